Source: an optimization exercise on an open RTL-to-GDS flow (aim: small area). Production flows keep margins and buffers that such runs may drop.
RTL that was checked went through simulation tests only; none was proved equivalent to the original.
Runs are listed by start time; runs that overlapped did not see each other's results, and the first one shown may already differ from the original design.
The series may have gaps, and a smaller design here may also do less where the tests do not look.
No functional check of the RTL was part of runs 1 and 3 to 5.
The flow treats the clock pin as an ideal source, which a real chip does not have.

## design/flow/config.mk

```make
export PLATFORM = sky130hd
export DESIGN_NAME = I2CDevice
export DESIGN_NICKNAME = I2CDevice
export VERILOG_FILES = /design/flow/design.v
export SDC_FILE = /design/flow/constraint.sdc
export NUM_CORES = 4
export LEC_CHECK = 0
export CAP_MARGIN = 20
export CORE_MARGIN = 2
export CORE_UTILIZATION = 40
export SLEW_MARGIN = 20
```

## design/flow/constraint.sdc

```tcl
create_clock -name core_clock -period 5.0 [get_ports {i_clk}]
set_input_delay 1.0000 -clock core_clock [delete_from_list [all_inputs] [get_ports {i_clk}]]
set_output_delay 1.0000 -clock core_clock [all_outputs]
set_load 0.01 [all_outputs]
```

## design/flow/design.v

```verilog
module DebounceFilter #(parameter DEBOUNCE_LIMIT = 5000000)(
	input i_clk,
	input i_rst,
	input i_bouncy,
	output o_debounced);
	reg [$clog2(DEBOUNCE_LIMIT):0] r_count;
	reg r_state;
	always @(posedge i_clk)
	begin
		if (i_rst)
		begin
			r_state <= 1'b0;
			r_count <= 0;
		end
		else if (i_bouncy != r_state && r_count < DEBOUNCE_LIMIT - 1)
			r_count <= r_count + 1;
		else if (r_count == DEBOUNCE_LIMIT - 1)
		begin
			r_state <= i_bouncy;
			r_count <= 0;
		end
		else
			r_count <= 0;
	end
	assign o_debounced = r_state;
endmodule
module StateMachineI2C(
	input i_clk,
	input i_rst,
	input [7:0] i_data,
	input i_scl,
	input [6:0] i_addr,
	input i_sda,
	output o_sda_oe,
	output o_sda_out,
	output  [7:0] o_rddata);
	localparam IDLE = 3'd0;
	localparam SHIFT_ADDR = 3'd1;
	localparam ADDR_ACK = 3'd2;
	localparam DATA_RX = 3'd3;
	localparam RX_ACK = 3'd4;
	localparam DATA_TX = 3'd5;
	localparam TX_ACK = 3'd6;
	reg [2:0] r_state;
	reg [1:0] r_sda_sync, r_scl_sync;
	reg r_drive_en;
	reg r_sda_out;
	reg [3:0] r_count;
	reg [7:0] r_addr_read;
	reg r_acked;
	wire w_sda_fall = r_sda_sync[1] && !r_sda_sync[0] && r_scl_sync[1];
	wire w_sda_rise = !r_sda_sync[1] && r_sda_sync[0] && r_scl_sync[1];
	wire w_scl_rise = !r_scl_sync[1] && r_scl_sync[0];
	wire w_scl_fall = r_scl_sync[1] && !r_scl_sync[0];
	always @(posedge i_clk)
	begin
		if (i_rst)
		begin
			r_state <= IDLE;
			r_drive_en <= 0;
			r_count <= 0;
			r_acked <= 0;
		end
		else if (w_sda_fall)
		begin
			r_state <= SHIFT_ADDR;
			r_drive_en <= 0;
			r_count <= 0;
			r_acked <= 0;
		end
		else if (w_sda_rise)
			r_state <= IDLE;
		else
		begin
			case (r_state)
			IDLE:
			begin
				r_drive_en <= 0;
				r_count <= 0;
				r_acked <= 0;
			end
			SHIFT_ADDR:
			begin
				if (r_count <= 3'd7)
				begin
					if (w_scl_rise)
					begin
						r_addr_read <= {r_addr_read[6:0], r_sda_sync[1]};
						r_count <= r_count + 1;
					end
				end
				else
				begin
					r_state <= ADDR_ACK;
					r_count <= 0;
				end
			end
			ADDR_ACK:
			begin
				if (w_scl_fall & !r_acked)
				begin
					r_acked <= 1'b1;
					if (i_addr == r_addr_read[7:1])
					begin
						r_drive_en <= 1'b1;
						r_sda_out <= 1'b0;
					end
					else
						r_state <= IDLE;
				end
				else if (w_scl_fall & r_acked)
				begin
					r_acked <= 1'b0;
					if (r_addr_read[0])
					begin
						r_drive_en <= 1'b1;
						r_state <= DATA_TX;
						r_sda_out <= i_data[7];
						r_count <= r_count + 1;
					end
					else
					begin
						r_state <= DATA_RX;
						r_drive_en <= 1'b0;
					end
				end
			end
			DATA_RX:
			begin
				if (r_count <= 7)
				begin
					if (w_scl_rise)
					begin
						r_count <= r_count + 1;
					end
				end
				else
				begin
					r_state <= RX_ACK;
					r_count <= 0;
				end
			end
			RX_ACK:
			begin
				if (w_scl_fall & !r_acked)
				begin
					r_acked <= 1'b1;
					r_drive_en <= 1'b1;
					r_sda_out <= 1'b0;
				end
				else if (w_scl_fall & r_acked)
				begin
					r_acked <= 1'b0;
					r_drive_en <= 1'b0;
					r_state <= DATA_RX;
				end
			end
			DATA_TX:
			begin
				if (w_scl_fall)
				begin
					if (r_count <= 3'd7)
					begin
						r_sda_out <= i_data[7 - r_count];
						r_count <= r_count + 1;
					end
					else
					begin
						r_count <= 0;
						r_drive_en <= 1'b0;
						r_state <= TX_ACK;
					end
				end
			end
			TX_ACK:
			begin
				if (w_scl_rise)
				begin
					if (!r_sda_sync[0])
					begin
						r_state <= DATA_TX;
						r_sda_out <= i_data[0];
						r_count <= r_count + 1;
					end
					else
						r_state <= IDLE;
				end
			end	
			default:
			begin
				r_state <= IDLE;
			end
			endcase	
		end
	end
	always @(posedge i_clk)
	begin
		r_sda_sync[0] <= i_sda;
		r_scl_sync[0] <= i_scl;
		r_sda_sync[1] <= r_sda_sync[0];
		r_scl_sync[1] <= r_scl_sync[0];
	end
	assign o_sda_oe = r_drive_en;
	assign o_sda_out = r_sda_out;
	assign o_rddata = r_state;
endmodule	
module I2CDevice(
	input i_clk,
	input i_rst,
	input [3:0] i_sw,
	input i_scl,
	input i_sda,
	output o_sda_oe,
	output o_sda_out,
	output [7:0] o_led);
	localparam DEBOUNCE_LIMIT = 5000000;
	localparam SLAVE_ADDR = 7'h50;
	wire [3:0] w_sw;
	wire [7:0] w_rddata;
	StateMachineI2C state_inst(
	.i_clk(i_clk),
	.i_rst(i_rst),
	.i_data(w_sw),
	.i_scl(i_scl),
	.i_addr(SLAVE_ADDR),
	.i_sda(i_sda),
	.o_sda_oe(o_sda_oe),
	.o_sda_out(o_sda_out),
	.o_rddata(w_rddata));
	DebounceFilter #(.DEBOUNCE_LIMIT(DEBOUNCE_LIMIT)) debounce_sw0(
		.i_clk(i_clk),
		.i_rst(i_rst),
		.i_bouncy(i_sw[0]),
		.o_debounced(w_sw[0]));
	DebounceFilter #(.DEBOUNCE_LIMIT(DEBOUNCE_LIMIT)) debounce_sw1(
		.i_clk(i_clk),
		.i_rst(i_rst),
		.i_bouncy(i_sw[1]),
		.o_debounced(w_sw[1]));
	DebounceFilter #(.DEBOUNCE_LIMIT(DEBOUNCE_LIMIT)) debounce_sw2(
		.i_clk(i_clk),
		.i_rst(i_rst),
		.i_bouncy(i_sw[2]),
		.o_debounced(w_sw[2]));
	DebounceFilter #(.DEBOUNCE_LIMIT(DEBOUNCE_LIMIT)) debounce_sw3(
		.i_clk(i_clk),
		.i_rst(i_rst),
		.i_bouncy(i_sw[3]),
		.o_debounced(w_sw[3]));
	assign o_led[0] = w_rddata[0];
	assign o_led[1] = w_rddata[1];
	assign o_led[2] = w_rddata[2];
	assign o_led[3] = w_rddata[3];
	assign o_led[4] = w_rddata[4];
	assign o_led[5] = w_rddata[5];
	assign o_led[6] = w_rddata[6];
	assign o_led[7] = w_rddata[7];
endmodule
```

## design/flow/run.sh

```bash
#!/bin/bash
# synth_recipe.tcl (not shown) runs the flow's synth.tcl, then flattens the netlist and writes it again
# the make line also repeats each setting of config.mk as NAME=value (left out here)
make -C /OpenROAD-flow-scripts/flow DESIGN_CONFIG=/design/flow/config.mk WORK_HOME=/design/flow/orfs CLKGATE_MAP_FILE= SYNTH_SCRIPT=/design/flow/synth_recipe.tcl finish
```

==> flow_summary.ini, run 1 <==
[layout]
fillers = 1334
syn_to_final_growth_pct = 13.9
nets = 690
final_cell_mix = 121 x nor2_1, 113 x dfxtp_1, 54 x xor2_1
final_common_cell = nor2_1
diodes = 0
drive_gt1_share_pct = 5.66

[grt]
grt_pass1_wl_um = 20100
grt_use_total_pct = 15.3
grt_pass1_vias = 4467
grt_overflow_total = 0
grt_antenna_before_repair = 0
grt_max_degree = 22

[critical_path]
required_ns = 4.00
slowest_stage = dfxtp_1
rr_startpoint = debounce_sw1.r_count[13]
crit_type = register to output pin
r2r_cells = 5
critPathTopFamily = flip-flops
crit_fanout = 20
reg2reg_to = debounce_sw1.r_count[11]
ff2ff_setup_slack_ns = 2.75
crit_chain = clkdlybuf4s50_1
slowest_delay_ns = 0.73
crit_path_end_kind = output pin
cp_num_buf_inv = 1
cp-start-kind = register
crit_start = state_inst.r_state[2]
crit_arrival_ns = 1.80

[clock_network]
clk_path_buf_depth = 2
cts-root-buf = clkbuf_16
cts_sinks = 122
cts_tree = yes
clk_latency_ns = 0.41
clkTransAtPathRegs_ns = 0.05
cts_buffers = 17
ctsResizeCount = 0
cts_hold_buf = 0
post_cts_buffers = 0
ctsHtreeMaxLevel = 4

[placed_design]
io_buffers = 12
hpwl_um = 8010
gp_congestion = 0.862

[sta]
grt_setup_unrepaired = false
fin_crit_sh_pct = 56.0
worstMarginPinSlew_ns = 0.908
clock.fmax_mhz = 357
layout_min_cycle_time_ns = 2.80
final_max_slew_viol_count = 0
relSlewSlack_pct = 39.3
tns_ns = 0
finClkSkew_ns = 0.00581
setup_viol = 0
hold_viol = 0

[routing]
drt_wl_total_um = 11500
drt_iter0_drc = 300
via_per_inst = 5.38
drtPass1Iterations = 4
wl_per_cell_um = 13.2
detail-route-antenna-nets = 0
vias = 4694
drcViolationCount = 0

[logic_synthesis]
ys_seq_area_share_pct = 43.5
syn_area_sq_mm = 0.00582
synth_area_per_cell_sq_um = 8.75
netlist_instances = 665
synthDistinctLibCells = 65
ys.flop_type = dfxtp_1
synth_seq_cells = 122
yosysWarnings = 3
postSynth.asyncResetShare_pct = 0
synth_edf_count = 9

[die]
die_area_sq_mm = 0.0155
die_h_um = 125
initial_utilization_pct = 40.5
fp.dieW_um = 125
pin_count = 18
core_area_sq_mm = 0.0144
num_rows = 44

[hold_path]
min_path_type = register to register
whs_path_depth = 0
hold_path.startpoint = state_inst.r_scl_sync[0]
worstHoldEndpoint = state_inst.r_scl_sync[1]

[outcome]
status = timing/DRC/antenna clean

[job]
drv_cap = 0
## layout make-up
cell class,instances,area [sq um],area share [%]
multi-input cells,510,3120,47.0
flip-flops and latches,122,2530,38.2
repair buffers,13,128,1.93
clock buffers,23,478,7.21
well taps,184,230,3.47
clock inverters,8,93.8,1.42
inverters,13,48.8,0.736
## worst max-delay path by stage
stage | to | slack, ns | cells after the start
after floorplan | state_inst.r_addr_read[0] | 2.31 | 3
after global placement | debounce_sw1.r_count[14] | 1.92 | 6
after detailed placement | debounce_sw1.r_count[11] | 1.84 | 6
after CTS | o_led[2] | 2.23 | 1
after global routing | debounce_sw1.r_count[1] | 2.07 | 6
final | o_led[2] | 2.20 | 1
## logic make-up (layout without fill, tap and decap cells)
kind of cell,Yosys count,count (layout),synth area share (%)
xor gates and xnor gates,83,83,12.5
muxes,4,4,0.903
buffers and inverters,41,57,3.44
and+or+nand+nor,332,332,29.5
DFF,122,122,43.5
AOI/OAI and AO/OA,77,77,8.99
other,1,9,0.0644
adders and majority gates,5,5,1.08
## routing by layer
layer  wire (um)  GRT usage, %  up-vias
li1            -             -     2361
met2        5430          24.8       80
met3         448          5.11       15
met1        5500          19.1     2238
met4         167          5.22        0
met5           0             0        -
## cell usage after synthesis (all sizes together), types with 4 or more instances
cell type	n	area, sq um
a211o	7	61.3
a21oi	19	95.1
a31oi	8	50.1
and2	8	50.1
and3	10	62.6
and4	9	78.8
buf	17	110
clkbuf	11	41.3
dfxtp	113	2260
edfxtp	9	270
ha	5	62.6
inv	13	48.8
nand2	38	143
nand2b	5	31.3
nand3	44	220
nand3b	5	37.5
nand4	21	138
nand4b	4	35.0
nor2	121	454
nor2b	4	25.0
nor3	26	130
nor4	11	96.3
o211ai	6	50.1
o21ai	14	70.1
or2	5	31.3
or4	4	33.8
xnor2	29	254
xor2	54	473
## sequential cells by signal, summed over array words and instances (netlist names)
signal,count
state_inst.r_state,3
debounce_sw3.r_state,1
state_inst.r_drive_en,1
debounce_sw2.r_state,1
state_inst.r_count,4
state_inst.r_sda_out,1
debounce_sw0.r_state,1
state_inst.r_scl_sync,2
debounce_sw1.r_state,1
debounce_sw2.r_count,24
state_inst.r_acked,1
state_inst.r_sda_sync,2
state_inst.r_addr_read,8
debounce_sw1.r_count,24
debounce_sw3.r_count,24
debounce_sw0.r_count,24
## per-stage QoR
step           cells  hold slack (ns)  cell area (sq um)  setup slack, ns  utilization (%)
2_1_floorplan    673            0.389               5850             2.31                -
3_3_place_gp     842            0.433               6060             1.92             42.1
3_5_place_dp     842            0.430               6060             1.84             42.1
4_1_cts          873            0.440               6630             2.23             46.1
5_1_grt          873            0.452               6630             2.07             46.1
6_report         873            0.435               6630             2.20             46.1
Power of run 1 is not shown: the default activity estimate is doubtful for this run.
==> run 2, diff against run 1 <==
==> design/flow/design.v (replaced) <==
module DebounceFilter(
	input i_clk,
	input i_rst,
	input i_bouncy,
	output o_debounced);
	localparam [22:0] START = 23'h28211b;
	localparam [22:0] TERM  = 23'h43ebf1;
	localparam [22:0] MASK  = 23'h7ffff0;
	reg [22:0] r_count;
	reg r_state;
	wire w_term = ((r_count ^ TERM) & MASK) == 23'd0;
	wire w_clr = i_rst | (i_bouncy == r_state) | w_term;
	wire [22:0] w_next = {~r_count[21:0], r_count[22] ~^ r_count[17]};
	always @(posedge i_clk)
	begin
		r_count <= w_clr ? START : w_next;
		if (i_rst)
			r_state <= 1'b0;
		else if (w_term)
			r_state <= i_bouncy;
	end
	assign o_debounced = r_state;
endmodule
module StateMachineI2C(
	input i_clk,
	input i_rst,
	input [3:0] i_data,
	input i_scl,
	input i_sda,
	output o_sda_oe,
	output o_sda_out,
	output [2:0] o_state);
	localparam IDLE = 3'd0;
	localparam SHIFT_ADDR = 3'd1;
	localparam ADDR_ACK = 3'd2;
	localparam DATA_RX = 3'd3;
	localparam RX_ACK = 3'd4;
	localparam DATA_TX = 3'd5;
	localparam TX_ACK = 3'd6;
	reg [2:0] r_state;
	reg [1:0] r_sda_sync, r_scl_sync;
	reg r_drive_en;
	reg r_sda_out;
	reg [3:0] r_count;
	wire w_sda_fall = r_sda_sync[1] && !r_sda_sync[0] && r_scl_sync[1];
	wire w_sda_rise = !r_sda_sync[1] && r_sda_sync[0] && r_scl_sync[1];
	wire w_scl_rise = !r_scl_sync[1] && r_scl_sync[0];
	wire w_scl_fall = r_scl_sync[1] && !r_scl_sync[0];
	wire w_addr_bit = !r_count[0] && !r_count[2];
	always @(posedge i_clk)
	begin
		if (i_rst)
		begin
			r_state <= IDLE;
			r_drive_en <= 1'b0;
		end
		else if (w_sda_fall)
		begin
			r_state <= SHIFT_ADDR;
			r_drive_en <= 1'b0;
			r_count <= 4'd0;
			r_sda_out <= 1'b1;
		end
		else if (w_sda_rise)
			r_state <= IDLE;
		else
		begin
			case (r_state)
			IDLE:
				r_drive_en <= 1'b0;
			SHIFT_ADDR:
			begin
				if (!r_count[3])
				begin
					if (w_scl_rise)
					begin
						r_count <= (r_count + 4'd1) | {3'b000, r_count[0] & r_count[1] & r_count[2] & r_sda_sync[1]};
						if (!(r_count[0] & r_count[1] & r_count[2]))
							r_sda_out <= r_sda_out & (r_sda_sync[1] == w_addr_bit);
					end
				end
				else
				begin
					r_state <= ADDR_ACK;
					r_count <= {3'b000, r_count[0]};
				end
			end
			ADDR_ACK:
			begin
				if (w_scl_fall)
				begin
					if (!r_drive_en)
					begin
						if (r_sda_out)
						begin
							r_drive_en <= 1'b1;
							r_sda_out <= 1'b0;
						end
						else
							r_state <= IDLE;
					end
					else if (r_count[0])
						r_state <= DATA_TX;
					else
					begin
						r_state <= DATA_RX;
						r_drive_en <= 1'b0;
					end
				end
			end
			DATA_RX:
			begin
				if (!r_count[3])
				begin
					if (w_scl_rise)
						r_count <= r_count + 4'd1;
				end
				else
				begin
					r_state <= RX_ACK;
					r_count <= 4'd0;
				end
			end
			RX_ACK:
			begin
				if (w_scl_fall)
				begin
					if (!r_drive_en)
					begin
						r_drive_en <= 1'b1;
						r_sda_out <= 1'b0;
					end
					else
					begin
						r_drive_en <= 1'b0;
						r_state <= DATA_RX;
					end
				end
			end
			DATA_TX:
			begin
				if (w_scl_fall)
				begin
					if (!r_count[3])
					begin
						r_sda_out <= r_count[2] & i_data[~r_count[1:0]];
						r_count <= r_count + 4'd1;
					end
					else
					begin
						r_count <= 4'd0;
						r_drive_en <= 1'b0;
						r_state <= TX_ACK;
					end
				end
			end
			TX_ACK:
			begin
				if (w_scl_rise)
				begin
					if (!r_sda_sync[0])
					begin
						r_state <= DATA_TX;
						r_count <= 4'd1;
					end
					else
						r_state <= IDLE;
				end
			end
			default:
				r_state <= IDLE;
			endcase
		end
	end
	always @(posedge i_clk)
	begin
		r_sda_sync[0] <= i_sda;
		r_scl_sync[0] <= i_scl;
		r_sda_sync[1] <= r_sda_sync[0];
		r_scl_sync[1] <= r_scl_sync[0];
	end
	assign o_sda_oe = r_drive_en;
	assign o_sda_out = r_sda_out;
	assign o_state = r_state;
endmodule
module I2CDevice(
	input i_clk,
	input i_rst,
	input [3:0] i_sw,
	input i_scl,
	input i_sda,
	output o_sda_oe,
	output o_sda_out,
	output [7:0] o_led);
	wire [3:0] w_sw;
	wire [2:0] w_state;
	StateMachineI2C state_inst(
		.i_clk(i_clk),
		.i_rst(i_rst),
		.i_data(w_sw),
		.i_scl(i_scl),
		.i_sda(i_sda),
		.o_sda_oe(o_sda_oe),
		.o_sda_out(o_sda_out),
		.o_state(w_state));
	DebounceFilter debounce_sw0(.i_clk(i_clk), .i_rst(i_rst), .i_bouncy(i_sw[0]), .o_debounced(w_sw[0]));
	DebounceFilter debounce_sw1(.i_clk(i_clk), .i_rst(i_rst), .i_bouncy(i_sw[1]), .o_debounced(w_sw[1]));
	DebounceFilter debounce_sw2(.i_clk(i_clk), .i_rst(i_rst), .i_bouncy(i_sw[2]), .o_debounced(w_sw[2]));
	DebounceFilter debounce_sw3(.i_clk(i_clk), .i_rst(i_rst), .i_bouncy(i_sw[3]), .o_debounced(w_sw[3]));
	assign o_led = {5'b00000, w_state};
endmodule
==> run 2 against run 1 <==
Effect of this change: worst hold slack got worse by 0.065 ns; utilization decreased by 1.1 points; area after synthesis decreased by 36%; maximum frequency increased by 0.44%; cell area decreased by 38%; die area decreased by 35%; worst setup slack improved by 0.012 ns; register-to-register slack improved by 0.11 ns; critical endpoint is now o_led[0]; final cell count decreased by 41%; global-route usage decreased by 1.1 points; clock skew increased by 0.0030 ns.
==> flow_summary.ini, run 2 <==
[die]
die_h_um = 101
die_area_sq_mm = 0.0102
core_area_sq_mm = 0.00915
fp.dieW_um = 101
pin_count = 18
num_rows = 35
initial_utilization_pct = 41.0

[critical_path]
crit_fanout = 21
cp-start-kind = register
slowest_stage = dfxtp_1
slowest_delay_ns = 0.76
cp_num_buf_inv = 1
crit_type = register to output pin
crit_chain = clkdlybuf4s50_1
crit_arrival_ns = 1.79
required_ns = 4.00
critPathTopFamily = flip-flops
crit_path_end_kind = output pin

[clock_network]
cts_hold_buf = 0
cts-root-buf = clkbuf_8
ctsResizeCount = 0
cts_buffers = 9
ctsHtreeMaxLevel = 3
clk_path_buf_depth = 2
clk_latency_ns = 0.36
cts_sinks = 109
post_cts_buffers = 0
cts_tree = yes
clkTransAtPathRegs_ns = 0.10

[sta]
fin_crit_sh_pct = 55.8
tns_ns = 0
setup_viol = 0
hold_viol = 0
finClkSkew_ns = 0.00878
whs_ns = 0.371
clock.fmax_mhz = 359
layout_min_cycle_time_ns = 2.79
relSlewSlack_pct = 55.8
worstMarginPinSlew_ns = 0.663
grt_setup_unrepaired = false
final_max_slew_viol_count = 0

[placed_design]
hpwl_um = 4620
gp_congestion = 0.829
io_buffers = 12

[logic_synthesis]
yosys.area.top_type = dfxtp_1
synthDistinctLibCells = 54
ys_seq_area_share_pct = 59.5
synth_edf_count = 5
postSynth.asyncResetShare_pct = 0
ys.flop_type = dfxtp_1
synth_area_per_cell_sq_um = 9.72
syn_area_sq_mm = 0.00375
ys_top_cells_by_count = 104 x dfxtp_1, 75 x nor2_1, 47 x nand2_1
yosys.area.top_type_share_pct = 55.5
yosysMostFrequentCell = dfxtp_1
synth_seq_cells = 109
yosysWarnings = 2
synthTopCellsByArea = dfxtp_1 56%, nor2_1 7.5%, nand2_1 4.7%
netlist_instances = 386

[layout]
syn_to_final_growth_pct = 9.77
nets = 406
diodes = 0
drive_gt1_share_pct = 6.00
final_cell_mix = 104 x dfxtp_1, 75 x nor2_1, 47 x nand2_1
final_common_cell = dfxtp_1

[routing]
drt_iter0_drc = 91
via_per_inst = 4.98
wl_per_cell_um = 12.6
drt_wl_total_um = 6460
drtPass1Iterations = 4
detail-route-antenna-nets = 0
drcViolationCount = 0
vias = 2544

[grt]
grt_use_total_pct = 14.2
grt_pass1_vias = 2502
grt_antenna_before_repair = 0
grt_max_degree = 22
grt_pass1_wl_um = 11500
grt_overflow_total = 0

[job]
drv_cap = 0

[outcome]
status = timing/DRC/antenna clean

[hold_path]
min_path_type = register to register
run 2: changes by cell type after synthesis, sizes merged, moves of 9 or more:
| cell | before | now |
|---|---|---|
| and3 | 10 | 1 |
| nor3 | 26 | 9 |
| nor4 | 11 | 1 |
| xnor2 | 29 | 0 |
| nor2 | 121 | 75 |
| and4 | 9 | 0 |
| nand2 | 38 | 48 |
| nand3 | 44 | 6 |
| dfxtp | 113 | 104 |
| nand4 | 21 | 10 |
| xor2 | 54 | 9 |
run 2: area by class of cell:
type | instances | area (sq um)
tap | 111 | 139
inverter | 6 | 22.5
clock buffer | 10 | 138
timing repair buffer | 12 | 120
multi-input combinational | 257 | 1410
sequential | 109 | 2230
clock inverter | 6 | 52.6
fill | 898 | 5030
run 2: worst reg2reg max path: cells and delay by family, from the launching register on:
family / cells / cell delay (ns)
DFF: 1 / 0.73
AOI/OAI and AO/OA: 2 / 0.45
and+or+nand+nor: 2 / 0.66
run 2: final timing paths:
| path | from | depth (start not counted) | slack [ns] | end |
|---|---|---|---|---|
| max | state_inst.r_state[0] | 1 | 2.21 | o_led[0] |
| max reg2reg | state_inst.r_state[1] | 4 | 2.86 | state_inst.r_count[2] |
| min reg2reg | debounce_sw3.r_count[3] | 1 | 0.37 | debounce_sw3.r_count[4] |
| min | debounce_sw3.r_count[3] | 1 | 0.37 | debounce_sw3.r_count[4] |
run 2: per-stage QoR:
step                      area (sq um)  utilization, %  worst slack [ns]  cells
after floorplan                   3770               -              3.00    390
after global placement            3930            42.9              2.11    495
after detailed placement          3930            42.9              2.05    495
after CTS                         4120            45.0              2.23    511
after global routing              4120            45.0              2.14    511
final                             4120            45.0              2.21    511
run 2: cells by family (layout without fill, tap and decap cells):
family / Yosys count / count (layout) / synth area share [%]
simple gates: 186 / 186 / 23.5
flops: 109 / 109 / 59.5
compound gates: 47 / 47 / 8.41
buf+inv: 24 / 34 / 3.20
xor+xnor: 9 / 9 / 2.10
mux: 6 / 6 / 1.93
fa+ha+maj: 4 / 4 / 1.27
other cells: 1 / 5 / 0.100
run 2: metal layers:
layer	track usage [%]	wire (um)	part of all wire, %	up-vias
met1	18.9	3210	50	1189
met5	0	0	0	-
met2	22.2	2920	45	33
met3	3.81	226	3.5	8
li1	-	-	-	1314
met4	5.69	109	1.7	0
Power of run 2 is not shown: the default activity estimate is doubtful for this run.
==> run 3, diff against run 2 <==
--- a/design/flow/design.v
+++ b/design/flow/design.v
@@ -46,7 +46,39 @@
 	wire w_sda_rise = !r_sda_sync[1] && r_sda_sync[0] && r_scl_sync[1];
 	wire w_scl_rise = !r_scl_sync[1] && r_scl_sync[0];
 	wire w_scl_fall = r_scl_sync[1] && !r_scl_sync[0];
+	wire w_shift = r_state == SHIFT_ADDR;
+	wire w_rx = r_state == DATA_RX;
+	wire w_tx = r_state == DATA_TX;
+	wire w_txack = r_state == TX_ACK;
+	wire w_last = r_count[2:0] == 3'd7;
 	wire w_addr_bit = !r_count[0] && !r_count[2];
+	wire w_inc = !r_count[3] && (((w_shift || w_rx) && w_scl_rise) || (w_tx && w_scl_fall)
+		|| (w_txack && w_scl_rise && !r_sda_sync[0]));
+	wire w_wrap = r_count[3] && (w_shift || w_rx || (w_tx && w_scl_fall));
+	always @(posedge i_clk)
+	begin
+		if (w_sda_fall)
+			r_count <= 4'd0;
+		else if (w_inc)
+			r_count <= (r_count + 4'd1) | {3'b000, w_shift && w_last && r_sda_sync[1]};
+		else if (w_wrap)
+			r_count <= {3'b000, r_count[0]};
+	end
+	always @(posedge i_clk)
+	begin
+		if (w_sda_fall)
+			r_sda_out <= 1'b1;
+		else if (!w_sda_rise)
+		begin
+			if (w_shift)
+			begin
+				if (w_scl_rise && !r_count[3] && !w_last)
+					r_sda_out <= r_sda_out & (r_sda_sync[1] == w_addr_bit);
+			end
+			else if (w_scl_fall)
+				r_sda_out <= w_tx & r_count[2] & i_data[~r_count[1:0]];
+		end
+	end
 	always @(posedge i_clk)
 	begin
 		if (i_rst)
@@ -58,8 +90,6 @@
 		begin
 			r_state <= SHIFT_ADDR;
 			r_drive_en <= 1'b0;
-			r_count <= 4'd0;
-			r_sda_out <= 1'b1;
 		end
 		else if (w_sda_rise)
 			r_state <= IDLE;
@@ -69,104 +99,42 @@
 			IDLE:
 				r_drive_en <= 1'b0;
 			SHIFT_ADDR:
-			begin
-				if (!r_count[3])
-				begin
-					if (w_scl_rise)
-					begin
-						r_count <= (r_count + 4'd1) | {3'b000, r_count[0] & r_count[1] & r_count[2] & r_sda_sync[1]};
-						if (!(r_count[0] & r_count[1] & r_count[2]))
-							r_sda_out <= r_sda_out & (r_sda_sync[1] == w_addr_bit);
-					end
-				end
-				else
-				begin
+				if (r_count[3])
 					r_state <= ADDR_ACK;
-					r_count <= {3'b000, r_count[0]};
-				end
-			end
 			ADDR_ACK:
-			begin
 				if (w_scl_fall)
 				begin
 					if (!r_drive_en)
 					begin
-						if (r_sda_out)
-						begin
-							r_drive_en <= 1'b1;
-							r_sda_out <= 1'b0;
-						end
-						else
+						r_drive_en <= r_sda_out;
+						if (!r_sda_out)
 							r_state <= IDLE;
-					end
-					else if (r_count[0])
-						r_state <= DATA_TX;
-					else
-					begin
-						r_state <= DATA_RX;
-						r_drive_en <= 1'b0;
-					end
-				end
-			end
-			DATA_RX:
-			begin
-				if (!r_count[3])
-				begin
-					if (w_scl_rise)
-						r_count <= r_count + 4'd1;
-				end
-				else
-				begin
-					r_state <= RX_ACK;
-					r_count <= 4'd0;
-				end
-			end
-			RX_ACK:
-			begin
-				if (w_scl_fall)
-				begin
-					if (!r_drive_en)
-					begin
-						r_drive_en <= 1'b1;
-						r_sda_out <= 1'b0;
 					end
 					else
 					begin
-						r_drive_en <= 1'b0;
-						r_state <= DATA_RX;
+						r_drive_en <= r_count[0];
+						r_state <= r_count[0] ? DATA_TX : DATA_RX;
 					end
 				end
-			end
-			DATA_TX:
-			begin
+			DATA_RX:
+				if (r_count[3])
+					r_state <= RX_ACK;
+			RX_ACK:
 				if (w_scl_fall)
 				begin
-					if (!r_count[3])
-					begin
-						r_sda_out <= r_count[2] & i_data[~r_count[1:0]];
-						r_count <= r_count + 4'd1;
-					end
-					else
-					begin
-						r_count <= 4'd0;
-						r_drive_en <= 1'b0;
-						r_state <= TX_ACK;
-					end
+					r_drive_en <= !r_drive_en;
+					if (r_drive_en)
+						r_state <= DATA_RX;
 				end
-			end
+			DATA_TX:
+				if (w_scl_fall && r_count[3])
+				begin
+					r_drive_en <= 1'b0;
+					r_state <= TX_ACK;
+				end
 			TX_ACK:
-			begin
 				if (w_scl_rise)
-				begin
-					if (!r_sda_sync[0])
-					begin
-						r_state <= DATA_TX;
-						r_count <= 4'd1;
-					end
-					else
-						r_state <= IDLE;
-				end
-			end
+					r_state <= r_sda_sync[0] ? IDLE : DATA_TX;
 			default:
 				r_state <= IDLE;
 			endcase
==> design/flow/flow/run.sh (new file) <==
#!/bin/bash
# Standard ORFS layout (standard.sh, standard synthesis unchanged) with
# area-oriented knobs: minimum-size port buffers, no CTS dummy loads, and
# power (area) recovery after global routing.
set -euo pipefail
export BUFFER_PORTS_ARGS="-buffer_cell sky130_fd_sc_hd__buf_1"
export CTS_ARGS="-sink_clustering_enable -repair_clock_nets -dont_use_dummy_load -buf_list {sky130_fd_sc_hd__clkbuf_4 sky130_fd_sc_hd__clkbuf_8}"
export RECOVER_POWER=100
bash standard.sh > standard_flow.log 2>&1
==> design/flow/standard.sh (new file) <==
#!/bin/bash
# synth_recipe.tcl (not shown) runs the flow's synth.tcl, then flattens the netlist and writes it again
# the make line also repeats each setting of config.mk as NAME=value (left out here)
make -C /OpenROAD-flow-scripts/flow DESIGN_CONFIG=/design/flow/config.mk WORK_HOME=/design/flow/orfs CLKGATE_MAP_FILE= SYNTH_SCRIPT=/design/flow/synth_recipe.tcl "${@:-finish}"
--- a/design/flow/config.mk
+++ b/design/flow/config.mk
@@ -5,7 +5,9 @@
 export SDC_FILE = /design/flow/constraint.sdc
 export NUM_CORES = 4
 export LEC_CHECK = 0
+export ABC_AREA = 1
 export CAP_MARGIN = 20
 export CORE_MARGIN = 2
-export CORE_UTILIZATION = 40
+export CORE_UTILIZATION = 60
+export CTS_BUF_LIST = sky130_fd_sc_hd__clkbuf_4 sky130_fd_sc_hd__clkbuf_8
 export SLEW_MARGIN = 20
removed: design/flow/run.sh
==> run 3 against run 2 <==
Effect of this change: still clean on timing, DRC and antenna; cell area decreased by 7.1%; sequential share of layout area up 2.8 points; maximum frequency is 13% higher; final cell count grew 1.2%; global-route usage up 5.4 points; routed wire length shrank 6.9%; via count grew 2.7%; critical endpoint is now debounce_sw3.r_count[9].
==> flow_summary.ini, run 3 <==
[outcome]
status = timing/DRC/antenna clean

[routing]
drt_iter0_drc = 91
drtPass1Iterations = 4
vias = 2612
wl_per_cell_um = 11.6
via_per_inst = 5.05
drt_wl_total_um = 6010
detail-route-antenna-nets = 0
drcViolationCount = 0

[sta]
fin_crit_sh_pct = 49.5
final_max_slew_viol_count = 0
relSlewSlack_pct = 53.2
hold_viol = 0
clock.fmax_mhz = 404
worstMarginPinSlew_ns = 0.702
tns_ns = 0
finClkSkew_ns = 0.0367
grt_setup_unrepaired = false
layout_min_cycle_time_ns = 2.47
setup_viol = 0

[placed_design]
io_buffers = 12
placedInstanceArea_sq_mm = 0.00373
hpwl_um = 4210
gp_congestion = 0.767

[die]
die_area_sq_mm = 0.00676
num_rows = 28
fp.dieW_um = 82.2
die_h_um = 82.2
core_area_sq_mm = 0.00592
initial_utilization_pct = 62.0
pin_count = 18

[clock_network]
cts-root-buf = clkbuf_8
clk_latency_ns = 0.36
post_cts_buffers = 0
cts_sinks = 109
clkTransAtPathRegs_ns = 0.11
cts_tree = yes
cts_buffers = 9
clk_path_buf_depth = 2
cts_hold_buf = 0
ctsResizeCount = 0
ctsHtreeMaxLevel = 3

[critical_path]
slowest_stage = a21oi_1
crit_arrival_ns = 2.74
ff2ff_setup_slack_ns = 3.20
required_ns = 5.26
r2r_cells = 4
crit_fanout = 15
crit_end = debounce_sw3.r_count[9]
crit_start = i_rst
reg2reg_to = debounce_sw3.r_count[9]
slowest_delay_ns = 0.57
crit_type = input pin to register
crit_chain = buf_1 > inv_1 > o21ai_0 > a21oi_1 > nand2_1 > nor2_1
rr_startpoint = debounce_sw3.r_state
crit_path_end_kind = register
cp-start-kind = input pin

[logic_synthesis]
netlist_instances = 429
yosysMostFrequentCell = dfxtp_1
ys.flop_type = dfxtp_1
synth_edf_count = 0
synth_area_per_cell_sq_um = 8.56
ys_top_cells_by_count = 109 x dfxtp_1, 97 x nor2_1, 82 x nand2_1
synthDistinctLibCells = 27
yosysWarnings = 2
yosys.area.top_type_share_pct = 59.4
synthTopCellsByArea = dfxtp_1 59%, nor2_1 9.9%, nand2_1 8.4%
yosys.area.top_type = dfxtp_1
ys_seq_area_share_pct = 59.4
postSynth.asyncResetShare_pct = 0
synth_seq_cells = 109
syn_area_sq_mm = 0.00367

[grt]
grt_use_total_pct = 19.6
grt_antenna_before_repair = 0
grt_pass1_vias = 2337
grt_overflow_total = 0
grt_pass1_wl_um = 10200
grt_max_degree = 22
grtUsageMet1_pct = 25.6
met3_usage_pct = 5.43
top_usage_layer = met2
grt_use_met2_pct = 31.0

[job]
drv_cap = 0

[hold_path]
whs_path_depth = 1
min_path_type = register to register

[layout]
nets = 454
drive_gt1_share_pct = 3.17
syn_to_final_growth_pct = 4.16
fin_area_sq_mm = 0.00382
final_common_cell = dfxtp_1
diodes = 0
final_cell_mix = 109 x dfxtp_1, 97 x nor2_1, 87 x nand2_1
[run 3: worst min path at each step]
stage                                    to                    start  slack (ns)
floorplan           debounce_sw1.r_count[1]  debounce_sw1.r_count[0]        0.35
global placement    debounce_sw2.r_count[1]  debounce_sw2.r_count[0]        0.35
detailed placement  debounce_sw1.r_count[3]  debounce_sw1.r_count[2]        0.36
CTS                 debounce_sw0.r_count[2]  debounce_sw0.r_count[1]        0.36
global route        debounce_sw0.r_count[2]  debounce_sw0.r_count[1]        0.37
finish              debounce_sw0.r_count[2]  debounce_sw0.r_count[1]        0.36
[run 3: metal layers]
layer	vias up	share of wire, %	wire length (um)
met5	-	0	0
met4	0	1.6	99
met3	10	4.0	240
met2	48	44	2670
met1	1169	50	3000
li1	1385	-	-
[run 3: logic make-up after synthesis]
logic type / count (synthesis) / share of synthesized area, %
AND/OR/NAND/NOR: 247 / 29.4
flip-flops: 109 / 59.4
buffers and inverters: 40 / 5.55
AO/OA/AOI/OAI: 25 / 3.61
XOR/XNOR: 5 / 1.19
adder cells (fa/ha/maj): 2 / 0.681
other: 1 / 0.102
[run 3: cell type report]
| cell class | instances | area [sq um] |
|---|---|---|
| multi-input combinational | 284 | 1270 |
| fill | 508 | 2100 |
| tap | 75 | 93.8 |
| sequential | 109 | 2180 |
| clock buffer | 9 | 124 |
| inverter | 28 | 105 |
| timing repair buffer | 12 | 45.0 |
[run 3: critical path, delay by kind of cell]
family / cells / cell delay, ns
AND/OR/NAND/NOR: 2 / 0.68
AO/OA/AOI/OAI: 2 / 0.72
buffers and inverters: 2 / 0.34
[run 3: metrics by stage]
stage,std cells,setup slack [ns],utilization [%],hold slack [ns]
6_report,517,2.53,64.6,0.364
5_1_grt,517,2.26,64.6,0.373
4_1_cts,517,2.87,65.0,0.362
3_5_place_dp,508,2.62,63.0,0.358
3_3_place_gp,508,2.71,63.0,0.354
2_1_floorplan,433,3.16,-,0.351
Power of run 3 is not shown: the default activity estimate is doubtful for this run.
==> run 4, diff against run 3 <==
==> design/flow/run.sh (new file) <==
#!/bin/bash
# synth_recipe.tcl (not shown) runs the flow's synth.tcl, then flattens the netlist and writes it again
# the make line also repeats each setting of config.mk as NAME=value (left out here)
make -C /OpenROAD-flow-scripts/flow DESIGN_CONFIG=/design/flow/config.mk WORK_HOME=/design/flow/orfs CLKGATE_MAP_FILE= SYNTH_SCRIPT=/design/flow/synth_recipe.tcl finish
--- a/design/flow/config.mk
+++ b/design/flow/config.mk
@@ -8,6 +8,5 @@
 export ABC_AREA = 1
 export CAP_MARGIN = 20
 export CORE_MARGIN = 2
-export CORE_UTILIZATION = 60
-export CTS_BUF_LIST = sky130_fd_sc_hd__clkbuf_4 sky130_fd_sc_hd__clkbuf_8
+export CORE_UTILIZATION = 40
 export SLEW_MARGIN = 20
removed: design/flow/flow/run.sh
removed: design/flow/standard.sh
==> run 4 against run 3 <==
Effect of this change: first-iteration DRC count shrank 40%; count of clock-buffer cells in the layout is 2 higher; global-route usage down 6.0 points; sequential share of layout area fell by 3.2 points; final cell count increased by 7.7%; via count rose by 0.88%; critical endpoint is now o_led[1].
==> flow_summary.ini, run 4 <==
[sta]
relSlewSlack_pct = 64.7
worstMarginPinSlew_ns = 0.528
grt_setup_unrepaired = false
hold_viol = 0
setup_viol = 0
tns_ns = 0
finClkSkew_ns = 0.0126
fin_crit_sh_pct = 51.4
final_max_slew_viol_count = 0
clock.fmax_mhz = 389
layout_min_cycle_time_ns = 2.57

[layout]
final_cells = 557
register_area_sq_mm = 0.00218
multiInputGateArea_sq_mm = 0.00130
diodes = 0
syn_to_final_growth_pct = 10.4
nets = 454
fillers = 854
drive_gt1_share_pct = 6.68
final_common_cell = dfxtp_1
final_cell_mix = 109 x dfxtp_1, 97 x nor2_1, 82 x nand2_1
fin_area_sq_mm = 0.00405

[die]
fp.dieW_um = 99.8
pin_count = 18
die_h_um = 99.8
initial_utilization_pct = 41.7
core_area_sq_mm = 0.00881
die_area_sq_mm = 0.00996
num_rows = 34

[logic_synthesis]
yosys.area.top_type_share_pct = 59.4
ys_seq_area_share_pct = 59.4
postSynth.asyncResetShare_pct = 0
netlist_instances = 429
yosys.area.top_type = dfxtp_1
ys_top_cells_by_count = 109 x dfxtp_1, 97 x nor2_1, 82 x nand2_1
synth_area_per_cell_sq_um = 8.56
ys.flop_type = dfxtp_1
synthTopCellsByArea = dfxtp_1 59%, nor2_1 9.9%, nand2_1 8.4%
synthDistinctLibCells = 27
synth_seq_cells = 109
yosysMostFrequentCell = dfxtp_1
syn_area_sq_mm = 0.00367
synth_edf_count = 0
yosysWarnings = 2

[clock_network]
cts_sinks = 109
clk_latency_ns = 0.37
cts-root-buf = clkbuf_8
cts_hold_buf = 0
cts_buffers = 9
clk_path_buf_depth = 2
clkTransAtPathRegs_ns = 0.10
post_cts_buffers = 0
ctsResizeCount = 0
cts_tree = yes
ctsHtreeMaxLevel = 3

[placed_design]
dp.cells = 541
hpwl_um = 4400
io_buffers = 12
gp_congestion = 0.877
placedInstanceArea_sq_mm = 0.00384

[hold_path]
whs_path_depth = 1
min_path_type = register to register

[critical_path]
worst-path-stages = 1
slowest_delay_ns = 0.62
crit_arrival_ns = 1.57
cp-start-kind = register
required_ns = 4.00
crit_fanout = 10
crit_chain = clkdlybuf4s50_1
slowest_stage = clkdlybuf4s50_1
critPathTopFamily = buffers and inverters
ff2ff_setup_slack_ns = 3.50
crit_path_end_kind = output pin
crit_type = register to output pin
r2r_cells = 7
cp_num_buf_inv = 1

[grt]
grt_pass1_wl_um = 10800
grt_max_degree = 19
grt_pass1_vias = 2517
grt_overflow_total = 0
grt_use_total_pct = 13.6
grt_antenna_before_repair = 0

[routing]
drt_wl_total_um = 6190
wl_per_cell_um = 11.1
drt_iter0_drc = 55
drcViolationCount = 0
vias = 2635
detail-route-antenna-nets = 0
drtPass1Iterations = 4
via_per_inst = 4.73

[outcome]
status = timing/DRC/antenna clean

[job]
drv_cap = 0
==> run 4: cell counts after synthesis <==
Identical to the previous run, type by type.
==> run 4: routing by layer <==
layer	vias up	GRT usage, %	routed length, um
li1	1401	-	-
met1	1189	16.9	3100
met2	36	22.1	2760
met3	9	3.76	209
met4	0	6.22	123
met5	-	0	0
==> run 4: path summary, 6_finish.rpt <==
kind | startpoint | endpoint
max reg2reg | debounce_sw2.r_count[21] | debounce_sw2.r_count[8]
max | state_inst.r_state[1] | o_led[1]
min | debounce_sw1.r_count[0] | debounce_sw1.r_count[1]
min reg2reg | debounce_sw1.r_count[0] | debounce_sw1.r_count[1]
==> run 4: layout make-up <==
type | instances | area share [%]
clock buffers | 11 | 3.49
inverters | 28 | 2.59
multi-input cells | 284 | 32.1
repair buffers | 12 | 2.96
flip-flops and latches | 109 | 53.8
clock inverters | 5 | 1.67
well taps | 108 | 3.33
==> run 4: cell families after synthesis <==
logic type / count (synthesis) / share of synthesized area [%]
DFF: 109 / 59.4
adders and majority gates: 2 / 0.681
buffers and inverters: 40 / 5.55
other: 1 / 0.102
xor gates and xnor gates: 5 / 1.19
and+or+nand+nor: 247 / 29.4
AOI/OAI and AO/OA: 25 / 3.61
==> run 4: metrics by stage <==
step	worst slack [ns]	util (%)	hold WS, ns
floorplan	3.16	-	0.351
global placement	2.33	43.6	0.355
detailed placement	2.27	43.6	0.356
CTS	2.42	46.0	0.380
global route	2.37	46.0	0.395
finish	2.43	46.0	0.378
==> run 4: worst register-to-register path, delay by kind of cell, from the launching register on <==
family,cells,cell delay (ns)
flip-flops,1,0.33
AND/OR/NAND/NOR,6,0.96
buffers and inverters,1,0.15
Power of run 4 is not shown: the default activity estimate is doubtful for this run.
==> run 5, diff against run 4 <==
--- a/design/flow/design.v
+++ b/design/flow/design.v
@@ -1,23 +1,59 @@
 module DebounceFilter(
 	input i_clk,
 	input i_rst,
+	input i_rst_n,
 	input i_bouncy,
 	output o_debounced);
-	localparam [22:0] START = 23'h28211b;
-	localparam [22:0] TERM  = 23'h43ebf1;
-	localparam [22:0] MASK  = 23'h7ffff0;
 	reg [22:0] r_count;
 	reg r_state;
-	wire w_term = ((r_count ^ TERM) & MASK) == 23'd0;
-	wire w_clr = i_rst | (i_bouncy == r_state) | w_term;
-	wire [22:0] w_next = {~r_count[21:0], r_count[22] ~^ r_count[17]};
-	always @(posedge i_clk)
-	begin
-		r_count <= w_clr ? START : w_next;
-		if (i_rst)
-			r_state <= 1'b0;
-		else if (w_term)
-			r_state <= i_bouncy;
+	wire [22:0] w_next;
+	wire w_ne, w_term_n, w_clrn, w_clr, w_fb, w_sn, w_s;
+	g_xor2 u_ne(.a(i_bouncy), .b(r_state), .y(w_ne));
+	wire w_o0;
+	g_nand4 u_o0(.a(r_count[4]), .b(r_count[5]), .c(r_count[8]), .d(r_count[9]), .y(w_o0));
+	wire w_o1;
+	g_nand4 u_o1(.a(r_count[10]), .b(r_count[11]), .c(r_count[14]), .d(r_count[16]), .y(w_o1));
+	wire w_o2;
+	g_nand3 u_o2(.a(r_count[17]), .b(r_count[18]), .c(r_count[21]), .y(w_o2));
+	wire w_ones;
+	g_nor3 u_ones(.a(w_o0), .b(w_o1), .c(w_o2), .y(w_ones));
+	wire w_z0;
+	g_nor4 u_z0(.a(r_count[6]), .b(r_count[7]), .c(r_count[12]), .d(r_count[13]), .y(w_z0));
+	wire w_z1;
+	g_nor4 u_z1(.a(r_count[15]), .b(r_count[19]), .c(r_count[20]), .d(r_count[22]), .y(w_z1));
+	g_nand3 u_term(.a(w_ones), .b(w_z0), .c(w_z1), .y(w_term_n));
+	g_nand3 u_clr(.a(i_rst_n), .b(w_ne), .c(w_term_n), .y(w_clr));
+	g_inv u_clrn(.a(w_clr), .y(w_clrn));
+	g_xor2 u_fb(.a(r_count[22]), .b(r_count[17]), .y(w_fb));
+	g_nand2 u_n0(.a(w_fb), .b(w_clrn), .y(w_next[0]));
+	g_nand2 u_n1(.a(r_count[0]), .b(w_clrn), .y(w_next[1]));
+	g_nor2 u_n2(.a(r_count[1]), .b(w_clr), .y(w_next[2]));
+	g_nand2 u_n3(.a(r_count[2]), .b(w_clrn), .y(w_next[3]));
+	g_nand2 u_n4(.a(r_count[3]), .b(w_clrn), .y(w_next[4]));
+	g_nor2 u_n5(.a(r_count[4]), .b(w_clr), .y(w_next[5]));
+	g_nor2 u_n6(.a(r_count[5]), .b(w_clr), .y(w_next[6]));
+	g_nand2 u_n7(.a(r_count[6]), .b(w_clrn), .y(w_next[7]));
+	g_nor2 u_n8(.a(r_count[7]), .b(w_clr), .y(w_next[8]));
+	g_nand2 u_n9(.a(r_count[8]), .b(w_clrn), .y(w_next[9]));
+	g_nand2 u_n10(.a(r_count[9]), .b(w_clrn), .y(w_next[10]));
+	g_nor2 u_n11(.a(r_count[10]), .b(w_clr), .y(w_next[11]));
+	g_nand2 u_n12(.a(r_count[11]), .b(w_clrn), .y(w_next[12]));
+	g_nor2 u_n13(.a(r_count[12]), .b(w_clr), .y(w_next[13]));
+	g_nand2 u_n14(.a(r_count[13]), .b(w_clrn), .y(w_next[14]));
+	g_nor2 u_n15(.a(r_count[14]), .b(w_clr), .y(w_next[15]));
+	g_nor2 u_n16(.a(r_count[15]), .b(w_clr), .y(w_next[16]));
+	g_nand2 u_n17(.a(r_count[16]), .b(w_clrn), .y(w_next[17]));
+	g_nor2 u_n18(.a(r_count[17]), .b(w_clr), .y(w_next[18]));
+	g_nor2 u_n19(.a(r_count[18]), .b(w_clr), .y(w_next[19]));
+	g_nand2 u_n20(.a(r_count[19]), .b(w_clrn), .y(w_next[20]));
+	g_nand2 u_n21(.a(r_count[20]), .b(w_clrn), .y(w_next[21]));
+	g_nand2 u_n22(.a(r_count[21]), .b(w_clrn), .y(w_next[22]));
+	g_mux2i u_sm(.a0(i_bouncy), .a1(r_state), .s(w_term_n), .y(w_sn));
+	g_nor2 u_s(.a(w_sn), .b(i_rst), .y(w_s));
+	always @(posedge i_clk)
+	begin
+		r_count <= w_next;
+		r_state <= w_s;
 	end
 	assign o_debounced = r_state;
 endmodule
@@ -162,6 +198,8 @@
 	output [7:0] o_led);
 	wire [3:0] w_sw;
 	wire [2:0] w_state;
+	wire w_rst_n;
+	g_inv u_rst_n(.a(i_rst), .y(w_rst_n));
 	StateMachineI2C state_inst(
 		.i_clk(i_clk),
 		.i_rst(i_rst),
@@ -171,9 +209,20 @@
 		.o_sda_oe(o_sda_oe),
 		.o_sda_out(o_sda_out),
 		.o_state(w_state));
-	DebounceFilter debounce_sw0(.i_clk(i_clk), .i_rst(i_rst), .i_bouncy(i_sw[0]), .o_debounced(w_sw[0]));
-	DebounceFilter debounce_sw1(.i_clk(i_clk), .i_rst(i_rst), .i_bouncy(i_sw[1]), .o_debounced(w_sw[1]));
-	DebounceFilter debounce_sw2(.i_clk(i_clk), .i_rst(i_rst), .i_bouncy(i_sw[2]), .o_debounced(w_sw[2]));
-	DebounceFilter debounce_sw3(.i_clk(i_clk), .i_rst(i_rst), .i_bouncy(i_sw[3]), .o_debounced(w_sw[3]));
+	DebounceFilter debounce_sw0(.i_clk(i_clk), .i_rst(i_rst), .i_rst_n(w_rst_n), .i_bouncy(i_sw[0]), .o_debounced(w_sw[0]));
+	DebounceFilter debounce_sw1(.i_clk(i_clk), .i_rst(i_rst), .i_rst_n(w_rst_n), .i_bouncy(i_sw[1]), .o_debounced(w_sw[1]));
+	DebounceFilter debounce_sw2(.i_clk(i_clk), .i_rst(i_rst), .i_rst_n(w_rst_n), .i_bouncy(i_sw[2]), .o_debounced(w_sw[2]));
+	DebounceFilter debounce_sw3(.i_clk(i_clk), .i_rst(i_rst), .i_rst_n(w_rst_n), .i_bouncy(i_sw[3]), .o_debounced(w_sw[3]));
 	assign o_led = {5'b00000, w_state};
 endmodule
+module g_inv(input a, output y); assign y = ~a; endmodule
+module g_nand2(input a, input b, output y); assign y = ~(a & b); endmodule
+module g_nor2(input a, input b, output y); assign y = ~(a | b); endmodule
+module g_nand3(input a, input b, input c, output y); assign y = ~(a & b & c); endmodule
+module g_nor3(input a, input b, input c, output y); assign y = ~(a | b | c); endmodule
+module g_nand4(input a, input b, input c, input d, output y); assign y = ~(a & b & c & d); endmodule
+module g_nor4(input a, input b, input c, input d, output y); assign y = ~(a | b | c | d); endmodule
+module g_and4(input a, input b, input c, input d, output y); assign y = a & b & c & d; endmodule
+module g_xor2(input a, input b, output y); assign y = a ^ b; endmodule
+module g_xnor2(input a, input b, output y); assign y = ~(a ^ b); endmodule
+module g_mux2i(input a0, input a1, input s, output y); assign y = ~(s ? a1 : a0); endmodule
==> design/flow/flow/run.sh (new file) <==
#!/bin/bash
# Standard ORFS layout (standard.sh, standard synthesis unchanged) with
# area-oriented knobs: minimum-size port buffers, no CTS dummy loads, and
# power (area) recovery after global routing.
set -euo pipefail
export BUFFER_PORTS_ARGS="-buffer_cell sky130_fd_sc_hd__buf_1"
export CTS_ARGS="-sink_clustering_enable -repair_clock_nets -dont_use_dummy_load -buf_list {sky130_fd_sc_hd__clkbuf_4 sky130_fd_sc_hd__clkbuf_8}"
export RECOVER_POWER=100
bash standard.sh > standard_flow.log 2>&1
==> design/flow/standard.sh (new file) <==
#!/bin/bash
# synth_recipe.tcl (not shown) runs the flow's synth.tcl, then flattens the netlist and writes it again
# the make line also repeats each setting of config.mk as NAME=value (left out here)
make -C /OpenROAD-flow-scripts/flow DESIGN_CONFIG=/design/flow/config.mk WORK_HOME=/design/flow/orfs CLKGATE_MAP_FILE= SYNTH_SCRIPT=/design/flow/synth_recipe.tcl "${@:-finish}"
--- a/design/flow/config.mk
+++ b/design/flow/config.mk
@@ -5,8 +5,9 @@
 export SDC_FILE = /design/flow/constraint.sdc
 export NUM_CORES = 4
 export LEC_CHECK = 0
-export ABC_AREA = 1
 export CAP_MARGIN = 20
 export CORE_MARGIN = 2
-export CORE_UTILIZATION = 40
+export CORE_UTILIZATION = 60
+export CTS_BUF_LIST = sky130_fd_sc_hd__clkbuf_4 sky130_fd_sc_hd__clkbuf_8
 export SLEW_MARGIN = 20
+export SYNTH_HIERARCHICAL = 1
removed: design/flow/run.sh
==> run 5 against run 4 <==
Effect of this change: still clean; sequential cell count stayed put; non-clock buffer count did not move; area after synthesis shrank 3.2%; critical endpoint is now o_led[2]; highest routed layer unchanged.
==> flow_summary.ini, run 5 <==
[routing]
drcViolationCount = 0
detail-route-antenna-nets = 0
wl_per_cell_um = 13.1
drt_iter0_drc = 76
drtPass1Iterations = 4
drt_wl_total_um = 5770
vias = 2311
via_per_inst = 5.23

[clock_network]
clk_path_buf_depth = 2
cts_sinks = 109
cts_buffers = 9
cts_hold_buf = 0
post_cts_buffers = 0
cts_tree = yes
cts-root-buf = clkbuf_8
clkTransAtPathRegs_ns = 0.09
ctsHtreeMaxLevel = 3
ctsResizeCount = 0
clk_latency_ns = 0.36

[hold_path]
min_path_type = register to register
hold_path.startpoint = debounce_sw3.r_count[2]

[critical_path]
crit_fanout = 18
slowest_stage = dfxtp_1
slowest_delay_ns = 0.67
rr_startpoint = state_inst.r_state[1]
cp_num_buf_inv = 1
crit_arrival_ns = 1.21
crit_chain = buf_1
critPathTopFamily = flip-flops
crit_start = state_inst.r_state[2]
crit_type = register to output pin
required_ns = 4.00
crit_path_end_kind = output pin
cp-start-kind = register

[sta]
tns_ns = 0
final_max_slew_viol_count = 0
setup_viol = 0
worstMarginPinSlew_ns = 0.552
grt_setup_unrepaired = false
hold_viol = 0
clock.fmax_mhz = 452
finClkSkew_ns = 0.0261
layout_min_cycle_time_ns = 2.21
relSlewSlack_pct = 63.1
fin_crit_sh_pct = 44.2

[logic_synthesis]
postSynth.asyncResetShare_pct = 0
synth_edf_count = 0
syn_area_sq_mm = 0.00356
ys_seq_area_share_pct = 61.4
synth_area_per_cell_sq_um = 10.1
netlist_instances = 352
synth_seq_cells = 109
yosys.area.top_type = dfxtp_1
ys.flop_type = dfxtp_1
ys_top_cells_by_count = 109 x dfxtp_1, 61 x nand2_1, 54 x nor2_1
synthTopCellsByArea = dfxtp_1 61%, nand2_1 6.4%, nor2_1 5.7%
yosys.area.top_type_share_pct = 61.4
synthDistinctLibCells = 47
yosysMostFrequentCell = dfxtp_1
yosysWarnings = 8

[layout]
fillers = 494
nets = 379
final_common_cell = dfxtp_1
drive_gt1_share_pct = 5.99
diodes = 0
register_area_sq_mm = 0.00218
syn_to_final_growth_pct = 5.49
final_cell_mix = 109 x dfxtp_1, 61 x nand2_1, 54 x nor2_1
multiInputGateArea_sq_mm = 0.00127

[die]
initial_utilization_pct = 61.1
die_h_um = 81.0
core_area_sq_mm = 0.00582
die_area_sq_mm = 0.00656
fp.dieW_um = 81.0
pin_count = 18
num_rows = 28

[grt]
grt_overflow_total = 0
grt_use_total_pct = 19.6
grt_antenna_before_repair = 0
grt_pass1_wl_um = 9680
grt_max_degree = 19
grt_pass1_vias = 2135

[outcome]
status = timing/DRC/antenna clean

[placed_design]
gp_congestion = 0.806
io_buffers = 12
hpwl_um = 4010

[job]
drv_cap = 0
-- run 5: cell types whose count changed after synthesis, sizes merged, moves of 4 or more --
| cell | delta |
|---|---|
| a21o | +4 |
| a21oi | -10 |
| inv | -19 |
| mux2i | +6 |
| nand2 | -26 |
| nand2b | +6 |
| nand3 | -16 |
| nand4 | -4 |
| nor2 | -44 |
| nor3 | -5 |
| nor4 | +8 |
| o21ai | -4 |
| xor2 | +5 |
-- run 5: per-layer routing --
metal | up-vias | wire [um] | global-route usage (%)
li1 | 1205 | - | -
met1 | 1058 | 2960 | 26.4
met4 | 0 | 103 | 8.14
met2 | 38 | 2460 | 28.6
met3 | 10 | 247 | 7.22
met5 | - | 0 | 0
-- run 5: modules after synthesis (local to each module, per instance), excerpt --
module,flip-flops and latches,area [sq um],times used,cells
I2CDevice,0,41.3,1,6
StateMachineI2C,13,853,1,105
g_inv,0,3.75,5,1
g_mux2i,0,10.0,4,1
g_nand2,0,3.75,52,1
g_nor2,0,3.75,44,1
g_xor2,0,8.76,8,1
-- run 5: area by class of cell --
class | instances | area share, %
multi-input cells | 228 | 33.9
clock buffers | 9 | 3.30
well taps | 75 | 2.50
repair buffers | 12 | 1.20
flip-flops and latches | 109 | 58.2
inverters | 9 | 0.901
-- run 5: worst paths after layout --
check / endpoint / slack [ns] / cells past startpoint
setup / recovery: o_led[2] / 2.79 / 1
hold / removal: debounce_sw3.r_count[3] / 0.36 / 1
setup reg to reg: state_inst.r_state[1] / 2.82 / 5
hold reg to reg: debounce_sw3.r_count[3] / 0.36 / 1
-- run 5: metrics by stage --
stage	hold slack, ns	std cells	utilization, %	cell area, sq um	setup slack (ns)
3_3_place_gp	0.354	433	62.8	3650	2.62
2_1_floorplan	0.352	356	-	3570	3.15
5_1_grt	0.372	442	64.5	3750	2.67
4_1_cts	0.358	442	64.9	3770	2.79
3_5_place_dp	0.356	433	62.8	3650	2.61
6_report	0.357	442	64.5	3750	2.79
-- run 5: cell families (layout without fill, tap and decap cells) --
family                     after synthesis  in the layout  synth area share, %
adders and majority gates                2              2                0.704
xor gates and xnor gates                10             10                 2.46
AOI/OAI and AO/OA                       29             29                 5.59
muxes                                    7              7                 2.32
and+or+nand+nor                        175            175                 24.8
DFF                                    109            109                 61.4
other                                    1              5                0.105
buffers and inverters                   19             30                 2.64
Power of run 5 is not shown: the default activity estimate is doubtful for this run.
==> run 6, diff against run 5 <==
--- a/design/flow/design.v
+++ b/design/flow/design.v
@@ -66,122 +66,52 @@
 	output o_sda_oe,
 	output o_sda_out,
 	output [2:0] o_state);
-	localparam IDLE = 3'd0;
-	localparam SHIFT_ADDR = 3'd1;
-	localparam ADDR_ACK = 3'd2;
-	localparam DATA_RX = 3'd3;
-	localparam RX_ACK = 3'd4;
-	localparam DATA_TX = 3'd5;
-	localparam TX_ACK = 3'd6;
 	reg [2:0] r_state;
 	reg [1:0] r_sda_sync, r_scl_sync;
 	reg r_drive_en;
 	reg r_sda_out;
 	reg [3:0] r_count;
-	wire w_sda_fall = r_sda_sync[1] && !r_sda_sync[0] && r_scl_sync[1];
-	wire w_sda_rise = !r_sda_sync[1] && r_sda_sync[0] && r_scl_sync[1];
-	wire w_scl_rise = !r_scl_sync[1] && r_scl_sync[0];
-	wire w_scl_fall = r_scl_sync[1] && !r_scl_sync[0];
-	wire w_shift = r_state == SHIFT_ADDR;
-	wire w_rx = r_state == DATA_RX;
-	wire w_tx = r_state == DATA_TX;
-	wire w_txack = r_state == TX_ACK;
-	wire w_last = r_count[2:0] == 3'd7;
-	wire w_addr_bit = !r_count[0] && !r_count[2];
-	wire w_inc = !r_count[3] && (((w_shift || w_rx) && w_scl_rise) || (w_tx && w_scl_fall)
-		|| (w_txack && w_scl_rise && !r_sda_sync[0]));
-	wire w_wrap = r_count[3] && (w_shift || w_rx || (w_tx && w_scl_fall));
+	wire a0 = r_sda_sync[0], a1 = r_sda_sync[1];
+	wire k0 = r_scl_sync[0], k1 = r_scl_sync[1];
+	wire b0 = r_state[0], b1 = r_state[1], b2 = r_state[2];
+	wire n0 = r_count[0], n1 = r_count[1], n2 = r_count[2], n3 = r_count[3];
+	wire de = r_drive_en, so = r_sda_out;
+	wire w_start = k1 & a1 & !a0;
+	wire w_stop = k1 & !a1 & a0;
+	wire w_keep = !(i_rst | (k1 & (a1 ^ a0)));    
+	wire w_rise = !k1 & k0;
+	wire w_fall = k1 & !k0 & !(a0 & !a1);         
+	wire q = n3 & (!b2 | w_fall);
+	wire fde = w_fall & de;
+	wire s_aack = b1 & !b2, s_rxack = b2 & !b1, s_txack = b1 & b2;    
+	wire n_0 = b0 ? !q : ((s_aack | s_rxack) & fde) | (s_txack & w_rise & !a0);
+	wire n_1 = b0 ? (b1 ^ q) : (s_aack & (!w_fall | (de ? !n0 : so))) | (s_rxack & fde) | (s_txack & !w_rise);
+	wire n_2 = b0 ? (b2 | (b1 & q)) : (s_aack & fde & n0) | (s_rxack & !fde) | (s_txack & !(w_rise & a0));
+	wire ev = !n3 & ((w_rise & ((!b2 & b0) | (s_txack & !b0 & !a0))) | (w_fall & b2 & b0));
+	wire e3 = ev & n0 & n1 & n2;
+	wire [3:0] w_count;
+	assign w_count[0] = (n0 ^ ev) | (e3 & !b2 & !b1 & a1);
+	assign w_count[1] = n1 ^ (ev & n0);
+	assign w_count[2] = n2 ^ (ev & n0 & n1);
+	assign w_count[3] = (n3 & b2 & !w_fall) | e3;
+	wire s_idle = !b2 & !b1 & !b0;
+	wire w_de_fall = b0 ? (b2 & de & !n3) : ((s_aack & (de ? n0 : so)) | (s_rxack & !de));
+	wire w_de = w_fall ? w_de_fall : (de & !s_idle);
+	wire s_shift = b0 & !b1 & !b2;
+	wire w_so_shift = w_rise & !n3 & !(n0 & n1 & n2);
+	wire w_addr_bit = !n0 & !n2;    
+	wire w_so = s_shift ? (w_so_shift ? (so & (a1 == w_addr_bit)) : so)
+		: (w_fall ? (b2 & b0 & n2 & i_data[~r_count[1:0]]) : so);
 	always @(posedge i_clk)
 	begin
-		if (w_sda_fall)
-			r_count <= 4'd0;
-		else if (w_inc)
-			r_count <= (r_count + 4'd1) | {3'b000, w_shift && w_last && r_sda_sync[1]};
-		else if (w_wrap)
-			r_count <= {3'b000, r_count[0]};
-	end
-	always @(posedge i_clk)
-	begin
-		if (w_sda_fall)
-			r_sda_out <= 1'b1;
-		else if (!w_sda_rise)
-		begin
-			if (w_shift)
-			begin
-				if (w_scl_rise && !r_count[3] && !w_last)
-					r_sda_out <= r_sda_out & (r_sda_sync[1] == w_addr_bit);
-			end
-			else if (w_scl_fall)
-				r_sda_out <= w_tx & r_count[2] & i_data[~r_count[1:0]];
-		end
-	end
-	always @(posedge i_clk)
-	begin
-		if (i_rst)
-		begin
-			r_state <= IDLE;
-			r_drive_en <= 1'b0;
-		end
-		else if (w_sda_fall)
-		begin
-			r_state <= SHIFT_ADDR;
-			r_drive_en <= 1'b0;
-		end
-		else if (w_sda_rise)
-			r_state <= IDLE;
-		else
-		begin
-			case (r_state)
-			IDLE:
-				r_drive_en <= 1'b0;
-			SHIFT_ADDR:
-				if (r_count[3])
-					r_state <= ADDR_ACK;
-			ADDR_ACK:
-				if (w_scl_fall)
-				begin
-					if (!r_drive_en)
-					begin
-						r_drive_en <= r_sda_out;
-						if (!r_sda_out)
-							r_state <= IDLE;
-					end
-					else
-					begin
-						r_drive_en <= r_count[0];
-						r_state <= r_count[0] ? DATA_TX : DATA_RX;
-					end
-				end
-			DATA_RX:
-				if (r_count[3])
-					r_state <= RX_ACK;
-			RX_ACK:
-				if (w_scl_fall)
-				begin
-					r_drive_en <= !r_drive_en;
-					if (r_drive_en)
-						r_state <= DATA_RX;
-				end
-			DATA_TX:
-				if (w_scl_fall && r_count[3])
-				begin
-					r_drive_en <= 1'b0;
-					r_state <= TX_ACK;
-				end
-			TX_ACK:
-				if (w_scl_rise)
-					r_state <= r_sda_sync[0] ? IDLE : DATA_TX;
-			default:
-				r_state <= IDLE;
-			endcase
-		end
-	end
-	always @(posedge i_clk)
-	begin
-		r_sda_sync[0] <= i_sda;
-		r_scl_sync[0] <= i_scl;
-		r_sda_sync[1] <= r_sda_sync[0];
-		r_scl_sync[1] <= r_scl_sync[0];
+		r_state[2] <= w_keep & n_2;
+		r_state[1] <= w_keep & n_1;
+		r_state[0] <= !i_rst & !w_stop & (w_start | n_0);
+		r_count <= w_start ? 4'd0 : w_count;
+		r_drive_en <= !i_rst & !w_start & w_de;
+		r_sda_out <= w_start | w_so;
+		r_sda_sync <= {r_sda_sync[0], i_sda};
+		r_scl_sync <= {r_scl_sync[0], i_scl};
 	end
 	assign o_sda_oe = r_drive_en;
 	assign o_sda_out = r_sda_out;
==> design/flow/flow/run.sh (replaced) <==
#!/bin/bash
# Standard ORFS layout (standard.sh, standard synthesis unchanged) with
# area-oriented knobs: minimum-size port buffers, combinational cells downsized
# before repair_design, no CTS dummy loads, and power (area) recovery after
# global routing. The full log of each ORFS step is in orfs/logs/; this
# script's own output is in standard_flow.log.
set -euo pipefail
export BUFFER_PORTS_ARGS="-buffer_cell sky130_fd_sc_hd__buf_1"
export PRE_RESIZE_TCL="$PWD/flow/downsize.tcl"
export CTS_ARGS="-sink_clustering_enable -repair_clock_nets -dont_use_dummy_load -buf_list {sky130_fd_sc_hd__clkbuf_4 sky130_fd_sc_hd__clkbuf_8}"
export RECOVER_POWER=100
bash standard.sh > standard_flow.log 2>&1
==> design/flow/flow/downsize.tcl (new file) <==
# Area recovery before repair_design: give every combinational cell the
# smallest drive strength of its own function (same cell family), skipping
# flip-flops, clock cells, tap/fill cells and don't-use cells. repair_design,
# which runs next, upsizes or buffers again wherever slew or capacitance
# needs it, and timing repair follows later in the flow.
set db [ord::get_db]
set block [[$db getChip] getBlock]
set dont_use [split $::env(DONT_USE_CELLS)]
set masters {}
foreach lib [$db getLibs] {
  foreach m [$lib getMasters] {
    dict set masters [$m getName] $m
  }
}
set n 0
foreach inst [$block getInsts] {
  set m [$inst getMaster]
  set name [$m getName]
  if {![regexp {^(sky130_fd_sc_hd__[a-z0-9]+)_([0-9]+)$} $name -> base drv]} { continue }
  if {[regexp {df|dl|clk|tap|fill|decap|conb|probe|lpflow|sdf|buf} $base]} { continue }
  set best $name
  set bestw [$m getWidth]
  dict for {cn cm} $masters {
    if {![regexp "^${base}_\[0-9\]+\$" $cn]} { continue }
    if {[lsearch -exact $dont_use $cn] >= 0} { continue }
    if {[$cm getWidth] < $bestw} { set best $cn; set bestw [$cm getWidth] }
  }
  if {$best ne $name} {
    replace_cell [$inst getName] $best
    incr n
  }
}
puts "downsize: resized $n instances"
==> run 6 against run 5 <==
Effect of this change: worst setup slack got worse by 0.19 ns; still clean on timing, DRC and antenna; via count is 3.9% lower; maximum frequency down 7.8%; final cell count shrank 4.5%; cell area is 3.6% lower; sequential share of layout area increased by 2.2 points.
==> flow_summary.ini, run 6 <==
[critical_path]
crit_path_end_kind = register
cp-start-kind = register
crit_start = state_inst.r_sda_sync[1]
worst-path-stages = 10
reg2reg_to = state_inst.r_count[2]
crit_chain = inv_1 > ha_1 > or3b_1 > nand2_1 > o21ai_0 > a211oi_1 > ha_1 > ha_1 > ha_1 > nor2b_1
slowest_stage = or3b_1
crit_path_frequent_cell = ha_1
r2r_cells = 10
crit_type = register to register
crit_fanout = 7
crit_end = state_inst.r_count[2]
cp_num_buf_inv = 1
slowest_delay_ns = 0.46
rr_startpoint = state_inst.r_sda_sync[1]
ff2ff_setup_slack_ns = 2.60
crit_arrival_ns = 2.62
required_ns = 5.22
critPathTopFamily = adder cells

[clock_network]
ctsHtreeMaxLevel = 3
ctsResizeCount = 0
cts_tree = yes
clkTransAtPathRegs_ns = 0.07
cts-root-buf = clkbuf_8
post_cts_buffers = 0
cts_sinks = 109
clk_latency_ns = 0.34
clk_path_buf_depth = 2
cts_hold_buf = 0
cts_buffers = 9

[hold_path]
min_path_type = register to register
whs_path_depth = 1

[logic_synthesis]
yosys.area.top_type = dfxtp_1
synthTopCellsByArea = dfxtp_1 62%, nand2_1 6.0%, nor2_1 5.2%
synth_area_per_cell_sq_um = 10.5
yosysWarnings = 8
synth_edf_count = 0
synth_seq_cells = 109
syn_area_sq_mm = 0.00352
ys_seq_area_share_pct = 61.9
netlist_instances = 336
synthDistinctLibCells = 45
ys.flop_type = dfxtp_1
ys_top_cells_by_count = 109 x dfxtp_1, 56 x nand2_1, 49 x nor2_1
postSynth.asyncResetShare_pct = 0
yosysMostFrequentCell = dfxtp_1
yosys.area.top_type_share_pct = 61.9

[routing]
met1_length_um = 2760
drtPass1Iterations = 4
via_per_inst = 5.26
drt_iter0_drc = 65
dr_wl_met2_um = 2560
vias = 2221
wl_per_cell_um = 13.2
drt_wl_total_um = 5590
wl_met3_um = 206
top_layer = met4
detail-route-antenna-nets = 0
drcViolationCount = 0

[sta]
tns_ns = 0
final_max_slew_viol_count = 0
setup_viol = 0
finClkSkew_ns = 0.0212
grt_setup_unrepaired = false
hold_viol = 0
clock.fmax_mhz = 417
layout_min_cycle_time_ns = 2.40
fin_crit_sh_pct = 47.9

[layout]
nets = 369
final_cells = 422
fillers = 486
diodes = 0
final_cell_mix = 109 x dfxtp_1, 57 x nand2_1, 49 x nor2_1
syn_to_final_growth_pct = 2.59
register_area_sq_mm = 0.00218
final_common_cell = dfxtp_1
multiInputGateArea_sq_mm = 0.00113
drive_gt1_share_pct = 3.14

[die]
fp.dieW_um = 80.6
die_area_sq_mm = 0.00650
pin_count = 18
num_rows = 27
core_area_sq_mm = 0.00557
initial_utilization_pct = 63.2
die_h_um = 80.6

[grt]
grt_use_total_pct = 19.5
grt_pass1_wl_um = 9540
grt_antenna_before_repair = 0
grt_overflow_total = 0
grt_max_degree = 20
grt_pass1_vias = 2131

[placed_design]
dp.cells = 413
hpwl_um = 3810
gp_congestion = 0.871
io_buffers = 12

[job]
drv_cap = 0

[outcome]
status = timing/DRC/antenna clean
## run 6: changes by cell type after synthesis, sizes merged, moves of 3 or more
cell	before	now
a21o	4	1
ha	2	9
inv	9	12
nand2	61	57
nand2b	6	3
nor2	54	49
## run 6: per-stage QoR
stage / hold slack (ns) / cell area, sq um / utilization, % / setup WS [ns]
after detailed placement: 0.356 / 3490 / 62.6 / 2.58
after floorplan: 0.352 / 3540 / - / 2.86
after global placement: 0.354 / 3590 / 64.5 / 2.60
after CTS: 0.374 / 3620 / 64.9 / 2.61
after global routing: 0.385 / 3620 / 64.9 / 2.35
final: 0.371 / 3620 / 64.9 / 2.60
## run 6: modules after synthesis (local to each module, per instance), excerpt
| module | cell area [sq um] | flip-flops and latches | cells |
|---|---|---|---|
| g_nor4 | 12.5 | 0 | 1 |
| g_nor3 | 10.0 | 0 | 1 |
| g_mux2i | 10.0 | 0 | 1 |
| g_xor2 | 8.76 | 0 | 1 |
| g_nand3 | 5.00 | 0 | 1 |
| g_inv | 3.75 | 0 | 1 |
| g_nand2 | 3.75 | 0 | 1 |
## run 6: cells by family (layout without fill, tap and decap cells)
logic type	count (synthesis)	count (layout)	share of synthesized area, %
compound gates	27	27	5.68
xor+xnor	8	8	1.99
fa+ha+maj	9	9	3.19
buf+inv	23	33	3.55
flops	109	109	61.9
mux	5	5	1.77
other cells	1	5	0.106
simple gates	154	154	21.8
## run 6: worst min path at each step
stage                            startpoint                       to  slack, ns
floorplan           debounce_sw0.r_count[0]  debounce_sw0.r_count[1]       0.35
global placement    debounce_sw2.r_count[3]  debounce_sw2.r_count[4]       0.35
detailed placement  debounce_sw3.r_count[0]  debounce_sw3.r_count[1]       0.36
CTS                 debounce_sw3.r_count[0]  debounce_sw3.r_count[1]       0.37
global route        debounce_sw2.r_count[2]  debounce_sw2.r_count[3]       0.39
finish              debounce_sw3.r_count[0]  debounce_sw3.r_count[1]       0.37
## run 6: layout make-up
type | count | share of cell area, %
inverter | 12 | 1.25
clock buffer | 9 | 3.43
tap | 72 | 2.49
sequential | 109 | 60.3
multi-input combinational | 208 | 31.2
timing repair buffer | 12 | 1.25
## run 6: metal layers
layer,vias up,GRT usage [%]
met3,8,6.74
met4,0,7.46
met1,1041,25.5
li1,1135,-
met2,37,29.6
met5,-,0
Power of run 6 is not shown: the default activity estimate is doubtful for this run.
==> run 7, diff against run 6 <==
--- a/design/flow/design.v
+++ b/design/flow/design.v
@@ -71,45 +71,21 @@
 	reg r_drive_en;
 	reg r_sda_out;
 	reg [3:0] r_count;
-	wire a0 = r_sda_sync[0], a1 = r_sda_sync[1];
-	wire k0 = r_scl_sync[0], k1 = r_scl_sync[1];
-	wire b0 = r_state[0], b1 = r_state[1], b2 = r_state[2];
-	wire n0 = r_count[0], n1 = r_count[1], n2 = r_count[2], n3 = r_count[3];
-	wire de = r_drive_en, so = r_sda_out;
-	wire w_start = k1 & a1 & !a0;
-	wire w_stop = k1 & !a1 & a0;
-	wire w_keep = !(i_rst | (k1 & (a1 ^ a0)));    
-	wire w_rise = !k1 & k0;
-	wire w_fall = k1 & !k0 & !(a0 & !a1);         
-	wire q = n3 & (!b2 | w_fall);
-	wire fde = w_fall & de;
-	wire s_aack = b1 & !b2, s_rxack = b2 & !b1, s_txack = b1 & b2;    
-	wire n_0 = b0 ? !q : ((s_aack | s_rxack) & fde) | (s_txack & w_rise & !a0);
-	wire n_1 = b0 ? (b1 ^ q) : (s_aack & (!w_fall | (de ? !n0 : so))) | (s_rxack & fde) | (s_txack & !w_rise);
-	wire n_2 = b0 ? (b2 | (b1 & q)) : (s_aack & fde & n0) | (s_rxack & !fde) | (s_txack & !(w_rise & a0));
-	wire ev = !n3 & ((w_rise & ((!b2 & b0) | (s_txack & !b0 & !a0))) | (w_fall & b2 & b0));
-	wire e3 = ev & n0 & n1 & n2;
+	wire [2:0] w_state;
 	wire [3:0] w_count;
-	assign w_count[0] = (n0 ^ ev) | (e3 & !b2 & !b1 & a1);
-	assign w_count[1] = n1 ^ (ev & n0);
-	assign w_count[2] = n2 ^ (ev & n0 & n1);
-	assign w_count[3] = (n3 & b2 & !w_fall) | e3;
-	wire s_idle = !b2 & !b1 & !b0;
-	wire w_de_fall = b0 ? (b2 & de & !n3) : ((s_aack & (de ? n0 : so)) | (s_rxack & !de));
-	wire w_de = w_fall ? w_de_fall : (de & !s_idle);
-	wire s_shift = b0 & !b1 & !b2;
-	wire w_so_shift = w_rise & !n3 & !(n0 & n1 & n2);
-	wire w_addr_bit = !n0 & !n2;    
-	wire w_so = s_shift ? (w_so_shift ? (so & (a1 == w_addr_bit)) : so)
-		: (w_fall ? (b2 & b0 & n2 & i_data[~r_count[1:0]]) : so);
+	wire w_drive_en, w_sda_out;
+	SM_next next_inst(
+		.a0(r_sda_sync[0]), .a1(r_sda_sync[1]), .k0(r_scl_sync[0]), .k1(r_scl_sync[1]),
+		.b0(r_state[0]), .b1(r_state[1]), .b2(r_state[2]),
+		.n0(r_count[0]), .n1(r_count[1]), .n2(r_count[2]), .n3(r_count[3]),
+		.de(r_drive_en), .so(r_sda_out), .rst(i_rst), .sw(i_data),
+		.nb(w_state), .nn(w_count), .nde(w_drive_en), .nso(w_sda_out));
 	always @(posedge i_clk)
 	begin
-		r_state[2] <= w_keep & n_2;
-		r_state[1] <= w_keep & n_1;
-		r_state[0] <= !i_rst & !w_stop & (w_start | n_0);
-		r_count <= w_start ? 4'd0 : w_count;
-		r_drive_en <= !i_rst & !w_start & w_de;
-		r_sda_out <= w_start | w_so;
+		r_state <= w_state;
+		r_count <= w_count;
+		r_drive_en <= w_drive_en;
+		r_sda_out <= w_sda_out;
 		r_sda_sync <= {r_sda_sync[0], i_sda};
 		r_scl_sync <= {r_scl_sync[0], i_scl};
 	end
@@ -117,6 +93,542 @@
 	assign o_sda_out = r_sda_out;
 	assign o_state = r_state;
 endmodule
+module SM_next(a0, a1, k0, k1, b0, b1, b2, n0, n1, n2, n3, de, so, rst, sw, nb, nn, nde, nso);
+  input a0;
+  wire a0;
+  input a1;
+  wire a1;
+  input k0;
+  wire k0;
+  input k1;
+  wire k1;
+  input b0;
+  wire b0;
+  input b1;
+  wire b1;
+  input b2;
+  wire b2;
+  input n0;
+  wire n0;
+  input n1;
+  wire n1;
+  input n2;
+  wire n2;
+  input n3;
+  wire n3;
+  input de;
+  wire de;
+  input so;
+  wire so;
+  input rst;
+  wire rst;
+  input [3:0] sw;
+  wire [3:0] sw;
+  output [2:0] nb;
+  wire [2:0] nb;
+  output [3:0] nn;
+  wire [3:0] nn;
+  output nde;
+  wire nde;
+  output nso;
+  wire nso;
+  wire _000_;
+  wire _001_;
+  wire _002_;
+  wire _003_;
+  wire _004_;
+  wire _005_;
+  wire _006_;
+  wire _007_;
+  wire _008_;
+  wire _009_;
+  wire _010_;
+  wire _011_;
+  wire _012_;
+  wire _013_;
+  wire _014_;
+  wire _015_;
+  wire _016_;
+  wire _017_;
+  wire _018_;
+  wire _019_;
+  wire _020_;
+  wire _021_;
+  wire _022_;
+  wire _023_;
+  wire _024_;
+  wire _025_;
+  wire _026_;
+  wire _027_;
+  wire _028_;
+  wire _029_;
+  wire _030_;
+  wire _031_;
+  wire _032_;
+  wire _033_;
+  wire _034_;
+  wire _035_;
+  wire _036_;
+  wire _037_;
+  wire _038_;
+  wire _039_;
+  wire _040_;
+  wire _041_;
+  wire _042_;
+  wire _043_;
+  wire _044_;
+  wire _045_;
+  wire _046_;
+  wire _047_;
+  wire _048_;
+  wire _049_;
+  wire _050_;
+  wire _051_;
+  wire _052_;
+  wire _053_;
+  wire _054_;
+  wire _055_;
+  wire _056_;
+  wire _057_;
+  wire _058_;
+  wire _059_;
+  wire _060_;
+  wire _061_;
+  wire _062_;
+  wire _063_;
+  wire _064_;
+  c_clkinv _065_ (
+    .A(n0),
+    .Y(_001_)
+  );
+  c_clkinv _066_ (
+    .A(k1),
+    .Y(_002_)
+  );
+  c_clkinv _067_ (
+    .A(b2),
+    .Y(_003_)
+  );
+  c_clkinv _068_ (
+    .A(b0),
+    .Y(_004_)
+  );
+  c_clkinv _069_ (
+    .A(b1),
+    .Y(_005_)
+  );
+  c_clkinv _070_ (
+    .A(a1),
+    .Y(_006_)
+  );
+  c_clkinv _071_ (
+    .A(n1),
+    .Y(_007_)
+  );
+  c_clkinv _072_ (
+    .A(n2),
+    .Y(_008_)
+  );
+  c_clkinv _073_ (
+    .A(de),
+    .Y(_009_)
+  );
+  c_nor2b _074_ (
+    .A(k1),
+    .B_N(k0),
+    .Y(_010_)
+  );
+  c_nand2 _075_ (
+    .A(a0),
+    .B(_010_),
+    .Y(_011_)
+  );
+  c_a31oi _076_ (
+    .A1(b2),
+    .A2(b1),
+    .A3(_011_),
+    .B1(b0),
+    .Y(_012_)
+  );
+  c_clkinv _077_ (
+    .A(_012_),
+    .Y(_013_)
+  );
+  c_nor2 _078_ (
+    .A(_003_),
+    .B(_004_),
+    .Y(_014_)
+  );
+  c_clkinv _079_ (
+    .A(_014_),
+    .Y(_015_)
+  );
+  c_a211oi _080_ (
+    .A1(a0),
+    .A2(_006_),
+    .B1(_002_),
+    .C1(k0),
+    .Y(_016_)
+  );
+  c_clkinv _081_ (
+    .A(_016_),
+    .Y(_017_)
+  );
+  c_nor2 _082_ (
+    .A(_010_),
+    .B(_014_),
+    .Y(_018_)
+  );
+  c_nor2 _083_ (
+    .A(n3),
+    .B(_018_),
+    .Y(_019_)
+  );
+  c_o211ai _084_ (
+    .A1(_015_),
+    .A2(_016_),
+    .B1(_019_),
+    .C1(_013_),
+    .Y(_020_)
+  );
+  c_nor2 _085_ (
+    .A(_001_),
+    .B(_020_),
+    .Y(_021_)
+  );
+  c_nand2 _086_ (
+    .A(n1),
+    .B(_021_),
+    .Y(_022_)
+  );
+  c_nor3 _087_ (
+    .A(_002_),
+    .B(_006_),
+    .C(a0),
+    .Y(_023_)
+  );
+  c_clkinv _088_ (
+    .A(_023_),
+    .Y(_024_)
+  );
+  c_o21ai _089_ (
+    .A1(n1),
+    .A2(_021_),
+    .B1(_022_),
+    .Y(_025_)
+  );
+  c_nor2 _090_ (
+    .A(_023_),
+    .B(_025_),
+    .Y(nn[1])
+  );
+  c_nand2 _091_ (
+    .A(_003_),
+    .B(_005_),
+    .Y(_026_)
+  );
+  c_o41a _092_ (
+    .A1(_006_),
+    .A2(_007_),
+    .A3(_008_),
+    .A4(_026_),
+    .B1(_021_),
+    .X(_027_)
+  );
+  c_a211oi _093_ (
+    .A1(_001_),
+    .A2(_020_),
+    .B1(_023_),
+    .C1(_027_),
+    .Y(nn[0])
+  );
+  c_nor2 _094_ (
+    .A(_008_),
+    .B(_022_),
+    .Y(_028_)
+  );
+  c_a211oi _095_ (
+    .A1(_008_),
+    .A2(_022_),
+    .B1(_023_),
+    .C1(_028_),
+    .Y(nn[2])
+  );
+  c_nor2 _096_ (
+    .A(_009_),
+    .B(_017_),
+    .Y(_029_)
+  );
+  c_nor2 _097_ (
+    .A(b1),
+    .B(_029_),
+    .Y(_030_)
+  );
+  c_nand3 _098_ (
+    .A(b2),
+    .B(_004_),
+    .C(_030_),
+    .Y(_031_)
+  );
+  c_o22ai _099_ (
+    .A1(_017_),
+    .A2(_019_),
+    .B1(b0),
+    .B2(_026_),
+    .Y(_032_)
+  );
+  c_nor3 _100_ (
+    .A(de),
+    .B(so),
+    .C(_017_),
+    .Y(_033_)
+  );
+  c_nor4 _101_ (
+    .A(b2),
+    .B(b0),
+    .C(_005_),
+    .D(_033_),
+    .Y(_034_)
+  );
+  c_o21ai _102_ (
+    .A1(n0),
+    .A2(_009_),
+    .B1(_034_),
+    .Y(_035_)
+  );
+  c_nor2 _103_ (
+    .A(rst),
+    .B(_023_),
+    .Y(_036_)
+  );
+  c_o21ai _104_ (
+    .A1(de),
+    .A2(_032_),
+    .B1(_036_),
+    .Y(_037_)
+  );
+  c_a31oi _105_ (
+    .A1(_032_),
+    .A2(_035_),
+    .A3(_031_),
+    .B1(_037_),
+    .Y(nde)
+  );
+  c_a31oi _106_ (
+    .A1(b2),
+    .A2(_017_),
+    .A3(n3),
+    .B1(_028_),
+    .Y(_038_)
+  );
+  c_nor2 _107_ (
+    .A(_023_),
+    .B(_038_),
+    .Y(nn[3])
+  );
+  c_a31o _108_ (
+    .A1(a0),
+    .A2(_006_),
+    .A3(k1),
+    .B1(rst),
+    .X(_039_)
+  );
+  c_o21ai _109_ (
+    .A1(_003_),
+    .A2(_016_),
+    .B1(n3),
+    .Y(_040_)
+  );
+  c_nor3 _110_ (
+    .A(_003_),
+    .B(b0),
+    .C(_010_),
+    .Y(_041_)
+  );
+  c_nor2 _111_ (
+    .A(_012_),
+    .B(_041_),
+    .Y(_042_)
+  );
+  c_nand2 _112_ (
+    .A(_040_),
+    .B(_042_),
+    .Y(_043_)
+  );
+  c_nand3 _113_ (
+    .A(_026_),
+    .B(_029_),
+    .C(_012_),
+    .Y(_044_)
+  );
+  c_a31oi _114_ (
+    .A1(_024_),
+    .A2(_044_),
+    .A3(_043_),
+    .B1(_039_),
+    .Y(nb[0])
+  );
+  c_a21oi _115_ (
+    .A1(_001_),
+    .A2(_008_),
+    .B1(a1),
+    .Y(_045_)
+  );
+  c_nor2 _116_ (
+    .A(_004_),
+    .B(_026_),
+    .Y(_046_)
+  );
+  c_a31oi _117_ (
+    .A1(_001_),
+    .A2(_008_),
+    .A3(a1),
+    .B1(_045_),
+    .Y(_047_)
+  );
+  c_nand3 _118_ (
+    .A(_019_),
+    .B(_046_),
+    .C(_047_),
+    .Y(_048_)
+  );
+  c_o221ai _119_ (
+    .A1(_017_),
+    .A2(_046_),
+    .B1(_028_),
+    .B2(_048_),
+    .C1(so),
+    .Y(_049_)
+  );
+  c_o22ai _120_ (
+    .A1(_007_),
+    .A2(sw[1]),
+    .B1(n1),
+    .B2(sw[3]),
+    .Y(_050_)
+  );
+  c_nand3 _121_ (
+    .A(n2),
+    .B(_014_),
+    .C(_016_),
+    .Y(_051_)
+  );
+  c_nor2 _122_ (
+    .A(_007_),
+    .B(sw[0]),
+    .Y(_052_)
+  );
+  c_nor2 _123_ (
+    .A(n1),
+    .B(sw[2]),
+    .Y(_053_)
+  );
+  c_o32a _124_ (
+    .A1(_001_),
+    .A2(_053_),
+    .A3(_052_),
+    .B1(n0),
+    .B2(_050_),
+    .X(_054_)
+  );
+  c_o211ai _125_ (
+    .A1(_051_),
+    .A2(_054_),
+    .B1(_024_),
+    .C1(_049_),
+    .Y(nso)
+  );
+  c_nor2 _126_ (
+    .A(_023_),
+    .B(_039_),
+    .Y(_055_)
+  );
+  c_nand2 _127_ (
+    .A(n0),
+    .B(_029_),
+    .Y(_056_)
+  );
+  c_a21oi _128_ (
+    .A1(_034_),
+    .A2(_056_),
+    .B1(_041_),
+    .Y(_057_)
+  );
+  c_nor2 _129_ (
+    .A(_030_),
+    .B(_057_),
+    .Y(_058_)
+  );
+  c_nand2 _130_ (
+    .A(_005_),
+    .B(_040_),
+    .Y(_059_)
+  );
+  c_nand2 _131_ (
+    .A(b1),
+    .B(n3),
+    .Y(_060_)
+  );
+  c_nand2 _132_ (
+    .A(b0),
+    .B(_060_),
+    .Y(_061_)
+  );
+  c_o21ai _133_ (
+    .A1(_015_),
+    .A2(_016_),
+    .B1(_061_),
+    .Y(_062_)
+  );
+  c_a21oi _134_ (
+    .A1(_059_),
+    .A2(_062_),
+    .B1(_058_),
+    .Y(_063_)
+  );
+  c_nor3 _135_ (
+    .A(_023_),
+    .B(_039_),
+    .C(_063_),
+    .Y(nb[1])
+  );
+  c_nand3 _136_ (
+    .A(n0),
+    .B(_029_),
+    .C(b1),
+    .Y(_064_)
+  );
+  c_o21ai _137_ (
+    .A1(b2),
+    .A2(_061_),
+    .B1(_055_),
+    .Y(_000_)
+  );
+  c_a31oi _138_ (
+    .A1(_012_),
+    .A2(_031_),
+    .A3(_064_),
+    .B1(_000_),
+    .Y(nb[2])
+  );
+endmodule
+module c_a211oi(input A1, input A2, input B1, input C1, output Y); assign Y = (~A1&~B1&~C1) | (~A2&~B1&~C1); endmodule
+module c_a21oi(input A1, input A2, input B1, output Y); assign Y = (~A1&~B1) | (~A2&~B1); endmodule
+module c_a31o(input A1, input A2, input A3, input B1, output X); assign X = (A1&A2&A3) | (B1); endmodule
+module c_a31oi(input A1, input A2, input A3, input B1, output Y); assign Y = (~A1&~B1) | (~A2&~B1) | (~A3&~B1); endmodule
+module c_clkinv(input A, output Y); assign Y = (~A); endmodule
+module c_nand2(input A, input B, output Y); assign Y = (~A) | (~B); endmodule
+module c_nand3(input A, input B, input C, output Y); assign Y = (~A) | (~B) | (~C); endmodule
+module c_nor2(input A, input B, output Y); assign Y = (~A&~B); endmodule
+module c_nor2b(input A, input B_N, output Y); assign Y = (~A&B_N); endmodule
+module c_nor3(input A, input B, input C, output Y); assign Y = (~A&~B&~C); endmodule
+module c_nor4(input A, input B, input C, input D, output Y); assign Y = (~A&~B&~C&~D); endmodule
+module c_o211ai(input A1, input A2, input B1, input C1, output Y); assign Y = (~A1&~A2) | (~B1) | (~C1); endmodule
+module c_o21ai(input A1, input A2, input B1, output Y); assign Y = (~A1&~A2) | (~B1); endmodule
+module c_o221ai(input A1, input A2, input B1, input B2, input C1, output Y); assign Y = (~B1&~B2) | (~A1&~A2) | (~C1); endmodule
+module c_o22ai(input A1, input A2, input B1, input B2, output Y); assign Y = (~B1&~B2) | (~A1&~A2); endmodule
+module c_o32a(input A1, input A2, input A3, input B1, input B2, output X); assign X = (A1&B1) | (A1&B2) | (A2&B1) | (A3&B1) | (A2&B2) | (A3&B2); endmodule
+module c_o41a(input A1, input A2, input A3, input A4, input B1, output X); assign X = (A1&B1) | (A2&B1) | (A3&B1) | (A4&B1); endmodule
 module I2CDevice(
 	input i_clk,
 	input i_rst,
==> run 7 against run 6 <==
Effect of this change: still clean; area after synthesis is 3.3% lower; via count is 1.5% lower; routed wire length is 7.2% lower; die area is 3.2% lower; clock skew is 0.0036 ns higher; global-route usage is 0.86 points lower; first-iteration DRC count is 35% higher; sequential cell count stayed put; critical path depth is 1 lower; critical path type unchanged.
==> flow_summary.ini, run 7 <==
[placed_design]
placedInstanceArea_sq_mm = 0.00337
gp_congestion = 0.838
hpwl_um = 3580
io_buffers = 12

[clock_network]
ctsResizeCount = 0
cts_buffers = 9
cts-root-buf = clkbuf_8
clk_latency_ns = 0.35
cts_sinks = 109
cts_hold_buf = 0
clkTransAtPathRegs_ns = 0.09
post_cts_buffers = 0
cts_tree = yes
clk_path_buf_depth = 2
ctsHtreeMaxLevel = 3

[critical_path]
crit_arrival_ns = 2.30
cp_num_buf_inv = 2
cp-start-kind = register
slowest_stage = a211oi_1
required_ns = 5.18
crit_chain = inv_1 > a211oi_1 > inv_1 > nor2_1 > nand2_1 > a21oi_1 > nor2_1 > a21oi_1 > nor3_1
slowest_delay_ns = 0.57
critPathTopFamily = compound AO/OA/AOI/OAI gates
crit_fanout = 5
crit_type = register to register
crit_path_end_kind = register

[layout]
multiInputGateArea_sq_um = 988
fillers = 476
drive_gt1_share_pct = 2.54
diodes = 0
final_common_cell = dfxtp_1
final_cell_mix = 109 x dfxtp_1, 60 x nand2_1, 60 x nor2_1
register_area_sq_mm = 0.00218
syn_to_final_growth_pct = 2.64
nets = 364
fin_area_sq_mm = 0.00350

[logic_synthesis]
ys_seq_area_share_pct = 64.0
yosysMostFrequentCell = dfxtp_1
synth_area_per_cell_sq_um = 10.2
synth_edf_count = 0
netlist_instances = 334
synthDistinctLibCells = 23
synthAdderAreaFrac_pct = 0
synthXorXnorAreaFrac_pct = 2.06
synth_seq_cells = 109
yosys.area.top_type_share_pct = 64.0
synth_compound_gate_area_share_pct = 6.28
ys.flop_type = dfxtp_1
ys_top_cells_by_count = 109 x dfxtp_1, 60 x nand2_1, 60 x nor2_1
postSynth.asyncResetShare_pct = 0
synth_top_family_by_area = simple AND/OR/NAND/NOR gates
synthTopCellsByArea = dfxtp_1 64%, nand2_1 6.6%, nor2_1 6.6%
syn_area_sq_mm = 0.00341
yosysWarnings = 8
synthSimpleGateAreaFrac_pct = 23.2
yosys.area.top_type = dfxtp_1
yosys-mux-area-fraction_pct = 1.18

[die]
die_area_sq_mm = 0.00630
num_rows = 27
pin_count = 18
initial_utilization_pct = 61.9
die_h_um = 79.4
fp.dieW_um = 79.4
core_area_sq_mm = 0.00551

[routing]
vias = 2187
drtPass1Iterations = 4
drcViolationCount = 0
wl_per_cell_um = 12.2
drt_iter0_drc = 88
drt_wl_total_um = 5190
via_per_inst = 5.13
detail-route-antenna-nets = 0

[sta]
worstMarginPinSlew_ns = 0.854
finClkSkew_ns = 0.0247
fin_crit_sh_pct = 42.4
layout_min_cycle_time_ns = 2.12
tns_ns = 0
final_max_slew_viol_count = 0
grt_setup_unrepaired = false
relSlewSlack_pct = 42.6
setup_viol = 0
clock.fmax_mhz = 472
hold_viol = 0

[outcome]
status = timing/DRC/antenna clean

[grt]
grt_pass1_wl_um = 9020
grt_use_total_pct = 18.6
grt_overflow_total = 0
grt_max_degree = 18
grt_pass1_vias = 2018
grt_antenna_before_repair = 0

[job]
drv_cap = 0

[hold_path]
min_path_type = register to register
[run 7: cell types whose count changed in the layout (fill, tap and decap cells not counted), sizes merged, moves of 2 or more]
| cell | delta |
|---|---|
| a21oi | -2 |
| a31oi | +2 |
| ha | -9 |
| inv | +6 |
| nand2 | +3 |
| nand2b | -3 |
| nand3 | +2 |
| nor2 | +11 |
| nor3 | +4 |
| o211ai | +2 |
| o22ai | +2 |
[run 7: worst reg2reg max path: stages (launching register included)]
cell and delay (ns):
dfxtp_1 0.36, inv_1 0.09, a211oi_1 0.57, inv_1 0.22
nor2_1 0.27, nand2_1 0.08, a21oi_1 0.14, nor2_1 0.06
a21oi_1 0.12, nor3_1 0.06
[run 7: logic make-up (layout without fill, tap and decap cells)]
family          Yosys count  after routing
simple gates            163            163
compound gates           26             26
mux                       4              4
buf+inv                  23             39
xor+xnor                  8              8
flops                   109            109
other cells               1              5
[run 7: Yosys stat by module (local to each module, per instance), excerpt]
| module | area (sq um) | flip-flops and latches |
|---|---|---|
| c_nor2b | 13.8 | 0 |
| c_o41a | 11.3 | 0 |
| c_nor3 | 10.0 | 0 |
| g_nor3 | 10.0 | 0 |
| g_nand4 | 6.26 | 0 |
| c_nand3 | 5.00 | 0 |
| g_nand2 | 3.75 | 0 |
[run 7: final cells by class]
type,count,area share (%)
inverters,18,1.93
clock buffers,9,3.54
well taps,72,2.58
flip-flops and latches,109,62.4
repair buffers,12,1.29
multi-input cells,206,28.3
[run 7: worst paths after layout]
path | from | to | slack, ns | cells past startpoint
max reg2reg | state_inst.r_sda_sync[1] | state_inst.r_state[1] | 2.88 | 9
min reg2reg | debounce_sw3.r_count[0] | debounce_sw3.r_count[1] | 0.36 | 1
min | debounce_sw3.r_count[0] | debounce_sw3.r_count[1] | 0.36 | 1
max | state_inst.r_sda_sync[1] | state_inst.r_state[1] | 2.88 | 9
[run 7: metrics by stage]
step	util, %	std cells	worst slack (ns)	hold WS, ns
detailed placement	61.3	417	2.61	0.359
global route	63.5	426	2.66	0.380
global placement	63.9	417	2.64	0.353
CTS	63.5	426	2.92	0.368
finish	63.5	426	2.88	0.360
floorplan	-	338	3.15	0.352
[run 7: metal layers]
layer	share of wire (%)	track usage, %	vias to the layer above
met5	0	0	-
met4	0.96	7.76	0
met3	3.5	5.80	5
met2	45	27.7	35
met1	51	25.1	1012
li1	-	-	1135
Power of run 7 is not shown: the default activity estimate is doubtful for this run.
==> run 8, diff against run 7 <==
--- a/design/flow/design.v
+++ b/design/flow/design.v
@@ -194,427 +194,408 @@
   wire _059_;
   wire _060_;
   wire _061_;
-  wire _062_;
-  wire _063_;
-  wire _064_;
-  c_clkinv _065_ (
+  c_clkinv _062_ (
+    .A(n1),
+    .Y(_000_)
+  );
+  c_clkinv _063_ (
     .A(n0),
     .Y(_001_)
   );
-  c_clkinv _066_ (
-    .A(k1),
+  c_clkinv _064_ (
+    .A(n3),
     .Y(_002_)
   );
-  c_clkinv _067_ (
-    .A(b2),
+  c_clkinv _065_ (
+    .A(b0),
     .Y(_003_)
   );
-  c_clkinv _068_ (
-    .A(b0),
+  c_clkinv _066_ (
+    .A(b2),
     .Y(_004_)
   );
-  c_clkinv _069_ (
-    .A(b1),
+  c_clkinv _067_ (
+    .A(k0),
     .Y(_005_)
   );
-  c_clkinv _070_ (
-    .A(a1),
+  c_clkinv _068_ (
+    .A(n2),
     .Y(_006_)
   );
-  c_clkinv _071_ (
-    .A(n1),
+  c_clkinv _069_ (
+    .A(b1),
     .Y(_007_)
   );
-  c_clkinv _072_ (
-    .A(n2),
+  c_clkinv _070_ (
+    .A(de),
     .Y(_008_)
   );
-  c_clkinv _073_ (
-    .A(de),
+  c_nand2 _071_ (
+    .A(a0),
+    .B(a1),
     .Y(_009_)
   );
-  c_nor2b _074_ (
-    .A(k1),
-    .B_N(k0),
+  c_o21ai _072_ (
+    .A1(a0),
+    .A2(a1),
+    .B1(_009_),
     .Y(_010_)
   );
-  c_nand2 _075_ (
-    .A(a0),
-    .B(_010_),
+  c_nand3 _073_ (
+    .A(k1),
+    .B(_005_),
+    .C(_010_),
     .Y(_011_)
   );
-  c_a31oi _076_ (
-    .A1(b2),
-    .A2(b1),
-    .A3(_011_),
-    .B1(b0),
+  c_clkinv _074_ (
+    .A(_011_),
     .Y(_012_)
   );
-  c_clkinv _077_ (
-    .A(_012_),
+  c_nor2 _075_ (
+    .A(_004_),
+    .B(_012_),
     .Y(_013_)
   );
-  c_nor2 _078_ (
-    .A(_003_),
-    .B(_004_),
+  c_nor2 _076_ (
+    .A(k1),
+    .B(_005_),
     .Y(_014_)
   );
-  c_clkinv _079_ (
-    .A(_014_),
+  c_nor2 _077_ (
+    .A(_003_),
+    .B(_004_),
     .Y(_015_)
   );
-  c_a211oi _080_ (
-    .A1(a0),
-    .A2(_006_),
+  c_o211ai _078_ (
+    .A1(b2),
+    .A2(_014_),
     .B1(_002_),
-    .C1(k0),
+    .C1(b0),
     .Y(_016_)
   );
-  c_clkinv _081_ (
-    .A(_016_),
+  c_nor2 _079_ (
+    .A(_013_),
+    .B(_016_),
     .Y(_017_)
   );
-  c_nor2 _082_ (
-    .A(_010_),
-    .B(_014_),
+  c_nand2 _080_ (
+    .A(n0),
+    .B(_017_),
     .Y(_018_)
   );
-  c_nor2 _083_ (
-    .A(n3),
+  c_nor2 _081_ (
+    .A(_000_),
     .B(_018_),
     .Y(_019_)
   );
-  c_o211ai _084_ (
-    .A1(_015_),
-    .A2(_016_),
-    .B1(_019_),
-    .C1(_013_),
+  c_nor2b _082_ (
+    .A(_010_),
+    .B_N(k1),
     .Y(_020_)
   );
-  c_nor2 _085_ (
-    .A(_001_),
+  c_nand2 _083_ (
+    .A(a1),
     .B(_020_),
     .Y(_021_)
   );
-  c_nand2 _086_ (
-    .A(n1),
-    .B(_021_),
+  c_clkinv _084_ (
+    .A(_021_),
     .Y(_022_)
   );
-  c_nor3 _087_ (
+  c_a211oi _085_ (
+    .A1(_000_),
+    .A2(_018_),
+    .B1(_019_),
+    .C1(_022_),
+    .Y(nn[1])
+  );
+  c_nor2 _086_ (
     .A(_002_),
-    .B(_006_),
-    .C(a0),
+    .B(_013_),
     .Y(_023_)
   );
-  c_clkinv _088_ (
+  c_clkinv _087_ (
     .A(_023_),
     .Y(_024_)
   );
-  c_o21ai _089_ (
-    .A1(n1),
-    .A2(_021_),
-    .B1(_022_),
+  c_a21oi _088_ (
+    .A1(_001_),
+    .A2(_006_),
+    .B1(a1),
     .Y(_025_)
   );
-  c_nor2 _090_ (
-    .A(_023_),
-    .B(_025_),
-    .Y(nn[1])
-  );
-  c_nand2 _091_ (
-    .A(_003_),
-    .B(_005_),
+  c_a311oi _089_ (
+    .A1(_001_),
+    .A2(_006_),
+    .A3(a1),
+    .B1(b1),
+    .C1(_025_),
     .Y(_026_)
   );
-  c_o41a _092_ (
-    .A1(_006_),
+  c_a31oi _090_ (
+    .A1(b0),
     .A2(_007_),
-    .A3(_008_),
-    .A4(_026_),
-    .B1(_021_),
-    .X(_027_)
-  );
-  c_a211oi _093_ (
-    .A1(_001_),
-    .A2(_020_),
-    .B1(_023_),
-    .C1(_027_),
-    .Y(nn[0])
+    .A3(_004_),
+    .B1(_011_),
+    .Y(_027_)
   );
-  c_nor2 _094_ (
-    .A(_008_),
-    .B(_022_),
+  c_nand2 _091_ (
+    .A(n2),
+    .B(_019_),
     .Y(_028_)
   );
-  c_a211oi _095_ (
-    .A1(_008_),
-    .A2(_022_),
-    .B1(_023_),
-    .C1(_028_),
-    .Y(nn[2])
-  );
-  c_nor2 _096_ (
-    .A(_009_),
-    .B(_017_),
+  c_a31oi _092_ (
+    .A1(_017_),
+    .A2(_026_),
+    .A3(_028_),
+    .B1(_027_),
     .Y(_029_)
   );
-  c_nor2 _097_ (
-    .A(b1),
-    .B(_029_),
+  c_a21oi _093_ (
+    .A1(_026_),
+    .A2(_029_),
+    .B1(_018_),
     .Y(_030_)
   );
-  c_nand3 _098_ (
-    .A(b2),
-    .B(_004_),
-    .C(_030_),
+  c_o21ai _094_ (
+    .A1(n0),
+    .A2(_017_),
+    .B1(_021_),
     .Y(_031_)
   );
-  c_o22ai _099_ (
-    .A1(_017_),
+  c_o22ai _095_ (
+    .A1(_004_),
+    .A2(_024_),
+    .B1(_030_),
+    .B2(_031_),
+    .Y(nn[0])
+  );
+  c_o21ai _096_ (
+    .A1(n2),
     .A2(_019_),
-    .B1(b0),
-    .B2(_026_),
+    .B1(_028_),
     .Y(_032_)
   );
-  c_nor3 _100_ (
-    .A(de),
-    .B(so),
-    .C(_017_),
+  c_nor2 _097_ (
+    .A(_022_),
+    .B(_032_),
+    .Y(nn[2])
+  );
+  c_nor2 _098_ (
+    .A(_001_),
+    .B(_007_),
     .Y(_033_)
   );
-  c_nor4 _101_ (
-    .A(b2),
-    .B(b0),
-    .C(_005_),
-    .D(_033_),
+  c_nor2 _099_ (
+    .A(_004_),
+    .B(b1),
     .Y(_034_)
   );
-  c_o21ai _102_ (
-    .A1(n0),
-    .A2(_009_),
-    .B1(_034_),
+  c_clkinv _100_ (
+    .A(_034_),
     .Y(_035_)
   );
-  c_nor2 _103_ (
-    .A(rst),
-    .B(_023_),
+  c_a21oi _101_ (
+    .A1(_004_),
+    .A2(b1),
+    .B1(_034_),
     .Y(_036_)
   );
-  c_o21ai _104_ (
-    .A1(de),
-    .A2(_032_),
-    .B1(_036_),
+  c_nor3 _102_ (
+    .A(_008_),
+    .B(_011_),
+    .C(_036_),
     .Y(_037_)
   );
-  c_a31oi _105_ (
-    .A1(_032_),
-    .A2(_035_),
-    .A3(_031_),
-    .B1(_037_),
-    .Y(nde)
-  );
-  c_a31oi _106_ (
-    .A1(b2),
-    .A2(_017_),
-    .A3(n3),
-    .B1(_028_),
+  c_clkinv _103_ (
+    .A(_037_),
     .Y(_038_)
   );
-  c_nor2 _107_ (
-    .A(_023_),
-    .B(_038_),
-    .Y(nn[3])
-  );
-  c_a31o _108_ (
-    .A1(a0),
-    .A2(_006_),
-    .A3(k1),
-    .B1(rst),
-    .X(_039_)
+  c_o21ai _104_ (
+    .A1(_033_),
+    .A2(_038_),
+    .B1(_003_),
+    .Y(_039_)
   );
-  c_o21ai _109_ (
-    .A1(_003_),
-    .A2(_016_),
-    .B1(n3),
+  c_nor3 _105_ (
+    .A(k1),
+    .B(_005_),
+    .C(a0),
     .Y(_040_)
   );
-  c_nor3 _110_ (
-    .A(_003_),
-    .B(b0),
-    .C(_010_),
+  c_a311oi _106_ (
+    .A1(b2),
+    .A2(b1),
+    .A3(_040_),
+    .B1(b0),
+    .C1(_037_),
     .Y(_041_)
   );
-  c_nor2 _111_ (
-    .A(_012_),
-    .B(_041_),
+  c_a21oi _107_ (
+    .A1(_035_),
+    .A2(_041_),
+    .B1(_039_),
     .Y(_042_)
   );
-  c_nand2 _112_ (
-    .A(_040_),
-    .B(_042_),
+  c_a21oi _108_ (
+    .A1(_008_),
+    .A2(so),
+    .B1(_011_),
     .Y(_043_)
   );
-  c_nand3 _113_ (
-    .A(_026_),
-    .B(_029_),
-    .C(_012_),
+  c_nor3 _109_ (
+    .A(b2),
+    .B(_007_),
+    .C(_043_),
     .Y(_044_)
   );
-  c_a31oi _114_ (
-    .A1(_024_),
-    .A2(_044_),
-    .A3(_043_),
-    .B1(_039_),
-    .Y(nb[0])
-  );
-  c_a21oi _115_ (
-    .A1(_001_),
-    .A2(_008_),
-    .B1(a1),
+  c_o21ai _110_ (
+    .A1(_004_),
+    .A2(_012_),
+    .B1(_016_),
     .Y(_045_)
   );
-  c_nor2 _116_ (
-    .A(_004_),
-    .B(_026_),
+  c_a2111oi _111_ (
+    .A1(b0),
+    .A2(_011_),
+    .B1(_045_),
+    .C1(_044_),
+    .D1(_042_),
     .Y(_046_)
   );
-  c_a31oi _117_ (
-    .A1(_001_),
-    .A2(_008_),
-    .A3(a1),
-    .B1(_045_),
+  c_a21oi _112_ (
+    .A1(_003_),
+    .A2(_012_),
+    .B1(de),
     .Y(_047_)
   );
-  c_nand3 _118_ (
-    .A(_019_),
-    .B(_046_),
+  c_nor4 _113_ (
+    .A(rst),
+    .B(_022_),
     .C(_047_),
+    .D(_046_),
+    .Y(nde)
+  );
+  c_nand2 _114_ (
+    .A(n3),
+    .B(_013_),
     .Y(_048_)
   );
-  c_o221ai _119_ (
-    .A1(_017_),
-    .A2(_046_),
-    .B1(_028_),
-    .B2(_048_),
-    .C1(so),
+  c_a21oi _115_ (
+    .A1(_028_),
+    .A2(_048_),
+    .B1(_022_),
+    .Y(nn[3])
+  );
+  c_nor2 _116_ (
+    .A(_003_),
+    .B(_024_),
     .Y(_049_)
   );
-  c_o22ai _120_ (
-    .A1(_007_),
-    .A2(sw[1]),
-    .B1(n1),
-    .B2(sw[3]),
-    .Y(_050_)
+  c_or2 _117_ (
+    .A(rst),
+    .B(_020_),
+    .X(_050_)
   );
-  c_nand3 _121_ (
-    .A(n2),
-    .B(_014_),
-    .C(_016_),
+  c_o32ai _118_ (
+    .A1(_041_),
+    .A2(_050_),
+    .A3(_049_),
+    .B1(rst),
+    .B2(_021_),
+    .Y(nb[0])
+  );
+  c_nand2 _119_ (
+    .A(so),
+    .B(_029_),
     .Y(_051_)
   );
-  c_nor2 _122_ (
-    .A(_007_),
+  c_nor2 _120_ (
+    .A(_001_),
     .B(sw[0]),
     .Y(_052_)
   );
-  c_nor2 _123_ (
-    .A(n1),
-    .B(sw[2]),
+  c_nor2 _121_ (
+    .A(n0),
+    .B(sw[1]),
     .Y(_053_)
   );
-  c_o32a _124_ (
+  c_o22ai _122_ (
     .A1(_001_),
-    .A2(_053_),
-    .A3(_052_),
+    .A2(sw[2]),
     .B1(n0),
-    .B2(_050_),
-    .X(_054_)
-  );
-  c_o211ai _125_ (
-    .A1(_051_),
-    .A2(_054_),
-    .B1(_024_),
-    .C1(_049_),
-    .Y(nso)
+    .B2(sw[3]),
+    .Y(_054_)
   );
-  c_nor2 _126_ (
-    .A(_023_),
-    .B(_039_),
-    .Y(_055_)
+  c_o32a _123_ (
+    .A1(_000_),
+    .A2(_053_),
+    .A3(_052_),
+    .B1(n1),
+    .B2(_054_),
+    .X(_055_)
   );
-  c_nand2 _127_ (
-    .A(n0),
-    .B(_029_),
+  c_nand2 _124_ (
+    .A(n2),
+    .B(_015_),
     .Y(_056_)
   );
-  c_a21oi _128_ (
-    .A1(_034_),
+  c_o311ai _125_ (
+    .A1(_011_),
     .A2(_056_),
-    .B1(_041_),
+    .A3(_055_),
+    .B1(_021_),
+    .C1(_051_),
+    .Y(nso)
+  );
+  c_nor3 _126_ (
+    .A(_004_),
+    .B(_007_),
+    .C(_014_),
     .Y(_057_)
   );
-  c_nor2 _129_ (
-    .A(_030_),
-    .B(_057_),
+  c_nor3 _127_ (
+    .A(_039_),
+    .B(_044_),
+    .C(_057_),
     .Y(_058_)
   );
-  c_nand2 _130_ (
-    .A(_005_),
-    .B(_040_),
+  c_nor3 _128_ (
+    .A(_003_),
+    .B(_024_),
+    .C(_007_),
     .Y(_059_)
   );
-  c_nand2 _131_ (
-    .A(b1),
-    .B(n3),
+  c_nor3 _129_ (
+    .A(_003_),
+    .B(b1),
+    .C(_023_),
     .Y(_060_)
   );
-  c_nand2 _132_ (
-    .A(b0),
+  c_nor4 _130_ (
+    .A(_050_),
     .B(_060_),
-    .Y(_061_)
-  );
-  c_o21ai _133_ (
-    .A1(_015_),
-    .A2(_016_),
-    .B1(_061_),
-    .Y(_062_)
-  );
-  c_a21oi _134_ (
-    .A1(_059_),
-    .A2(_062_),
-    .B1(_058_),
-    .Y(_063_)
-  );
-  c_nor3 _135_ (
-    .A(_023_),
-    .B(_039_),
-    .C(_063_),
+    .C(_058_),
+    .D(_059_),
     .Y(nb[1])
   );
-  c_nand3 _136_ (
-    .A(n0),
-    .B(_029_),
-    .C(b1),
-    .Y(_064_)
-  );
-  c_o21ai _137_ (
-    .A1(b2),
-    .A2(_061_),
-    .B1(_055_),
-    .Y(_000_)
+  c_nor4 _131_ (
+    .A(_057_),
+    .B(_059_),
+    .C(_042_),
+    .D(_015_),
+    .Y(_061_)
   );
-  c_a31oi _138_ (
-    .A1(_012_),
-    .A2(_031_),
-    .A3(_064_),
-    .B1(_000_),
+  c_nor2 _132_ (
+    .A(_050_),
+    .B(_061_),
     .Y(nb[2])
   );
 endmodule
+module c_a2111oi(input A1, input A2, input B1, input C1, input D1, output Y); assign Y = (~A1&~B1&~C1&~D1) | (~A2&~B1&~C1&~D1); endmodule
 module c_a211oi(input A1, input A2, input B1, input C1, output Y); assign Y = (~A1&~B1&~C1) | (~A2&~B1&~C1); endmodule
 module c_a21oi(input A1, input A2, input B1, output Y); assign Y = (~A1&~B1) | (~A2&~B1); endmodule
-module c_a31o(input A1, input A2, input A3, input B1, output X); assign X = (A1&A2&A3) | (B1); endmodule
+module c_a311oi(input A1, input A2, input A3, input B1, input C1, output Y); assign Y = (~A1&~B1&~C1) | (~A2&~B1&~C1) | (~A3&~B1&~C1); endmodule
 module c_a31oi(input A1, input A2, input A3, input B1, output Y); assign Y = (~A1&~B1) | (~A2&~B1) | (~A3&~B1); endmodule
 module c_clkinv(input A, output Y); assign Y = (~A); endmodule
 module c_nand2(input A, input B, output Y); assign Y = (~A) | (~B); endmodule
@@ -625,10 +606,11 @@
 module c_nor4(input A, input B, input C, input D, output Y); assign Y = (~A&~B&~C&~D); endmodule
 module c_o211ai(input A1, input A2, input B1, input C1, output Y); assign Y = (~A1&~A2) | (~B1) | (~C1); endmodule
 module c_o21ai(input A1, input A2, input B1, output Y); assign Y = (~A1&~A2) | (~B1); endmodule
-module c_o221ai(input A1, input A2, input B1, input B2, input C1, output Y); assign Y = (~B1&~B2) | (~A1&~A2) | (~C1); endmodule
 module c_o22ai(input A1, input A2, input B1, input B2, output Y); assign Y = (~B1&~B2) | (~A1&~A2); endmodule
+module c_o311ai(input A1, input A2, input A3, input B1, input C1, output Y); assign Y = (~A1&~A2&~A3) | (~B1) | (~C1); endmodule
 module c_o32a(input A1, input A2, input A3, input B1, input B2, output X); assign X = (A1&B1) | (A1&B2) | (A2&B1) | (A3&B1) | (A2&B2) | (A3&B2); endmodule
-module c_o41a(input A1, input A2, input A3, input A4, input B1, output X); assign X = (A1&B1) | (A2&B1) | (A3&B1) | (A4&B1); endmodule
+module c_o32ai(input A1, input A2, input A3, input B1, input B2, output Y); assign Y = (~A1&~A2&~A3) | (~B1&~B2); endmodule
+module c_or2(input A, input B, output X); assign X = (A) | (B); endmodule
 module I2CDevice(
 	input i_clk,
 	input i_rst,
==> design/flow/flow/run.sh (replaced) <==
#!/bin/bash
# Standard ORFS layout (standard.sh, standard synthesis unchanged) with
# area-oriented knobs: minimum-size port buffers, combinational cells downsized
# before repair_design, no CTS dummy loads, clock buffers downsized after CTS
# where the clock slew allows, and power (area) recovery after
# global routing. The full log of each ORFS step is in orfs/logs/; this
# script's own output is in standard_flow.log.
set -euo pipefail
export BUFFER_PORTS_ARGS="-buffer_cell sky130_fd_sc_hd__buf_1"
export PRE_RESIZE_TCL="$PWD/flow/downsize.tcl"
export CTS_ARGS="-sink_clustering_enable -repair_clock_nets -dont_use_dummy_load -buf_list {sky130_fd_sc_hd__clkbuf_4 sky130_fd_sc_hd__clkbuf_8}"
export POST_CTS_TCL="$PWD/flow/clock_downsize.tcl"
export CLK_SLEW_TARGET=0.120
export RECOVER_POWER=100
bash standard.sh > standard_flow.log 2>&1
==> design/flow/flow/clock_downsize.tcl (new file) <==
set target 0.100
if {[info exists ::env(CLK_SLEW_TARGET)]} { set target $::env(CLK_SLEW_TARGET) }
set sizes {sky130_fd_sc_hd__clkbuf_1 sky130_fd_sc_hd__clkbuf_2 sky130_fd_sc_hd__clkbuf_4 sky130_fd_sc_hd__clkbuf_8 sky130_fd_sc_hd__clkbuf_16}
estimate_parasitics -placement

proc clk_worst_slew {} {
  set w 0.0
  foreach p [get_pins -hierarchical */CLK] {
    set s [get_property $p slew_max]
    if {$s > $w} { set w $s }
  }
  foreach b $::clk_tree_bufs {
    set s [get_property [get_pins $b/A] slew_max]
    if {$s > $w} { set w $s }
  }
  return $w
}

# clock-tree buffers: clkbufs whose output drives flip-flop CLK pins or other clkbufs
set ::clk_tree_bufs {}
foreach inst [get_cells *] {
  if {![string match "sky130_fd_sc_hd__clkbuf_*" [get_property $inst ref_name]]} { continue }
  set b [get_full_name $inst]
  set isclk 0
  foreach p [get_pins -of_objects [get_nets -of_objects [get_pins $b/X]]] {
    set pn [get_full_name $p]
    if {$pn eq "$b/X"} { continue }
    if {[string match "*/CLK" $pn]} { set isclk 1 }
    if {[string match "sky130_fd_sc_hd__clkbuf_*" [get_property [get_cells -of_objects $p] ref_name]]} { set isclk 1 }
  }
  if {$isclk} { lappend ::clk_tree_bufs $b }
}
set bufs $::clk_tree_bufs
puts "clock_downsize: start worst clock slew [clk_worst_slew]"
set changed 0
foreach b [lreverse $bufs] {
  set orig [get_property [get_cells $b] ref_name]
  foreach c $sizes {
    if {$c eq $orig} { break }
    replace_cell $b $c
    if {[clk_worst_slew] <= $target} { incr changed; break }
    replace_cell $b $orig
  }
}
puts "clock_downsize: resized $changed buffers, worst clock slew [clk_worst_slew]"
==> run 8 against run 7 <==
Effect of this change: area after synthesis increased by 0.59%; cell area fell by 1.1%; maximum frequency fell by 4.5%; non-clock buffer count stayed put; sequential cell count unchanged; worst setup slack got worse by 0.10 ns; final cell count shrank 0.70%; routed wire length is 5.2% higher; utilization fell by 0.73 points; count of clock-buffer cells in the layout unchanged; synthesized cell count is 0.90% lower; highest routed layer unchanged.
==> flow_summary.ini, run 8 <==
[logic_synthesis]
netlist_instances = 331
yosysMostFrequentCell = dfxtp_1
ys_top_cells_by_count = 109 x dfxtp_1, 59 x nand2_1, 57 x nor2_1
synth_seq_cells = 109
yosys.area.top_type = dfxtp_1
yosysWarnings = 8
synth_edf_count = 0
synthDistinctLibCells = 25
postSynth.asyncResetShare_pct = 0
synth_area_per_cell_sq_um = 10.4
ys.flop_type = dfxtp_1
yosys.area.top_type_share_pct = 63.7
synthTopCellsByArea = dfxtp_1 64%, nand2_1 6.5%, nor2_1 6.2%
syn_area_sq_mm = 0.00343
ys_seq_area_share_pct = 63.7

[critical_path]
crit_path_end_kind = register
crit_end = state_inst.r_count[0]
slowest_delay_ns = 0.36
crit_path_frequent_cell = nor2_1
critPathTopFamily = simple AND/OR/NAND/NOR gates
crit_type = register to register
ff2ff_setup_slack_ns = 2.78
cp_num_buf_inv = 1
rr_startpoint = state_inst.r_sda_sync[1]
cp-start-kind = register
crit_fanout = 6
crit_chain = o21ai_0 > nand3_1 > inv_1 > nor2_1 > nor2_1 > nand2_1 > nor2_1 > nand2_1 > a31oi_1 > a21oi_1 > o22ai_1
crit_start = state_inst.r_sda_sync[1]
reg2reg_to = state_inst.r_count[0]
slowest_stage = dfxtp_1
worst-path-stages = 11
crit_arrival_ns = 2.59
r2r_cells = 11
required_ns = 5.37

[hold_path]
min_path_type = register to register

[routing]
drtPass1Iterations = 4
via_per_inst = 5.17
wl_per_cell_um = 12.9
drt_wl_total_um = 5460
detail-route-antenna-nets = 0
vias = 2187
drcViolationCount = 0
drt_iter0_drc = 102

[die]
pin_count = 18
num_rows = 27
die_area_sq_mm = 0.00633
initial_utilization_pct = 62.2
die_h_um = 79.6
core_area_sq_mm = 0.00551
fp.dieW_um = 79.6

[clock_network]
clk_latency_ns = 0.44
clkTransAtPathRegs_ns = 0.11
cts_sinks = 109
cts_tree = yes

[grt]
grt_max_degree = 19
grt_antenna_before_repair = 0
grt_pass1_wl_um = 9280
grt_overflow_total = 0
grt_use_total_pct = 19.2
grt_pass1_vias = 2080

[layout]
diodes = 0
final_common_cell = dfxtp_1
drive_gt1_share_pct = 2.56
final_cell_mix = 109 x dfxtp_1, 59 x nand2_1, 57 x nor2_1
syn_to_final_growth_pct = 0.876
register_area_sq_mm = 0.00218
multiInputGateArea_sq_um = 970
final_cells = 423
fin_util_pct = 62.8
nets = 361
fillers = 491

[outcome]
status = timing/DRC/antenna clean

[sta]
grt_setup_unrepaired = false
fin_crit_sh_pct = 44.4
clock.fmax_mhz = 451
final_max_slew_viol_count = 0
setup_viol = 0
layout_min_cycle_time_ns = 2.22
finClkSkew_ns = 0.0336
hold_viol = 0
tns_ns = 0

[placed_design]
gp_congestion = 0.813
hpwl_um = 3690
dp.cells = 414
io_buffers = 12

[job]
drv_cap = 0
run 8: changes by cell type in the layout (fill, tap and decap cells not counted), moves of 3 or more:
cell	change
nor2_1	-3
a21oi_1	+4
nor3_1	+3
nand3_1	-4
clkbuf_8	-4
clkbuf_4	+4
a31oi_1	-4
o21ai_1	-3
run 8: modules after synthesis, one instance, submodules excluded, a selection:
module	cell area, sq um	cells	flops+latches	copies in the design
DebounceFilter	480	24	24	4
I2CDevice	41.3	6	0	1
c_a21oi	8.76	1	0	7
c_a311oi	8.76	1	0	2
c_clkinv	3.75	1	0	14
c_nand2	3.75	1	0	7
c_nor2	3.75	1	0	13
c_nor4	12.5	1	0	3
c_o211ai	12.5	1	0	1
c_o22ai	6.26	1	0	2
c_o311ai	8.76	1	0	1
g_inv	3.75	1	0	5
g_nand2	3.75	1	0	52
g_nand3	5.00	1	0	12
g_nor2	3.75	1	0	44
g_xor2	8.76	1	0	8
run 8: per-stage QoR:
step,cell area [sq um],setup slack (ns),hold slack (ns)
final,3460,2.78,0.352
after detailed placement,3360,2.57,0.343
after global placement,3540,2.50,0.336
after global routing,3460,2.44,0.350
after floorplan,3440,2.85,0.331
run 8: worst min-delay path by stage:
stage,from,end,slack (ns),depth (start not counted)
final,state_inst.r_scl_sync[0],state_inst.r_scl_sync[1],0.35,0
after global routing,state_inst.r_scl_sync[0],state_inst.r_scl_sync[1],0.35,0
after detailed placement,state_inst.r_scl_sync[0],state_inst.r_scl_sync[1],0.34,0
after global placement,state_inst.r_scl_sync[0],state_inst.r_scl_sync[1],0.34,0
after floorplan,state_inst.r_scl_sync[0],state_inst.r_scl_sync[1],0.33,0
run 8: kinds of logic (layout without fill, tap and decap cells):
| logic type | Yosys count | count (layout) | synth area share, % |
|---|---|---|---|
| XOR/XNOR | 8 | 8 | 2.04 |
| flip-flops | 109 | 109 | 63.7 |
| other | 1 | 5 | 0.109 |
| AND/OR/NAND/NOR | 161 | 161 | 23.9 |
| buffers and inverters | 24 | 40 | 3.18 |
| multiplexers | 4 | 4 | 1.17 |
| AO/OA/AOI/OAI | 24 | 24 | 5.95 |
run 8: area by class of cell:
cell class              count  share of cell area [%]
repair buffers             12                    1.30
clock buffers               9                    2.86
multi-input cells         202                    28.0
flip-flops and latches    109                    63.1
well taps                  72                    2.61
inverters                  19                    2.06
run 8: routing by layer:
metal	up-vias	global-route usage (%)	wire (um)
met5	-	0	0
met4	0	7.59	85
met3	11	7.01	232
met2	42	28.9	2390
met1	1010	25.2	2750
li1	1124	-	-
Power of run 8 is not shown: the default activity estimate is doubtful for this run.
==> run 9, diff against run 8 <==
--- a/design/flow/flow/run.sh
+++ b/design/flow/flow/run.sh
@@ -8,7 +8,7 @@
 set -euo pipefail
 export BUFFER_PORTS_ARGS="-buffer_cell sky130_fd_sc_hd__buf_1"
 export PRE_RESIZE_TCL="$PWD/flow/downsize.tcl"
-export CTS_ARGS="-sink_clustering_enable -repair_clock_nets -dont_use_dummy_load -buf_list {sky130_fd_sc_hd__clkbuf_4 sky130_fd_sc_hd__clkbuf_8}"
+export CTS_ARGS="-sink_clustering_enable -repair_clock_nets -dont_use_dummy_load -buf_list {sky130_fd_sc_hd__clkbuf_2 sky130_fd_sc_hd__clkbuf_4 sky130_fd_sc_hd__clkbuf_8} -sink_clustering_size 8 -sink_clustering_max_diameter 25"
 export POST_CTS_TCL="$PWD/flow/clock_downsize.tcl"
 export CLK_SLEW_TARGET=0.120
 export RECOVER_POWER=100
==> run 9 against run 8 <==
Effect of this change: still clean on timing, DRC and antenna; global-route usage did not move; register-to-register slack barely moved; routed wire length did not move; final cell count did not move; utilization did not move; cell area did not move; sequential cell count did not move; clock skew did not move; sequential share of layout area did not move; synthesized cell count did not move; maximum frequency did not move; first-iteration DRC count did not move; critical path type unchanged; largest cell class unchanged.
==> flow_summary.ini, run 9 <==
[die]
initial_utilization_pct = 62.2
die_h_um = 79.6
core_area_sq_mm = 0.00551
num_rows = 27
die_area_sq_mm = 0.00633
pin_count = 18
fp.dieW_um = 79.6

[hold_path]
hold_path.startpoint = state_inst.r_scl_sync[0]
min_path_type = register to register
whs_path_depth = 0
worstHoldEndpoint = state_inst.r_scl_sync[1]

[critical_path]
rr_startpoint = state_inst.r_sda_sync[1]
crit_fanout = 6
crit_type = register to register
crit_arrival_ns = 2.59
critPathTopFamily = simple AND/OR/NAND/NOR gates
slowest_delay_ns = 0.36
crit_chain = o21ai_0 > nand3_1 > inv_1 > nor2_1 > nor2_1 > nand2_1 > nor2_1 > nand2_1 > a31oi_1 > a21oi_1 > o22ai_1
r2r_cells = 11
crit_path_end_kind = register
cp-start-kind = register
worst-path-stages = 11
ff2ff_setup_slack_ns = 2.78
crit_path_frequent_cell = nor2_1
slowest_stage = dfxtp_1
required_ns = 5.37
cp_num_buf_inv = 1
reg2reg_to = state_inst.r_count[0]

[logic_synthesis]
yosys.area.top_type_share_pct = 63.7
postSynth.asyncResetShare_pct = 0
synthTopCellsByArea = dfxtp_1 64%, nand2_1 6.5%, nor2_1 6.2%
ys_seq_area_share_pct = 63.7
ys_top_cells_by_count = 109 x dfxtp_1, 59 x nand2_1, 57 x nor2_1
synth_edf_count = 0
yosysWarnings = 8
synthDistinctLibCells = 25
synth_area_per_cell_sq_um = 10.4
ys.flop_type = dfxtp_1
yosysMostFrequentCell = dfxtp_1
netlist_instances = 331
syn_area_sq_mm = 0.00343
synth_seq_cells = 109
yosys.area.top_type = dfxtp_1

[layout]
fillers = 491
syn_to_final_growth_pct = 0.876
register_area_sq_mm = 0.00218
final_cell_mix = 109 x dfxtp_1, 59 x nand2_1, 57 x nor2_1
multiInputGateArea_sq_um = 970
final_common_cell = dfxtp_1
diodes = 0
drive_gt1_share_pct = 2.56
nets = 361

[routing]
drtPass1Iterations = 4
drt_iter0_drc = 102
vias = 2187
drt_wl_total_um = 5460
detail-route-antenna-nets = 0
wl_per_cell_um = 12.9
drcViolationCount = 0
via_per_inst = 5.17

[placed_design]
gp_congestion = 0.813
hpwl_um = 3690
io_buffers = 12

[sta]
hold_viol = 0
grt_setup_unrepaired = false
finClkSkew_ns = 0.0336
layout_min_cycle_time_ns = 2.22
clock.fmax_mhz = 451
setup_viol = 0
tns_ns = 0
fin_crit_sh_pct = 44.4
final_max_slew_viol_count = 0

[grt]
grt_use_total_pct = 19.2
grt_antenna_before_repair = 0
grt_max_degree = 19
grt_overflow_total = 0
met3_usage_pct = 7.01
grtUsageMet1_pct = 25.2
top_usage_layer = met2
grt_use_met2_pct = 28.9
grt_pass1_wl_um = 9280
grt_pass1_vias = 2080

[clock_network]
cts_sinks = 109
clkTransAtPathRegs_ns = 0.11
clk_latency_ns = 0.44
cts_tree = yes

[job]
drv_cap = 0

[outcome]
status = timing/DRC/antenna clean
## run 9: kinds of logic after synthesis
family,share of synthesized area (%)
XOR/XNOR,2.04
AO/OA/AOI/OAI,5.95
AND/OR/NAND/NOR,23.9
flip-flops,63.7
other,0.109
multiplexers,1.17
buffers and inverters,3.18
## run 9: worst max path at each step
stage / start / end
6_report: state_inst.r_sda_sync[1] / state_inst.r_count[0]
5_1_grt: state_inst.r_sda_sync[1] / state_inst.r_count[0]
3_5_place_dp: i_rst / debounce_sw2.r_count[12]
3_3_place_gp: state_inst.r_sda_sync[1] / state_inst.r_count[0]
2_1_floorplan: state_inst.r_sda_sync[1] / state_inst.r_count[0]
## run 9: layout make-up
class / count / share of cell area, %
Tap cell: 72 / 2.61
Inverter: 19 / 2.06
Multi-Input combinational cell: 202 / 28.0
Clock buffer: 9 / 2.86
Timing Repair Buffer: 12 / 1.30
Sequential cell: 109 / 63.1
## run 9: modules after synthesis (local to each module, per instance), excerpt
module	flops+latches	copies in the design
DebounceFilter	24	4
I2CDevice	0	1
c_o32ai	0	1
c_a2111oi	0	1
c_o211ai	0	1
g_mux2i	0	4
c_o32a	0	1
c_a21oi	0	7
g_xor2	0	8
c_o311ai	0	1
g_nand4	0	8
c_o21ai	0	5
c_nor2	0	13
c_clkinv	0	14
c_nand2	0	7
g_nor2	0	44
## run 9: worst register-to-register path, delay by kind of cell, from the launching register on
kind / cells / cell delay, ns
compound gates: 4 / 0.72
buf+inv: 1 / 0.16
flops: 1 / 0.36
simple gates: 6 / 0.94
## run 9: per-layer routing
layer	wire [um]	share of wire [%]
met1	2750	50
met2	2390	44
met3	232	4.3
met4	85	1.6
met5	0	0
## run 9: through the flow
step	setup slack [ns]	util [%]	hold WS [ns]	instances	instance area [sq um]
6_report	2.78	62.8	0.352	423	3460
2_1_floorplan	2.85	-	0.331	335	3440
3_3_place_gp	2.50	64.3	0.336	414	3540
3_5_place_dp	2.57	61.0	0.343	414	3360
5_1_grt	2.44	62.8	0.350	423	3460
Power of run 9 is not shown: the default activity estimate is doubtful for this run.
==> run 10, diff against run 9 <==
--- a/design/flow/flow/run.sh
+++ b/design/flow/flow/run.sh
@@ -8,7 +8,7 @@
 set -euo pipefail
 export BUFFER_PORTS_ARGS="-buffer_cell sky130_fd_sc_hd__buf_1"
 export PRE_RESIZE_TCL="$PWD/flow/downsize.tcl"
-export CTS_ARGS="-sink_clustering_enable -repair_clock_nets -dont_use_dummy_load -buf_list {sky130_fd_sc_hd__clkbuf_2 sky130_fd_sc_hd__clkbuf_4 sky130_fd_sc_hd__clkbuf_8} -sink_clustering_size 8 -sink_clustering_max_diameter 25"
+export CTS_ARGS="-sink_clustering_enable -repair_clock_nets -dont_use_dummy_load -buf_list {sky130_fd_sc_hd__clkbuf_4 sky130_fd_sc_hd__clkbuf_8}"
 export POST_CTS_TCL="$PWD/flow/clock_downsize.tcl"
 export CLK_SLEW_TARGET=0.120
 export RECOVER_POWER=100
--- a/design/flow/config.mk
+++ b/design/flow/config.mk
@@ -7,7 +7,8 @@
 export LEC_CHECK = 0
 export CAP_MARGIN = 20
 export CORE_MARGIN = 2
-export CORE_UTILIZATION = 60
+export CORE_UTILIZATION = 80
 export CTS_BUF_LIST = sky130_fd_sc_hd__clkbuf_4 sky130_fd_sc_hd__clkbuf_8
+export PLACE_DENSITY = 0.85
 export SLEW_MARGIN = 20
 export SYNTH_HIERARCHICAL = 1
==> run 10 against run 9 <==
Effect of this change: critical path depth stayed put; still clean; non-clock buffer count stayed put; count of clock-buffer cells in the layout stayed put; first-iteration DRC count is 66% higher; utilization is 22 points higher; global-route usage is 7.7 points higher; highest routed layer unchanged; sequential cell count stayed put; worst hold slack better by 0.014 ns.
==> flow_summary.ini, run 10 <==
[clock_network]
cts_tree = yes
clk_latency_ns = 0.43
clkTransAtPathRegs_ns = 0.10
cts_sinks = 109

[critical_path]
crit_arrival_ns = 2.68
crit_path_end_kind = register
ff2ff_setup_slack_ns = 2.69
r2r_cells = 11
required_ns = 5.37
rr_startpoint = state_inst.r_sda_sync[1]
cp-start-kind = register
crit_type = register to register
reg2reg_to = state_inst.r_count[0]
crit_fanout = 6

[routing]
via_per_inst = 5.72
drt_wl_total_um = 5980
vias = 2292
wl_per_cell_um = 14.9
drcViolationCount = 0
drtPass1Iterations = 4
drt_iter0_drc = 169
detail-route-antenna-nets = 0

[sta]
clock.fmax_mhz = 432
finClkSkew_ns = 0.0275
setup_viol = 0
fin_crit_sh_pct = 46.3
tns_ns = 0
grt_setup_unrepaired = false
layout_min_cycle_time_ns = 2.31
hold_viol = 0
final_max_slew_viol_count = 0

[grt]
grt_overflow_total = 0
grt_use_total_pct = 27.0
grt_pass1_vias = 2305
grt_antenna_before_repair = 0
grt_pass1_wl_um = 10100
grt_max_degree = 19

[placed_design]
dp.cells = 392
io_buffers = 12
hpwl_um = 4230
gp_congestion = 0.840

[die]
core_area_sq_mm = 0.00406
die_area_sq_mm = 0.00482
pin_count = 18
initial_utilization_pct = 84.5
die_h_um = 69.5
fp.dieW_um = 69.5
num_rows = 23

[layout]
final_cells = 401
final_common_cell = dfxtp_1
diodes = 0
nets = 361
final_cell_mix = 109 x dfxtp_1, 59 x nand2_1, 57 x nor2_1
drive_gt1_share_pct = 2.56
syn_to_final_growth_pct = 0.0730

[logic_synthesis]
ys.flop_type = dfxtp_1
netlist_instances = 331
synth_area_per_cell_sq_um = 10.4
synthDistinctLibCells = 25
yosysWarnings = 8
syn_area_sq_mm = 0.00343
synth_seq_cells = 109
synth_edf_count = 0
synthTopCellsByArea = dfxtp_1 64%, nand2_1 6.5%, nor2_1 6.2%
postSynth.asyncResetShare_pct = 0
yosys.area.top_type = dfxtp_1
ys_top_cells_by_count = 109 x dfxtp_1, 59 x nand2_1, 57 x nor2_1
ys_seq_area_share_pct = 63.7
yosys.area.top_type_share_pct = 63.7
yosysMostFrequentCell = dfxtp_1

[hold_path]
whs_path_depth = 0
hold_path.startpoint = state_inst.r_scl_sync[0]
min_path_type = register to register
worstHoldEndpoint = state_inst.r_scl_sync[1]

[job]
drv_cap = 0

[outcome]
status = timing/DRC/antenna clean
==> run 10: layout make-up <==
cell class / count / area (sq um)
flip-flops and latches: 109 / 2180
multi-input cells: 202 / 970
fillers: 243 / 628
clock buffers: 9 / 98.8
inverters: 19 / 71.3
well taps: 50 / 62.6
repair buffers: 12 / 45.0
==> run 10: worst max-delay path, cell delays in order, from the launching register on <==
cell     delay [ns]
dfxtp_1        0.35
o21ai_0        0.23
nand3_1        0.26
inv_1          0.16
nor2_1         0.08
nor2_1         0.19
nand2_1        0.14
nor2_1         0.20
nand2_1        0.14
a31oi_1        0.24
a21oi_1        0.10
o22ai_1        0.15
==> run 10: kinds of logic after synthesis <==
family,after synthesis,synth area share [%]
other,1,0.109
xor gates and xnor gates,8,2.04
buffers and inverters,24,3.18
and+or+nand+nor,161,23.9
muxes,4,1.17
AOI/OAI and AO/OA,24,5.95
DFF,109,63.7
==> run 10: worst max path at each step <==
stage                             start                 endpoint  slack (ns)  cells past startpoint
3_5_place_dp                      i_rst  debounce_sw2.r_count[9]        2.54                      5
3_3_place_gp   state_inst.r_sda_sync[1]    state_inst.r_count[0]        2.59                     12
6_report       state_inst.r_sda_sync[1]    state_inst.r_count[0]        2.69                     11
2_1_floorplan  state_inst.r_sda_sync[1]    state_inst.r_count[0]        2.85                     12
5_1_grt        state_inst.r_sda_sync[1]    state_inst.r_count[0]        2.43                     11
==> run 10: per-layer routing <==
layer | up-vias | wire length (um) | GRT usage, %
met5 | - | 0 | 0
met3 | 21 | 337 | 10.9
met4 | 0 | 199 | 12.9
met2 | 72 | 2850 | 44.0
met1 | 1072 | 2600 | 30.8
li1 | 1127 | - | -
==> run 10: stage by stage <==
| step | hold WS, ns | utilization (%) | setup WS [ns] | area (sq um) |
|---|---|---|---|---|
| 6_report | 0.366 | 84.5 | 2.69 | 3430 |
| 2_1_floorplan | 0.331 | - | 2.85 | 3440 |
| 3_3_place_gp | 0.334 | 86.6 | 2.59 | 3510 |
| 3_5_place_dp | 0.351 | 82.1 | 2.54 | 3330 |
| 5_1_grt | 0.372 | 84.5 | 2.43 | 3430 |
==> run 10: Yosys stat by module, one instance, submodules excluded, a selection <==
module	times used	flip-flops and latches	cells
c_or2	1	0	1
g_nor4	8	0	1
c_a311oi	2	0	1
c_o22ai	2	0	1
g_mux2i	4	0	1
g_nand2	52	0	1
c_a31oi	2	0	1
c_a211oi	1	0	1
c_nor2	13	0	1
c_nor2b	1	0	1
c_o32a	1	0	1
DebounceFilter	4	24	24
c_clkinv	14	0	1
c_a21oi	7	0	1
c_nor4	3	0	1
Power of run 10 is not shown: the default activity estimate is doubtful for this run.
==> run 11, diff against run 10 <==
--- a/design/flow/flow/run.sh
+++ b/design/flow/flow/run.sh
@@ -8,7 +8,7 @@
 set -euo pipefail
 export BUFFER_PORTS_ARGS="-buffer_cell sky130_fd_sc_hd__buf_1"
 export PRE_RESIZE_TCL="$PWD/flow/downsize.tcl"
-export CTS_ARGS="-sink_clustering_enable -repair_clock_nets -dont_use_dummy_load -buf_list {sky130_fd_sc_hd__clkbuf_4 sky130_fd_sc_hd__clkbuf_8}"
+export CTS_ARGS="-sink_clustering_enable -repair_clock_nets -dont_use_dummy_load -buf_list {sky130_fd_sc_hd__clkbuf_4 sky130_fd_sc_hd__clkbuf_8} -sink_clustering_size 12 -sink_clustering_max_diameter 40 -sink_clustering_buffer sky130_fd_sc_hd__clkbuf_4 -sink_clustering_levels 1"
 export POST_CTS_TCL="$PWD/flow/clock_downsize.tcl"
 export CLK_SLEW_TARGET=0.120
 export RECOVER_POWER=100
--- a/design/flow/config.mk
+++ b/design/flow/config.mk
@@ -7,8 +7,7 @@
 export LEC_CHECK = 0
 export CAP_MARGIN = 20
 export CORE_MARGIN = 2
-export CORE_UTILIZATION = 80
+export CORE_UTILIZATION = 60
 export CTS_BUF_LIST = sky130_fd_sc_hd__clkbuf_4 sky130_fd_sc_hd__clkbuf_8
-export PLACE_DENSITY = 0.85
 export SLEW_MARGIN = 20
 export SYNTH_HIERARCHICAL = 1
==> run 11 against run 10 <==
Effect of this change: first-iteration DRC count is 40% lower; critical path depth stayed put; worst setup slack gained 0.095 ns; clock skew increased by 0.0061 ns; sequential share of layout area decreased by 0.51 points; routed wire length decreased by 8.8%; sequential cell count unchanged; area after synthesis did not move; count of clock-buffer cells in the layout unchanged.
==> flow_summary.ini, run 11 <==
[die]
num_rows = 27
fp.dieW_um = 79.6
die_area_sq_mm = 0.00633
core_area_sq_mm = 0.00551
pin_count = 18
initial_utilization_pct = 62.2
die_h_um = 79.6

[logic_synthesis]
yosys.area.top_type_share_pct = 63.7
synth_edf_count = 0
postSynth.asyncResetShare_pct = 0
netlist_instances = 331
yosysWarnings = 8
ys_seq_area_share_pct = 63.7
ys_top_cells_by_count = 109 x dfxtp_1, 59 x nand2_1, 57 x nor2_1
synthTopCellsByArea = dfxtp_1 64%, nand2_1 6.5%, nor2_1 6.2%
yosys.area.top_type = dfxtp_1
synthDistinctLibCells = 25
ys.flop_type = dfxtp_1
yosysMostFrequentCell = dfxtp_1
synth_seq_cells = 109
syn_area_sq_mm = 0.00343
synth_area_per_cell_sq_um = 10.4

[routing]
drtPass1Iterations = 4
drcViolationCount = 0
drt_iter0_drc = 102
detail-route-antenna-nets = 0
via_per_inst = 5.17
drt_wl_total_um = 5460
wl_per_cell_um = 12.9
vias = 2187

[outcome]
status = timing/DRC/antenna clean

[grt]
grt_antenna_before_repair = 0
grt_use_total_pct = 19.2
grt_pass1_wl_um = 9280
grt_overflow_total = 0
grt_max_degree = 19
grt_pass1_vias = 2080

[critical_path]
required_ns = 5.37
rr_startpoint = state_inst.r_sda_sync[1]
critPathTopFamily = simple AND/OR/NAND/NOR gates
r2r_cells = 11
cp_num_buf_inv = 1
crit_chain = o21ai_0 > nand3_1 > inv_1 > nor2_1 > nor2_1 > nand2_1 > nor2_1 > nand2_1 > a31oi_1 > a21oi_1 > o22ai_1
crit_type = register to register
crit_path_frequent_cell = nor2_1
cp-start-kind = register
ff2ff_setup_slack_ns = 2.78
crit_arrival_ns = 2.59
slowest_stage = dfxtp_1
slowest_delay_ns = 0.36
crit_path_end_kind = register
reg2reg_to = state_inst.r_count[0]
crit_fanout = 6

[clock_network]
clk_latency_ns = 0.44
clkTransAtPathRegs_ns = 0.11
cts_tree = yes
cts_sinks = 109

[sta]
hold_viol = 0
setup_viol = 0
grt_setup_unrepaired = false
layout_min_cycle_time_ns = 2.22
final_max_slew_viol_count = 0
finClkSkew_ns = 0.0336
tns_ns = 0
clock.fmax_mhz = 451
fin_crit_sh_pct = 44.4

[placed_design]
hpwl_um = 3690
io_buffers = 12
gp_congestion = 0.813

[hold_path]
whs_path_depth = 0
worstHoldEndpoint = state_inst.r_scl_sync[1]
hold_path.startpoint = state_inst.r_scl_sync[0]
min_path_type = register to register

[layout]
nets = 361
diodes = 0
drive_gt1_share_pct = 2.56
final_common_cell = dfxtp_1
final_cell_mix = 109 x dfxtp_1, 59 x nand2_1, 57 x nor2_1
syn_to_final_growth_pct = 0.876

[job]
drv_cap = 0
run 11: cell counts in the layout (fill, tap and decap cells not counted):
Identical to the previous run, type by type.
run 11: kinds of logic (layout without fill, tap and decap cells):
family / after synthesis / after routing / synth area share [%]
AO/OA/AOI/OAI: 24 / 24 / 5.95
other: 1 / 5 / 0.109
AND/OR/NAND/NOR: 161 / 161 / 23.9
buffers and inverters: 24 / 40 / 3.18
flip-flops: 109 / 109 / 63.7
multiplexers: 4 / 4 / 1.17
XOR/XNOR: 8 / 8 / 2.04
run 11: worst reg2reg max path: stages (launching register included):
cell and delay (ns):
dfxtp_1 0.36, o21ai_0 0.22, nand3_1 0.24, inv_1 0.16, nor2_1 0.09, nor2_1 0.18, nand2_1 0.12, nor2_1 0.19
nand2_1 0.12, a31oi_1 0.24, a21oi_1 0.10, o22ai_1 0.16
run 11: through the flow:
step                      hold WS, ns  cells  cell area (sq um)  worst slack, ns  util [%]
after floorplan                 0.331    335               3440             2.85         -
after global placement          0.336    414               3540             2.50      64.3
after detailed placement        0.343    414               3360             2.57      61.0
after global routing            0.350    423               3460             2.44      62.8
final                           0.352    423               3460             2.78      62.8
run 11: how the worst max path moves through the flow:
| stage | startpoint | end | slack [ns] | cells after the start |
|---|---|---|---|---|
| floorplan | state_inst.r_sda_sync[1] | state_inst.r_count[0] | 2.85 | 12 |
| global placement | state_inst.r_sda_sync[1] | state_inst.r_count[0] | 2.50 | 12 |
| detailed placement | i_rst | debounce_sw2.r_count[12] | 2.57 | 5 |
| global route | state_inst.r_sda_sync[1] | state_inst.r_count[0] | 2.44 | 11 |
| finish | state_inst.r_sda_sync[1] | state_inst.r_count[0] | 2.78 | 11 |
run 11: cell type report:
class | instances | area, sq um
Sequential cell | 109 | 2180
Fill cell | 491 | 2050
Multi-Input combinational cell | 202 | 970
Clock buffer | 9 | 98.8
Tap cell | 72 | 90.1
Inverter | 19 | 71.3
Timing Repair Buffer | 12 | 45.0
run 11: routing by layer:
metal	part of all wire, %	global-route usage (%)	up-vias
met1	50	25.2	1010
li1	-	-	1124
met2	44	28.9	42
met4	1.6	7.59	0
met3	4.3	7.01	11
met5	0	0	-
run 11: modules after synthesis, one instance, submodules excluded, a selection:
module	flip-flops and latches	cells
g_nor3	0	1
c_a311oi	0	1
c_o211ai	0	1
c_clkinv	0	1
g_nand2	0	1
c_nor2	0	1
c_nor3	0	1
c_a211oi	0	1
g_mux2i	0	1
g_nand3	0	1
StateMachineI2C	13	13
g_xor2	0	1
Power of run 11 is not shown: the default activity estimate is doubtful for this run.
==> run 12, diff against run 11 <==
==> design/flow/flow/run.sh (replaced) <==
#!/bin/bash
# Standard ORFS layout (standard.sh, standard synthesis unchanged) with
# area-oriented knobs: minimum-size port buffers, combinational cells downsized
# before repair_design, no CTS dummy loads, the clock tree's leaves
# re-partitioned after CTS into clusters of at most 11 flip-flops with every
# clock buffer downsized as far as the clock slew allows, and power (area) recovery after
# global routing. The full log of each ORFS step is in orfs/logs/; this
# script's own output is in standard_flow.log.
set -euo pipefail
export BUFFER_PORTS_ARGS="-buffer_cell sky130_fd_sc_hd__buf_1"
export PRE_RESIZE_TCL="$PWD/flow/downsize.tcl"
export CTS_ARGS="-sink_clustering_enable -repair_clock_nets -dont_use_dummy_load -buf_list {sky130_fd_sc_hd__clkbuf_4 sky130_fd_sc_hd__clkbuf_8}"
export POST_CTS_TCL="$PWD/flow/clock_rebalance.tcl"
export CLK_LEAF_CAP=11
export CLK_SLEW_TARGET=0.120
export RECOVER_POWER=100
bash standard.sh > standard_flow.log 2>&1
==> design/flow/flow/clock_rebalance.tcl (new file) <==
set cap 11
if {[info exists ::env(CLK_LEAF_CAP)]} { set cap $::env(CLK_LEAF_CAP) }
set target 0.120
if {[info exists ::env(CLK_SLEW_TARGET)]} { set target $::env(CLK_SLEW_TARGET) }
set sizes {sky130_fd_sc_hd__clkbuf_1 sky130_fd_sc_hd__clkbuf_2 sky130_fd_sc_hd__clkbuf_4 sky130_fd_sc_hd__clkbuf_8 sky130_fd_sc_hd__clkbuf_16}
set block [ord::get_db_block]
set dbu [$block getDefUnits]

proc is_clkbuf {inst} { return [string match "sky130_fd_sc_hd__clkbuf_*" [get_property $inst ref_name]] }
proc inst_xy {name} {
  set i [sta::sta_to_db_inst [get_cells $name]]
  set bb [$i getBBox]
  return [list [expr {([$bb xMin] + [$bb xMax]) / 2.0}] [expr {([$bb yMin] + [$bb yMax]) / 2.0}]]
}

# leaves: clkbufs driving flip-flop CLK pins; root net: the net driving their inputs
set leaves {}
set sinks {}
set rootnet ""
foreach inst [get_cells *] {
  if {![is_clkbuf $inst]} { continue }
  set b [get_full_name $inst]
  set out [get_nets -of_objects [get_pins $b/X]]
  set ck {}
  foreach p [get_pins -of_objects $out] {
    if {[string match "*/CLK" [get_full_name $p]]} { lappend ck [get_full_name $p] }
  }
  if {[llength $ck] == 0} { continue }
  lappend leaves $b
  foreach p $ck { lappend sinks $p }
  set rn [get_full_name [get_nets -of_objects [get_pins $b/A]]]
  if {$rootnet eq ""} { set rootnet $rn } elseif {$rootnet ne $rn} { puts "clock_rebalance: leaves on different nets, skipped"; return }
}
set n [llength $sinks]
set k [expr {($n + $cap - 1) / $cap}]
puts "clock_rebalance: $n clock pins, [llength $leaves] leaves, target $k leaves of at most $cap"
if {$k <= [llength $leaves]} { set k [llength $leaves] }

# sink locations
set sx {}; set sy {}
foreach p $sinks {
  set i [sta::sta_to_db_inst [get_cells -of_objects [get_pins $p]]]
  set bb [$i getBBox]
  set xy [list [expr {([$bb xMin] + [$bb xMax]) / 2.0}] [expr {([$bb yMin] + [$bb yMax]) / 2.0}]]
  lappend sx [lindex $xy 0]; lappend sy [lindex $xy 1]
}
# initial centres: existing leaves, then the sinks farthest from all centres
set cx {}; set cy {}
foreach b $leaves { set xy [inst_xy $b]; lappend cx [lindex $xy 0]; lappend cy [lindex $xy 1] }
while {[llength $cx] < $k} {
  set best -1; set bd -1
  for {set i 0} {$i < $n} {incr i} {
    set d 1e30
    foreach x $cx y $cy { set e [expr {abs($x - [lindex $sx $i]) + abs($y - [lindex $sy $i])}]; if {$e < $d} { set d $e } }
    if {$d > $bd} { set bd $d; set best $i }
  }
  lappend cx [lindex $sx $best]; lappend cy [lindex $sy $best]
}
# capacitated k-means (greedy assignment by distance)
for {set it 0} {$it < 20} {incr it} {
  set pairs {}
  for {set i 0} {$i < $n} {incr i} {
    for {set c 0} {$c < $k} {incr c} {
      lappend pairs [list [expr {abs([lindex $cx $c] - [lindex $sx $i]) + abs([lindex $cy $c] - [lindex $sy $i])}] $i $c]
    }
  }
  set pairs [lsort -real -index 0 $pairs]
  set assign [lrepeat $n -1]; set cnt [lrepeat $k 0]
  foreach pr $pairs {
    lassign $pr d i c
    if {[lindex $assign $i] >= 0 || [lindex $cnt $c] >= $cap} { continue }
    lset assign $i $c; lset cnt $c [expr {[lindex $cnt $c] + 1}]
  }
  set nx [lrepeat $k 0.0]; set ny [lrepeat $k 0.0]
  for {set i 0} {$i < $n} {incr i} {
    set c [lindex $assign $i]
    lset nx $c [expr {[lindex $nx $c] + [lindex $sx $i]}]; lset ny $c [expr {[lindex $ny $c] + [lindex $sy $i]}]
  }
  for {set c 0} {$c < $k} {incr c} {
    if {[lindex $cnt $c] > 0} {
      lset cx $c [expr {[lindex $nx $c] / [lindex $cnt $c]}]; lset cy $c [expr {[lindex $ny $c] / [lindex $cnt $c]}]
    }
  }
}
puts "clock_rebalance: cluster sizes $cnt"

# leaf buffers: the existing ones for the first clusters, new ones for the rest
set bufs $leaves
set nets {}
foreach b $leaves { lappend nets [get_full_name [get_nets -of_objects [get_pins $b/X]]] }
set db [ord::get_db]
set rootdbnet [$block findNet $rootnet]
for {set c [llength $leaves]} {$c < $k} {incr c} {
  set b "clkbuf_leaf_rb_$c"; set nn "clknet_leaf_rb_$c"
  set inst [odb::dbInst_create $block [$db findMaster sky130_fd_sc_hd__clkbuf_8] $b]
  set net [odb::dbNet_create $block $nn]
  $net setSigType CLOCK
  [$inst findITerm A] connect $rootdbnet
  [$inst findITerm X] connect $net
  lappend bufs $b; lappend nets $nn
}
# rewire the clock pins
for {set i 0} {$i < $n} {incr i} {
  set p [lindex $sinks $i]
  set old [get_full_name [get_nets -of_objects [get_pins $p]]]
  set new [lindex $nets [lindex $assign $i]]
  if {$old ne $new} {
    set it [[sta::sta_to_db_inst [get_cells -of_objects [get_pins $p]]] findITerm CLK]
    $it disconnect
    $it connect [$block findNet $new]
  }
}
# all leaves at the largest leaf size while placing; sized down below
foreach b $leaves { replace_cell $b sky130_fd_sc_hd__clkbuf_8 }
# place every leaf at its cluster's centre, then legalise
for {set c 0} {$c < $k} {incr c} {
  set b [lindex $bufs $c]
  place_inst -name $b -location [list [expr {[lindex $cx $c] / $dbu}] [expr {[lindex $cy $c] / $dbu}]] -status PLACED
}
detailed_placement
estimate_parasitics -placement

proc leaf_slew {b} {
  set w 0.0
  foreach p [get_pins -of_objects [get_nets -of_objects [get_pins $b/X]]] {
    if {[string match "*/CLK" [get_full_name $p]]} { set s [get_property $p slew_max]; if {$s > $w} { set w $s } }
  }
  return $w
}
# smallest size per leaf (only downsizing, so placement stays legal)
foreach b $bufs {
  set orig [get_property [get_cells $b] ref_name]
  foreach c $sizes {
    if {$c eq $orig} { break }
    replace_cell $b $c
    if {[leaf_slew $b] <= $target} { break }
    replace_cell $b $orig
  }
  puts [format "clock_rebalance: %s %s slew %.4f" $b [get_property [get_cells $b] ref_name] [leaf_slew $b]]
}
# root: smallest size keeping every leaf within target
set root [get_full_name [get_cells -of_objects [lindex [get_pins -of_objects [get_nets $rootnet] -filter "direction==output"] 0]]]
if {[is_clkbuf [get_cells $root]]} {
  set orig [get_property [get_cells $root] ref_name]
  foreach c $sizes {
    if {$c eq $orig} { break }
    replace_cell $root $c
    set ok 1
    foreach b $bufs { if {[leaf_slew $b] > $target} { set ok 0 } }
    if {$ok} { break }
    replace_cell $root $orig
  }
  puts "clock_rebalance: root $root [get_property [get_cells $root] ref_name]"
}
detailed_placement
check_placement
removed: design/flow/flow/clock_downsize.tcl
==> run 12 against run 11 <==
Effect of this change: still clean on timing, DRC and antenna; highest routed layer unchanged; die area unchanged; first-iteration DRC count decreased by 6.9%; critical path depth decreased by 10; worst hold slack got worse by 0.086 ns; via count decreased by 1.3%; largest cell class unchanged; synthesized cell count unchanged.
==> flow_summary.ini, run 12 <==
[placed_design]
io_buffers = 12
place_worst_setup_slack_ns = 2.57
dp.cells = 414
hpwl_um = 3690
gp_congestion = 0.813

[layout]
final_cells = 425
final_cell_mix = 109 x dfxtp_1, 59 x nand2_1, 57 x nor2_1
drive_gt1_share_pct = 2.83
diodes = 0
final_common_cell = dfxtp_1
fin_util_pct = 62.4
syn_to_final_growth_pct = 0.292
nets = 363

[clock_network]
cts_sinks = 109
cts_tree = yes
clk_latency_ns = 0.81
clkTransAtPathRegs_ns = 0.11

[sta]
tns_ns = 0
grt_setup_unrepaired = false
setup_viol = 0
clock.fmax_mhz = 406
setup_ws_ns = 2.54
fin_crit_sh_pct = 49.3
worstMarginPinSlew_ns = 0.633
relSlewSlack_pct = 57.8
layout_min_cycle_time_ns = 2.46
hold_viol = 0
final_max_slew_viol_count = 0
finClkSkew_ns = 0.00871

[critical_path]
crit_fanout = 7
cp_num_buf_inv = 1
cp-start-kind = register
slowest_stage = dfxtp_1
crit_type = register to output pin
crit_path_end_kind = output pin
required_ns = 4.00
slowest_delay_ns = 0.47
critPathTopFamily = flip-flops
crit_chain = buf_1
crit_arrival_ns = 1.46

[grt]
grt_antenna_before_repair = 0
grt_max_degree = 14
grt_use_total_pct = 19.5
grt_pass1_wl_um = 9240
grt_pass1_vias = 2078
grt_overflow_total = 0

[logic_synthesis]
syn_area_sq_mm = 0.00343
ys_top_cells_by_count = 109 x dfxtp_1, 59 x nand2_1, 57 x nor2_1
postSynth.asyncResetShare_pct = 0
yosysWarnings = 8
synth_edf_count = 0
netlist_instances = 331
ys_seq_area_share_pct = 63.7
synthDistinctLibCells = 25
synth_seq_cells = 109
synth_area_per_cell_sq_um = 10.4
yosys.area.top_type = dfxtp_1
yosys.area.top_type_share_pct = 63.7
yosysMostFrequentCell = dfxtp_1
synthTopCellsByArea = dfxtp_1 64%, nand2_1 6.5%, nor2_1 6.2%
ys.flop_type = dfxtp_1

[routing]
via_per_inst = 5.08
drcViolationCount = 0
drt_iter0_drc = 95
drt_wl_total_um = 5370
detail-route-antenna-nets = 0
drtPass1Iterations = 4
vias = 2159
wl_per_cell_um = 12.6

[job]
drv_cap = 0

[outcome]
status = timing/DRC/antenna clean

[die]
num_rows = 27
die_h_um = 79.6
core_area_sq_mm = 0.00551
initial_utilization_pct = 62.2
die_area_sq_mm = 0.00633
fp.dieW_um = 79.6
pin_count = 18

[hold_path]
min_path_type = input pin to register
==> run 12: metrics by stage <==
stage | cell area (sq um) | hold WS (ns)
after global routing | 3440 | 0.141
final | 3440 | 0.266
after floorplan | 3440 | 0.331
after global placement | 3540 | 0.336
after detailed placement | 3360 | 0.343
==> run 12: layout make-up, clock buffers not listed <==
type                       instances  area, sq um
multi-input combinational        202          970
tap                               72         90.1
inverter                          19         71.3
sequential                       109         2180
buffer                             2         15.0
fill                             487         2070
timing repair buffer              12         45.0
==> run 12: worst reg2reg max path, cell delays in order (launching register included) <==
cell,delay (ns)
dfxtp_1,0.36
o21ai_0,0.23
nand3_1,0.24
inv_1,0.16
nor2_1,0.09
nor2_1,0.17
nand2_1,0.12
nor2_1,0.19
nand2_1,0.12
a31oi_1,0.23
a21oi_1,0.10
o22ai_1,0.16
==> run 12: per-module statistics from Yosys (local to each module, per instance), excerpt <==
module | cells inside | copies in the design
I2CDevice | 6 | 1
c_a21oi | 1 | 7
c_a311oi | 1 | 2
c_a31oi | 1 | 2
c_clkinv | 1 | 14
c_nand2 | 1 | 7
c_nor2 | 1 | 13
c_nor2b | 1 | 1
c_o311ai | 1 | 1
c_o32a | 1 | 1
c_or2 | 1 | 1
g_inv | 1 | 5
g_mux2i | 1 | 4
g_nor2 | 1 | 44
g_nor4 | 1 | 8
g_xor2 | 1 | 8
==> run 12: worst paths after layout <==
path / startpoint / endpoint / slack, ns / depth (start not counted)
setup reg to reg: state_inst.r_sda_sync[1] / state_inst.r_count[0] / 2.76 / 11
hold / removal: i_sda / state_inst.r_sda_sync[0] / 0.27 / 1
hold reg to reg: state_inst.r_scl_sync[0] / state_inst.r_scl_sync[1] / 0.36 / 0
setup / recovery: state_inst.r_state[1] / o_led[1] / 2.54 / 1
==> run 12: kinds of logic after synthesis <==
family | Yosys count | synth area share (%)
other cells | 1 | 0.109
compound gates | 24 | 5.95
mux | 4 | 1.17
xor+xnor | 8 | 2.04
flops | 109 | 63.7
buf+inv | 24 | 3.18
simple gates | 161 | 23.9
==> run 12: layer usage <==
layer | global-route usage [%] | share of wire (%)
met1 | 25.0 | 51
met2 | 28.7 | 44
met3 | 8.94 | 3.5
met4 | 7.07 | 0.86
met5 | 0 | 0
Power of run 12 is not shown: the default activity estimate is doubtful for this run.
==> run 13, diff against run 12 <==
--- a/design/flow/flow/run.sh
+++ b/design/flow/flow/run.sh
@@ -14,4 +14,5 @@
 export CLK_LEAF_CAP=11
 export CLK_SLEW_TARGET=0.120
 export RECOVER_POWER=100
+export SKIP_REPAIR_TIE_FANOUT=1
 bash standard.sh > standard_flow.log 2>&1
==> run 13 against run 12 <==
Effect of this change: synthesized cell count is the same; utilization shrank 0.27 points; critical path depth is the same; register-to-register slack lost 0.02 ns; global-route usage shrank 0.087 points; die area is the same; worst hold slack gained 0.038 ns; worst setup slack gained 0.020 ns; sequential cell count is the same; first-iteration DRC count shrank 16%; clock skew grew 0.0039 ns; critical path type unchanged; critical endpoint unchanged; largest cell class unchanged.
==> flow_summary.ini, run 13 <==
[hold_path]
whs_path_depth = 1
min_path_type = input pin to register

[layout]
diodes = 0
drive_gt1_share_pct = 2.87
final_cell_mix = 109 x dfxtp_1, 59 x nand2_1, 57 x nor2_1
nets = 359
syn_to_final_growth_pct = -0.146
final_common_cell = dfxtp_1

[logic_synthesis]
ys_top_cells_by_count = 109 x dfxtp_1, 59 x nand2_1, 57 x nor2_1
synthDistinctLibCells = 25
synth_area_per_cell_sq_um = 10.4
syn_area_sq_mm = 0.00343
synthTopCellsByArea = dfxtp_1 64%, nand2_1 6.5%, nor2_1 6.2%
yosys.area.top_type_share_pct = 63.7
yosysMostFrequentCell = dfxtp_1
ys.flop_type = dfxtp_1
yosysWarnings = 8
yosys.area.top_type = dfxtp_1
synth_seq_cells = 109
netlist_instances = 331
postSynth.asyncResetShare_pct = 0
ys_seq_area_share_pct = 63.7
synth_edf_count = 0

[routing]
drt_wl_total_um = 5340
drtPass1Iterations = 4
wl_per_cell_um = 12.7
vias = 2165
via_per_inst = 5.14
drcViolationCount = 0
drt_iter0_drc = 80
detail-route-antenna-nets = 0

[grt]
grt_max_degree = 14
grt_pass1_vias = 2050
grt_pass1_wl_um = 9230
grt_overflow_total = 0
grt_antenna_before_repair = 0
grt_use_total_pct = 19.4

[sta]
layout_min_cycle_time_ns = 2.44
worstMarginPinSlew_ns = 0.596
grt_setup_unrepaired = false
finClkSkew_ns = 0.0126
tns_ns = 0
clock.fmax_mhz = 409
fin_crit_sh_pct = 48.8
setup_viol = 0
final_max_slew_viol_count = 0
hold_viol = 0
relSlewSlack_pct = 60.3
setup_ws_ns = 2.56

[critical_path]
slowest_delay_ns = 0.48
critPathTopFamily = flip-flops
worst-path-stages = 1
crit_chain = buf_1
ff2ff_setup_slack_ns = 2.74
crit_type = register to output pin
cp_num_buf_inv = 1
cp-start-kind = register
crit_arrival_ns = 1.44
r2r_cells = 11
slowest_stage = dfxtp_1
crit_fanout = 7
crit_path_end_kind = output pin
required_ns = 4.00

[die]
num_rows = 27
core_area_sq_mm = 0.00551
die_area_sq_mm = 0.00633
pin_count = 18
initial_utilization_pct = 62.2
die_h_um = 79.6
fp.dieW_um = 79.6

[placed_design]
gp_congestion = 0.780
hpwl_um = 3650
io_buffers = 12
place_worst_setup_slack_ns = 2.55

[clock_network]
cts_tree = yes
clk_latency_ns = 0.78
clkTransAtPathRegs_ns = 0.12
cts_sinks = 109

[outcome]
status = timing/DRC/antenna clean

[job]
drv_cap = 0
run 13: cell counts after synthesis:
Identical to the previous run, type by type.
run 13: path summary, 6_finish.rpt:
path,start,end
worst max-delay path,state_inst.r_state[1],o_led[1]
worst min-delay path,i_scl,state_inst.r_scl_sync[0]
worst max register to register,state_inst.r_sda_sync[1],state_inst.r_count[0]
worst min register to register,state_inst.r_scl_sync[0],state_inst.r_scl_sync[1]
run 13: area by class of cell, clock buffers not listed:
class / instances / area, sq um
inverter: 19 / 71.3
fill: 502 / 2080
sequential: 109 / 2180
tap: 72 / 90.1
timing repair buffer: 12 / 45.0
multi-input combinational: 198 / 955
buffer: 2 / 15.0
run 13: modules after synthesis (local to each module, per instance), a selection:
| module | flip-flops and latches | times used | area (sq um) |
|---|---|---|---|
| g_nand3 | 0 | 12 | 5.00 |
| c_nor3 | 0 | 7 | 10.0 |
| c_a2111oi | 0 | 1 | 15.0 |
| g_nor2 | 0 | 44 | 3.75 |
| c_o32ai | 0 | 1 | 16.3 |
| c_nor4 | 0 | 3 | 12.5 |
| g_xor2 | 0 | 8 | 8.76 |
| StateMachineI2C | 13 | 1 | 260 |
run 13: cells by family after synthesis:
kind of cell / share of synthesized area [%]
buffers and inverters: 3.18
other: 0.109
muxes: 1.17
and+or+nand+nor: 23.9
DFF: 63.7
xor gates and xnor gates: 2.04
AOI/OAI and AO/OA: 5.95
run 13: metal layers:
layer	global-route usage (%)	wire, um	share of wire [%]	up-vias
met4	7.93	105	2.0	0
met5	0	0	0	-
met1	25.2	2710	51	1001
met2	27.5	2310	43	37
met3	9.39	218	4.1	6
li1	-	-	-	1121
run 13: per-stage QoR:
| step | utilization [%] | area (sq um) | hold WS [ns] | instances |
|---|---|---|---|---|
| final | 62.1 | 3420 | 0.304 | 421 |
| after global routing | 62.1 | 3420 | 0.140 | 421 |
| after detailed placement | 60.7 | 3340 | 0.343 | 410 |
| after floorplan | - | 3430 | 0.331 | 331 |
| after global placement | 64.0 | 3520 | 0.335 | 410 |
Power of run 13 is not shown: the default activity estimate is doubtful for this run.
==> run 14, diff against run 13 <==
--- a/design/flow/flow/run.sh
+++ b/design/flow/flow/run.sh
@@ -3,8 +3,8 @@
 # area-oriented knobs: minimum-size port buffers, combinational cells downsized
 # before repair_design, no CTS dummy loads, the clock tree's leaves
 # re-partitioned after CTS into clusters of at most 11 flip-flops with every
-# clock buffer downsized as far as the clock slew allows, and power (area) recovery after
-# global routing. The full log of each ORFS step is in orfs/logs/; this
+# clock buffer downsized as far as the clock slew allows, power (area) recovery
+# after global routing, and a single tie cell for the constant outputs. The full log of each ORFS step is in orfs/logs/; this
 # script's own output is in standard_flow.log.
 set -euo pipefail
 export BUFFER_PORTS_ARGS="-buffer_cell sky130_fd_sc_hd__buf_1"
@@ -14,5 +14,6 @@
 export CLK_LEAF_CAP=11
 export CLK_SLEW_TARGET=0.120
 export RECOVER_POWER=100
+# one tie cell for the constant outputs o_led[7:3] instead of one per port
 export SKIP_REPAIR_TIE_FANOUT=1
 bash standard.sh > standard_flow.log 2>&1
==> run 14 against run 13 <==
Effect of this change: still clean; maximum frequency did not move; clock skew did not move; cell area is the same; die area unchanged; via count unchanged; utilization unchanged; sequential share of layout area unchanged; routed wire length is the same; register-to-register slack about the same.
==> flow_summary.ini, run 14 <==
[placed_design]
hpwl_um = 3650
io_buffers = 12
gp_congestion = 0.780

[logic_synthesis]
yosysMostFrequentCell = dfxtp_1
ys_seq_area_share_pct = 63.7
synth_area_per_cell_sq_um = 10.4
postSynth.asyncResetShare_pct = 0
yosys.area.top_type_share_pct = 63.7
synthTopCellsByArea = dfxtp_1 64%, nand2_1 6.5%, nor2_1 6.2%
syn_area_sq_mm = 0.00343
yosysWarnings = 8
synthDistinctLibCells = 25
ys.flop_type = dfxtp_1
synth_edf_count = 0
synth_seq_cells = 109
ys_top_cells_by_count = 109 x dfxtp_1, 59 x nand2_1, 57 x nor2_1
yosys.area.top_type = dfxtp_1
netlist_instances = 331

[critical_path]
cp_num_buf_inv = 1
slowest_stage = dfxtp_1
crit_path_end_kind = output pin
ff2ff_setup_slack_ns = 2.74
critPathTopFamily = flip-flops
crit_type = register to output pin
crit_arrival_ns = 1.44
rr_startpoint = state_inst.r_sda_sync[1]
crit_start = state_inst.r_state[1]
crit_chain = buf_1
slowest_delay_ns = 0.48
crit_fanout = 7
cp-start-kind = register
required_ns = 4.00

[sta]
grt_setup_unrepaired = false
relSlewSlack_pct = 60.3
final_max_slew_viol_count = 0
fin_crit_sh_pct = 48.8
setup_viol = 0
worstMarginPinSlew_ns = 0.596
finClkSkew_ns = 0.0126
clock.fmax_mhz = 409
hold_viol = 0
layout_min_cycle_time_ns = 2.44
tns_ns = 0

[die]
initial_utilization_pct = 62.2
num_rows = 27
pin_count = 18
die_area_sq_mm = 0.00633
core_area_sq_mm = 0.00551
fp.dieW_um = 79.6
die_h_um = 79.6

[layout]
nets = 359
final_common_cell = dfxtp_1
drive_gt1_share_pct = 2.87
final_cell_mix = 109 x dfxtp_1, 59 x nand2_1, 57 x nor2_1
syn_to_final_growth_pct = -0.146
fillers = 502
diodes = 0

[routing]
detail-route-antenna-nets = 0
drt_iter0_drc = 80
drtPass1Iterations = 4
drcViolationCount = 0
wl_per_cell_um = 12.7
vias = 2165
via_per_inst = 5.14
drt_wl_total_um = 5340

[grt]
grt_antenna_before_repair = 0
grt_overflow_total = 0
grt_pass1_vias = 2050
grt_use_total_pct = 19.4
grt_pass1_wl_um = 9230
grt_max_degree = 14

[job]
drv_cap = 0

[clock_network]
clk_latency_ns = 0.78
cts_sinks = 109
cts_tree = yes
clkTransAtPathRegs_ns = 0.12

[hold_path]
hold_path.startpoint = i_scl
min_path_type = input pin to register

[outcome]
status = timing/DRC/antenna clean
-- run 14: cell counts in the layout (fill, tap and decap cells not counted) --
Identical to the previous run, type by type.
-- run 14: worst paths after layout --
check	cells after the start	to
max	1	o_led[1]
min	1	state_inst.r_scl_sync[0]
max reg2reg	11	state_inst.r_count[0]
min reg2reg	0	state_inst.r_scl_sync[1]
-- run 14: layout make-up, clock buffers not listed --
cell class | instances | area [sq um] | area share [%]
multi-input cells | 198 | 955 | 27.9
well taps | 72 | 90.1 | 2.63
plain buffers | 2 | 15.0 | 0.439
inverters | 19 | 71.3 | 2.08
flip-flops and latches | 109 | 2180 | 63.8
repair buffers | 12 | 45.0 | 1.32
-- run 14: per-layer routing --
metal / GRT usage [%] / routed length [um]
met2: 27.5 / 2310
met4: 7.93 / 105
met1: 25.2 / 2710
met3: 9.39 / 218
met5: 0 / 0
-- run 14: Yosys stat by module, one instance, submodules excluded, a selection --
module     cell area [sq um]  cells
I2CDevice               41.3      6
c_nor4                  12.5      1
g_nor4                  12.5      1
g_mux2i                 10.0      1
g_xor2                  8.76      1
c_a311oi                8.76      1
c_a21oi                 8.76      1
g_nand4                 6.26      1
c_or2                   6.26      1
c_o21ai                 5.00      1
c_nor2                  3.75      1
-- run 14: through the flow --
stage	hold slack [ns]	util (%)	cell area [sq um]	setup WS, ns	std cells
3_5_place_dp	0.343	60.7	3340	2.55	410
3_3_place_gp	0.335	64.0	3520	2.53	410
2_1_floorplan	0.331	-	3430	2.85	331
5_1_grt	0.140	62.1	3420	2.33	421
6_report	0.304	62.1	3420	2.56	421
-- run 14: cells by family after synthesis --
logic type	Yosys count	synth area share, %
other	1	0.109
and+or+nand+nor	161	23.9
buffers and inverters	24	3.18
AOI/OAI and AO/OA	24	5.95
xor gates and xnor gates	8	2.04
muxes	4	1.17
DFF	109	63.7
Power of run 14 is not shown: the default activity estimate is doubtful for this run.

[port drivers added, routing unchanged]
In the flow no input, the clock included, has a driving cell. The finished layouts below were timed again as built, in two steps. Step 1 (the two cells are an assumption about what drives the block):
set clk [get_ports {i_clk}]
set_driving_cell -lib_cell sky130_fd_sc_hd__clkbuf_16 $clk
set_driving_cell -lib_cell sky130_fd_sc_hd__buf_2 [delete_from_list [all_inputs] $clk]
Step 2 times the ports against the registers' clock, not the clock port: input delays grow and output delays shrink by t, the midpoint of the rising clock arrivals with the driver on. Slacks: ideal ports / drivers / drivers and shift; pairs: ideal ports / drivers.
run | t, ns | setup WS [ns] | clock arrival spread, ns | slew at the worst register clock pin (ns) | worst slew at a driven data input, ns
run 1 | 0.444 | 2.200 / 2.159 / 1.827 | 0.006 / 0.006 | 0.05 / 0.05 | 0.04
run 2 | 0.388 | 2.212 / 2.181 / 2.081 | 0.010 / 0.010 | 0.10 / 0.10 | 0.03
run 3 | 0.373 | 2.526 / 2.534 / 2.160 | 0.037 / 0.037 | 0.11 / 0.11 | 0.03
run 4 | 0.396 | 2.428 / 2.394 / 2.271 | 0.013 / 0.014 | 0.11 / 0.11 | 0.04
run 5 | 0.376 | 2.790 / 2.760 / 2.619 | 0.034 / 0.034 | 0.10 / 0.10 | 0.04
run 6 | 0.364 | 2.604 / 2.604 / 2.572 | 0.029 / 0.029 | 0.09 / 0.09 | 0.04
run 7 | 0.370 | 2.882 / 2.882 / 2.664 | 0.025 / 0.025 | 0.09 / 0.09 | 0.03
run 8 | 0.446 | 2.781 / 2.781 / 2.557 | 0.034 / 0.034 | 0.11 / 0.11 | 0.04
run 9 | 0.446 | 2.781 / 2.781 / 2.557 | 0.034 / 0.034 | 0.11 / 0.11 | 0.04
run 10 | 0.444 | 2.686 / 2.686 / 2.510 | 0.028 / 0.028 | 0.11 / 0.11 | 0.04
run 11 | 0.446 | 2.781 / 2.781 / 2.557 | 0.034 / 0.034 | 0.11 / 0.11 | 0.04
run 12 | 0.835 | 2.537 / 2.510 / 2.575 | 0.009 / 0.010 | 0.11 / 0.11 | 0.04
run 13 | 0.802 | 2.558 / 2.529 / 2.555 | 0.017 / 0.017 | 0.12 / 0.12 | 0.07
run 14 | 0.802 | 2.558 / 2.529 / 2.555 | 0.017 / 0.017 | 0.12 / 0.12 | 0.07
After both steps setup and hold are still met in every run listed. For run 1, which loses most, drivers alone change the setup slack by -0.041 ns; drivers and shift together by -0.373 ns.
